This is an optimization exercise on Yosys and OpenROAD, whose aim is small area, not a production implementation. Where RTL was checked, it was by simulation tests only, not by an equivalence proof against the original. The runs stand in the order in which they began. Some may have run side by side, so a run need not build on the results above it, and the first need not be the original design. The series may have gaps, and a smaller design here may also do less where the tests do not look. No functional check of the RTL was part of runs 1 and 4 to 7. No activity file was given, so power comes from the tool's default toggle rates.

--- design/flow/run.sh ---
#!/bin/bash
# synth_recipe.tcl (not shown) runs the flow's synth.tcl, then flattens the netlist and writes it again
# the make line also repeats each setting of config.mk as NAME=value (left out here)
make -C /OpenROAD-flow-scripts/flow DESIGN_CONFIG=/design/flow/config.mk WORK_HOME=/design/flow/orfs CLKGATE_MAP_FILE= SYNTH_SCRIPT=/design/flow/synth_recipe.tcl finish
--- design/flow/config.mk ---
export PLATFORM = sky130hd
export DESIGN_NAME = two_stage_combined_functional_unit
export DESIGN_NICKNAME = two_stage_combined_functional_unit
export VERILOG_FILES = /design/flow/design.v
export SDC_FILE = /design/flow/constraint.sdc
export NUM_CORES = 4
export LEC_CHECK = 0
export CAP_MARGIN = 20
export CORE_MARGIN = 2
export CORE_UTILIZATION = 30
export PLACE_DENSITY = 0.5
export SLEW_MARGIN = 20
--- design/flow/constraint.sdc ---
create_clock -name core_clock -period 13.0 [get_ports {clock}]
set_input_delay 2.6000 -clock core_clock [delete_from_list [all_inputs] [get_ports {clock}]]
set_output_delay 2.6000 -clock core_clock [all_outputs]
set_load 0.01 [all_outputs]
--- design/flow/design.v ---
module two_stage_combined_functional_unit
    (input logic clock,  
     input logic reset,  
     input logic enable,  
     input logic [5:0] op,  
     input logic [31:0] operand_0,
     input logic [31:0] operand_1,
     input logic [31:0] operand_2,
     output logic [31:0] result);  
    localparam TIA_WORD_WIDTH = 32;
    localparam TIA_NUM_OPS = 63;
    localparam TIA_OP_WIDTH = $clog2(TIA_NUM_OPS);
    localparam TIA_OP_NOP = 0;
    localparam TIA_OP_MOV = 1;
    localparam TIA_OP_ADD = 2;
    localparam TIA_OP_SUB = 3;
    localparam TIA_OP_SL = 4;
    localparam TIA_OP_ASR = 5;
    localparam TIA_OP_LSR = 6;
    localparam TIA_OP_EQ = 7;
    localparam TIA_OP_NE = 8;
    localparam TIA_OP_SGT = 9;
    localparam TIA_OP_UGT = 10;
    localparam TIA_OP_SLT = 11;
    localparam TIA_OP_ULT = 12;
    localparam TIA_OP_SGE = 13;
    localparam TIA_OP_UGE = 14;
    localparam TIA_OP_SLE = 15;
    localparam TIA_OP_ULE = 16;
    localparam TIA_OP_BAND = 17;
    localparam TIA_OP_BNAND = 18;
    localparam TIA_OP_BOR = 19;
    localparam TIA_OP_BNOR = 20;
    localparam TIA_OP_BXOR = 21;
    localparam TIA_OP_BXNOR = 22;
    localparam TIA_OP_LAND = 23;
    localparam TIA_OP_LNAND = 24;
    localparam TIA_OP_LOR = 25;
    localparam TIA_OP_LNOR = 26;
    localparam TIA_OP_LXOR = 27;
    localparam TIA_OP_LXNOR = 28;
    localparam TIA_OP_GB = 33;
    localparam TIA_OP_SB = 34;
    localparam TIA_OP_CB = 35;
    localparam TIA_OP_MB = 36;
    localparam TIA_OP_CLZ = 37;
    localparam TIA_OP_CTZ = 38;
    localparam TIA_OP_HALT = 39;
    localparam TIA_OP_LMUL = 45;
    localparam TIA_OP_SHMUL = 46;
    localparam TIA_OP_UHMUL = 47;
    localparam TIA_OP_MAC = 48;
    logic signed [TIA_WORD_WIDTH - 1:0] signed_operand_0, signed_operand_1, signed_operand_2;
    logic [TIA_WORD_WIDTH - 1:0] unsigned_operand_0, unsigned_operand_1, unsigned_operand_2;
    logic signed [TIA_WORD_WIDTH - 1:0] signed_factor_0, signed_factor_1;
    logic [TIA_WORD_WIDTH - 1:0] unsigned_factor_0, unsigned_factor_1;
    logic signed [TIA_WORD_WIDTH - 1:0] signed_result;
    logic [TIA_WORD_WIDTH - 1:0] unsigned_result;
    logic signed [2 * TIA_WORD_WIDTH - 1:0] signed_product;
    logic [2 * TIA_WORD_WIDTH - 1:0] unsigned_product;
    integer candidate_index_clz, candidate_index_ctz;
    logic [TIA_WORD_WIDTH - 1:0] first_stage_result;
    assign signed_operand_0 = operand_0;
    assign signed_operand_1 = operand_1;
    assign signed_operand_2 = operand_2;
    assign unsigned_operand_0 = operand_0;
    assign unsigned_operand_1 = operand_1;
    assign unsigned_operand_2 = operand_2;
    always_comb begin
        unique case (op)
            TIA_OP_ASR: signed_result = signed_operand_0 >>> signed_operand_1;
            TIA_OP_SGT: signed_result = signed_operand_0 > signed_operand_1;
            TIA_OP_SLT: signed_result = signed_operand_0 < signed_operand_1;
            TIA_OP_SGE: signed_result = signed_operand_0 >= signed_operand_1;
            TIA_OP_SLE: signed_result = signed_operand_0 <= signed_operand_1;
            default: signed_result = 0;
        endcase
    end
    always_comb begin
        candidate_index_clz = TIA_WORD_WIDTH;
        candidate_index_ctz = TIA_WORD_WIDTH;
        unique case (op)
            TIA_OP_NOP: unsigned_result = 0;
            TIA_OP_MOV: unsigned_result = unsigned_operand_0;
            TIA_OP_ADD: unsigned_result = unsigned_operand_0 + unsigned_operand_1;
            TIA_OP_SUB: unsigned_result = unsigned_operand_0 - unsigned_operand_1;
            TIA_OP_SL: unsigned_result = unsigned_operand_0 << unsigned_operand_1;
            TIA_OP_LSR: unsigned_result = unsigned_operand_0 >> unsigned_operand_1;
            TIA_OP_EQ: unsigned_result = unsigned_operand_0 == unsigned_operand_1;
            TIA_OP_NE: unsigned_result = unsigned_operand_0 != unsigned_operand_1;
            TIA_OP_UGT: unsigned_result = unsigned_operand_0 > unsigned_operand_1;
            TIA_OP_ULT: unsigned_result = unsigned_operand_0 < unsigned_operand_1;
            TIA_OP_UGE: unsigned_result = unsigned_operand_0 >= unsigned_operand_1;
            TIA_OP_ULE: unsigned_result = unsigned_operand_0 <= unsigned_operand_1;
            TIA_OP_BAND: unsigned_result = unsigned_operand_0 & unsigned_operand_1;
            TIA_OP_BNAND: unsigned_result = ~(unsigned_operand_0 & unsigned_operand_1);
            TIA_OP_BOR: unsigned_result = unsigned_operand_0 | unsigned_operand_1;
            TIA_OP_BNOR: unsigned_result = ~(unsigned_operand_0 | unsigned_operand_1);
            TIA_OP_BXOR: unsigned_result = unsigned_operand_0 ^ unsigned_operand_1;
            TIA_OP_BXNOR: unsigned_result = ~(unsigned_operand_0 ^ unsigned_operand_1);
            TIA_OP_LAND: unsigned_result = unsigned_operand_0 && unsigned_operand_1;
            TIA_OP_LNAND: unsigned_result = !(unsigned_operand_0 && unsigned_operand_1);
            TIA_OP_LOR: unsigned_result = unsigned_operand_0 || unsigned_operand_1;
            TIA_OP_LNOR: unsigned_result = !(unsigned_operand_0 || unsigned_operand_1);
            TIA_OP_LXOR: unsigned_result = !unsigned_operand_0 ^ !unsigned_operand_1;
            TIA_OP_LXNOR: unsigned_result = !(!unsigned_operand_0 ^ !unsigned_operand_1);
            TIA_OP_GB: unsigned_result = unsigned_operand_0[unsigned_operand_1[$clog2(TIA_WORD_WIDTH) - 1:0]];
            TIA_OP_SB: begin
                if (unsigned_operand_2)
                    unsigned_result = unsigned_operand_0 | (1 << unsigned_operand_1[$clog2(TIA_WORD_WIDTH) - 1:0]);
                else
                    unsigned_result = unsigned_operand_0 & ~(1 << unsigned_operand_1[$clog2(TIA_WORD_WIDTH) - 1:0]);
            end
            TIA_OP_CB: unsigned_result = unsigned_operand_0 & ~(1 << unsigned_operand_1[$clog2(TIA_WORD_WIDTH) - 1:0]);
            TIA_OP_MB: unsigned_result = unsigned_operand_0 | (1 << unsigned_operand_1[$clog2(TIA_WORD_WIDTH) - 1:0]);
            TIA_OP_CLZ: begin
                candidate_index_clz = TIA_WORD_WIDTH;
                for (int i = 0; i < TIA_WORD_WIDTH; i++) begin
                    if (unsigned_operand_0[i] == 1)
                        candidate_index_clz = i;
                end
                if (unsigned_operand_1) begin
                    if (candidate_index_clz == TIA_WORD_WIDTH)
                        unsigned_result = {TIA_WORD_WIDTH{1'b1}};
                    else
                        unsigned_result = candidate_index_clz;
                end else begin
                    if (candidate_index_clz == TIA_WORD_WIDTH)
                        unsigned_result = {TIA_WORD_WIDTH{1'b1}};
                    else
                        unsigned_result = TIA_WORD_WIDTH - 1 - candidate_index_clz;
                end
            end
            TIA_OP_CTZ: begin
                candidate_index_ctz = TIA_WORD_WIDTH;
                for (int j = TIA_WORD_WIDTH - 1; j >= 0; j--) begin
                    if (unsigned_operand_0[j] == 1)
                        candidate_index_ctz = j;
                end
                if (candidate_index_ctz == TIA_WORD_WIDTH)
                    unsigned_result = {TIA_WORD_WIDTH{1'b1}};
                else
                    unsigned_result = candidate_index_ctz;
            end
            TIA_OP_HALT: unsigned_result = 0;
            default: unsigned_result = 0;
        endcase
    end
    always_comb begin
        unique case (op)
            TIA_OP_SHMUL: begin
                signed_factor_0 = signed_operand_0;
                signed_factor_1 = signed_operand_1;
                unsigned_factor_0 = 0;
                unsigned_factor_1 = 0;
            end
            TIA_OP_LMUL, TIA_OP_UHMUL: begin
                signed_factor_0 = 0;
                signed_factor_1 = 0;
                unsigned_factor_0 = unsigned_operand_0;
                unsigned_factor_1 = unsigned_operand_1;
            end
            TIA_OP_MAC: begin
                signed_factor_0 = operand_1;
                signed_factor_1 = operand_2;
                unsigned_factor_0 = 0;
                unsigned_factor_1 = 0;
            end
            default: begin
                signed_factor_0 = 0;
                signed_factor_1 = 0;
                unsigned_factor_0 = 0;
                unsigned_factor_1 = 0;
            end
        endcase
        signed_product = signed_factor_0 * signed_factor_1;
        unsigned_product = unsigned_factor_0 * unsigned_factor_1;
    end
    always_comb begin
        unique case (op)
            TIA_OP_ASR, TIA_OP_SGT, TIA_OP_SLT, TIA_OP_SGE, TIA_OP_SLE:
                first_stage_result = signed_result;
            TIA_OP_NOP, TIA_OP_MOV, TIA_OP_ADD, TIA_OP_SUB, TIA_OP_SL, TIA_OP_LSR, TIA_OP_EQ, TIA_OP_NE,
            TIA_OP_UGT, TIA_OP_ULT, TIA_OP_UGE, TIA_OP_ULE, TIA_OP_BAND, TIA_OP_BNAND, TIA_OP_BOR,
            TIA_OP_BNOR, TIA_OP_BXOR, TIA_OP_BXNOR, TIA_OP_LAND, TIA_OP_LNAND, TIA_OP_LOR, TIA_OP_LNOR,
            TIA_OP_LXOR, TIA_OP_LXNOR, TIA_OP_GB, TIA_OP_SB, TIA_OP_CB, TIA_OP_MB,
            TIA_OP_CLZ, TIA_OP_CTZ, TIA_OP_HALT:
                first_stage_result = unsigned_result;
            TIA_OP_LMUL: first_stage_result = unsigned_product[TIA_WORD_WIDTH - 1:0];
                TIA_OP_SHMUL: first_stage_result = signed_product[2 * TIA_WORD_WIDTH - 1:TIA_WORD_WIDTH];
                TIA_OP_UHMUL: first_stage_result = unsigned_product[2 * TIA_WORD_WIDTH - 1:TIA_WORD_WIDTH];
            TIA_OP_MAC: first_stage_result = signed_operand_0 + signed_product[TIA_WORD_WIDTH - 1:0];
            default: first_stage_result = 0;
        endcase
    end
    always_ff @(posedge clock) begin
        if (reset)
            result <= 0;
        else if (enable)
            result <= first_stage_result;
    end
endmodule
==> results.json, run 1 <==
{
  "status": "complete, no violations",
  "vias_per_cell": 5.56,
  "grt_pass1_wl_um": 652000,
  "wire_per_inst_um": 31.8,
  "ir_drop_mv": 0.0511,
  "cap_viol_max_count": 0,
  "synth-edff-count": 0,
  "grtUsageTotal": 0.316,
  "powerDensity_mw_per_mm2": 18.9,
  "fp.coreArea_sq_mm": 0.285,
  "post_cts_buffers": 0,
  "synth-compound-area-share": 0.119,
  "num_io_pins": 137,
  "clk_pin_slew_ns": 0.07,
  "wl_um": 466000,
  "ctsHoldBuffers": 0,
  "critPathLaunchType": "input pin",
  "skew_ns": 0,
  "tightest_slew_ns": 1.35,
  "insertion_delay_ns": 0.32,
  "cts.path.max_buffers": 2,
  "placementRows": 196,
  "initial_core_util": 0.301,
  "synth_area_per_cell_sq_um": 8.12,
  "root_buffer": "clkbuf_16",
  "synth-simple-area-share": 0.170,
  "fin_util": 0.340,
  "ys_seq_area_frac": 0.00747,
  "cts_made_buffers": 5,
  "cp.arrival_ns": 12.90,
  "synth_ff_type": "dfxtp_1",
  "nFillCells": 30000,
  "dr.pass1.iters": 6,
  "fp.dieArea_sq_mm": 0.290,
  "synth_adder_area_share": 0.547,
  "grt_max_degree": 67,
  "syn-instance-count": 10600,
  "ant_nets": 0,
  "die_x_um": 539,
  "reg_top3": "result (32)",
  "grt_pass1_vias": 84000,
  "hold_violations": 0,
  "min_period_ns": 12.71,
  "drc": 0,
  "place.gp.congestion": 1.06,
  "slew_headroom": 0.0942,
  "critical_path_class": "in2reg",
  "worst_setup_path_end_kind": "flop",
  "slew_violations": 0,
  "cp_slowest_cell": "o21ai_2",
  "synth_xor_area_frac": 0.0142,
  "syn_area_sq_mm": 0.0857,
  "cts_max_level": 2,
  "post-dp-hpwl_um": 385000,
  "area_delta_synth_final_pct": 13.1,
  "clock.fmax_mhz": 78.7,
  "cts_resized": 0,
  "fin_setup_tns_ns": 0,
  "period_share": 0.978,
  "async_reset_ff_frac": 0,
  "fp.dieH_um": 539,
  "yosys_warnings": 1,
  "portBuffers": 136,
  "largest_reg_flops": 32,
  "cts_tree": "yes",
  "critical_path.most_common_cell": "fa_1",
  "cp.required_ns": 13.19,
  "whs_ns": 0.556,
  "drive_gt1_frac": 0.105,
  "regMostFlops": "result",
  "critPathMaxFanout": 25,
  "synth_top_family_by_area": "adder cells",
  "clock_sinks": 32,
  "place_area_sq_mm": 0.0967,
  "finalInstanceArea_sq_mm": 0.0969,
  "yosys.cell_types.count": 119,
  "max_stage_delay_ns": 0.69,
  "setup_viol": 0,
  "p_leak_nw": 44.0,
  "min_path_type": "reg2reg",
  "grt_overflow": 0,
  "synthMuxAreaShare": 0.0174,
  "ys_seq_elements": 32,
  "drtIter0Drc": 8642,
  "fin_nets": 13500,
  "num_vias": 81600,
  "grt_setup_unrepaired": "yes",
  "antenna_found_initial": 47
}
-- metal layers --
layer,GRT usage,wire length (um)
met2,0.507,212000
met4,0.195,35100
met1,0.398,181000
met5,0,105
met3,0.0522,37600
-- cell usage after synthesis (69+ instances only) --
master	n	share of area
nand4_1	73	0.0053
mux2i_1	69	0.0081
fa_1	1981	0.46
nor2_1	772	0.034
a21oi_1	404	0.024
nand3_1	130	0.0076
nand2_1	1775	0.078
clkbuf_1	571	0.025
a21o_1	85	0.0074
a211oi_1	74	0.0065
xnor2_1	102	0.010
a22oi_1	90	0.0079
nor3_1	89	0.0052
o21ai_0	295	0.017
and3_1	94	0.0069
and2_1	172	0.013
inv_1	2142	0.094
ha_1	576	0.084
-- power by group --
group	internal (mW)	switching, mW
Clock	0.0770	0.0673
Combinational	0.460	1.11
Sequential	0.104	0.0184
-- layout make-up --
| class | count | area, sq um | share of cell area |
|---|---|---|---|
| Clock buffer | 7 | 143 | 0.00147 |
| Antenna cell | 19 | 47.5 | 0.000491 |
| Tap cell | 3762 | 4710 | 0.0486 |
| Timing Repair Buffer | 992 | 8460 | 0.0872 |
| Sequential cell | 32 | 641 | 0.00661 |
| Multi-Input combinational cell | 7701 | 74900 | 0.772 |
| Inverter | 2148 | 8060 | 0.0832 |
| Clock inverter | 1 | 7.51 | 0.0000775 |
-- placed cells by master, fill, tap and decap left out, types with 70 or more instances in the layout --
master / n
a211oi_1: 73
a21o_1: 85
a21oi_1: 372
and2_1: 172
and3_1: 94
buf_12: 70
buf_4: 788
clkdlybuf4s50_1: 91
fa_1: 1981
ha_1: 576
inv_1: 2142
nand2_1: 1774
nand3_1: 130
nand4_1: 73
nor2_1: 764
nor3_1: 87
o21ai_0: 278
xnor2_1: 102
-- kinds of logic after synthesis --
family / after synthesis
simple gates: 3359
buf+inv: 2824
fa+ha+maj: 2557
compound gates: 1533
xor+xnor: 139
mux: 113
flops: 32
-- worst paths after layout --
check                                              from                       to  slack [ns]  cells after the start
worst max-delay path                              op[1]  result[28]$_SDFFE_PP0P_        0.29                     36
worst min register to register   result[4]$_SDFFE_PP0P_   result[4]$_SDFFE_PP0P_        0.56                      2
worst min-delay path             result[4]$_SDFFE_PP0P_   result[4]$_SDFFE_PP0P_        0.56                      2
worst max register to register  result[27]$_SDFFE_PP0P_  result[27]$_SDFFE_PP0P_        9.54                      9
-- metrics by stage --
stage                     cells  total power, mW  setup WS (ns)
after floorplan           10600            0.828          0.950
after CTS                 14600             1.77          0.315
after global placement    14600             1.63         -0.282
after detailed placement  14600             1.61         0.0556
final                     14700             1.84          0.290
after global routing      14600             1.87        -0.0472
-- worst max-delay path: cells and delay by family --
family                   cells  cell delay (ns)
XOR/XNOR                     1             0.18
adder cells (fa/ha/maj)     10             4.75
buffers and inverters        7             1.35
AND/OR/NAND/NOR              6             1.21
AO/OA/AOI/OAI               12             2.71
==> run 2: too many edits to list; what changed since run 1 <==
design/flow/design.v: 202 -> 3799 lines; modules unchanged: 0
  two_stage_combined_functional_unit: edited, 202 -> 3799 lines, shown in part
==> module two_stage_combined_functional_unit as of run 2, first 50 of 3799 lines <==
module two_stage_combined_functional_unit
    (input logic clock,  
     input logic reset,  
     input logic enable,  
     input logic [5:0] op,  
     input logic [31:0] operand_0,
     input logic [31:0] operand_1,
     input logic [31:0] operand_2,
     output logic [31:0] result);  
    logic [31:0] a, b, c;
    assign a = operand_0;
    assign b = operand_1;
    assign c = operand_2;
    logic o_mov, o_add, o_sub, o_sl, o_asr, o_lsr, o_eq, o_ne;
    logic o_sgt, o_ugt, o_slt, o_ult, o_sge, o_uge, o_sle, o_ule;
    logic o_band, o_bnand, o_bor, o_bnor, o_bxor, o_bxnor;
    logic o_land, o_lnand, o_lor, o_lnor, o_lxor, o_lxnor;
    logic o_gb, o_sb, o_cb, o_mb, o_clz, o_ctz;
    logic o_lmul, o_shmul, o_uhmul, o_mac;
    assign o_mov   = op == 6'd1;
    assign o_add   = op == 6'd2;
    assign o_sub   = op == 6'd3;
    assign o_sl    = op == 6'd4;
    assign o_asr   = op == 6'd5;
    assign o_lsr   = op == 6'd6;
    assign o_eq    = op == 6'd7;
    assign o_ne    = op == 6'd8;
    assign o_sgt   = op == 6'd9;
    assign o_ugt   = op == 6'd10;
    assign o_slt   = op == 6'd11;
    assign o_ult   = op == 6'd12;
    assign o_sge   = op == 6'd13;
    assign o_uge   = op == 6'd14;
    assign o_sle   = op == 6'd15;
    assign o_ule   = op == 6'd16;
    assign o_band  = op == 6'd17;
    assign o_bnand = op == 6'd18;
    assign o_bor   = op == 6'd19;
    assign o_bnor  = op == 6'd20;
    assign o_bxor  = op == 6'd21;
    assign o_bxnor = op == 6'd22;
    assign o_land  = op == 6'd23;
    assign o_lnand = op == 6'd24;
    assign o_lor   = op == 6'd25;
    assign o_lnor  = op == 6'd26;
    assign o_lxor  = op == 6'd27;
    assign o_lxnor = op == 6'd28;
    assign o_gb    = op == 6'd33;
    assign o_sb    = op == 6'd34;
    assign o_cb    = op == 6'd35;
--- a/design/flow/config.mk
+++ b/design/flow/config.mk
@@ -5,6 +5,7 @@
 export SDC_FILE = /design/flow/constraint.sdc
 export NUM_CORES = 4
 export LEC_CHECK = 0
+export ABC_AREA = 1
 export CAP_MARGIN = 20
 export CORE_MARGIN = 2
 export CORE_UTILIZATION = 30
==> results.json, run 2 <==
{
  "area_delta_synth_final_pct": 12.4,
  "cap_viol_max_count": 0,
  "slew_violations": 0,
  "grt_pass1_wl_um": 241000,
  "place.gp.congestion": 1.03,
  "worst_setup_path_end_kind": "flop",
  "fp.dieH_um": 332,
  "synth_most_common_cell": "inv_1",
  "critPathMaxFanout": 31,
  "synth_top_area_share": 0.315,
  "synthTopCellsByArea": "fa_1, xor2_1, inv_1",
  "portBuffers": 136,
  "fp.coreArea_sq_mm": 0.107,
  "ys_seq_elements": 32,
  "die_x_um": 332,
  "regMostFlops": "result",
  "min_path_type": "reg2reg",
  "cp.required_ns": 13.21,
  "synth_area_per_cell_sq_um": 7.39,
  "seq_area_sq_um": 641,
  "cp_slowest_cell": "clkdlybuf4s50_1",
  "vias_per_cell": 5.61,
  "final_common_cell": "inv_1",
  "cts_made_buffers": 5,
  "mostFrequentLayoutCells": "inv_1, nand2_1, xor2_1",
  "drc": 0,
  "cp_num_buf_inv": 8,
  "num_vias": 32800,
  "placementRows": 120,
  "clock.fmax_mhz": 80.7,
  "wl_um": 169000,
  "grtUsageTotal": 0.302,
  "cts_tree": "yes",
  "drive_gt1_frac": 0.0910,
  "skew_ns": 0,
  "critical_path.most_common_cell": "nand2_1",
  "finalInstanceArea_sq_mm": 0.0362,
  "syn_area_sq_mm": 0.0322,
  "ys_seq_area_frac": 0.0199,
  "min_period_ns": 12.39,
  "grt_setup_unrepaired": "no",
  "ctsHoldBuffers": 0,
  "root_buffer": "clkbuf_16",
  "status": "complete, no violations",
  "yosysTopAreaCell": "fa_1",
  "insertion_delay_ns": 0.31,
  "tightest_slew_ns": 1.03,
  "hold_violations": 0,
  "grt_overflow": 0,
  "clock_sinks": 32,
  "cp.arrival_ns": 12.59,
  "setup_viol": 0,
  "cts.path.max_buffers": 2,
  "fp.dieArea_sq_mm": 0.110,
  "dr.pass1.iters": 6,
  "post-dp-hpwl_um": 134000,
  "period_share": 0.953,
  "yosys_warnings": 1,
  "yosys.cell_types.count": 59,
  "synth-edff-count": 0,
  "critPathLaunchType": "input pin",
  "synthTopCellsByCount": "inv_1, nand2_1, xor2_1, fa_1, o22ai_1",
  "syn-instance-count": 4355,
  "async_reset_ff_frac": 0,
  "wire_per_inst_um": 29.0,
  "slew_headroom": 0.314,
  "grt_max_degree": 34,
  "reg_top3": "result (32)",
  "nFillCells": 11400,
  "largest_reg_flops": 32,
  "fin_setup_tns_ns": 0,
  "antenna_found_initial": 10,
  "synth_ff_type": "dfxtp_1",
  "clk_pin_slew_ns": 0.06,
  "num_io_pins": 137,
  "cts_max_level": 2,
  "initial_core_util": 0.302,
  "place_area_sq_mm": 0.0360,
  "ant_nets": 0,
  "drtIter0Drc": 3912,
  "grt_pass1_vias": 32400,
  "multi_input_area_sq_mm": 0.0270,
  "path_delay_family": "adder cells",
  "max_stage_delay_ns": 0.62,
  "critical_path_class": "in2reg",
  "fin_nets": 5171
}
## run 2: logic make-up (layout without fill, tap and decap cells)
kind of cell,Yosys count,after routing,share of synthesized area
adder cells (fa/ha/maj),629,629,0.363
other,0,3,0
AO/OA/AOI/OAI,958,958,0.190
flip-flops,32,32,0.0199
XOR/XNOR,536,536,0.146
AND/OR/NAND/NOR,1060,1060,0.139
buffers and inverters,1140,1223,0.142
## run 2: metrics by stage
step                      hold WS [ns]  utilization  setup slack (ns)  std cells
final                            0.483        0.339             0.612       5844
after global routing             0.526        0.339             0.153       5841
after CTS                        0.484        0.339             0.684       5841
after detailed placement         0.466        0.337             0.397       5833
after global placement           0.464        0.337             0.314       5833
after floorplan                  0.516            -              2.42       4355
## run 2: layout make-up
| type | count | share of cell area |
|---|---|---|
| Multi-Input combinational cell | 3183 | 0.747 |
| Timing Repair Buffer | 386 | 0.0961 |
| Inverter | 829 | 0.0862 |
| Tap cell | 1403 | 0.0485 |
| Sequential cell | 32 | 0.0177 |
| Clock buffer | 5 | 0.00346 |
| Clock inverter | 3 | 0.00128 |
| Antenna cell | 3 | 0.000208 |
## run 2: layer usage
metal	global-route usage	share of wire
met1	0.399	0.41
met5	0	0.00037
met4	0.171	0.069
met3	0.0679	0.10
met2	0.453	0.42
## run 2: repair_timing
item                                   CTS  global route
endpoints found under the hold margin    0             0
setup endpoints to repair                0             1
buffers inserted                         0             0
gates resized for setup                  0             1
## run 2: path summary, 6_finish.rpt
| kind | from | endpoint | slack [ns] | cells after the start |
|---|---|---|---|---|
| worst min-delay path | result[10]$_SDFFE_PP0P_ | result[10]$_SDFFE_PP0P_ | 0.48 | 2 |
| worst min register to register | result[10]$_SDFFE_PP0P_ | result[10]$_SDFFE_PP0P_ | 0.48 | 2 |
| worst max register to register | result[3]$_SDFFE_PP0P_ | result[3]$_SDFFE_PP0P_ | 12.10 | 2 |
| worst max-delay path | op[0] | result[7]$_SDFFE_PP0P_ | 0.61 | 39 |
## run 2: tightest hold or removal path: cells and delay by family, from the launching register on
family	cells	cell delay, ns
AO/OA/AOI/OAI	1	0.08
buffers and inverters	1	0.05
flip-flops	1	0.32
Power of run 2 is not shown: default switching activity piles up to over one toggle a cycle in this logic, so the estimate is an artifact.
## Run 3: large edit since run 2, in outline
design/flow/design.v: 3799 -> 3257 lines; modules unchanged: 0
  two_stage_combined_functional_unit: edited, 3799 -> 3249 lines, shown in part
  tia_fa: new, 4 lines
  tia_ha: new, 4 lines
==> module two_stage_combined_functional_unit, changes in run 3, first 46 of 2803 lines <==
@@ -754,2251 +754,1701 @@
     assign pp16[32] = ((m[32] & b1[16]) | (m[31] & b2[16])) ^ bn[16];
     assign pp16[33] = ((m[32] & b1[16]) | (m[32] & b2[16])) ^ bn[16];
     logic s1;
-    assign s1 = bn[16] ^ ~ad_ext;
     logic c2;
-    assign c2 = bn[16] & ~ad_ext;
+    tia_ha ha1 (.a(bn[16]), .b(~ad_ext), .s(s1), .co(c2));
     logic s3;
-    assign s3 = bn[11] ^ ad[22];
     logic c4;
-    assign c4 = bn[11] & ad[22];
+    tia_ha ha2 (.a(bn[11]), .b(ad[22]), .s(s3), .co(c4));
     logic s5;
-    assign s5 = ad[23] ^ pp0[23];
     logic c6;
-    assign c6 = ad[23] & pp0[23];
+    tia_ha ha3 (.a(ad[23]), .b(pp0[23]), .s(s5), .co(c6));
     logic s7;
     logic c8;
-    assign s7 = bn[12] ^ ad[24] ^ pp0[24];
-    assign c8 = (bn[12] & ad[24]) | (bn[12] & pp0[24]) | (ad[24] & pp0[24]);
+    tia_fa fa1 (.a(bn[12]), .b(ad[24]), .c(pp0[24]), .s(s7), .co(c8));
     logic s9;
-    assign s9 = pp1[22] ^ pp2[20];
     logic c10;
-    assign c10 = pp1[22] & pp2[20];
+    tia_ha ha4 (.a(pp1[22]), .b(pp2[20]), .s(s9), .co(c10));
     logic s11;
     logic c12;
-    assign s11 = ad[25] ^ pp0[25] ^ pp1[23];
-    assign c12 = (ad[25] & pp0[25]) | (ad[25] & pp1[23]) | (pp0[25] & pp1[23]);
+    tia_fa fa2 (.a(ad[25]), .b(pp0[25]), .c(pp1[23]), .s(s11), .co(c12));
     logic s13;
-    assign s13 = pp2[21] ^ pp3[19];
     logic c14;
-    assign c14 = pp2[21] & pp3[19];
+    tia_ha ha5 (.a(pp2[21]), .b(pp3[19]), .s(s13), .co(c14));
     logic s15;
     logic c16;
-    assign s15 = bn[13] ^ ad[26] ^ pp0[26];
-    assign c16 = (bn[13] & ad[26]) | (bn[13] & pp0[26]) | (ad[26] & pp0[26]);
+    tia_fa fa3 (.a(bn[13]), .b(ad[26]), .c(pp0[26]), .s(s15), .co(c16));
     logic s17;
     logic c18;
-    assign s17 = pp1[24] ^ pp2[22] ^ pp3[20];
==> module tia_fa as of run 3 <==
module tia_fa (input logic a, input logic b, input logic c, output logic s, output logic co);
    assign s = a ^ b ^ c;
    assign co = (a & b) | (a & c) | (b & c);
endmodule
==> module tia_ha as of run 3 <==
module tia_ha (input logic a, input logic b, output logic s, output logic co);
    assign s = a ^ b;
    assign co = a & b;
endmodule
removed: design/flow/run.sh
==> design/flow/flow/run.sh (new file) <==
#!/bin/bash
# Standard ORFS layout; only the ABC mapping script of synthesis is replaced by an
# area-oriented one (flow/abc_area.script). Each step's output goes to its own log.
set -euo pipefail
W=$(pwd)
rm -rf "$W/myscripts"
cp -r "$FLOW_HOME/scripts" "$W/myscripts"
cp "$W/flow/abc_area.script" "$W/myscripts/abc_area.script"
bash standard.sh SCRIPTS_DIR="$W/myscripts" synth > "$W/synth.log" 2>&1
bash standard.sh finish > "$W/layout.log" 2>&1
==> design/flow/flow/abc_area.script (new file) <==
strash
dch
map -a
topo
stime -c
==> design/flow/standard.sh (new file) <==
#!/bin/bash
# synth_recipe.tcl (not shown) runs the flow's synth.tcl, then flattens the netlist and writes it again
# the make line also repeats each setting of config.mk as NAME=value (left out here)
make -C /OpenROAD-flow-scripts/flow DESIGN_CONFIG=/design/flow/config.mk WORK_HOME=/design/flow/orfs CLKGATE_MAP_FILE= SYNTH_SCRIPT=/design/flow/synth_recipe.tcl "${@:-finish}"
--- a/design/flow/config.mk
+++ b/design/flow/config.mk
@@ -8,6 +8,8 @@
 export ABC_AREA = 1
 export CAP_MARGIN = 20
 export CORE_MARGIN = 2
-export CORE_UTILIZATION = 30
-export PLACE_DENSITY = 0.5
+export CORE_UTILIZATION = 50
+export PLACE_DENSITY = 0.6
 export SLEW_MARGIN = 20
+export SYNTH_HIERARCHICAL = 1
+export SYNTH_MINIMUM_KEEP_SIZE = 0
==> results.json, run 3 <==
{
  "clk_pin_slew_ns": 0.07,
  "critical_path.most_common_cell": "buf_4",
  "async_reset_ff_frac": 0,
  "setup_viol": 0,
  "fp.coreArea_sq_mm": 0.0538,
  "drc": 0,
  "ant_nets": 0,
  "skew_ns": 0,
  "fp.dieArea_sq_mm": 0.0564,
  "yosys.cell_types.count": 36,
  "grt_overflow": 0,
  "vias_per_cell": 6.90,
  "mostFrequentLayoutCells": "xor2_1, o22ai_1, buf_4",
  "cts.path.max_buffers": 2,
  "synthTopCellsByCount": "o22ai_1, xor2_1, fa_1, clkinv_1, nor2_1",
  "clock.fmax_mhz": 78.8,
  "critical_path_class": "in2reg",
  "syn-instance-count": 3195,
  "num_io_pins": 137,
  "syn_area_sq_mm": 0.0272,
  "critPathLaunchType": "input pin",
  "cts_made_buffers": 5,
  "portBuffers": 136,
  "critPathMaxFanout": 22,
  "drive_gt1_frac": 0.181,
  "grtUsageTotal": 0.502,
  "synthTopCellsByArea": "fa_1, xor2_1, o22ai_1",
  "nFillCells": 4604,
  "fp.dieH_um": 237,
  "cp.arrival_ns": 12.90,
  "root_buffer": "clkbuf_16",
  "tightest_slew_ns": 1.08,
  "slew_headroom": 0.278,
  "place.gp.congestion": 1.12,
  "yosys_warnings": 7,
  "whs_ns": 0.546,
  "grt_pass1_wl_um": 209000,
  "drtIter0Drc": 4196,
  "cp.required_ns": 13.22,
  "cp_num_buf_inv": 15,
  "synth-edff-count": 0,
  "insertion_delay_ns": 0.29,
  "cts_tree": "yes",
  "antenna_found_initial": 2,
  "min_period_ns": 12.68,
  "cts_max_level": 2,
  "die_x_um": 237,
  "initial_core_util": 0.506,
  "path_delay_family": "simple AND/OR/NAND/NOR gates",
  "hold_violations": 0,
  "placementRows": 85,
  "synth_area_per_cell_sq_um": 8.53,
  "reg_top3": "result (32)",
  "final_common_cell": "xor2_1",
  "ys_seq_area_frac": 0.0235,
  "grt_max_degree": 38,
  "num_vias": 31600,
  "worst_setup_path_end_kind": "flop",
  "ctsHoldBuffers": 0,
  "min_path_type": "reg2reg",
  "synth_top_area_share": 0.373,
  "wire_per_inst_um": 31.2,
  "fin_nets": 4625,
  "area_delta_synth_final_pct": 27.4,
  "synth_ff_type": "dfxtp_1",
  "ys_seq_elements": 32,
  "grt_pass1_vias": 32100,
  "dr.pass1.iters": 8,
  "synth_most_common_cell": "o22ai_1",
  "slew_violations": 0,
  "wl_um": 143000,
  "largest_reg_flops": 32,
  "regMostFlops": "result",
  "cap_viol_max_count": 0,
  "max_stage_delay_ns": 0.60,
  "yosysTopAreaCell": "fa_1",
  "period_share": 0.976,
  "status": "complete, no violations",
  "clock_sinks": 32,
  "cp_slowest_cell": "fa_2",
  "post-dp-hpwl_um": 111000
}
==> run 3: cell count changes in the layout (fill, tap and decap cells not counted), sizes merged, moves of 22 or more <==
| cell | change |
|---|---|
| clkinv | +293 |
| a21oi | +30 |
| nor4 | +22 |
| nand2 | -384 |
| inv | -809 |
| o221ai | -31 |
| buf | +292 |
| o22ai | +103 |
| nand3 | -109 |
==> run 3: worst min-delay path, delay by kind of cell (launching register included) <==
kind / cells / cell delay (ns)
flip-flops: 1 / 0.34
AO/OA/AOI/OAI: 2 / 0.18
==> run 3: path summary, 6_finish.rpt <==
path                                         startpoint                 endpoint  slack, ns  depth (start not counted)
worst max-delay path                              op[0]   result[0]$_SDFFE_PP0P_       0.32                         47
worst max register to register   result[0]$_SDFFE_PP0P_   result[0]$_SDFFE_PP0P_      12.18                          2
worst min-delay path            result[26]$_SDFFE_PP0P_  result[26]$_SDFFE_PP0P_       0.55                          2
worst min register to register  result[26]$_SDFFE_PP0P_  result[26]$_SDFFE_PP0P_       0.55                          2
==> run 3: cell type report <==
class / count / area (sq um) / area share
Antenna cell: 1 / 2.50 / 0.0000721
Multi-Input combinational cell: 2852 / 26300 / 0.757
Tap cell: 696 / 871 / 0.0251
Timing Repair Buffer: 678 / 5530 / 0.159
Clock inverter: 3 / 42.5 / 0.00123
Sequential cell: 32 / 641 / 0.0185
Clock buffer: 5 / 125 / 0.00360
Inverter: 315 / 1200 / 0.0347
==> run 3: per-layer routing <==
| metal | share of wire | global-route usage | wire length, um | vias up |
|---|---|---|---|---|
| met5 | 0.00048 | 0.00260 | 68 | - |
| met4 | 0.098 | 0.355 | 14100 | 4 |
| met3 | 0.13 | 0.153 | 19300 | 889 |
| met2 | 0.42 | 0.758 | 60200 | 2908 |
| met1 | 0.34 | 0.615 | 49200 | 15000 |
| li1 | - | - | - | 12800 |
==> run 3: logic make-up (layout without fill, tap and decap cells) <==
logic type | Yosys count | count (layout) | synth area share
xor+xnor | 554 | 554 | 0.178
other cells | 1 | 6 | 0.000138
simple gates | 599 | 599 | 0.0926
compound gates | 1058 | 1058 | 0.230
flops | 32 | 32 | 0.0235
fa+ha+maj | 636 | 636 | 0.432
buf+inv | 315 | 1001 | 0.0434
==> run 3: through the flow <==
step / utilization / instances / TNS, ns / cell area (sq um) / setup WS [ns]
global placement: 0.635 / 4567 / -0.707 / 34200 / -0.238
detailed placement: 0.635 / 4567 / -0.637 / 34200 / -0.301
global route: 0.645 / 4581 / -0.137 / 34700 / -0.0754
CTS: 0.638 / 4575 / 0 / 34400 / 0.0461
floorplan: - / 3199 / 0 / 27600 / 0.000425
finish: 0.645 / 4582 / 0 / 34700 / 0.317
==> run 3: timing repair <==
| action | 4_1_cts | 5_1_grt |
|---|---|---|
| gates resized for setup | 1 | 92 |
| endpoints found under the hold margin | 0 | 0 |
| cloned | 0 | 0 |
| pin swaps | 0 | 21 |
| setup endpoints to repair | 1 | 32 |
| buffers inserted | 0 | 6 |
==> run 3: Yosys stat by module (local to each module, per instance) <==
| module | area (sq um) | copies in the design | flip-flops and latches |
|---|---|---|---|
| tia_fa | 20.0 | 502 | 0 |
| tia_ha | 12.5 | 49 | 0 |
| two_stage_combined_functional_unit | 16600 | 1 | 32 |
Power of run 3 is left out for the same reason.
--- run 4: outline of the changes from run 3 ---
design/flow/design.v: 3257 -> 2974 lines; modules unchanged: 2
  two_stage_combined_functional_unit: edited, 3249 -> 2550 lines, shown in part
  tia_cpa: new, 412 lines
  tia_bsel: new, 4 lines
==> module two_stage_combined_functional_unit, changes in run 4, first 43 of 4450 lines <==
@@ -67,32 +67,47 @@
     assign bz  = b == 32'd0;
     assign cz  = c == 32'd0;
     assign big = b[31:5] != 27'd0;
-    logic [4:0] s, k;
-    logic [31:0] dec;
+    logic [4:0] s, ns;
+    logic [31:0] dec, ndec;
     assign s = b[4:0];
-    assign k = (o_rsh | o_gb) ? 5'd0 - s : s;
-    assign dec = 32'd1 << k;
-    logic sel_ma, sel_mb, sel_mr;
+    assign ns = 5'd0 - s;
+    assign dec = 32'd1 << s;
+    assign ndec = 32'd1 << ns;
+    logic sel_ma, sel_mb, sel_mc, sel_mr;
     assign sel_ma = o_mul | o_sl | o_rsh | o_gb | o_ctz;
-    assign sel_mb = o_mac | o_add | o_sub | o_cmp;
+    assign sel_mb = o_add | o_sub | o_cmp;
+    assign sel_mc = o_mac;
     assign sel_mr = o_clz;
     logic [31:0] a_rev;
     always_comb for (int i = 0; i < 32; i++) a_rev[i] = a[31 - i];
     logic [32:0] m;
-    assign m[31:0] = ({32{sel_ma}} & a) | ({32{sel_mb}} & b) | ({32{sel_mr}} & a_rev);
+    assign m[31:0] = ({32{sel_ma}} & a) | ({32{sel_mb}} & b) | ({32{sel_mc}} & c)
+                   | ({32{sel_mr}} & a_rev);
     assign m[32] = ((o_shmul | o_asr) & a[31]) | (o_scmp & b[31]);
-    logic sel_rb, sel_rc, sel_rv, r_ones, r_one0, v_gate;
-    assign sel_rb = o_mul | o_bitw;
-    assign sel_rc = o_mac;
-    assign sel_rv = o_sl | o_rsh | o_gb | o_bitop;
-    assign v_gate = ~(big & (o_sl | o_rsh));
-    assign r_ones = o_sub | o_cmp | o_ctz | o_clz;
-    assign r_one0 = o_add | (o_rsh & big);
-    logic [33:0] r;    
-    assign r[31:0] = ({32{sel_rb}} & b) | ({32{sel_rc}} & c) | ({32{sel_rv & v_gate}} & dec)
-                   | {32{r_ones}} | {31'd0, r_one0};
-    assign r[32] = (o_shmul & b[31]) | r_ones;
-    assign r[33] = r[32];
+    logic sel_bd, sel_l, sel_r, d_one0, d_neg0;
+    assign sel_bd = o_mul | o_mac;
+    assign sel_l  = o_sl & ~big;
==> module tia_cpa as of run 4 <==
module tia_cpa (input logic [63:0] sx, input logic [63:0] sy, output logic [63:0] p);
    logic [63:0] pg, pq, cc;
    assign pg = sx & sy;
    assign pq = sx ^ sy;
    assign cc[0] = 1'b0;
    logic gg1, gp1;
    assign gg1 = pg[1] | (pq[1] & pg[0]);
    assign gp1 = pq[1] & pq[0];
    logic gg2, gp2;
    assign gg2 = pg[3] | (pq[3] & pg[2]);
    assign gp2 = pq[3] & pq[2];
    logic gg3, gp3;
    assign gg3 = pg[5] | (pq[5] & pg[4]);
    assign gp3 = pq[5] & pq[4];
    logic gg4, gp4;
    assign gg4 = pg[7] | (pq[7] & pg[6]);
    assign gp4 = pq[7] & pq[6];
    logic gg5, gp5;
    assign gg5 = pg[9] | (pq[9] & pg[8]);
    assign gp5 = pq[9] & pq[8];
    logic gg6, gp6;
    assign gg6 = pg[11] | (pq[11] & pg[10]);
    assign gp6 = pq[11] & pq[10];
    logic gg7, gp7;
    assign gg7 = pg[13] | (pq[13] & pg[12]);
    assign gp7 = pq[13] & pq[12];
    logic gg8, gp8;
    assign gg8 = pg[15] | (pq[15] & pg[14]);
    assign gp8 = pq[15] & pq[14];
    logic gg9, gp9;
    assign gg9 = pg[17] | (pq[17] & pg[16]);
    assign gp9 = pq[17] & pq[16];
    logic gg10, gp10;
    assign gg10 = pg[19] | (pq[19] & pg[18]);
    assign gp10 = pq[19] & pq[18];
    logic gg11, gp11;
    assign gg11 = pg[21] | (pq[21] & pg[20]);
    assign gp11 = pq[21] & pq[20];
    logic gg12, gp12;
    assign gg12 = pg[23] | (pq[23] & pg[22]);
    assign gp12 = pq[23] & pq[22];
    logic gg13, gp13;
    assign gg13 = pg[25] | (pq[25] & pg[24]);
    assign gp13 = pq[25] & pq[24];
    logic gg14, gp14;
    assign gg14 = pg[27] | (pq[27] & pg[26]);
    assign gp14 = pq[27] & pq[26];
    logic gg15, gp15;
    assign gg15 = pg[29] | (pq[29] & pg[28]);
    assign gp15 = pq[29] & pq[28];
    logic gg16, gp16;
    assign gg16 = pg[31] | (pq[31] & pg[30]);
    assign gp16 = pq[31] & pq[30];
    logic gg17, gp17;
    assign gg17 = pg[33] | (pq[33] & pg[32]);
    assign gp17 = pq[33] & pq[32];
    logic gg18, gp18;
    assign gg18 = pg[35] | (pq[35] & pg[34]);
    assign gp18 = pq[35] & pq[34];
    logic gg19, gp19;
    assign gg19 = pg[37] | (pq[37] & pg[36]);
    assign gp19 = pq[37] & pq[36];
    logic gg20, gp20;
    assign gg20 = pg[39] | (pq[39] & pg[38]);
    assign gp20 = pq[39] & pq[38];
    logic gg21, gp21;
    assign gg21 = pg[41] | (pq[41] & pg[40]);
    assign gp21 = pq[41] & pq[40];
    logic gg22, gp22;
    assign gg22 = pg[43] | (pq[43] & pg[42]);
    assign gp22 = pq[43] & pq[42];
    logic gg23, gp23;
    assign gg23 = pg[45] | (pq[45] & pg[44]);
    assign gp23 = pq[45] & pq[44];
    logic gg24, gp24;
    assign gg24 = pg[47] | (pq[47] & pg[46]);
    assign gp24 = pq[47] & pq[46];
    logic gg25, gp25;
    assign gg25 = pg[49] | (pq[49] & pg[48]);
    assign gp25 = pq[49] & pq[48];
    logic gg26, gp26;
    assign gg26 = pg[51] | (pq[51] & pg[50]);
    assign gp26 = pq[51] & pq[50];
    logic gg27, gp27;
    assign gg27 = pg[53] | (pq[53] & pg[52]);
    assign gp27 = pq[53] & pq[52];
    logic gg28, gp28;
    assign gg28 = pg[55] | (pq[55] & pg[54]);
    assign gp28 = pq[55] & pq[54];
    logic gg29, gp29;
    assign gg29 = pg[57] | (pq[57] & pg[56]);
    assign gp29 = pq[57] & pq[56];
    logic gg30, gp30;
    assign gg30 = pg[59] | (pq[59] & pg[58]);
    assign gp30 = pq[59] & pq[58];
    logic gg31, gp31;
    assign gg31 = pg[61] | (pq[61] & pg[60]);
    assign gp31 = pq[61] & pq[60];
    logic gg32, gp32;
    assign gg32 = gg2 | (gp2 & gg1);
    assign gp32 = gp2 & gp1;
    logic gg33, gp33;
    assign gg33 = gg4 | (gp4 & gg3);
    assign gp33 = gp4 & gp3;
    logic gg34, gp34;
    assign gg34 = gg6 | (gp6 & gg5);
    assign gp34 = gp6 & gp5;
    logic gg35, gp35;
    assign gg35 = gg8 | (gp8 & gg7);
    assign gp35 = gp8 & gp7;
    logic gg36, gp36;
    assign gg36 = gg10 | (gp10 & gg9);
    assign gp36 = gp10 & gp9;
    logic gg37, gp37;
    assign gg37 = gg12 | (gp12 & gg11);
    assign gp37 = gp12 & gp11;
    logic gg38, gp38;
    assign gg38 = gg14 | (gp14 & gg13);
    assign gp38 = gp14 & gp13;
    logic gg39, gp39;
    assign gg39 = gg16 | (gp16 & gg15);
    assign gp39 = gp16 & gp15;
    logic gg40, gp40;
    assign gg40 = gg18 | (gp18 & gg17);
    assign gp40 = gp18 & gp17;
    logic gg41, gp41;
    assign gg41 = gg20 | (gp20 & gg19);
    assign gp41 = gp20 & gp19;
    logic gg42, gp42;
    assign gg42 = gg22 | (gp22 & gg21);
    assign gp42 = gp22 & gp21;
    logic gg43, gp43;
    assign gg43 = gg24 | (gp24 & gg23);
    assign gp43 = gp24 & gp23;
    logic gg44, gp44;
    assign gg44 = gg26 | (gp26 & gg25);
    assign gp44 = gp26 & gp25;
    logic gg45, gp45;
    assign gg45 = gg28 | (gp28 & gg27);
    assign gp45 = gp28 & gp27;
    logic gg46, gp46;
    assign gg46 = gg30 | (gp30 & gg29);
    assign gp46 = gp30 & gp29;
    logic gg47, gp47;
    assign gg47 = gg33 | (gp33 & gg32);
    assign gp47 = gp33 & gp32;
    logic gg48, gp48;
    assign gg48 = gg35 | (gp35 & gg34);
    assign gp48 = gp35 & gp34;
    logic gg49, gp49;
    assign gg49 = gg37 | (gp37 & gg36);
    assign gp49 = gp37 & gp36;
    logic gg50, gp50;
    assign gg50 = gg39 | (gp39 & gg38);
    assign gp50 = gp39 & gp38;
    logic gg51, gp51;
    assign gg51 = gg41 | (gp41 & gg40);
    assign gp51 = gp41 & gp40;
    logic gg52, gp52;
    assign gg52 = gg43 | (gp43 & gg42);
    assign gp52 = gp43 & gp42;
    logic gg53, gp53;
    assign gg53 = gg45 | (gp45 & gg44);
    assign gp53 = gp45 & gp44;
    logic gg54, gp54;
    assign gg54 = gg48 | (gp48 & gg47);
    assign gp54 = gp48 & gp47;
    logic gg55, gp55;
    assign gg55 = gg50 | (gp50 & gg49);
    assign gp55 = gp50 & gp49;
    logic gg56, gp56;
    assign gg56 = gg52 | (gp52 & gg51);
    assign gp56 = gp52 & gp51;
    logic gg57, gp57;
    assign gg57 = gg55 | (gp55 & gg54);
    assign gp57 = gp55 & gp54;
    logic gg58, gp58;
    assign gg58 = gg56 | (gp56 & gg57);
    assign gp58 = gp56 & gp57;
    logic gg59, gp59;
    assign gg59 = gg49 | (gp49 & gg54);
    assign gp59 = gp49 & gp54;
    logic gg60, gp60;
    assign gg60 = gg51 | (gp51 & gg57);
    assign gp60 = gp51 & gp57;
    logic gg61, gp61;
    assign gg61 = gg53 | (gp53 & gg58);
    assign gp61 = gp53 & gp58;
    logic gg62, gp62;
    assign gg62 = gg34 | (gp34 & gg47);
    assign gp62 = gp34 & gp47;
    logic gg63, gp63;
    assign gg63 = gg36 | (gp36 & gg54);
    assign gp63 = gp36 & gp54;
    logic gg64, gp64;
    assign gg64 = gg38 | (gp38 & gg59);
    assign gp64 = gp38 & gp59;
    logic gg65, gp65;
    assign gg65 = gg40 | (gp40 & gg57);
    assign gp65 = gp40 & gp57;
    logic gg66, gp66;
    assign gg66 = gg42 | (gp42 & gg60);
    assign gp66 = gp42 & gp60;
    logic gg67, gp67;
    assign gg67 = gg44 | (gp44 & gg58);
    assign gp67 = gp44 & gp58;
    logic gg68, gp68;
    assign gg68 = gg46 | (gp46 & gg61);
    assign gp68 = gp46 & gp61;
    logic gg69, gp69;
    assign gg69 = gg3 | (gp3 & gg32);
    assign gp69 = gp3 & gp32;
    logic gg70, gp70;
    assign gg70 = gg5 | (gp5 & gg47);
    assign gp70 = gp5 & gp47;
    logic gg71, gp71;
    assign gg71 = gg7 | (gp7 & gg62);
    assign gp71 = gp7 & gp62;
    logic gg72, gp72;
    assign gg72 = gg9 | (gp9 & gg54);
    assign gp72 = gp9 & gp54;
    logic gg73, gp73;
    assign gg73 = gg11 | (gp11 & gg63);
    assign gp73 = gp11 & gp63;
    logic gg74, gp74;
    assign gg74 = gg13 | (gp13 & gg59);
    assign gp74 = gp13 & gp59;
    logic gg75, gp75;
    assign gg75 = gg15 | (gp15 & gg64);
    assign gp75 = gp15 & gp64;
    logic gg76, gp76;
    assign gg76 = gg17 | (gp17 & gg57);
    assign gp76 = gp17 & gp57;
    logic gg77, gp77;
    assign gg77 = gg19 | (gp19 & gg65);
    assign gp77 = gp19 & gp65;
    logic gg78, gp78;
    assign gg78 = gg21 | (gp21 & gg60);
    assign gp78 = gp21 & gp60;
    logic gg79, gp79;
    assign gg79 = gg23 | (gp23 & gg66);
    assign gp79 = gp23 & gp66;
    logic gg80, gp80;
    assign gg80 = gg25 | (gp25 & gg58);
    assign gp80 = gp25 & gp58;
    logic gg81, gp81;
    assign gg81 = gg27 | (gp27 & gg67);
    assign gp81 = gp27 & gp67;
    logic gg82, gp82;
    assign gg82 = gg29 | (gp29 & gg61);
    assign gp82 = gp29 & gp61;
    logic gg83, gp83;
    assign gg83 = gg31 | (gp31 & gg68);
    assign gp83 = gp31 & gp68;
    logic gg84, gp84;
    assign gg84 = pg[2] | (pq[2] & gg1);
    assign gp84 = pq[2] & gp1;
    logic gg85, gp85;
    assign gg85 = pg[4] | (pq[4] & gg32);
    assign gp85 = pq[4] & gp32;
    logic gg86, gp86;
    assign gg86 = pg[6] | (pq[6] & gg69);
    assign gp86 = pq[6] & gp69;
    logic gg87, gp87;
    assign gg87 = pg[8] | (pq[8] & gg47);
    assign gp87 = pq[8] & gp47;
    logic gg88, gp88;
    assign gg88 = pg[10] | (pq[10] & gg70);
    assign gp88 = pq[10] & gp70;
    logic gg89, gp89;
    assign gg89 = pg[12] | (pq[12] & gg62);
    assign gp89 = pq[12] & gp62;
    logic gg90, gp90;
    assign gg90 = pg[14] | (pq[14] & gg71);
    assign gp90 = pq[14] & gp71;
    logic gg91, gp91;
    assign gg91 = pg[16] | (pq[16] & gg54);
    assign gp91 = pq[16] & gp54;
    logic gg92, gp92;
    assign gg92 = pg[18] | (pq[18] & gg72);
    assign gp92 = pq[18] & gp72;
    logic gg93, gp93;
    assign gg93 = pg[20] | (pq[20] & gg63);
    assign gp93 = pq[20] & gp63;
    logic gg94, gp94;
    assign gg94 = pg[22] | (pq[22] & gg73);
    assign gp94 = pq[22] & gp73;
    logic gg95, gp95;
    assign gg95 = pg[24] | (pq[24] & gg59);
    assign gp95 = pq[24] & gp59;
    logic gg96, gp96;
    assign gg96 = pg[26] | (pq[26] & gg74);
    assign gp96 = pq[26] & gp74;
    logic gg97, gp97;
    assign gg97 = pg[28] | (pq[28] & gg64);
    assign gp97 = pq[28] & gp64;
    logic gg98, gp98;
    assign gg98 = pg[30] | (pq[30] & gg75);
    assign gp98 = pq[30] & gp75;
    logic gg99, gp99;
    assign gg99 = pg[32] | (pq[32] & gg57);
    assign gp99 = pq[32] & gp57;
    logic gg100, gp100;
    assign gg100 = pg[34] | (pq[34] & gg76);
    assign gp100 = pq[34] & gp76;
    logic gg101, gp101;
    assign gg101 = pg[36] | (pq[36] & gg65);
    assign gp101 = pq[36] & gp65;
    logic gg102, gp102;
    assign gg102 = pg[38] | (pq[38] & gg77);
    assign gp102 = pq[38] & gp77;
    logic gg103, gp103;
    assign gg103 = pg[40] | (pq[40] & gg60);
    assign gp103 = pq[40] & gp60;
    logic gg104, gp104;
    assign gg104 = pg[42] | (pq[42] & gg78);
    assign gp104 = pq[42] & gp78;
    logic gg105, gp105;
    assign gg105 = pg[44] | (pq[44] & gg66);
    assign gp105 = pq[44] & gp66;
    logic gg106, gp106;
    assign gg106 = pg[46] | (pq[46] & gg79);
    assign gp106 = pq[46] & gp79;
    logic gg107, gp107;
    assign gg107 = pg[48] | (pq[48] & gg58);
    assign gp107 = pq[48] & gp58;
    logic gg108, gp108;
    assign gg108 = pg[50] | (pq[50] & gg80);
    assign gp108 = pq[50] & gp80;
    logic gg109, gp109;
    assign gg109 = pg[52] | (pq[52] & gg67);
    assign gp109 = pq[52] & gp67;
    logic gg110, gp110;
    assign gg110 = pg[54] | (pq[54] & gg81);
    assign gp110 = pq[54] & gp81;
    logic gg111, gp111;
    assign gg111 = pg[56] | (pq[56] & gg61);
    assign gp111 = pq[56] & gp61;
    logic gg112, gp112;
    assign gg112 = pg[58] | (pq[58] & gg82);
    assign gp112 = pq[58] & gp82;
    logic gg113, gp113;
    assign gg113 = pg[60] | (pq[60] & gg68);
    assign gp113 = pq[60] & gp68;
    logic gg114, gp114;
    assign gg114 = pg[62] | (pq[62] & gg83);
    assign gp114 = pq[62] & gp83;
    assign cc[1] = pg[0];
    assign cc[2] = gg1;
    assign cc[3] = gg84;
    assign cc[4] = gg32;
    assign cc[5] = gg85;
    assign cc[6] = gg69;
    assign cc[7] = gg86;
    assign cc[8] = gg47;
    assign cc[9] = gg87;
    assign cc[10] = gg70;
    assign cc[11] = gg88;
    assign cc[12] = gg62;
    assign cc[13] = gg89;
    assign cc[14] = gg71;
    assign cc[15] = gg90;
    assign cc[16] = gg54;
    assign cc[17] = gg91;
    assign cc[18] = gg72;
    assign cc[19] = gg92;
    assign cc[20] = gg63;
    assign cc[21] = gg93;
    assign cc[22] = gg73;
    assign cc[23] = gg94;
    assign cc[24] = gg59;
    assign cc[25] = gg95;
    assign cc[26] = gg74;
    assign cc[27] = gg96;
    assign cc[28] = gg64;
    assign cc[29] = gg97;
    assign cc[30] = gg75;
    assign cc[31] = gg98;
    assign cc[32] = gg57;
    assign cc[33] = gg99;
    assign cc[34] = gg76;
    assign cc[35] = gg100;
    assign cc[36] = gg65;
    assign cc[37] = gg101;
    assign cc[38] = gg77;
    assign cc[39] = gg102;
    assign cc[40] = gg60;
    assign cc[41] = gg103;
    assign cc[42] = gg78;
    assign cc[43] = gg104;
    assign cc[44] = gg66;
    assign cc[45] = gg105;
    assign cc[46] = gg79;
    assign cc[47] = gg106;
    assign cc[48] = gg58;
    assign cc[49] = gg107;
    assign cc[50] = gg80;
    assign cc[51] = gg108;
    assign cc[52] = gg67;
    assign cc[53] = gg109;
    assign cc[54] = gg81;
    assign cc[55] = gg110;
    assign cc[56] = gg61;
    assign cc[57] = gg111;
    assign cc[58] = gg82;
    assign cc[59] = gg112;
    assign cc[60] = gg68;
    assign cc[61] = gg113;
    assign cc[62] = gg83;
    assign cc[63] = gg114;
    assign p = pq ^ cc;
endmodule
==> module tia_bsel as of run 4 <==
module tia_bsel (input logic m1, input logic m0, input logic one, input logic two, input logic neg,
                 output logic pp);
    assign pp = ((m1 & one) | (m0 & two)) ^ neg;
endmodule
removed: design/flow/flow/abc_area.script
==> design/flow/flow/run.sh (replaced) <==
#!/bin/bash
# Standard ORFS layout (standard.sh), with one change in synthesis: the
# modules named in flow/area_modules.txt (Booth selector cell, final adder, ...) are
# technology-mapped by ABC with an area-oriented script (strash; dch; map -a) before
# the standard ABC call maps the rest. Each step's output goes to its own log file.
set -euo pipefail
W=$(pwd)
rm -rf "$W/myscripts"
cp -r "$FLOW_HOME/scripts" "$W/myscripts"
printf 'strash\ndch\nmap -a\n' > "$W/myscripts/abc_map_a.script"
python3 - "$W/myscripts/synth.tcl" > "$W/patch.log" 2>&1 <<'PY'
import sys
p = sys.argv[1]
s = open(p).read()
old = "  log_cmd abc {*}$abc_args\n"
assert s.count(old) == 1
new = """  if { [info exists ::env(AREA_MAP_MODULES)] } {
    set area_args [lreplace $abc_args 1 1 $::env(SCRIPTS_DIR)/abc_map_a.script]
    foreach m $::env(AREA_MAP_MODULES) {
      log_cmd abc {*}$area_args $m
    }
  }
  log_cmd abc {*}$abc_args
"""
open(p, "w").write(s.replace(old, new))
print("patched", p)
PY
export AREA_MAP_MODULES="$(cat "$W/flow/area_modules.txt")"
bash standard.sh SCRIPTS_DIR="$W/myscripts" synth > "$W/synth.log" 2>&1
bash standard.sh finish > "$W/layout.log" 2>&1
==> design/flow/flow/area_modules.txt (new file) <==
tia_bsel tia_cpa
==> results.json, run 4 <==
{
  "cts_max_level": 2,
  "vias_per_cell": 7.08,
  "post_cts_buffers": 0,
  "fp.coreArea_sq_mm": 0.0590,
  "grt_setup_unrepaired": "no",
  "slew_violations": 0,
  "clk_pin_slew_ns": 0.06,
  "finalInstanceArea_sq_mm": 0.0345,
  "ys_seq_area_frac": 0.0214,
  "synth_most_common_cell": "xnor2_1",
  "syn-instance-count": 3500,
  "max_stage_delay_ns": 0.71,
  "cp.arrival_ns": 12.60,
  "ys_seq_elements": 32,
  "min_period_ns": 12.45,
  "ant_nets": 0,
  "grt_use_met1": 0.631,
  "grt_overflow": 0,
  "critical_path.most_common_cell": "fa_1",
  "initial_core_util": 0.507,
  "tightest_slew_ns": 1.16,
  "insertion_delay_ns": 0.27,
  "critical_path_class": "in2reg",
  "yosysTopAreaCell": "fa_1",
  "status": "complete, no violations",
  "cts_made_buffers": 5,
  "syn_area_sq_mm": 0.0299,
  "final_common_cell": "xnor2_1",
  "top_usage_layer": "met2",
  "wl_um": 156000,
  "ctsHoldBuffers": 0,
  "post-place-cells": 4544,
  "fin_cells": 4554,
  "slew_headroom": 0.228,
  "drive_gt1_frac": 0.0881,
  "synthTopCellsByArea": "fa_1, xnor2_1, a22oi_1",
  "fp.dieH_um": 249,
  "largest_reg_flops": 32,
  "fin_setup_tns_ns": 0,
  "drtIter0Drc": 5433,
  "skew_ns": 0,
  "cts_resized": 0,
  "grtUsageTotal": 0.495,
  "reg_top3": "result (32)",
  "period_share": 0.958,
  "dr.pass1.iters": 7,
  "num_io_pins": 137,
  "grt_pass1_vias": 32700,
  "cp_slowest_cell": "clkdlybuf4s50_1",
  "regMostFlops": "result",
  "die_x_um": 249,
  "portBuffers": 136,
  "synth_top_area_share": 0.356,
  "root_buffer": "clkbuf_16",
  "grt_max_degree": 76,
  "synth_area_per_cell_sq_um": 8.54,
  "fin_nets": 4554,
  "setup_viol": 0,
  "fp.dieArea_sq_mm": 0.0618,
  "synthTopCellsByCount": "xnor2_1, fa_1, a22oi_1, nand2_1, inv_1",
  "yosys.cell_types.count": 52,
  "ir_drop_mv": 0.136,
  "mostFrequentLayoutCells": "xnor2_1, fa_1, a22oi_1",
  "yosys_warnings": 7,
  "area_delta_synth_final_pct": 15.2,
  "p_leak_nw": 14.0,
  "wire_per_inst_um": 34.2,
  "synth_ff_type": "dfxtp_1",
  "place.gp.congestion": 1.09,
  "synth-edff-count": 0,
  "drc": 0,
  "cp.required_ns": 13.14,
  "grtUsageMet2": 0.715,
  "post-dp-hpwl_um": 119000,
  "place_area_sq_mm": 0.0343,
  "hold_violations": 0,
  "cts.path.max_buffers": 2,
  "cts_tree": "yes",
  "async_reset_ff_frac": 0,
  "powerDensity_mw_per_mm2": 90.4,
  "cap_viol_max_count": 0,
  "grt_use_met3": 0.173,
  "critPathMaxFanout": 12,
  "critPathLaunchType": "input pin",
  "clock.fmax_mhz": 80.3,
  "worst_setup_path_end_kind": "flop",
  "num_vias": 32300,
  "clock_sinks": 32,
  "min_path_type": "reg2reg",
  "antenna_found_initial": 13,
  "grt_pass1_wl_um": 225000,
  "placementRows": 89
}
run 4: worst max-delay path, delay by kind of cell:
| kind | cells | cell delay [ns] |
|---|---|---|
| fa+ha+maj | 7 | 3.23 |
| simple gates | 9 | 2.23 |
| compound gates | 9 | 1.59 |
| xor+xnor | 2 | 0.35 |
| buf+inv | 11 | 2.56 |
run 4: power by group:
group	switching [mW]	leakage, nW	internal, mW
combinational	1.89	13.7	0.973
sequential	0.00684	0.264	0.109
clock	0.0447	0.0809	0.0901
total	1.94	14.0	1.17
run 4: layer usage:
layer	vias up	share of wire
li1	12800	-
met1	15800	0.35
met2	2982	0.41
met3	722	0.15
met4	22	0.080
met5	-	0.0012
run 4: path summary, 6_finish.rpt:
path              cells past startpoint                      end  slack [ns]                    from
setup / recovery                     38  result[29]$_SDFFE_PP0P_        0.55                   op[1]
hold / removal                        2   result[0]$_SDFFE_PP0P_        0.53  result[0]$_SDFFE_PP0P_
hold reg to reg                       2   result[0]$_SDFFE_PP0P_        0.53  result[0]$_SDFFE_PP0P_
setup reg to reg                      2   result[1]$_SDFFE_PP0P_       12.18  result[1]$_SDFFE_PP0P_
run 4: area by class of cell:
type	count	area, sq um
repair buffers	348	3250
fillers	5312	24600
multi-input cells	3084	28300
diodes	2	5.00
clock inverters	2	35.0
clock buffers	6	129
inverters	307	1150
flip-flops and latches	32	641
well taps	773	967
run 4: modules after synthesis, one instance, submodules excluded:
module                              area [sq um]  cells inside
two_stage_combined_functional_unit          8110          1580
tia_fa                                      20.0             1
tia_ha                                      12.5             1
tia_bsel                                    16.3             2
tia_cpa                                     2590           316
run 4: logic make-up after synthesis:
| logic type | Yosys count | synth area share |
|---|---|---|
| compound gates | 859 | 0.202 |
| xor+xnor | 579 | 0.170 |
| fa+ha+maj | 671 | 0.414 |
| buf+inv | 388 | 0.0528 |
| flops | 32 | 0.0214 |
| mux | 1 | 0.000335 |
| other cells | 1 | 0.000125 |
| simple gates | 969 | 0.140 |
run 4: through the flow:
stage                     utilization  hold WS (ns)  power (mW)  worst slack, ns
after floorplan                     -         0.540        1.59            0.971
after global placement          0.581         0.501        2.75            0.682
after detailed placement        0.581         0.517        2.80            0.662
after CTS                       0.584         0.528        2.95            0.892
after global routing            0.584         0.575        3.22            0.246
final                           0.584         0.526        3.11            0.549
==> run 5: changes to the inputs <==
==> design/flow/flow/area_modules.txt (replaced) <==
tia_bsel tia_cpa two_stage_combined_functional_unit
==> results.json, run 5 <==
{
  "cp.required_ns": 13.18,
  "grt_pass1_wl_um": 213000,
  "reg_top3": "result (32)",
  "ys_seq_elements": 32,
  "die_x_um": 243,
  "cts_max_level": 2,
  "drive_gt1_frac": 0.0916,
  "status": "complete, no violations",
  "placementRows": 87,
  "fp.coreArea_sq_mm": 0.0563,
  "fin_setup_tns_ns": 0,
  "critPathLaunchType": "input pin",
  "ir_drop_mv": 0.128,
  "yosys_warnings": 7,
  "synth_ff_type": "dfxtp_1",
  "wl_um": 147000,
  "initial_core_util": 0.506,
  "max_stage_delay_ns": 0.62,
  "critical_path.most_common_cell": "fa_1",
  "place.gp.congestion": 1.09,
  "ant_nets": 0,
  "root_buffer": "clkbuf_16",
  "insertion_delay_ns": 0.31,
  "fp.dieArea_sq_mm": 0.0588,
  "grt_use_met3": 0.168,
  "drtIter0Drc": 4702,
  "cap_viol_max_count": 0,
  "wire_per_inst_um": 34.3,
  "dr.pass1.iters": 7,
  "drc": 0,
  "skew_ns": 0,
  "syn-instance-count": 3129,
  "syn_area_sq_mm": 0.0285,
  "slew_headroom": 0.211,
  "grt_overflow": 0,
  "top_usage_layer": "met2",
  "post-dp-hpwl_um": 112000,
  "seq_area_sq_um": 641,
  "grtUsageMet2": 0.733,
  "multi_input_area_sq_mm": 0.0273,
  "min_period_ns": 12.61,
  "setup_ws_ns": 0.390,
  "grt_pass1_vias": 30900,
  "period_share": 0.970,
  "regMostFlops": "result",
  "hold_violations": 0,
  "yosysTopAreaCell": "fa_1",
  "post-place-cells": 4273,
  "cts_made_buffers": 5,
  "num_io_pins": 137,
  "powerDensity_mw_per_mm2": 96.7,
  "fin_nets": 4301,
  "vias_per_cell": 7.04,
  "clock.fmax_mhz": 79.3,
  "clk_pin_slew_ns": 0.07,
  "area_delta_synth_final_pct": 17.9,
  "min_path_type": "reg2reg",
  "fin_cells": 4285,
  "worst_setup_path_end_kind": "flop",
  "fp.dieH_um": 243,
  "yosys.cell_types.count": 38,
  "cp.arrival_ns": 12.79,
  "slew_violations": 0,
  "critPathMaxFanout": 27,
  "num_vias": 30200,
  "grt_setup_unrepaired": "no",
  "place_area_sq_mm": 0.0333,
  "grt_use_met1": 0.615,
  "synth_area_per_cell_sq_um": 9.09,
  "nFillCells": 5005,
  "clock_sinks": 32,
  "async_reset_ff_frac": 0,
  "mostFrequentLayoutCells": "a22oi_1, xnor2_1, fa_1",
  "finalInstanceArea_sq_mm": 0.0335,
  "synth_most_common_cell": "a22oi_1",
  "cts.path.max_buffers": 2,
  "grt_max_degree": 43,
  "portBuffers": 136,
  "critical_path_class": "in2reg",
  "grtUsageTotal": 0.495,
  "cp_slowest_cell": "nand2_1",
  "pre_cts_slack_ns": 0.0959,
  "cts_tree": "yes",
  "tightest_slew_ns": 1.18,
  "final_common_cell": "a22oi_1",
  "synthTopCellsByCount": "a22oi_1, xnor2_1, fa_1, nor2_1, nand2_1",
  "setup_viol": 0,
  "synth_top_area_share": 0.374,
  "synthTopCellsByArea": "fa_1, xnor2_1, a22oi_1",
  "synth-edff-count": 0,
  "p_leak_nw": 12.8,
  "ys_seq_area_frac": 0.0225,
  "largest_reg_flops": 32,
  "antenna_found_initial": 9,
  "power.total_mw": 3.24
}
run 5: changes by cell type after synthesis, sizes merged, moves of 34 or more:
cell    previous run  this run
nand3            168        35
nand2            482       248
a22oi            529       576
clkinv            76       240
nor2             215       252
inv              231         0
clkbuf            47         0
buf               34         0
run 5: worst paths after layout:
path              cells past startpoint                     from  slack [ns]                      end
setup / recovery                     37                    op[5]        0.39  result[29]$_SDFFE_PP0P_
hold / removal                        2   result[5]$_SDFFE_PP0P_        0.53   result[5]$_SDFFE_PP0P_
setup reg to reg                      2  result[29]$_SDFFE_PP0P_       12.07  result[29]$_SDFFE_PP0P_
hold reg to reg                       2   result[5]$_SDFFE_PP0P_        0.53   result[5]$_SDFFE_PP0P_
run 5: per-module statistics from Yosys, one instance, submodules excluded:
module                              area, sq um  cells inside  times used
tia_ha                                     12.5             1          48
tia_fa                                     20.0             1         500
tia_bsel                                   16.3             2         528
tia_cpa                                    2590           316           1
two_stage_combined_functional_unit         6670          1209           1
run 5: critical path: cells and delay by family:
kind,cells,cell delay [ns]
XOR/XNOR,2,0.46
adder cells (fa/ha/maj),8,3.70
AO/OA/AOI/OAI,12,2.54
AND/OR/NAND/NOR,8,1.81
buffers and inverters,7,1.68
run 5: metrics by stage:
step,hold WS (ns),util
2_1_floorplan,0.554,-
3_3_place_gp,0.506,0.592
4_1_cts,0.528,0.595
6_report,0.526,0.596
3_5_place_dp,0.511,0.592
5_1_grt,0.568,0.596
run 5: final cells by class:
class	instances	share of cell area
clock buffers	6	0.00384
well taps	756	0.0282
multi-input cells	2861	0.814
clock inverters	2	0.00104
flip-flops and latches	32	0.0191
inverters	240	0.0269
repair buffers	385	0.107
diodes	3	0.000224
run 5: logic make-up (layout without fill, tap and decap cells):
kind of cell / after synthesis / after routing / synth area share
compound gates: 964 / 964 / 0.233
xor+xnor: 581 / 581 / 0.179
fa+ha+maj: 671 / 671 / 0.435
buf+inv: 240 / 633 / 0.0317
flops: 32 / 32 / 0.0225
mux: 24 / 24 / 0.00844
other cells: 1 / 8 / 0.000132
simple gates: 616 / 616 / 0.0897
run 5: per-layer routing:
metal	vias up	wire length, um
met4	6	12600
li1	12100	-
met5	-	34
met3	674	20900
met2	2621	61700
met1	14800	51500
run 5: power breakdown:
part	internal [mW]	leakage (nW)	switching, mW
clock	0.0907	0.0809	0.0626
combinational	1.07	12.4	1.91
sequential	0.108	0.264	0.00912
total	1.27	12.8	1.98
run 5: what timing repair did:
| item | CTS | global route |
|---|---|---|
| hold buffers | 0 | 0 |
| gates resized for setup | 0 | 5 |
| setup endpoints to repair | 0 | 5 |
| buffers inserted | 0 | 0 |
==> run 6: changes to the inputs <==
--- a/design/flow/flow/run.sh
+++ b/design/flow/flow/run.sh
@@ -27,4 +27,4 @@
 PY
 export AREA_MAP_MODULES="$(cat "$W/flow/area_modules.txt")"
 bash standard.sh SCRIPTS_DIR="$W/myscripts" synth > "$W/synth.log" 2>&1
-bash standard.sh finish > "$W/layout.log" 2>&1
+bash standard.sh "BUFFER_PORTS_ARGS=-buffer_cell sky130_fd_sc_hd__buf_1" finish > "$W/layout.log" 2>&1
--- a/design/flow/config.mk
+++ b/design/flow/config.mk
@@ -6,10 +6,10 @@
 export NUM_CORES = 4
 export LEC_CHECK = 0
 export ABC_AREA = 1
-export CAP_MARGIN = 20
+export CAP_MARGIN = 5
 export CORE_MARGIN = 2
 export CORE_UTILIZATION = 50
 export PLACE_DENSITY = 0.6
-export SLEW_MARGIN = 20
+export SLEW_MARGIN = 5
 export SYNTH_HIERARCHICAL = 1
 export SYNTH_MINIMUM_KEEP_SIZE = 0
==> results.json, run 6 <==
{
  "status": "complete, no violations",
  "cts_resized": 0,
  "reg_top3": "result (32)",
  "setup_viol": 0,
  "cp.arrival_ns": 12.33,
  "cp_slowest_cell": "o21ai_2",
  "min_path_type": "reg2reg",
  "grt_pass1_wl_um": 212000,
  "clock.fmax_mhz": 82.4,
  "grt_overflow": 0,
  "root_buffer": "clkbuf_16",
  "grt_pass1_vias": 30600,
  "clock_sinks": 32,
  "clk_pin_slew_ns": 0.08,
  "nFillCells": 5148,
  "synth_most_common_cell": "a22oi_1",
  "p_sw_mw": 2.01,
  "grt_max_degree": 43,
  "tightest_slew_ns": 1.29,
  "num_io_pins": 137,
  "grtUsageTotal": 0.495,
  "placementRows": 87,
  "fp.coreArea_sq_mm": 0.0563,
  "synthTopCellsByCount": "a22oi_1, xnor2_1, fa_1, nor2_1, nand2_1",
  "post_cts_buffers": 0,
  "cap_viol_max_count": 0,
  "synth_top_area_share": 0.374,
  "skew_ns": 0,
  "critical_path.most_common_cell": "clkinv_1",
  "place.gp.congestion": 1.08,
  "cts_tree": "yes",
  "yosysTopAreaCell": "fa_1",
  "swShare": 0.619,
  "area_delta_synth_final_pct": 14.8,
  "hold_violations": 0,
  "drc": 0,
  "max_stage_delay_ns": 0.67,
  "fp.dieArea_sq_mm": 0.0588,
  "post-dp-hpwl_um": 112000,
  "fin_setup_tns_ns": 0,
  "num_vias": 30100,
  "whs_ns": 0.526,
  "wl_um": 147000,
  "synth-edff-count": 0,
  "regMostFlops": "result",
  "portBuffers": 136,
  "dr.pass1.iters": 7,
  "synthTopCellsByArea": "fa_1, xnor2_1, a22oi_1",
  "cts_made_buffers": 5,
  "slew_violations": 0,
  "largest_reg_flops": 32,
  "worst_setup_path_end_kind": "flop",
  "slew_headroom": 0.143,
  "critPathMaxFanout": 16,
  "seqPwrFrac": 0.036,
  "yosys.cell_types.count": 38,
  "yosys_warnings": 7,
  "drive_gt1_frac": 0.0887,
  "syn-instance-count": 3129,
  "p_leak_nw": 12.4,
  "multi_input_area_sq_mm": 0.0273,
  "power_frac_comb": 0.918,
  "die_x_um": 243,
  "cp.required_ns": 13.19,
  "antenna_found_initial": 5,
  "syn_area_sq_mm": 0.0285,
  "seq_area_sq_um": 641,
  "cts.path.max_buffers": 2,
  "ys_seq_elements": 32,
  "clkPwrFrac": 0.047,
  "grt_setup_unrepaired": "no",
  "ys_seq_area_frac": 0.0225,
  "mostFrequentLayoutCells": "a22oi_1, xnor2_1, fa_1",
  "synth_ff_type": "dfxtp_1",
  "cts_max_level": 2,
  "ir_drop_mv": 0.138,
  "ctsHoldBuffers": 0,
  "period_share": 0.934,
  "async_reset_ff_frac": 0,
  "fp.dieH_um": 243,
  "ant_nets": 0,
  "final_common_cell": "a22oi_1",
  "initial_core_util": 0.506,
  "wire_per_inst_um": 34.3,
  "vias_per_cell": 7.03,
  "fin_nets": 4293,
  "critPathLaunchType": "input pin",
  "critical_path_class": "in2reg",
  "insertion_delay_ns": 0.29,
  "p_int_mw": 1.23,
  "powerDensity_mw_per_mm2": 99.2,
  "min_period_ns": 12.14,
  "synth_area_per_cell_sq_um": 9.09,
  "drtIter0Drc": 4310
}
[run 6: cell counts after synthesis]
No cell type changed its count.
[run 6: cell type report]
class | count | share of cell area
diodes | 7 | 0.000536
clock buffers | 6 | 0.00395
clock inverters | 2 | 0.00107
inverters | 240 | 0.0276
multi-input cells | 2861 | 0.836
flip-flops and latches | 32 | 0.0196
well taps | 756 | 0.0290
repair buffers | 377 | 0.0825
[run 6: layer usage]
layer  track usage  up-vias  routed length (um)
li1              -    12100                   -
met1         0.613    14900               51300
met2         0.728     2529               62300
met3         0.162      606               20400
met4         0.347        2               12800
met5             0        -                  13
[run 6: power groups by stage]
stage | clock [mW] | sequential [mW] | combinational [mW]
floorplan | 0 | 0.120 | 1.43
global placement | 0 | 0.118 | 2.76
detailed placement | 0 | 0.118 | 2.81
CTS | 0.152 | 0.116 | 2.82
global route | 0.152 | 0.117 | 3.09
finish | 0.151 | 0.117 | 2.97
[run 6: cell families after synthesis]
group	after synthesis	share of synthesized area
other	1	0.000132
XOR/XNOR	581	0.179
buffers and inverters	240	0.0317
AND/OR/NAND/NOR	616	0.0897
multiplexers	24	0.00844
flip-flops	32	0.0225
AO/OA/AOI/OAI	964	0.233
adder cells (fa/ha/maj)	671	0.435
[run 6: final timing paths]
check | startpoint | endpoint | slack (ns) | depth (start not counted)
setup / recovery | op[2] | result[31]$_SDFFE_PP0P_ | 0.86 | 41
setup reg to reg | result[30]$_SDFFE_PP0P_ | result[30]$_SDFFE_PP0P_ | 12.16 | 2
hold reg to reg | result[22]$_SDFFE_PP0P_ | result[22]$_SDFFE_PP0P_ | 0.53 | 2
hold / removal | result[22]$_SDFFE_PP0P_ | result[22]$_SDFFE_PP0P_ | 0.53 | 2
[run 6: metrics by stage]
stage / power (mW) / instances / cell area, sq um / setup WS (ns) / utilization
6_report: 3.24 / 4281 / 32700 / 0.857 / 0.580
5_1_grt: 3.36 / 4274 / 32600 / 0.405 / 0.580
4_1_cts: 3.09 / 4274 / 32600 / 1.01 / 0.580
3_5_place_dp: 2.93 / 4266 / 32500 / 0.709 / 0.577
3_3_place_gp: 2.88 / 4266 / 32500 / 0.889 / 0.577
2_1_floorplan: 1.54 / 3133 / 28500 / 0.421 / -
[run 6: critical path, delay by kind of cell]
kind            cells  cell delay, ns
fa+ha+maj           7            2.85
buf+inv            11            1.85
simple gates        9            1.86
compound gates     12            2.85
xor+xnor            2            0.29
[run 6: modules after synthesis, one instance, submodules excluded]
module,cell area (sq um),flip-flops and latches,copies in the design
tia_bsel,16.3,0,528
tia_cpa,2590,0,1
tia_fa,20.0,0,500
tia_ha,12.5,0,48
two_stage_combined_functional_unit,6670,32,1
==> run 7: changes to the inputs <==
--- a/design/flow/config.mk
+++ b/design/flow/config.mk
@@ -8,8 +8,8 @@
 export ABC_AREA = 1
 export CAP_MARGIN = 5
 export CORE_MARGIN = 2
-export CORE_UTILIZATION = 50
-export PLACE_DENSITY = 0.6
+export CORE_UTILIZATION = 65
+export PLACE_DENSITY = 0.75
 export SLEW_MARGIN = 5
 export SYNTH_HIERARCHICAL = 1
 export SYNTH_MINIMUM_KEEP_SIZE = 0
==> results.json, run 7 <==
{
  "status": "complete, no violations",
  "final_common_cell": "a22oi_1",
  "cp.arrival_ns": 12.44,
  "grtUsageMet2": 0.851,
  "synth_ff_type": "dfxtp_1",
  "fp.dieArea_sq_mm": 0.0455,
  "place.gp.congestion": 1.23,
  "fp.coreArea_sq_mm": 0.0432,
  "min_path_type": "reg2reg",
  "post_cts_buffers": 0,
  "hold_violations": 0,
  "grt_use_met3": 0.374,
  "setup_ws_ns": 0.732,
  "synthTopCellsByArea": "fa_1, xnor2_1, a22oi_1",
  "critical_path_class": "in2reg",
  "fp.dieH_um": 213,
  "placementRows": 76,
  "cp_num_buf_inv": 9,
  "fin_setup_tns_ns": 0,
  "ir_drop_mv": 0.121,
  "mostFrequentLayoutCells": "a22oi_1, xnor2_1, fa_1",
  "hold_depth": 2,
  "syn-instance-count": 3129,
  "nFillCells": 3158,
  "insertion_delay_ns": 0.29,
  "synth-edff-count": 0,
  "largest_reg_flops": 32,
  "grt_overflow": 0,
  "clk_pin_slew_ns": 0.07,
  "critPathMaxFanout": 21,
  "clock.fmax_mhz": 81.5,
  "pre_cts_slack_ns": 0.795,
  "reg_top3": "result (32)",
  "p_leak_nw": 12.0,
  "top_usage_layer": "met2",
  "yosys.cell_types.count": 38,
  "path_depth": 41,
  "grt_pass1_wl_um": 207000,
  "min_period_ns": 12.27,
  "setup_viol": 0,
  "worst_setup_path_end_kind": "flop",
  "path_delay_family": "adder cells",
  "area_delta_synth_final_pct": 11.6,
  "num_vias": 32300,
  "yosys_warnings": 7,
  "async_reset_ff_frac": 0,
  "root_buffer": "clkbuf_16",
  "cts_tree": "yes",
  "cts_resized": 0,
  "max_stage_delay_ns": 0.64,
  "powerDensity_mw_per_mm2": 90.3,
  "dr.pass1.iters": 22,
  "clock_sinks": 32,
  "critPathLaunchType": "input pin",
  "ys_seq_area_frac": 0.0225,
  "grt_use_met1": 0.713,
  "cap_viol_max_count": 0,
  "cp_slowest_cell": "fa_1",
  "grtUsageTotal": 0.633,
  "grt_setup_unrepaired": "no",
  "initial_core_util": 0.659,
  "synth_top_area_share": 0.374,
  "drtIter0Drc": 6804,
  "drc": 0,
  "vias_per_cell": 7.99,
  "slew_violations": 0,
  "yosysTopAreaCell": "fa_1",
  "ys_seq_elements": 32,
  "synth_area_per_cell_sq_um": 9.09,
  "period_share": 0.944,
  "grt_pass1_vias": 32900,
  "num_io_pins": 137,
  "critical_path.most_common_cell": "fa_1",
  "ctsHoldBuffers": 0,
  "reg2reg_depth": 2,
  "drive_gt1_frac": 0.0710,
  "cts_max_level": 2,
  "regMostFlops": "result",
  "syn_area_sq_mm": 0.0285,
  "die_x_um": 213,
  "wire_per_inst_um": 35.6,
  "post-dp-hpwl_um": 104000,
  "slew_headroom": 0.185,
  "grt_max_degree": 43,
  "tightest_slew_ns": 1.22,
  "skew_ns": 0,
  "antenna_found_initial": 7,
  "portBuffers": 136,
  "synth_most_common_cell": "a22oi_1",
  "wl_um": 144000,
  "cts_made_buffers": 5,
  "synthTopCellsByCount": "a22oi_1, xnor2_1, fa_1, nor2_1, nand2_1",
  "cp.required_ns": 13.18,
  "cts.path.max_buffers": 2,
  "ant_nets": 0,
  "fin_nets": 4226
}
[run 7: worst min-delay path, delay by kind of cell (launching register included)]
family	cells	cell delay, ns
flip-flops	1	0.33
AO/OA/AOI/OAI	2	0.18
[run 7: final timing paths]
check,slack [ns],end,startpoint
min,0.54,result[20]$_SDFFE_PP0P_,result[20]$_SDFFE_PP0P_
max reg2reg,12.16,result[4]$_SDFFE_PP0P_,result[4]$_SDFFE_PP0P_
min reg2reg,0.54,result[20]$_SDFFE_PP0P_,result[20]$_SDFFE_PP0P_
max,0.73,result[31]$_SDFFE_PP0P_,op[2]
[run 7: layout make-up]
type / count / area [sq um] / share of cell area
multi-input combinational: 2861 / 27200 / 0.857
timing repair buffer: 310 / 2090 / 0.0659
tap: 585 / 732 / 0.0231
clock buffer: 5 / 125 / 0.00394
antenna: 7 / 17.5 / 0.000552
sequential: 32 / 641 / 0.0202
clock inverter: 3 / 23.8 / 0.000749
inverter: 240 / 901 / 0.0284
[run 7: through the flow]
stage	instance area, sq um	instances	hold WS, ns	utilization	power, mW
2_1_floorplan	28500	3133	0.554	-	1.54
3_3_place_gp	31600	4027	0.511	0.731	2.41
3_5_place_dp	31600	4027	0.518	0.731	2.51
4_1_cts	31700	4035	0.537	0.735	2.64
5_1_grt	31700	4036	0.576	0.735	2.91
6_report	31800	4043	0.544	0.735	2.87
[run 7: logic make-up after synthesis]
group                      share of synthesized area
other                                       0.000132
AOI/OAI and AO/OA                              0.233
and+or+nand+nor                               0.0897
xor gates and xnor gates                       0.179
DFF                                           0.0225
muxes                                        0.00844
buffers and inverters                         0.0317
adders and majority gates                      0.435
[run 7: modules after synthesis (local to each module, per instance)]
module                              cells inside  times used
tia_fa                                         1         500
tia_bsel                                       2         528
two_stage_combined_functional_unit          1209           1
tia_ha                                         1          48
tia_cpa                                      316           1
[run 7: metal layers]
metal	wire length [um]	vias up
li1	-	11900
met1	43300	15000
met2	55100	3889
met3	28600	1498
met4	16800	12
met5	238	-
[run 7: power by group]
group          switching [mW]  internal [mW]  leakage [nW]
registers              0.0103          0.108         0.264
logic                    1.75          0.871          11.7
clock network          0.0580         0.0715        0.0661
total                    1.82           1.05          12.0
==> run 8: changes to the inputs <==
--- a/design/flow/design.v
+++ b/design/flow/design.v
@@ -115,13 +115,15 @@
     assign ad = {32{sel_a}} & a;
     assign ad_ext = o_scmp & a[31];
     logic [3:0] t;
-    assign t[3] = o_band | o_bor | o_bxnor | o_mov | o_mb | (o_sb & ~cz);
-    assign t[2] = o_bnand | o_bor | o_bxor | o_mov | o_mb | o_cb | o_sb | o_cmp;
-    assign t[1] = o_bnand | o_bor | o_bxor | o_mb | (o_sb & ~cz) | o_cmp;
+    assign t[3] = o_band | o_bor | o_bxnor | o_mov | o_bitop;
+    assign t[2] = o_bnand | o_bor | o_bxor | o_mov | o_bitop | o_cmp;
+    assign t[1] = o_bnand | o_bor | o_bxor | o_cmp;
     assign t[0] = o_bnand | o_bnor | o_bxnor;
-    logic [31:0] y, lu;
-    assign y = o_bitop ? dec : b;
-    always_comb for (int i = 0; i < 32; i++) lu[i] = t[{a[i], y[i]}];
+    logic [31:0] lt_, lu;
+    always_comb for (int i = 0; i < 32; i++) lt_[i] = t[{a[i], b[i]}];
+    logic bset;
+    assign bset = o_mb | (o_sb & ~cz);
+    assign lu = (lt_ & ~({32{o_bitop}} & dec)) | ({32{bset}} & dec);
     logic eqz;
     assign eqz = lu == 32'd0;    
     logic [33:0] pp0;
@@ -158,7 +160,7 @@
     tia_bsel bs0_30 (.m1(m[30]), .m0(m[29]), .one(d1[0]), .two(d2[0]), .neg(dn[0]), .pp(pp0[30]));
     tia_bsel bs0_31 (.m1(m[31]), .m0(m[30]), .one(d1[0]), .two(d2[0]), .neg(dn[0]), .pp(pp0[31]));
     tia_bsel bs0_32 (.m1(m[32]), .m0(m[31]), .one(d1[0]), .two(d2[0]), .neg(dn[0]), .pp(pp0[32]));
-    tia_bsel bs0_33 (.m1(m[32]), .m0(m[32]), .one(d1[0]), .two(d2[0]), .neg(dn[0]), .pp(pp0[33]));
+    tia_bseln bs0_33 (.m1(m[32]), .m0(m[32]), .one(d1[0]), .two(d2[0]), .neg(dn[0]), .ppn(pp0[33]));
     logic [33:0] pp1;
     assign pp1[0] = ((m[0] & d1[1])) ^ dn[1];
     tia_bsel bs1_1 (.m1(m[1]), .m0(m[0]), .one(d1[1]), .two(d2[1]), .neg(dn[1]), .pp(pp1[1]));
@@ -193,7 +195,7 @@
     tia_bsel bs1_30 (.m1(m[30]), .m0(m[29]), .one(d1[1]), .two(d2[1]), .neg(dn[1]), .pp(pp1[30]));
     tia_bsel bs1_31 (.m1(m[31]), .m0(m[30]), .one(d1[1]), .two(d2[1]), .neg(dn[1]), .pp(pp1[31]));
     tia_bsel bs1_32 (.m1(m[32]), .m0(m[31]), .one(d1[1]), .two(d2[1]), .neg(dn[1]), .pp(pp1[32]));
-    tia_bsel bs1_33 (.m1(m[32]), .m0(m[32]), .one(d1[1]), .two(d2[1]), .neg(dn[1]), .pp(pp1[33]));
+    tia_bseln bs1_33 (.m1(m[32]), .m0(m[32]), .one(d1[1]), .two(d2[1]), .neg(dn[1]), .ppn(pp1[33]));
     logic [33:0] pp2;
     assign pp2[0] = ((m[0] & d1[2])) ^ dn[2];
     tia_bsel bs2_1 (.m1(m[1]), .m0(m[0]), .one(d1[2]), .two(d2[2]), .neg(dn[2]), .pp(pp2[1]));
@@ -228,7 +230,7 @@
     tia_bsel bs2_30 (.m1(m[30]), .m0(m[29]), .one(d1[2]), .two(d2[2]), .neg(dn[2]), .pp(pp2[30]));
     tia_bsel bs2_31 (.m1(m[31]), .m0(m[30]), .one(d1[2]), .two(d2[2]), .neg(dn[2]), .pp(pp2[31]));
     tia_bsel bs2_32 (.m1(m[32]), .m0(m[31]), .one(d1[2]), .two(d2[2]), .neg(dn[2]), .pp(pp2[32]));
-    tia_bsel bs2_33 (.m1(m[32]), .m0(m[32]), .one(d1[2]), .two(d2[2]), .neg(dn[2]), .pp(pp2[33]));
+    tia_bseln bs2_33 (.m1(m[32]), .m0(m[32]), .one(d1[2]), .two(d2[2]), .neg(dn[2]), .ppn(pp2[33]));
     logic [33:0] pp3;
     assign pp3[0] = ((m[0] & d1[3])) ^ dn[3];
     tia_bsel bs3_1 (.m1(m[1]), .m0(m[0]), .one(d1[3]), .two(d2[3]), .neg(dn[3]), .pp(pp3[1]));
@@ -263,7 +265,7 @@
     tia_bsel bs3_30 (.m1(m[30]), .m0(m[29]), .one(d1[3]), .two(d2[3]), .neg(dn[3]), .pp(pp3[30]));
     tia_bsel bs3_31 (.m1(m[31]), .m0(m[30]), .one(d1[3]), .two(d2[3]), .neg(dn[3]), .pp(pp3[31]));
     tia_bsel bs3_32 (.m1(m[32]), .m0(m[31]), .one(d1[3]), .two(d2[3]), .neg(dn[3]), .pp(pp3[32]));
-    tia_bsel bs3_33 (.m1(m[32]), .m0(m[32]), .one(d1[3]), .two(d2[3]), .neg(dn[3]), .pp(pp3[33]));
+    tia_bseln bs3_33 (.m1(m[32]), .m0(m[32]), .one(d1[3]), .two(d2[3]), .neg(dn[3]), .ppn(pp3[33]));
     logic [33:0] pp4;
     assign pp4[0] = ((m[0] & d1[4])) ^ dn[4];
     tia_bsel bs4_1 (.m1(m[1]), .m0(m[0]), .one(d1[4]), .two(d2[4]), .neg(dn[4]), .pp(pp4[1]));
@@ -298,7 +300,7 @@
     tia_bsel bs4_30 (.m1(m[30]), .m0(m[29]), .one(d1[4]), .two(d2[4]), .neg(dn[4]), .pp(pp4[30]));
     tia_bsel bs4_31 (.m1(m[31]), .m0(m[30]), .one(d1[4]), .two(d2[4]), .neg(dn[4]), .pp(pp4[31]));
     tia_bsel bs4_32 (.m1(m[32]), .m0(m[31]), .one(d1[4]), .two(d2[4]), .neg(dn[4]), .pp(pp4[32]));
-    tia_bsel bs4_33 (.m1(m[32]), .m0(m[32]), .one(d1[4]), .two(d2[4]), .neg(dn[4]), .pp(pp4[33]));
+    tia_bseln bs4_33 (.m1(m[32]), .m0(m[32]), .one(d1[4]), .two(d2[4]), .neg(dn[4]), .ppn(pp4[33]));
     logic [33:0] pp5;
     assign pp5[0] = ((m[0] & d1[5])) ^ dn[5];
     tia_bsel bs5_1 (.m1(m[1]), .m0(m[0]), .one(d1[5]), .two(d2[5]), .neg(dn[5]), .pp(pp5[1]));
@@ -333,7 +335,7 @@
     tia_bsel bs5_30 (.m1(m[30]), .m0(m[29]), .one(d1[5]), .two(d2[5]), .neg(dn[5]), .pp(pp5[30]));
     tia_bsel bs5_31 (.m1(m[31]), .m0(m[30]), .one(d1[5]), .two(d2[5]), .neg(dn[5]), .pp(pp5[31]));
     tia_bsel bs5_32 (.m1(m[32]), .m0(m[31]), .one(d1[5]), .two(d2[5]), .neg(dn[5]), .pp(pp5[32]));
-    tia_bsel bs5_33 (.m1(m[32]), .m0(m[32]), .one(d1[5]), .two(d2[5]), .neg(dn[5]), .pp(pp5[33]));
+    tia_bseln bs5_33 (.m1(m[32]), .m0(m[32]), .one(d1[5]), .two(d2[5]), .neg(dn[5]), .ppn(pp5[33]));
     logic [33:0] pp6;
     assign pp6[0] = ((m[0] & d1[6])) ^ dn[6];
     tia_bsel bs6_1 (.m1(m[1]), .m0(m[0]), .one(d1[6]), .two(d2[6]), .neg(dn[6]), .pp(pp6[1]));
@@ -368,7 +370,7 @@
     tia_bsel bs6_30 (.m1(m[30]), .m0(m[29]), .one(d1[6]), .two(d2[6]), .neg(dn[6]), .pp(pp6[30]));
     tia_bsel bs6_31 (.m1(m[31]), .m0(m[30]), .one(d1[6]), .two(d2[6]), .neg(dn[6]), .pp(pp6[31]));
     tia_bsel bs6_32 (.m1(m[32]), .m0(m[31]), .one(d1[6]), .two(d2[6]), .neg(dn[6]), .pp(pp6[32]));
-    tia_bsel bs6_33 (.m1(m[32]), .m0(m[32]), .one(d1[6]), .two(d2[6]), .neg(dn[6]), .pp(pp6[33]));
+    tia_bseln bs6_33 (.m1(m[32]), .m0(m[32]), .one(d1[6]), .two(d2[6]), .neg(dn[6]), .ppn(pp6[33]));
     logic [33:0] pp7;
     assign pp7[0] = ((m[0] & d1[7])) ^ dn[7];
     tia_bsel bs7_1 (.m1(m[1]), .m0(m[0]), .one(d1[7]), .two(d2[7]), .neg(dn[7]), .pp(pp7[1]));
@@ -403,7 +405,7 @@
     tia_bsel bs7_30 (.m1(m[30]), .m0(m[29]), .one(d1[7]), .two(d2[7]), .neg(dn[7]), .pp(pp7[30]));
     tia_bsel bs7_31 (.m1(m[31]), .m0(m[30]), .one(d1[7]), .two(d2[7]), .neg(dn[7]), .pp(pp7[31]));
     tia_bsel bs7_32 (.m1(m[32]), .m0(m[31]), .one(d1[7]), .two(d2[7]), .neg(dn[7]), .pp(pp7[32]));
-    tia_bsel bs7_33 (.m1(m[32]), .m0(m[32]), .one(d1[7]), .two(d2[7]), .neg(dn[7]), .pp(pp7[33]));
+    tia_bseln bs7_33 (.m1(m[32]), .m0(m[32]), .one(d1[7]), .two(d2[7]), .neg(dn[7]), .ppn(pp7[33]));
     logic [33:0] pp8;
     assign pp8[0] = ((m[0] & d1[8])) ^ dn[8];
     tia_bsel bs8_1 (.m1(m[1]), .m0(m[0]), .one(d1[8]), .two(d2[8]), .neg(dn[8]), .pp(pp8[1]));
@@ -438,7 +440,7 @@
     tia_bsel bs8_30 (.m1(m[30]), .m0(m[29]), .one(d1[8]), .two(d2[8]), .neg(dn[8]), .pp(pp8[30]));
     tia_bsel bs8_31 (.m1(m[31]), .m0(m[30]), .one(d1[8]), .two(d2[8]), .neg(dn[8]), .pp(pp8[31]));
     tia_bsel bs8_32 (.m1(m[32]), .m0(m[31]), .one(d1[8]), .two(d2[8]), .neg(dn[8]), .pp(pp8[32]));
-    tia_bsel bs8_33 (.m1(m[32]), .m0(m[32]), .one(d1[8]), .two(d2[8]), .neg(dn[8]), .pp(pp8[33]));
+    tia_bseln bs8_33 (.m1(m[32]), .m0(m[32]), .one(d1[8]), .two(d2[8]), .neg(dn[8]), .ppn(pp8[33]));
     logic [33:0] pp9;
     assign pp9[0] = ((m[0] & d1[9])) ^ dn[9];
     tia_bsel bs9_1 (.m1(m[1]), .m0(m[0]), .one(d1[9]), .two(d2[9]), .neg(dn[9]), .pp(pp9[1]));
@@ -473,7 +475,7 @@
     tia_bsel bs9_30 (.m1(m[30]), .m0(m[29]), .one(d1[9]), .two(d2[9]), .neg(dn[9]), .pp(pp9[30]));
     tia_bsel bs9_31 (.m1(m[31]), .m0(m[30]), .one(d1[9]), .two(d2[9]), .neg(dn[9]), .pp(pp9[31]));
     tia_bsel bs9_32 (.m1(m[32]), .m0(m[31]), .one(d1[9]), .two(d2[9]), .neg(dn[9]), .pp(pp9[32]));
-    tia_bsel bs9_33 (.m1(m[32]), .m0(m[32]), .one(d1[9]), .two(d2[9]), .neg(dn[9]), .pp(pp9[33]));
+    tia_bseln bs9_33 (.m1(m[32]), .m0(m[32]), .one(d1[9]), .two(d2[9]), .neg(dn[9]), .ppn(pp9[33]));
     logic [33:0] pp10;
     assign pp10[0] = ((m[0] & d1[10])) ^ dn[10];
     tia_bsel bs10_1 (.m1(m[1]), .m0(m[0]), .one(d1[10]), .two(d2[10]), .neg(dn[10]), .pp(pp10[1]));
@@ -508,7 +510,7 @@
     tia_bsel bs10_30 (.m1(m[30]), .m0(m[29]), .one(d1[10]), .two(d2[10]), .neg(dn[10]), .pp(pp10[30]));
     tia_bsel bs10_31 (.m1(m[31]), .m0(m[30]), .one(d1[10]), .two(d2[10]), .neg(dn[10]), .pp(pp10[31]));
     tia_bsel bs10_32 (.m1(m[32]), .m0(m[31]), .one(d1[10]), .two(d2[10]), .neg(dn[10]), .pp(pp10[32]));
-    tia_bsel bs10_33 (.m1(m[32]), .m0(m[32]), .one(d1[10]), .two(d2[10]), .neg(dn[10]), .pp(pp10[33]));
+    tia_bseln bs10_33 (.m1(m[32]), .m0(m[32]), .one(d1[10]), .two(d2[10]), .neg(dn[10]), .ppn(pp10[33]));
     logic [33:0] pp11;
     assign pp11[0] = ((m[0] & d1[11])) ^ dn[11];
     tia_bsel bs11_1 (.m1(m[1]), .m0(m[0]), .one(d1[11]), .two(d2[11]), .neg(dn[11]), .pp(pp11[1]));
@@ -543,7 +545,7 @@
     tia_bsel bs11_30 (.m1(m[30]), .m0(m[29]), .one(d1[11]), .two(d2[11]), .neg(dn[11]), .pp(pp11[30]));
     tia_bsel bs11_31 (.m1(m[31]), .m0(m[30]), .one(d1[11]), .two(d2[11]), .neg(dn[11]), .pp(pp11[31]));
     tia_bsel bs11_32 (.m1(m[32]), .m0(m[31]), .one(d1[11]), .two(d2[11]), .neg(dn[11]), .pp(pp11[32]));
-    tia_bsel bs11_33 (.m1(m[32]), .m0(m[32]), .one(d1[11]), .two(d2[11]), .neg(dn[11]), .pp(pp11[33]));
+    tia_bseln bs11_33 (.m1(m[32]), .m0(m[32]), .one(d1[11]), .two(d2[11]), .neg(dn[11]), .ppn(pp11[33]));
     logic [33:0] pp12;
     assign pp12[0] = ((m[0] & d1[12])) ^ dn[12];
     tia_bsel bs12_1 (.m1(m[1]), .m0(m[0]), .one(d1[12]), .two(d2[12]), .neg(dn[12]), .pp(pp12[1]));
@@ -578,7 +580,7 @@
     tia_bsel bs12_30 (.m1(m[30]), .m0(m[29]), .one(d1[12]), .two(d2[12]), .neg(dn[12]), .pp(pp12[30]));
     tia_bsel bs12_31 (.m1(m[31]), .m0(m[30]), .one(d1[12]), .two(d2[12]), .neg(dn[12]), .pp(pp12[31]));
     tia_bsel bs12_32 (.m1(m[32]), .m0(m[31]), .one(d1[12]), .two(d2[12]), .neg(dn[12]), .pp(pp12[32]));
-    tia_bsel bs12_33 (.m1(m[32]), .m0(m[32]), .one(d1[12]), .two(d2[12]), .neg(dn[12]), .pp(pp12[33]));
+    tia_bseln bs12_33 (.m1(m[32]), .m0(m[32]), .one(d1[12]), .two(d2[12]), .neg(dn[12]), .ppn(pp12[33]));
     logic [33:0] pp13;
     assign pp13[0] = ((m[0] & d1[13])) ^ dn[13];
     tia_bsel bs13_1 (.m1(m[1]), .m0(m[0]), .one(d1[13]), .two(d2[13]), .neg(dn[13]), .pp(pp13[1]));
@@ -613,7 +615,7 @@
     tia_bsel bs13_30 (.m1(m[30]), .m0(m[29]), .one(d1[13]), .two(d2[13]), .neg(dn[13]), .pp(pp13[30]));
     tia_bsel bs13_31 (.m1(m[31]), .m0(m[30]), .one(d1[13]), .two(d2[13]), .neg(dn[13]), .pp(pp13[31]));
     tia_bsel bs13_32 (.m1(m[32]), .m0(m[31]), .one(d1[13]), .two(d2[13]), .neg(dn[13]), .pp(pp13[32]));
-    tia_bsel bs13_33 (.m1(m[32]), .m0(m[32]), .one(d1[13]), .two(d2[13]), .neg(dn[13]), .pp(pp13[33]));
+    tia_bseln bs13_33 (.m1(m[32]), .m0(m[32]), .one(d1[13]), .two(d2[13]), .neg(dn[13]), .ppn(pp13[33]));
     logic [33:0] pp14;
     assign pp14[0] = ((m[0] & d1[14])) ^ dn[14];
     tia_bsel bs14_1 (.m1(m[1]), .m0(m[0]), .one(d1[14]), .two(d2[14]), .neg(dn[14]), .pp(pp14[1]));
@@ -648,7 +650,7 @@
     tia_bsel bs14_30 (.m1(m[30]), .m0(m[29]), .one(d1[14]), .two(d2[14]), .neg(dn[14]), .pp(pp14[30]));
     tia_bsel bs14_31 (.m1(m[31]), .m0(m[30]), .one(d1[14]), .two(d2[14]), .neg(dn[14]), .pp(pp14[31]));
     tia_bsel bs14_32 (.m1(m[32]), .m0(m[31]), .one(d1[14]), .two(d2[14]), .neg(dn[14]), .pp(pp14[32]));
-    tia_bsel bs14_33 (.m1(m[32]), .m0(m[32]), .one(d1[14]), .two(d2[14]), .neg(dn[14]), .pp(pp14[33]));
+    tia_bseln bs14_33 (.m1(m[32]), .m0(m[32]), .one(d1[14]), .two(d2[14]), .neg(dn[14]), .ppn(pp14[33]));
     logic [33:0] pp15;
     assign pp15[0] = ((m[0] & d1[15])) ^ dn[15];
     tia_bsel bs15_1 (.m1(m[1]), .m0(m[0]), .one(d1[15]), .two(d2[15]), .neg(dn[15]), .pp(pp15[1]));
@@ -683,7 +685,7 @@
     tia_bsel bs15_30 (.m1(m[30]), .m0(m[29]), .one(d1[15]), .two(d2[15]), .neg(dn[15]), .pp(pp15[30]));
     tia_bsel bs15_31 (.m1(m[31]), .m0(m[30]), .one(d1[15]), .two(d2[15]), .neg(dn[15]), .pp(pp15[31]));
     tia_bsel bs15_32 (.m1(m[32]), .m0(m[31]), .one(d1[15]), .two(d2[15]), .neg(dn[15]), .pp(pp15[32]));
-    tia_bsel bs15_33 (.m1(m[32]), .m0(m[32]), .one(d1[15]), .two(d2[15]), .neg(dn[15]), .pp(pp15[33]));
+    tia_bseln bs15_33 (.m1(m[32]), .m0(m[32]), .one(d1[15]), .two(d2[15]), .neg(dn[15]), .ppn(pp15[33]));
     logic [31:0] urow;
     assign urow = {32{u_row}} & a;
     logic s1;
@@ -797,7 +799,7 @@
     tia_ha ha11 (.a(pp12[8]), .b(pp13[6]), .s(s71), .co(c72));
     logic s73;
     logic c74;
-    tia_fa fa25 (.a(urow[1]), .b(~pp0[33]), .c(pp1[31]), .s(s73), .co(c74));
+    tia_fa fa25 (.a(urow[1]), .b(pp0[33]), .c(pp1[31]), .s(s73), .co(c74));
     logic s75;
     logic c76;
     tia_fa fa26 (.a(pp2[29]), .b(pp3[27]), .c(pp4[25]), .s(s75), .co(c76));
@@ -828,7 +830,7 @@
     tia_ha ha12 (.a(pp11[12]), .b(pp12[10]), .s(s91), .co(c92));
     logic s93;
     logic c94;
-    tia_fa fa33 (.a(urow[3]), .b(~pp1[33]), .c(pp2[31]), .s(s93), .co(c94));
+    tia_fa fa33 (.a(urow[3]), .b(pp1[33]), .c(pp2[31]), .s(s93), .co(c94));
     logic s95;
     logic c96;
     tia_fa fa34 (.a(pp3[29]), .b(pp4[27]), .c(pp5[25]), .s(s95), .co(c96));
@@ -853,7 +855,7 @@
     tia_ha ha13 (.a(pp9[18]), .b(pp10[16]), .s(s107), .co(c108));
     logic s109;
     logic c110;
-    tia_fa fa39 (.a(urow[5]), .b(~pp2[33]), .c(pp3[31]), .s(s109), .co(c110));
+    tia_fa fa39 (.a(urow[5]), .b(pp2[33]), .c(pp3[31]), .s(s109), .co(c110));
     logic s111;
     logic c112;
     tia_fa fa40 (.a(pp4[29]), .b(pp5[27]), .c(pp6[25]), .s(s111), .co(c112));
@@ -872,7 +874,7 @@
     tia_ha ha14 (.a(pp7[24]), .b(pp8[22]), .s(s119), .co(c120));
     logic s121;
     logic c122;
-    tia_fa fa43 (.a(urow[7]), .b(~pp3[33]), .c(pp4[31]), .s(s121), .co(c122));
+    tia_fa fa43 (.a(urow[7]), .b(pp3[33]), .c(pp4[31]), .s(s121), .co(c122));
     logic s123;
     logic c124;
     tia_fa fa44 (.a(pp5[29]), .b(pp6[27]), .c(pp7[25]), .s(s123), .co(c124));
@@ -885,7 +887,7 @@
     tia_ha ha15 (.a(pp5[30]), .b(pp6[28]), .s(s127), .co(c128));
     logic s129;
     logic c130;
-    tia_fa fa45 (.a(urow[9]), .b(~pp4[33]), .c(pp5[31]), .s(s129), .co(c130));
+    tia_fa fa45 (.a(urow[9]), .b(pp4[33]), .c(pp5[31]), .s(s129), .co(c130));
     logic s131;
     logic c132;
     tia_ha ha16 (.a(urow[10]), .b(1'b1), .s(s131), .co(c132));
@@ -1203,7 +1205,7 @@
     tia_fa fa141 (.a(pp13[16]), .b(pp14[14]), .c(pp15[12]), .s(s339), .co(c340));
     logic s341;
     logic c342;
-    tia_fa fa142 (.a(urow[11]), .b(c132), .c(~pp5[33]), .s(s341), .co(c342));
+    tia_fa fa142 (.a(urow[11]), .b(c132), .c(pp5[33]), .s(s341), .co(c342));
     logic s343;
     logic c344;
     tia_fa fa143 (.a(pp6[31]), .b(pp7[29]), .c(pp8[27]), .s(s343), .co(c344));
@@ -1228,7 +1230,7 @@
     tia_ha ha25 (.a(pp13[18]), .b(pp14[16]), .s(s355), .co(c356));
     logic s357;
     logic c358;
-    tia_fa fa148 (.a(urow[13]), .b(~pp6[33]), .c(pp7[31]), .s(s357), .co(c358));
+    tia_fa fa148 (.a(urow[13]), .b(pp6[33]), .c(pp7[31]), .s(s357), .co(c358));
     logic s359;
     logic c360;
     tia_fa fa149 (.a(pp8[29]), .b(pp9[27]), .c(pp10[25]), .s(s359), .co(c360));
@@ -1247,7 +1249,7 @@
     tia_ha ha26 (.a(pp11[24]), .b(pp12[22]), .s(s367), .co(c368));
     logic s369;
     logic c370;
-    tia_fa fa152 (.a(urow[15]), .b(~pp7[33]), .c(pp8[31]), .s(s369), .co(c370));
+    tia_fa fa152 (.a(urow[15]), .b(pp7[33]), .c(pp8[31]), .s(s369), .co(c370));
     logic s371;
     logic c372;
     tia_fa fa153 (.a(pp9[29]), .b(pp10[27]), .c(pp11[25]), .s(s371), .co(c372));
@@ -1260,7 +1262,7 @@
     tia_ha ha27 (.a(pp9[30]), .b(pp10[28]), .s(s375), .co(c376));
     logic s377;
     logic c378;
-    tia_fa fa154 (.a(urow[17]), .b(~pp8[33]), .c(pp9[31]), .s(s377), .co(c378));
+    tia_fa fa154 (.a(urow[17]), .b(pp8[33]), .c(pp9[31]), .s(s377), .co(c378));
     logic s379;
     logic c380;
     tia_ha ha28 (.a(urow[18]), .b(1'b1), .s(s379), .co(c380));
@@ -1635,7 +1637,7 @@
     tia_fa fa271 (.a(pp14[22]), .b(pp15[20]), .c(c378), .s(s625), .co(c626));
     logic s627;
     logic c628;
-    tia_fa fa272 (.a(urow[19]), .b(c380), .c(~pp9[33]), .s(s627), .co(c628));
+    tia_fa fa272 (.a(urow[19]), .b(c380), .c(pp9[33]), .s(s627), .co(c628));
     logic s629;
     logic c630;
     tia_fa fa273 (.a(pp10[31]), .b(pp11[29]), .c(pp12[27]), .s(s629), .co(c630));
@@ -1654,7 +1656,7 @@
     tia_ha ha35 (.a(pp14[24]), .b(pp15[22]), .s(s637), .co(c638));
     logic s639;
     logic c640;
-    tia_fa fa276 (.a(urow[21]), .b(~pp10[33]), .c(pp11[31]), .s(s639), .co(c640));
+    tia_fa fa276 (.a(urow[21]), .b(pp10[33]), .c(pp11[31]), .s(s639), .co(c640));
     logic s641;
     logic c642;
     tia_fa fa277 (.a(pp12[29]), .b(pp13[27]), .c(pp14[25]), .s(s641), .co(c642));
@@ -1667,7 +1669,7 @@
     tia_ha ha36 (.a(pp12[30]), .b(pp13[28]), .s(s645), .co(c646));
     logic s647;
     logic c648;
-    tia_fa fa278 (.a(urow[23]), .b(~pp11[33]), .c(pp12[31]), .s(s647), .co(c648));
+    tia_fa fa278 (.a(urow[23]), .b(pp11[33]), .c(pp12[31]), .s(s647), .co(c648));
     logic s649;
     logic c650;
     tia_ha ha37 (.a(urow[24]), .b(1'b1), .s(s649), .co(c650));
@@ -1985,7 +1987,7 @@
     tia_fa fa378 (.a(pp14[28]), .b(pp15[26]), .c(c648), .s(s857), .co(c858));
     logic s859;
     logic c860;
-    tia_fa fa379 (.a(urow[25]), .b(c650), .c(~pp12[33]), .s(s859), .co(c860));
+    tia_fa fa379 (.a(urow[25]), .b(c650), .c(pp12[33]), .s(s859), .co(c860));
     logic s861;
     logic c862;
     tia_fa fa380 (.a(pp13[31]), .b(pp14[29]), .c(pp15[27]), .s(s861), .co(c862));
@@ -1998,7 +2000,7 @@
     tia_ha ha42 (.a(pp14[30]), .b(pp15[28]), .s(s865), .co(c866));
     logic s867;
     logic c868;
-    tia_fa fa381 (.a(urow[27]), .b(~pp13[33]), .c(pp14[31]), .s(s867), .co(c868));
+    tia_fa fa381 (.a(urow[27]), .b(pp13[33]), .c(pp14[31]), .s(s867), .co(c868));
     logic s869;
     logic c870;
     tia_ha ha43 (.a(urow[28]), .b(1'b1), .s(s869), .co(c870));
@@ -2181,331 +2183,325 @@
     tia_fa fa438 (.a(s869), .b(pp14[32]), .c(pp15[30]), .s(s987), .co(c988));
     logic s989;
     logic c990;
-    tia_fa fa439 (.a(urow[29]), .b(c870), .c(~pp14[33]), .s(s989), .co(c990));
+    tia_fa fa439 (.a(urow[29]), .b(c870), .c(pp14[33]), .s(s989), .co(c990));
     logic s991;
     logic c992;
     tia_ha ha46 (.a(urow[30]), .b(1'b1), .s(s991), .co(c992));
     logic s993;
     logic c994;
-    tia_ha ha47 (.a(dn[0]), .b(ad[0]), .s(s993), .co(c994));
+    tia_ha ha47 (.a(s871), .b(pp0[2]), .s(s993), .co(c994));
     logic s995;
     logic c996;
-    tia_ha ha48 (.a(ad[1]), .b(pp0[1]), .s(s995), .co(c996));
+    tia_fa fa440 (.a(c872), .b(pp1[1]), .c(s873), .s(s995), .co(c996));
     logic s997;
     logic c998;
-    tia_fa fa440 (.a(s871), .b(pp0[2]), .c(pp1[0]), .s(s997), .co(c998));
+    tia_fa fa441 (.a(pp2[0]), .b(c874), .c(s875), .s(s997), .co(c998));
     logic s999;
     logic c1000;
-    tia_fa fa441 (.a(c872), .b(pp1[1]), .c(s873), .s(s999), .co(c1000));
+    tia_fa fa442 (.a(c876), .b(s877), .c(s653), .s(s999), .co(c1000));
     logic s1001;
     logic c1002;
-    tia_fa fa442 (.a(pp2[0]), .b(c874), .c(s875), .s(s1001), .co(c1002));
+    tia_fa fa443 (.a(c878), .b(s657), .c(s879), .s(s1001), .co(c1002));
     logic s1003;
     logic c1004;
-    tia_fa fa443 (.a(c876), .b(s877), .c(s653), .s(s1003), .co(c1004));
+    tia_fa fa444 (.a(s661), .b(c880), .c(s881), .s(s1003), .co(c1004));
     logic s1005;
     logic c1006;
-    tia_fa fa444 (.a(c878), .b(s657), .c(s879), .s(s1005), .co(c1006));
+    tia_fa fa445 (.a(s665), .b(c882), .c(s883), .s(s1005), .co(c1006));
     logic s1007;
     logic c1008;
-    tia_fa fa445 (.a(s661), .b(c880), .c(s881), .s(s1007), .co(c1008));
+    tia_fa fa446 (.a(c884), .b(s885), .c(s669), .s(s1007), .co(c1008));
     logic s1009;
     logic c1010;
-    tia_fa fa446 (.a(s665), .b(c882), .c(s883), .s(s1009), .co(c1010));
+    tia_fa fa447 (.a(c886), .b(s673), .c(s887), .s(s1009), .co(c1010));
     logic s1011;
     logic c1012;
-    tia_fa fa447 (.a(c884), .b(s885), .c(s669), .s(s1011), .co(c1012));
+    tia_fa fa448 (.a(s677), .b(c888), .c(s889), .s(s1011), .co(c1012));
     logic s1013;
     logic c1014;
-    tia_fa fa448 (.a(c886), .b(s673), .c(s887), .s(s1013), .co(c1014));
+    tia_fa fa449 (.a(s681), .b(c890), .c(s891), .s(s1013), .co(c1014));
     logic s1015;
     logic c1016;
-    tia_fa fa449 (.a(s677), .b(c888), .c(s889), .s(s1015), .co(c1016));
+    tia_fa fa450 (.a(s685), .b(c892), .c(s893), .s(s1015), .co(c1016));
     logic s1017;
     logic c1018;
-    tia_fa fa450 (.a(s681), .b(c890), .c(s891), .s(s1017), .co(c1018));
+    tia_fa fa451 (.a(s689), .b(c894), .c(s895), .s(s1017), .co(c1018));
     logic s1019;
     logic c1020;
-    tia_fa fa451 (.a(s685), .b(c892), .c(s893), .s(s1019), .co(c1020));
+    tia_fa fa452 (.a(c896), .b(s897), .c(s693), .s(s1019), .co(c1020));
     logic s1021;
     logic c1022;
-    tia_fa fa452 (.a(s689), .b(c894), .c(s895), .s(s1021), .co(c1022));
+    tia_fa fa453 (.a(c898), .b(s697), .c(s899), .s(s1021), .co(c1022));
     logic s1023;
     logic c1024;
-    tia_fa fa453 (.a(c896), .b(s897), .c(s693), .s(s1023), .co(c1024));
+    tia_fa fa454 (.a(s701), .b(c900), .c(s901), .s(s1023), .co(c1024));
     logic s1025;
     logic c1026;
-    tia_fa fa454 (.a(c898), .b(s697), .c(s899), .s(s1025), .co(c1026));
+    tia_fa fa455 (.a(s705), .b(c902), .c(s903), .s(s1025), .co(c1026));
     logic s1027;
     logic c1028;
-    tia_fa fa455 (.a(s701), .b(c900), .c(s901), .s(s1027), .co(c1028));
+    tia_fa fa456 (.a(s709), .b(c904), .c(s905), .s(s1027), .co(c1028));
     logic s1029;
     logic c1030;
-    tia_fa fa456 (.a(s705), .b(c902), .c(s903), .s(s1029), .co(c1030));
+    tia_fa fa457 (.a(s713), .b(c906), .c(s907), .s(s1029), .co(c1030));
     logic s1031;
     logic c1032;
-    tia_fa fa457 (.a(s709), .b(c904), .c(s905), .s(s1031), .co(c1032));
+    tia_fa fa458 (.a(s717), .b(c908), .c(s909), .s(s1031), .co(c1032));
     logic s1033;
     logic c1034;
-    tia_fa fa458 (.a(s713), .b(c906), .c(s907), .s(s1033), .co(c1034));
+    tia_fa fa459 (.a(s721), .b(c910), .c(s911), .s(s1033), .co(c1034));
     logic s1035;
     logic c1036;
-    tia_fa fa459 (.a(s717), .b(c908), .c(s909), .s(s1035), .co(c1036));
+    tia_fa fa460 (.a(s725), .b(c912), .c(s913), .s(s1035), .co(c1036));
     logic s1037;
     logic c1038;
-    tia_fa fa460 (.a(s721), .b(c910), .c(s911), .s(s1037), .co(c1038));
+    tia_fa fa461 (.a(c914), .b(s915), .c(s729), .s(s1037), .co(c1038));
     logic s1039;
     logic c1040;
-    tia_fa fa461 (.a(s725), .b(c912), .c(s913), .s(s1039), .co(c1040));
+    tia_fa fa462 (.a(c916), .b(s733), .c(s917), .s(s1039), .co(c1040));
     logic s1041;
     logic c1042;
-    tia_fa fa462 (.a(c914), .b(s915), .c(s729), .s(s1041), .co(c1042));
+    tia_fa fa463 (.a(s737), .b(c918), .c(s919), .s(s1041), .co(c1042));
     logic s1043;
     logic c1044;
-    tia_fa fa463 (.a(c916), .b(s733), .c(s917), .s(s1043), .co(c1044));
+    tia_fa fa464 (.a(s741), .b(c920), .c(s921), .s(s1043), .co(c1044));
     logic s1045;
     logic c1046;
-    tia_fa fa464 (.a(s737), .b(c918), .c(s919), .s(s1045), .co(c1046));
+    tia_fa fa465 (.a(s745), .b(c922), .c(s923), .s(s1045), .co(c1046));
     logic s1047;
     logic c1048;
-    tia_fa fa465 (.a(s741), .b(c920), .c(s921), .s(s1047), .co(c1048));
+    tia_fa fa466 (.a(s749), .b(c924), .c(s925), .s(s1047), .co(c1048));
     logic s1049;
     logic c1050;
-    tia_fa fa466 (.a(s745), .b(c922), .c(s923), .s(s1049), .co(c1050));
+    tia_fa fa467 (.a(s753), .b(c926), .c(s927), .s(s1049), .co(c1050));
     logic s1051;
     logic c1052;
-    tia_fa fa467 (.a(s749), .b(c924), .c(s925), .s(s1051), .co(c1052));
+    tia_fa fa468 (.a(s757), .b(c928), .c(s929), .s(s1051), .co(c1052));
     logic s1053;
     logic c1054;
-    tia_fa fa468 (.a(s753), .b(c926), .c(s927), .s(s1053), .co(c1054));
+    tia_fa fa469 (.a(s761), .b(c930), .c(s931), .s(s1053), .co(c1054));
     logic s1055;
     logic c1056;
-    tia_fa fa469 (.a(s757), .b(c928), .c(s929), .s(s1055), .co(c1056));
+    tia_fa fa470 (.a(s765), .b(c932), .c(s933), .s(s1055), .co(c1056));
     logic s1057;
     logic c1058;
-    tia_fa fa470 (.a(s761), .b(c930), .c(s931), .s(s1057), .co(c1058));
+    tia_fa fa471 (.a(s769), .b(c934), .c(s935), .s(s1057), .co(c1058));
     logic s1059;
     logic c1060;
-    tia_fa fa471 (.a(s765), .b(c932), .c(s933), .s(s1059), .co(c1060));
+    tia_fa fa472 (.a(s773), .b(c936), .c(s937), .s(s1059), .co(c1060));
     logic s1061;
     logic c1062;
-    tia_fa fa472 (.a(s769), .b(c934), .c(s935), .s(s1061), .co(c1062));
+    tia_fa fa473 (.a(s777), .b(c938), .c(s939), .s(s1061), .co(c1062));
     logic s1063;
     logic c1064;
-    tia_fa fa473 (.a(s773), .b(c936), .c(s937), .s(s1063), .co(c1064));
+    tia_fa fa474 (.a(s781), .b(c940), .c(s941), .s(s1063), .co(c1064));
     logic s1065;
     logic c1066;
-    tia_fa fa474 (.a(s777), .b(c938), .c(s939), .s(s1065), .co(c1066));
+    tia_fa fa475 (.a(s785), .b(c942), .c(s943), .s(s1065), .co(c1066));
     logic s1067;
     logic c1068;
-    tia_fa fa475 (.a(s781), .b(c940), .c(s941), .s(s1067), .co(c1068));
+    tia_fa fa476 (.a(s789), .b(c944), .c(s945), .s(s1067), .co(c1068));
     logic s1069;
     logic c1070;
-    tia_fa fa476 (.a(s785), .b(c942), .c(s943), .s(s1069), .co(c1070));
+    tia_fa fa477 (.a(s793), .b(c946), .c(s947), .s(s1069), .co(c1070));
     logic s1071;
     logic c1072;
-    tia_fa fa477 (.a(s789), .b(c944), .c(s945), .s(s1071), .co(c1072));
+    tia_fa fa478 (.a(s797), .b(c948), .c(s949), .s(s1071), .co(c1072));
     logic s1073;
     logic c1074;
-    tia_fa fa478 (.a(s793), .b(c946), .c(s947), .s(s1073), .co(c1074));
+    tia_fa fa479 (.a(s801), .b(c950), .c(s951), .s(s1073), .co(c1074));
     logic s1075;
     logic c1076;
-    tia_fa fa479 (.a(s797), .b(c948), .c(s949), .s(s1075), .co(c1076));
+    tia_fa fa480 (.a(s805), .b(c952), .c(s953), .s(s1075), .co(c1076));
     logic s1077;
     logic c1078;
-    tia_fa fa480 (.a(s801), .b(c950), .c(s951), .s(s1077), .co(c1078));
+    tia_fa fa481 (.a(s955), .b(c806), .c(c954), .s(s1077), .co(c1078));
     logic s1079;
     logic c1080;
-    tia_fa fa481 (.a(s805), .b(c952), .c(s953), .s(s1079), .co(c1080));
+    tia_fa fa482 (.a(s813), .b(c956), .c(s957), .s(s1079), .co(c1080));
     logic s1081;
     logic c1082;
-    tia_fa fa482 (.a(s955), .b(c806), .c(c954), .s(s1081), .co(c1082));
+    tia_fa fa483 (.a(s817), .b(c958), .c(s959), .s(s1081), .co(c1082));
     logic s1083;
     logic c1084;
-    tia_fa fa483 (.a(s813), .b(c956), .c(s957), .s(s1083), .co(c1084));
+    tia_fa fa484 (.a(s821), .b(c960), .c(s961), .s(s1083), .co(c1084));
     logic s1085;
     logic c1086;
-    tia_fa fa484 (.a(s817), .b(c958), .c(s959), .s(s1085), .co(c1086));
+    tia_fa fa485 (.a(s825), .b(c962), .c(s963), .s(s1085), .co(c1086));
     logic s1087;
     logic c1088;
-    tia_fa fa485 (.a(s821), .b(c960), .c(s961), .s(s1087), .co(c1088));
+    tia_fa fa486 (.a(s829), .b(c964), .c(s965), .s(s1087), .co(c1088));
     logic s1089;
     logic c1090;
-    tia_fa fa486 (.a(s825), .b(c962), .c(s963), .s(s1089), .co(c1090));
+    tia_fa fa487 (.a(s833), .b(c966), .c(s967), .s(s1089), .co(c1090));
     logic s1091;
     logic c1092;
-    tia_fa fa487 (.a(s829), .b(c964), .c(s965), .s(s1091), .co(c1092));
+    tia_fa fa488 (.a(s837), .b(c968), .c(s969), .s(s1091), .co(c1092));
     logic s1093;
     logic c1094;
-    tia_fa fa488 (.a(s833), .b(c966), .c(s967), .s(s1093), .co(c1094));
+    tia_fa fa489 (.a(s971), .b(c838), .c(c970), .s(s1093), .co(c1094));
     logic s1095;
     logic c1096;
-    tia_fa fa489 (.a(s837), .b(c968), .c(s969), .s(s1095), .co(c1096));
+    tia_fa fa490 (.a(s845), .b(c972), .c(s973), .s(s1095), .co(c1096));
     logic s1097;
     logic c1098;
-    tia_fa fa490 (.a(s971), .b(c838), .c(c970), .s(s1097), .co(c1098));
+    tia_fa fa491 (.a(s849), .b(c974), .c(s975), .s(s1097), .co(c1098));
     logic s1099;
     logic c1100;
-    tia_fa fa491 (.a(s845), .b(c972), .c(s973), .s(s1099), .co(c1100));
+    tia_fa fa492 (.a(s853), .b(c976), .c(s977), .s(s1099), .co(c1100));
     logic s1101;
     logic c1102;
-    tia_fa fa492 (.a(s849), .b(c974), .c(s975), .s(s1101), .co(c1102));
+    tia_fa fa493 (.a(s857), .b(c978), .c(s979), .s(s1101), .co(c1102));
     logic s1103;
     logic c1104;
-    tia_fa fa493 (.a(s853), .b(c976), .c(s977), .s(s1103), .co(c1104));
+    tia_fa fa494 (.a(s981), .b(c858), .c(c980), .s(s1103), .co(c1104));
     logic s1105;
     logic c1106;
-    tia_fa fa494 (.a(s857), .b(c978), .c(s979), .s(s1105), .co(c1106));
+    tia_fa fa495 (.a(s865), .b(c982), .c(s983), .s(s1105), .co(c1106));
     logic s1107;
     logic c1108;
-    tia_fa fa495 (.a(s981), .b(c858), .c(c980), .s(s1107), .co(c1108));
+    tia_fa fa496 (.a(s867), .b(c984), .c(s985), .s(s1107), .co(c1108));
     logic s1109;
     logic c1110;
-    tia_fa fa496 (.a(s865), .b(c982), .c(s983), .s(s1109), .co(c1110));
+    tia_fa fa497 (.a(s987), .b(c868), .c(c986), .s(s1109), .co(c1110));
     logic s1111;
     logic c1112;
-    tia_fa fa497 (.a(s867), .b(c984), .c(s985), .s(s1111), .co(c1112));
+    tia_fa fa498 (.a(pp15[31]), .b(c988), .c(s989), .s(s1111), .co(c1112));
     logic s1113;
     logic c1114;
-    tia_fa fa498 (.a(s987), .b(c868), .c(c986), .s(s1113), .co(c1114));
+    tia_fa fa499 (.a(s991), .b(pp15[32]), .c(c990), .s(s1113), .co(c1114));
     logic s1115;
-    logic c1116;
-    tia_fa fa499 (.a(pp15[31]), .b(c988), .c(s989), .s(s1115), .co(c1116));
-    logic s1117;
-    logic c1118;
-    tia_fa fa500 (.a(s991), .b(pp15[32]), .c(c990), .s(s1117), .co(c1118));
-    logic s1119;
-    assign s1119 = urow[31] ^ c992 ^ ~pp15[33];
+    assign s1115 = urow[31] ^ c992 ^ pp15[33];
     logic [63:0] sx, sy, p;
-    assign sx[0] = s993;
+    assign sx[0] = ad[0];
     assign sy[0] = pp0[0];
-    assign sx[1] = c994;
-    assign sy[1] = s995;
-    assign sx[2] = c996;
-    assign sy[2] = s997;
-    assign sx[3] = c998;
-    assign sy[3] = s999;
-    assign sx[4] = c1000;
-    assign sy[4] = s1001;
-    assign sx[5] = c1002;
-    assign sy[5] = s1003;
-    assign sx[6] = c1004;
-    assign sy[6] = s1005;
-    assign sx[7] = c1006;
-    assign sy[7] = s1007;
-    assign sx[8] = c1008;
-    assign sy[8] = s1009;
-    assign sx[9] = c1010;
-    assign sy[9] = s1011;
-    assign sx[10] = c1012;
-    assign sy[10] = s1013;
-    assign sx[11] = c1014;
-    assign sy[11] = s1015;
-    assign sx[12] = c1016;
-    assign sy[12] = s1017;
-    assign sx[13] = c1018;
-    assign sy[13] = s1019;
-    assign sx[14] = c1020;
-    assign sy[14] = s1021;
-    assign sx[15] = c1022;
-    assign sy[15] = s1023;
-    assign sx[16] = c1024;
-    assign sy[16] = s1025;
-    assign sx[17] = c1026;
-    assign sy[17] = s1027;
-    assign sx[18] = c1028;
-    assign sy[18] = s1029;
-    assign sx[19] = c1030;
-    assign sy[19] = s1031;
-    assign sx[20] = c1032;
-    assign sy[20] = s1033;
-    assign sx[21] = c1034;
-    assign sy[21] = s1035;
-    assign sx[22] = c1036;
-    assign sy[22] = s1037;
-    assign sx[23] = c1038;
-    assign sy[23] = s1039;
-    assign sx[24] = c1040;
-    assign sy[24] = s1041;
-    assign sx[25] = c1042;
-    assign sy[25] = s1043;
-    assign sx[26] = c1044;
-    assign sy[26] = s1045;
-    assign sx[27] = c1046;
-    assign sy[27] = s1047;
-    assign sx[28] = c1048;
-    assign sy[28] = s1049;
-    assign sx[29] = c1050;
-    assign sy[29] = s1051;
-    assign sx[30] = c1052;
-    assign sy[30] = s1053;
-    assign sx[31] = c1054;
-    assign sy[31] = s1055;
-    assign sx[32] = c1056;
-    assign sy[32] = s1057;
-    assign sx[33] = c1058;
-    assign sy[33] = s1059;
-    assign sx[34] = c1060;
-    assign sy[34] = s1061;
-    assign sx[35] = c1062;
-    assign sy[35] = s1063;
-    assign sx[36] = c1064;
-    assign sy[36] = s1065;
-    assign sx[37] = c1066;
-    assign sy[37] = s1067;
-    assign sx[38] = c1068;
-    assign sy[38] = s1069;
-    assign sx[39] = c1070;
-    assign sy[39] = s1071;
-    assign sx[40] = c1072;
-    assign sy[40] = s1073;
-    assign sx[41] = c1074;
-    assign sy[41] = s1075;
-    assign sx[42] = c1076;
-    assign sy[42] = s1077;
-    assign sx[43] = c1078;
-    assign sy[43] = s1079;
-    assign sx[44] = c1080;
-    assign sy[44] = s1081;
-    assign sx[45] = c1082;
-    assign sy[45] = s1083;
-    assign sx[46] = c1084;
-    assign sy[46] = s1085;
-    assign sx[47] = c1086;
-    assign sy[47] = s1087;
-    assign sx[48] = c1088;
-    assign sy[48] = s1089;
-    assign sx[49] = c1090;
-    assign sy[49] = s1091;
-    assign sx[50] = c1092;
-    assign sy[50] = s1093;
-    assign sx[51] = c1094;
-    assign sy[51] = s1095;
-    assign sx[52] = c1096;
-    assign sy[52] = s1097;
-    assign sx[53] = c1098;
-    assign sy[53] = s1099;
-    assign sx[54] = c1100;
-    assign sy[54] = s1101;
-    assign sx[55] = c1102;
-    assign sy[55] = s1103;
-    assign sx[56] = c1104;
-    assign sy[56] = s1105;
-    assign sx[57] = c1106;
-    assign sy[57] = s1107;
-    assign sx[58] = c1108;
-    assign sy[58] = s1109;
-    assign sx[59] = c1110;
-    assign sy[59] = s1111;
-    assign sx[60] = c1112;
-    assign sy[60] = s1113;
-    assign sx[61] = c1114;
-    assign sy[61] = s1115;
-    assign sx[62] = c1116;
-    assign sy[62] = s1117;
-    assign sx[63] = c1118;
-    assign sy[63] = s1119;
-    tia_cpa cpa (.sx(sx), .sy(sy), .p(p));
+    assign sx[1] = ad[1];
+    assign sy[1] = pp0[1];
+    assign sx[2] = s993;
+    assign sy[2] = pp1[0];
+    assign sx[3] = c994;
+    assign sy[3] = s995;
+    assign sx[4] = c996;
+    assign sy[4] = s997;
+    assign sx[5] = c998;
+    assign sy[5] = s999;
+    assign sx[6] = c1000;
+    assign sy[6] = s1001;
+    assign sx[7] = c1002;
+    assign sy[7] = s1003;
+    assign sx[8] = c1004;
+    assign sy[8] = s1005;
+    assign sx[9] = c1006;
+    assign sy[9] = s1007;
+    assign sx[10] = c1008;
+    assign sy[10] = s1009;
+    assign sx[11] = c1010;
+    assign sy[11] = s1011;
+    assign sx[12] = c1012;
+    assign sy[12] = s1013;
+    assign sx[13] = c1014;
+    assign sy[13] = s1015;
+    assign sx[14] = c1016;
+    assign sy[14] = s1017;
+    assign sx[15] = c1018;
+    assign sy[15] = s1019;
+    assign sx[16] = c1020;
+    assign sy[16] = s1021;
+    assign sx[17] = c1022;
+    assign sy[17] = s1023;
+    assign sx[18] = c1024;
+    assign sy[18] = s1025;
+    assign sx[19] = c1026;
+    assign sy[19] = s1027;
+    assign sx[20] = c1028;
+    assign sy[20] = s1029;
+    assign sx[21] = c1030;
+    assign sy[21] = s1031;
+    assign sx[22] = c1032;
+    assign sy[22] = s1033;
+    assign sx[23] = c1034;
+    assign sy[23] = s1035;
+    assign sx[24] = c1036;
+    assign sy[24] = s1037;
+    assign sx[25] = c1038;
+    assign sy[25] = s1039;
+    assign sx[26] = c1040;
+    assign sy[26] = s1041;
+    assign sx[27] = c1042;
+    assign sy[27] = s1043;
+    assign sx[28] = c1044;
+    assign sy[28] = s1045;
+    assign sx[29] = c1046;
+    assign sy[29] = s1047;
+    assign sx[30] = c1048;
+    assign sy[30] = s1049;
+    assign sx[31] = c1050;
+    assign sy[31] = s1051;
+    assign sx[32] = c1052;
+    assign sy[32] = s1053;
+    assign sx[33] = c1054;
+    assign sy[33] = s1055;
+    assign sx[34] = c1056;
+    assign sy[34] = s1057;
+    assign sx[35] = c1058;
+    assign sy[35] = s1059;
+    assign sx[36] = c1060;
+    assign sy[36] = s1061;
+    assign sx[37] = c1062;
+    assign sy[37] = s1063;
+    assign sx[38] = c1064;
+    assign sy[38] = s1065;
+    assign sx[39] = c1066;
+    assign sy[39] = s1067;
+    assign sx[40] = c1068;
+    assign sy[40] = s1069;
+    assign sx[41] = c1070;
+    assign sy[41] = s1071;
+    assign sx[42] = c1072;
+    assign sy[42] = s1073;
+    assign sx[43] = c1074;
+    assign sy[43] = s1075;
+    assign sx[44] = c1076;
+    assign sy[44] = s1077;
+    assign sx[45] = c1078;
+    assign sy[45] = s1079;
+    assign sx[46] = c1080;
+    assign sy[46] = s1081;
+    assign sx[47] = c1082;
+    assign sy[47] = s1083;
+    assign sx[48] = c1084;
+    assign sy[48] = s1085;
+    assign sx[49] = c1086;
+    assign sy[49] = s1087;
+    assign sx[50] = c1088;
+    assign sy[50] = s1089;
+    assign sx[51] = c1090;
+    assign sy[51] = s1091;
+    assign sx[52] = c1092;
+    assign sy[52] = s1093;
+    assign sx[53] = c1094;
+    assign sy[53] = s1095;
+    assign sx[54] = c1096;
+    assign sy[54] = s1097;
+    assign sx[55] = c1098;
+    assign sy[55] = s1099;
+    assign sx[56] = c1100;
+    assign sy[56] = s1101;
+    assign sx[57] = c1102;
+    assign sy[57] = s1103;
+    assign sx[58] = c1104;
+    assign sy[58] = s1105;
+    assign sx[59] = c1106;
+    assign sy[59] = s1107;
+    assign sx[60] = c1108;
+    assign sy[60] = s1109;
+    assign sx[61] = c1110;
+    assign sy[61] = s1111;
+    assign sx[62] = c1112;
+    assign sy[62] = s1113;
+    assign sx[63] = c1114;
+    assign sy[63] = s1115;
+    tia_cpa cpa (.sx(sx), .sy(sy), .cin(dn[0]), .p(p));
     logic lt;
     assign lt = p[32];
     logic [31:0] onehot;
@@ -2548,13 +2544,13 @@
             result <= f;
     end
 endmodule
-module tia_cpa (input logic [63:0] sx, input logic [63:0] sy, output logic [63:0] p);
+module tia_cpa (input logic [63:0] sx, input logic [63:0] sy, input logic cin, output logic [63:0] p);
     logic [63:0] pg, pq, cc;
     assign pg = sx & sy;
     assign pq = sx ^ sy;
-    assign cc[0] = 1'b0;
+    assign cc[0] = cin;
     logic gg1, gp1;
-    assign gg1 = pg[1] | (pq[1] & pg[0]);
+    assign gg1 = pg[1] | (pq[1] & (pg[0] | (pq[0] & cc[0])));
     assign gp1 = pq[1] & pq[0];
     logic gg2, gp2;
     assign gg2 = pg[3] | (pq[3] & pg[2]);
@@ -2895,7 +2891,7 @@
     logic gg114, gp114;
     assign gg114 = pg[62] | (pq[62] & gg83);
     assign gp114 = pq[62] & gp83;
-    assign cc[1] = pg[0];
+    assign cc[1] = (pg[0] | (pq[0] & cc[0]));
     assign cc[2] = gg1;
     assign cc[3] = gg84;
     assign cc[4] = gg32;
@@ -2968,6 +2964,10 @@
     assign s = a ^ b;
     assign co = a & b;
 endmodule
+module tia_bseln (input logic m1, input logic m0, input logic one, input logic two, input logic neg,
+                  output logic ppn);
+    assign ppn = ~(((m1 & one) | (m0 & two)) ^ neg);
+endmodule
 module tia_bsel (input logic m1, input logic m0, input logic one, input logic two, input logic neg,
                  output logic pp);
     assign pp = ((m1 & one) | (m0 & two)) ^ neg;
==> design/flow/flow/area_modules.txt (replaced) <==
tia_bsel tia_bseln tia_cpa two_stage_combined_functional_unit
--- a/design/flow/config.mk
+++ b/design/flow/config.mk
@@ -8,8 +8,10 @@
 export ABC_AREA = 1
 export CAP_MARGIN = 5
 export CORE_MARGIN = 2
-export CORE_UTILIZATION = 65
-export PLACE_DENSITY = 0.75
+export CORE_UTILIZATION = 60
+export CTS_BUF_LIST = sky130_fd_sc_hd__clkbuf_4 sky130_fd_sc_hd__clkbuf_8
+export PLACE_DENSITY = 0.7
+export SETUP_SLACK_MARGIN = 0.35
 export SLEW_MARGIN = 5
 export SYNTH_HIERARCHICAL = 1
 export SYNTH_MINIMUM_KEEP_SIZE = 0
==> results.json, run 8 <==
{
  "status": "complete, no violations",
  "rrSetupSlack_ns": 12.09,
  "min_to": "result[18]$_SDFFE_PP0P_",
  "multi_input_area_sq_mm": 0.0274,
  "vias_per_cell": 7.75,
  "synthTopCellsByCount": "a22oi_1, xnor2_1, fa_1, clkinv_1, nor2_1",
  "setup_viol": 0,
  "setup_ws_ns": 0.438,
  "synth-compound-area-share": 0.256,
  "grtUsageTotal": 0.589,
  "synth_area_per_cell_sq_um": 9.17,
  "drc": 0,
  "grt_pass1_vias": 32600,
  "grt_pass1_wl_um": 212000,
  "reg_top3": "result (32)",
  "finalInstanceArea_sq_mm": 0.0324,
  "grt_overflow": 0,
  "regMostFlops": "result",
  "critPathLaunchType": "input pin",
  "hold_violations": 0,
  "critical_path.most_common_cell": "fa_1",
  "period_share": 0.966,
  "reg2reg_depth": 2,
  "synth_top_family_by_area": "adder cells",
  "skew_ns": 0,
  "slew_violations": 0,
  "hp-start": "result[18]$_SDFFE_PP0P_",
  "p_leak_nw": 12.2,
  "seq_area_sq_um": 641,
  "cts.path.max_buffers": 2,
  "cap_viol_max_count": 0,
  "fp.dieH_um": 221,
  "fin_nets": 4241,
  "post-place-cells": 4052,
  "num_io_pins": 137,
  "wl_um": 146000,
  "placementRows": 79,
  "hold_depth": 2,
  "drtIter0Drc": 6602,
  "synth_xor_area_frac": 0.179,
  "worst_setup_path_end_kind": "flop",
  "min_path_type": "reg2reg",
  "mostFrequentLayoutCells": "a22oi_1, xnor2_1, fa_1",
  "pre_cts_slack_ns": -0.0632,
  "tightest_slew_ns": 1.26,
  "syn-instance-count": 3087,
  "ir_drop_mv": 0.130,
  "cts_made_buffers": 5,
  "cts_tree": "yes",
  "initial_core_util": 0.608,
  "powerDensity_mw_per_mm2": 100,
  "ant_nets": 0,
  "synth_adder_area_share": 0.437,
  "synth-edff-count": 0,
  "synth-simple-area-share": 0.0724,
  "wire_per_inst_um": 35.8,
  "clk_pin_slew_ns": 0.08,
  "ys_seq_elements": 32,
  "num_vias": 31600,
  "place_area_sq_mm": 0.0320,
  "cp.arrival_ns": 12.74,
  "insertion_delay_ns": 0.31,
  "drive_gt1_frac": 0.0923,
  "async_reset_ff_frac": 0,
  "largest_reg_flops": 32,
  "synth_most_common_cell": "a22oi_1",
  "final_common_cell": "a22oi_1",
  "cp_slowest_cell": "or4_2",
  "fp.coreArea_sq_mm": 0.0466,
  "yosys.cell_types.count": 40,
  "clock_sinks": 32,
  "cp.required_ns": 13.18,
  "synth_top_area_share": 0.376,
  "max_stage_delay_ns": 0.68,
  "fp.dieArea_sq_mm": 0.0489,
  "dr.pass1.iters": 19,
  "post-dp-hpwl_um": 110000,
  "ctsHoldBuffers": 0,
  "critical_path_class": "in2reg",
  "portBuffers": 136,
  "nFillCells": 3536,
  "place.gp.congestion": 1.18,
  "grt_setup_unrepaired": "no",
  "synth_ff_type": "dfxtp_1",
  "rr_endpoint": "result[13]$_SDFFE_PP0P_",
  "yosysTopAreaCell": "fa_1",
  "ys_seq_area_frac": 0.0226,
  "clock.fmax_mhz": 79.6,
  "root_buffer": "clkbuf_8",
  "cts_max_level": 2,
  "synthMuxAreaShare": 0,
  "synthTopCellsByArea": "fa_1, xnor2_1, a22oi_1",
  "critPathMaxFanout": 20,
  "grt_max_degree": 36,
  "r2r_start": "result[13]$_SDFFE_PP0P_",
  "yosys_warnings": 7,
  "die_x_um": 221,
  "area_delta_synth_final_pct": 14.5,
  "fin_cells": 4081,
  "antenna_found_initial": 10,
  "slew_headroom": 0.151,
  "syn_area_sq_mm": 0.0283,
  "min_period_ns": 12.56
}
==> run 8: worst max-delay path by stage <==
| stage | end | cells after the start | from |
|---|---|---|---|
| 6_report | result[31]$_SDFFE_PP0P_ | 37 | operand_1[7] |
| 5_1_grt | result[31]$_SDFFE_PP0P_ | 40 | op[2] |
| 4_1_cts | result[29]$_SDFFE_PP0P_ | 38 | op[2] |
| 3_5_place_dp | result[29]$_SDFFE_PP0P_ | 38 | op[2] |
| 3_3_place_gp | result[29]$_SDFFE_PP0P_ | 38 | op[2] |
| 2_1_floorplan | result[31]$_SDFFE_PP0P_ | 28 | op[2] |
==> run 8: logic make-up after synthesis <==
| family | Yosys count |
|---|---|
| AO/OA/AOI/OAI | 1070 |
| buffers and inverters | 247 |
| adder cells (fa/ha/maj) | 669 |
| XOR/XNOR | 580 |
| other | 1 |
| flip-flops | 32 |
| AND/OR/NAND/NOR | 488 |
==> run 8: report_power, final <==
group          leakage (nW)  switching, mW  internal (mW)
sequential            0.264        0.00867          0.109
clock                0.0542         0.0501         0.0569
combinational          11.8           2.04          0.994
total                  12.2           2.10           1.16
==> run 8: what timing repair did <==
item / in CTS / in global routing
gates resized for setup: 2 / 26
endpoints found under the setup margin: 2 / 15
pin swaps: 0 / 7
setup buffers: 0 / 14
==> run 8: per-stage QoR <==
stage	total power [mW]	TNS [ns]	hold WS, ns	utilization
finish	3.26	0	0.535	0.696
floorplan	1.60	0	0.557	-
global placement	2.79	-0.0254	0.505	0.687
detailed placement	2.87	-0.0825	0.511	0.687
CTS	2.99	0	0.533	0.689
global route	3.30	0	0.564	0.696
==> run 8: worst max-delay path: cells and delay by family <==
| kind | cells | cell delay (ns) |
|---|---|---|
| fa+ha+maj | 8 | 3.48 |
| xor+xnor | 2 | 0.50 |
| buf+inv | 10 | 1.94 |
| simple gates | 6 | 1.36 |
| compound gates | 11 | 2.83 |
==> run 8: final cells by class <==
class / instances / share of cell area
diodes: 6 / 0.000463
clock buffers: 5 / 0.00212
clock inverters: 3 / 0.00131
inverters: 247 / 0.0287
multi-input cells: 2812 / 0.844
flip-flops and latches: 32 / 0.0198
well taps: 607 / 0.0234
repair buffers: 369 / 0.0802
==> run 8: layer usage <==
metal	track usage	routed length, um	vias up
met5	0.00684	54	-
met4	0.481	16900	8
met2	0.826	58000	3453
met3	0.279	25400	1243
li1	-	-	12000
met1	0.683	45900	14900
==> run 8: modules after synthesis, one instance, submodules excluded <==
module | flops+latches | copies in the design | cells inside
two_stage_combined_functional_unit | 32 | 1 | 1173
tia_cpa | 0 | 1 | 312
tia_fa | 0 | 499 | 1
tia_bsel | 0 | 512 | 2
tia_bseln | 0 | 16 | 2
tia_ha | 0 | 47 | 1
==> run 9: changes to the inputs <==
--- a/design/flow/flow/run.sh
+++ b/design/flow/flow/run.sh
@@ -2,7 +2,9 @@
 # Standard ORFS layout (standard.sh), with one change in synthesis: the
 # modules named in flow/area_modules.txt (Booth selector cell, final adder, ...) are
 # technology-mapped by ABC with an area-oriented script (strash; dch; map -a) before
-# the standard ABC call maps the rest. Each step's output goes to its own log file.
+# the standard ABC call maps the rest. Before global placement, flow/prebuf.tcl drives
+# each high-fanout net through one buf_2, so that max-cap/max-slew repair does not
+# build larger buffer trees. Each step's output goes to its own log file.
 set -euo pipefail
 W=$(pwd)
 rm -rf "$W/myscripts"
@@ -27,4 +29,5 @@
 PY
 export AREA_MAP_MODULES="$(cat "$W/flow/area_modules.txt")"
 bash standard.sh SCRIPTS_DIR="$W/myscripts" synth > "$W/synth.log" 2>&1
-bash standard.sh "BUFFER_PORTS_ARGS=-buffer_cell sky130_fd_sc_hd__buf_1" finish > "$W/layout.log" 2>&1
+export PRE_GLOBAL_PLACE_TCL="$W/flow/prebuf.tcl"
+bash standard.sh "BUFFER_PORTS_ARGS=-buffer_cell sky130_fd_sc_hd__buf_1" "PRE_GLOBAL_PLACE_TCL=$W/flow/prebuf.tcl" finish > "$W/layout.log" 2>&1
==> design/flow/flow/prebuf.tcl (new file) <==
# Drive every high-fanout signal net through one buf_2 (0.32 pF) right after its
# gate, so that max-cap/max-slew repair does not have to build buffer trees.
set pb_thr 20
set pb_block [ord::get_db_block]
set pb_nets {}
foreach net [$pb_block getNets] {
  set st [$net getSigType]
  if {$st eq "POWER" || $st eq "GROUND" || $st eq "CLOCK"} { continue }
  if {[llength [$net getBTerms]] > 0} { continue }
  set drv ""
  set loads 0
  foreach it [$net getITerms] {
    if {[$it isOutputSignal]} { set drv $it } elseif {[$it isInputSignal]} { incr loads }
  }
  if {$drv eq "" || $loads < $pb_thr} { continue }
  set mname [[[$drv getInst] getMaster] getName]
  if {[string match "*buf*" $mname] || [string match "*df*" $mname]} { continue }
  lappend pb_nets [$net getName]
}
foreach n $pb_nets {
  insert_buffer -buffer_cell sky130_fd_sc_hd__buf_2 -net [get_nets $n]
}
puts "prebuf: buffered [llength $pb_nets] nets with at least $pb_thr loads"
--- a/design/flow/config.mk
+++ b/design/flow/config.mk
@@ -10,6 +10,7 @@
 export CORE_MARGIN = 2
 export CORE_UTILIZATION = 60
 export CTS_BUF_LIST = sky130_fd_sc_hd__clkbuf_4 sky130_fd_sc_hd__clkbuf_8
+export GPL_TIMING_DRIVEN = 0
 export PLACE_DENSITY = 0.7
 export SETUP_SLACK_MARGIN = 0.35
 export SLEW_MARGIN = 5
==> results.json, run 9 <==
{
  "finalInstanceArea_sq_mm": 0.0311,
  "p_leak_nw": 11.5,
  "place_area_sq_mm": 0.0302,
  "ys_seq_area_frac": 0.0226,
  "p_int_mw": 1.10,
  "synth_ff_type": "dfxtp_1",
  "multi_input_area_sq_mm": 0.0269,
  "r2r_start": "result[1]$_SDFFE_PP0P_",
  "hold_depth": 2,
  "regMostFlops": "result",
  "reg2reg_depth": 2,
  "reg_top3": "result (32)",
  "cts_made_buffers": 5,
  "clk_pin_slew_ns": 0.07,
  "tightest_slew_ns": 1.39,
  "cts.path.max_buffers": 2,
  "drc": 0,
  "critical_path_class": "in2reg",
  "synthTopCellsByCount": "a22oi_1, xnor2_1, fa_1, clkinv_1, nor2_1",
  "powerDensity_mw_per_mm2": 105,
  "power_frac_comb": 0.933,
  "critical_path.most_common_cell": "fa_1",
  "fp.coreArea_sq_mm": 0.0466,
  "swShare": 0.663,
  "hp-start": "result[0]$_SDFFE_PP0P_",
  "yosysTopAreaCell": "fa_1",
  "drtIter0Drc": 5670,
  "wire_per_inst_um": 36.6,
  "portBuffers": 136,
  "area_delta_synth_final_pct": 9.72,
  "synth_most_common_cell": "a22oi_1",
  "cp.required_ns": 13.16,
  "grtUsageTotal": 0.576,
  "status": "complete, no violations",
  "async_reset_ff_frac": 0,
  "dr.pass1.iters": 10,
  "yosys.cell_types.count": 40,
  "die_x_um": 221,
  "ys_seq_elements": 32,
  "slew_violations": 0,
  "grt_overflow": 0,
  "period_share": 0.966,
  "synth_top_area_share": 0.376,
  "root_buffer": "clkbuf_8",
  "cp_slowest_cell": "fa_1",
  "vias_per_cell": 7.98,
  "whs_ns": 0.534,
  "synth-edff-count": 0,
  "cap_viol_max_count": 0,
  "num_vias": 31500,
  "clock.fmax_mhz": 79.6,
  "setup_viol": 0,
  "grt_max_degree": 49,
  "cts_tree": "yes",
  "initial_core_util": 0.608,
  "rrSetupSlack_ns": 12.27,
  "worst_setup_path_end_kind": "flop",
  "syn-instance-count": 3087,
  "ant_nets": 0,
  "mostFrequentLayoutCells": "a22oi_1, xnor2_1, fa_1",
  "p_sw_mw": 2.16,
  "critPathLaunchType": "input pin",
  "cp.arrival_ns": 12.72,
  "grt_pass1_vias": 32600,
  "min_path_type": "reg2reg",
  "place.gp.congestion": 1.12,
  "largest_reg_flops": 32,
  "num_io_pins": 137,
  "syn_area_sq_mm": 0.0283,
  "nFillCells": 3830,
  "skew_ns": 0,
  "fp.dieArea_sq_mm": 0.0489,
  "clkPwrFrac": 0.032,
  "max_stage_delay_ns": 0.71,
  "synthTopCellsByArea": "fa_1, xnor2_1, a22oi_1",
  "fin_util": 0.667,
  "rr_endpoint": "result[1]$_SDFFE_PP0P_",
  "cts_max_level": 2,
  "final_common_cell": "a22oi_1",
  "hold_violations": 0,
  "wl_um": 145000,
  "post-dp-hpwl_um": 94600,
  "fin_nets": 4113,
  "drive_gt1_frac": 0.0449,
  "fp.dieH_um": 221,
  "slew_headroom": 0.0731,
  "placementRows": 79,
  "seq_area_sq_um": 641,
  "min_period_ns": 12.56,
  "seqPwrFrac": 0.035,
  "antenna_found_initial": 8,
  "insertion_delay_ns": 0.28,
  "min_to": "result[0]$_SDFFE_PP0P_",
  "grt_pass1_wl_um": 208000,
  "synth_area_per_cell_sq_um": 9.17,
  "grt_setup_unrepaired": "yes",
  "ir_drop_mv": 0.118,
  "critPathMaxFanout": 34,
  "path_delay_family": "adder cells",
  "ctsHoldBuffers": 0,
  "yosys_warnings": 7,
  "clock_sinks": 32,
  "cp_num_buf_inv": 7
}
[run 9: cell count changes in the layout (fill, tap and decap cells not counted), moves of 17 or more]
cell / delta
buf_4: -177
nor2_4: -17
buf_2: +20
buf_6: +18
o221ai_1: +23
[run 9: power groups by stage]
stage / clock [mW] / combinational [mW] / sequential [mW]
CTS: 0.107 / 2.68 / 0.114
floorplan: 0 / 1.48 / 0.120
global route: 0.111 / 3.07 / 0.115
global placement: 0 / 2.52 / 0.116
detailed placement: 0 / 2.63 / 0.116
finish: 0.106 / 3.04 / 0.114
[run 9: area by class of cell]
type                            instances  share of cell area
Clock buffer                            7             0.00310
Timing Repair Buffer                  241              0.0539
Antenna cell                            4            0.000322
Tap cell                              607              0.0245
Sequential cell                        32              0.0206
Multi-Input combinational cell       2812               0.867
Clock inverter                          1            0.000967
Inverter                              247              0.0301
[run 9: stage by stage]
stage | TNS, ns | instances | setup WS (ns) | total power, mW
after CTS | 0 | 3944 | 0.287 | 2.90
final | 0 | 3951 | 0.441 | 3.26
after floorplan | 0 | 3091 | 0.350 | 1.60
after global placement | -22.04 | 3932 | -1.71 | 2.63
after global routing | 0 | 3948 | 0.258 | 3.30
after detailed placement | -8.81 | 3936 | -1.23 | 2.75
[run 9: how the worst max path moves through the flow]
stage | slack, ns | endpoint | from | cells past startpoint
detailed placement | -1.23 | result[0]$_SDFFE_PP0P_ | op[5] | 34
global placement | -1.71 | result[30]$_SDFFE_PP0P_ | op[5] | 33
finish | 0.44 | result[31]$_SDFFE_PP0P_ | operand_1[29] | 37
global route | 0.26 | result[0]$_SDFFE_PP0P_ | operand_1[29] | 36
floorplan | 0.35 | result[31]$_SDFFE_PP0P_ | op[2] | 28
CTS | 0.29 | result[0]$_SDFFE_PP0P_ | op[2] | 37
[run 9: per-module statistics from Yosys (local to each module, per instance)]
module                              cell area [sq um]  flops+latches
tia_cpa                                          2600              0
tia_fa                                           20.0              0
tia_bseln                                        16.3              0
tia_ha                                           12.5              0
two_stage_combined_functional_unit               6540             32
tia_bsel                                         16.3              0
[run 9: timing repair]
action                                  4_1_cts  5_1_grt
endpoints found under the setup margin       22       18
gates resized for setup                      96       89
setup buffers                                 0        2
cloned                                        0        1
pin swaps                                     0        3
[run 9: cell families (layout without fill, tap and decap cells)]
logic type | Yosys count | after routing | synth area share
AOI/OAI and AO/OA | 1070 | 1070 | 0.256
adders and majority gates | 669 | 669 | 0.437
xor gates and xnor gates | 580 | 580 | 0.179
and+or+nand+nor | 488 | 488 | 0.0724
buffers and inverters | 247 | 496 | 0.0328
DFF | 32 | 32 | 0.0226
other | 1 | 9 | 0.000132
[run 9: per-layer routing]
metal  global-route usage  wire length [um]  share of wire
met5               0.0371               265         0.0018
met4                0.477             15600           0.11
met3                0.293             26100           0.18
met2                0.797             57000           0.39
met1                0.660             45600           0.32
[run 9: tightest hold or removal path, cell delays in order, from the launching register on]
cell     delay, ns
dfxtp_1       0.31
o21ai_0       0.14
a31oi_1       0.05

## port drivers added, routing unchanged
No port has a modelled driver above. Below, the same layouts with a new extraction and two added sets of constraints. Step 1, drivers: a clkbuf_16 drives clock and a buf_2 each remaining input, both assumed. Step 2 moves the port delays by t, midway between the first and last clock arrival at a register: inputs arrive t later, outputs are due t later. That takes back most of the time a late clock gives input paths. Slacks: ideal ports / drivers / drivers and shift; pairs: ideal ports / drivers.
run | shift t [ns] | setup slack, ns | worst hold slack (ns) | slew at the worst register clock pin (ns) | worst slew at a driven data input, ns
run 1 | 0.388 | 0.290 / 0.332 / -0.056 | 0.556 / 0.556 / 0.556 | 0.08 / 0.08 | 0.17
run 2 | 0.343 | 0.612 / 0.628 / 0.285 | 0.483 / 0.483 / 0.483 | 0.07 / 0.07 | 0.09
run 3 | 0.343 | 0.317 / 0.339 / -0.003 | 0.546 / 0.546 / 0.546 | 0.07 / 0.07 | 0.08
run 4 | 0.312 | 0.549 / 0.559 / 0.247 | 0.526 / 0.526 / 0.526 | 0.06 / 0.06 | 0.09
run 5 | 0.356 | 0.390 / 0.411 / 0.055 | 0.526 / 0.526 / 0.526 | 0.07 / 0.07 | 0.05
run 6 | 0.353 | 0.857 / 0.887 / 0.534 | 0.526 / 0.526 / 0.526 | 0.08 / 0.08 | 0.04
run 7 | 0.346 | 0.732 / 0.759 / 0.413 | 0.544 / 0.544 / 0.544 | 0.07 / 0.07 | 0.05
run 8 | 0.340 | 0.438 / 0.437 / 0.097 | 0.535 / 0.535 / 0.535 | 0.09 / 0.09 | 0.07
run 9 | 0.314 | 0.441 / 0.439 / 0.126 | 0.534 / 0.534 / 0.534 | 0.07 / 0.07 | 0.12
With both steps, setup timing fails in run 1 and run 3, where it was met with ideal ports. The setup slack of run 1, which loses most, moves by +0.042 ns with the drivers and by -0.346 ns with both steps.
